From an optimization exercise on the open Yosys and OpenROAD flow, aimed at small area; shortcuts taken in it are not production practice. Where RTL was checked, it was by simulation tests only, not by an equivalence proof against the original. Runs are listed by start time; runs that overlapped did not see each other's results, and the first one shown may already differ from the original design. The series may have gaps, and a smaller design here may also do less where the tests do not look. Only the layout flow was run in runs 1 to 5; the RTL was not checked for function there. Power figures rest on the tool's default switching activity, not on a simulated workload.

===== flow/run.sh =====
#!/bin/bash
# synth_recipe.tcl (not shown) runs the flow's synth.tcl, then flattens the netlist and writes it again
# the make line also repeats each setting of config.mk as NAME=value (left out here)
make -C /OpenROAD-flow-scripts/flow DESIGN_CONFIG=/design/flow/config.mk WORK_HOME=/design/flow/orfs CLKGATE_MAP_FILE= SYNTH_SCRIPT=/design/flow/synth_recipe.tcl finish

===== flow/config.mk =====
export PLATFORM = sky130hd
export DESIGN_NAME = vga_enh_top
export DESIGN_NICKNAME = vga_enh_top
export VERILOG_FILES = /design/flow/design.v
export SDC_FILE = /design/flow/constraint.sdc
export NUM_CORES = 4
export LEC_CHECK = 0
export CAP_MARGIN = 20
export CORE_MARGIN = 2
export CORE_UTILIZATION = 40
export SLEW_MARGIN = 20

===== flow/constraint.sdc =====
create_clock -name core_clock -period 10.0 [get_ports {wb_clk_i}]
set_input_delay 2.0000 -clock core_clock [delete_from_list [all_inputs] [get_ports {wb_clk_i}]]
set_output_delay 2.0000 -clock core_clock [all_outputs]
set_load 0.01 [all_outputs]

===== flow/design.v =====
`timescale 1ns / 10ps
 `timescale 1ns / 10ps
module vga_clkgen (
	pclk_i, rst_i, pclk_o, dvi_pclk_p_o, dvi_pclk_m_o, pclk_ena_o
);
	input  pclk_i;        
	input  rst_i;         
	output pclk_o;        
	output dvi_pclk_p_o;  
	output dvi_pclk_m_o;  
	output pclk_ena_o;    
	reg dvi_pclk_p_o;
	reg dvi_pclk_m_o;
	always @(posedge pclk_i)
	  if (rst_i) begin
	    dvi_pclk_p_o <= 1'b0;
	    dvi_pclk_m_o <= 1'b0;
	  end else begin
	    dvi_pclk_p_o <= ~dvi_pclk_p_o;
	    dvi_pclk_m_o <= dvi_pclk_p_o;
	  end
	assign pclk_o     = pclk_i;
	assign pclk_ena_o = 1'b1;
endmodule
 `timescale 1ns / 10ps
module vga_vtim(clk, ena, rst, Tsync, Tgdel, Tgate, Tlen, Sync, Gate, Done);
	input clk;  
	input ena;  
	input rst;  
	input [ 7:0] Tsync;  
	input [ 7:0] Tgdel;  
	input [15:0] Tgate;  
	input [15:0] Tlen;   
	output Sync;  
	output Gate;  
	output Done;  
	reg Sync;
	reg Gate;
	reg Done;
	reg  [15:0] cnt, cnt_len;
	wire [16:0] cnt_nxt, cnt_len_nxt;
	wire        cnt_done, cnt_len_done;
	assign cnt_nxt = {1'b0, cnt} -17'h1;
	assign cnt_done = cnt_nxt[16];
	assign cnt_len_nxt = {1'b0, cnt_len} -17'h1;
	assign cnt_len_done = cnt_len_nxt[16];
	reg [4:0] state;
	parameter [4:0] idle_state = 5'b00001;
	parameter [4:0] sync_state = 5'b00010;
	parameter [4:0] gdel_state = 5'b00100;
	parameter [4:0] gate_state = 5'b01000;
	parameter [4:0] len_state  = 5'b10000;
	always @(posedge clk)
	  if (rst)
	    begin
	        state   <= idle_state;
	        cnt     <= 16'h0;
	        cnt_len <= 16'b0;
	        Sync    <= 1'b0;
	        Gate    <= 1'b0;
	        Done    <= 1'b0;
	    end
	  else if (ena)
	    begin
	        cnt     <= cnt_nxt[15:0];
	        cnt_len <= cnt_len_nxt[15:0];
	        Done    <= 1'b0;
	        case (state)
	          idle_state:
	            begin
	                state   <= sync_state;
	                cnt     <= Tsync;
	                cnt_len <= Tlen;
	                Sync    <= 1'b1;
	            end
	          sync_state:
	            if (cnt_done)
	              begin
	                  state <= gdel_state;
	                  cnt   <= Tgdel;
	                  Sync  <= 1'b0;
	              end
	          gdel_state:
	            if (cnt_done)
	              begin
	                  state <= gate_state;
	                  cnt   <= Tgate;
	                  Gate  <= 1'b1;
	              end
	          gate_state:
	            if (cnt_done)
	              begin
	                  state <= len_state;
	                  Gate  <= 1'b0;
	              end
	          len_state:
	            if (cnt_len_done)
	              begin
	                  state   <= sync_state;
	                  cnt     <= Tsync;
	                  cnt_len <= Tlen;
	                  Sync    <= 1'b1;
	                  Done    <= 1'b1;
	              end
	        endcase
	    end
endmodule
 `timescale 1ns / 10ps
module vga_tgen(
	clk, clk_ena, rst,
	Thsync, Thgdel, Thgate, Thlen, Tvsync, Tvgdel, Tvgate, Tvlen,
	eol, eof, gate, hsync, vsync, csync, blank
	);
	input clk;
	input clk_ena;
	input rst;
	input [ 7:0] Thsync;  
	input [ 7:0] Thgdel;  
	input [15:0] Thgate;  
	input [15:0] Thlen;   
	input [ 7:0] Tvsync;  
	input [ 7:0] Tvgdel;  
	input [15:0] Tvgate;  
	input [15:0] Tvlen;   
	output eol;   
	output eof;   
	output gate;  
	output hsync;  
	output vsync;  
	output csync;  
	output blank;  
	wire Hgate, Vgate;
	wire Hdone;
	vga_vtim hor_gen(
		.clk(clk),
		.ena(clk_ena),
		.rst(rst),
		.Tsync(Thsync),
		.Tgdel(Thgdel),
		.Tgate(Thgate),
		.Tlen(Thlen),
		.Sync(hsync),
		.Gate(Hgate),
		.Done(Hdone)
	);
	wire vclk_ena = Hdone & clk_ena;
	vga_vtim ver_gen(
		.clk(clk),
		.ena(vclk_ena),
		.rst(rst),
		.Tsync(Tvsync),
		.Tgdel(Tvgdel),
		.Tgate(Tvgate),
		.Tlen(Tvlen),
		.Sync(vsync),
		.Gate(Vgate),
		.Done(eof)
	);
	assign eol  = Hdone;
	assign gate = Hgate & Vgate;
	assign csync = hsync | vsync;
	assign blank = ~gate;
endmodule
 `timescale 1ns / 10ps
module vga_colproc(clk, srst, vdat_buffer_di, ColorDepth, PseudoColor, 
	vdat_buffer_empty, vdat_buffer_rreq, rgb_fifo_full,
	rgb_fifo_wreq, r, g, b,
	clut_req, clut_ack, clut_offs, clut_q
	);
	input clk;                     
	input srst;                    
	input [31:0] vdat_buffer_di;   
	input [1:0] ColorDepth;        
	input       PseudoColor;       
	input  vdat_buffer_empty;
	output vdat_buffer_rreq;       
	reg    vdat_buffer_rreq;
	input  rgb_fifo_full;
	output rgb_fifo_wreq;
	reg    rgb_fifo_wreq;
	output [7:0] r, g, b;          
	reg    [7:0] r, g, b;
	output        clut_req;        
	reg clut_req;
	input         clut_ack;        
	output [ 7:0] clut_offs;       
	reg [7:0] clut_offs;
	input  [23:0] clut_q;          
	reg [31:0] DataBuffer;
	reg [7:0] Ra, Ga, Ba;
	reg [1:0] colcnt;
	reg RGBbuf_wreq;
	always @(posedge clk)
		if (vdat_buffer_rreq)
			DataBuffer <= vdat_buffer_di;
	parameter idle        = 7'b000_0000, 
	          fill_buf    = 7'b000_0001,
	          bw_8bpp     = 7'b000_0010,
	          col_8bpp    = 7'b000_0100,
	          col_16bpp_a = 7'b000_1000,
	          col_16bpp_b = 7'b001_0000,
	          col_24bpp   = 7'b010_0000,
	          col_32bpp   = 7'b100_0000;
	reg [6:0] c_state;    
	reg [6:0] nxt_state;  
	always @(c_state or vdat_buffer_empty or ColorDepth or PseudoColor or rgb_fifo_full or colcnt or clut_ack)
	begin : nxt_state_decoder
		nxt_state = c_state;
		case (c_state)
			idle:
				if (!vdat_buffer_empty && !rgb_fifo_full)
					nxt_state = fill_buf;
			fill_buf:
				case (ColorDepth)
					2'b00: 
						if (PseudoColor)
							nxt_state = col_8bpp;
						else
							nxt_state = bw_8bpp;
					2'b01:
						nxt_state = col_16bpp_a;
					2'b10:
						nxt_state = col_24bpp;
					2'b11:
						nxt_state = col_32bpp;
				endcase
			bw_8bpp:
				if (!rgb_fifo_full && !(|colcnt) )
					if (!vdat_buffer_empty)
						nxt_state = fill_buf;
					else
						nxt_state = idle;
			col_8bpp:
				if (!(|colcnt))
					if (!vdat_buffer_empty && !rgb_fifo_full)
						nxt_state = fill_buf;
					else
						nxt_state = idle;
			col_16bpp_a:
				if (!rgb_fifo_full)
					nxt_state = col_16bpp_b;
			col_16bpp_b:
				if (!rgb_fifo_full)
					if (!vdat_buffer_empty)
						nxt_state = fill_buf;
					else
						nxt_state = idle;
			col_24bpp:
				if (!rgb_fifo_full)
					if (colcnt == 2'h1)  
						nxt_state = col_24bpp;  
					else if (!vdat_buffer_empty)
						nxt_state = fill_buf;
					else
						nxt_state = idle;
			col_32bpp:
				if (!rgb_fifo_full)
					if (!vdat_buffer_empty)
						nxt_state = fill_buf;
					else
						nxt_state = idle;
		endcase
	end  
	always @(posedge clk)
			if (srst)
				c_state <= idle;
			else
				c_state <= nxt_state;
	reg iclut_req;
	reg ivdat_buf_rreq;
	reg [7:0] iR, iG, iB, iRa, iGa, iBa;
	always @(c_state or vdat_buffer_empty or colcnt or DataBuffer or rgb_fifo_full or clut_ack or clut_q or Ba or Ga or Ra)
	begin : output_decoder
		ivdat_buf_rreq = 1'b0;
		RGBbuf_wreq = 1'b0;
		iclut_req = 1'b0;
		iR  = 'h0;
		iG  = 'h0;
		iB  = 'h0;
		iRa = 'h0;
		iGa = 'h0;
		iBa = 'h0;
		case (c_state)
			idle:
				begin
					if (!rgb_fifo_full)
						if (!vdat_buffer_empty)
							ivdat_buf_rreq = 1'b1;
					RGBbuf_wreq = clut_ack;
					iR = clut_q[23:16];
					iG = clut_q[15: 8];
					iB = clut_q[ 7: 0];
				end
			fill_buf:
				begin
					RGBbuf_wreq = clut_ack;
					iR = clut_q[23:16];
					iG = clut_q[15: 8];
					iB = clut_q[ 7: 0];
				end
			bw_8bpp:
			begin
				if (!rgb_fifo_full)
					begin
						RGBbuf_wreq = 1'b1;
						if ( (!vdat_buffer_empty) && !(|colcnt) )
							ivdat_buf_rreq = 1'b1;
					end
				case (colcnt)
					2'b11:
					begin
						iR = DataBuffer[31:24];
						iG = DataBuffer[31:24];
						iB = DataBuffer[31:24];
					end
					2'b10:
					begin
						iR = DataBuffer[23:16];
						iG = DataBuffer[23:16];
						iB = DataBuffer[23:16];
					end
					2'b01:
					begin
						iR = DataBuffer[15:8];
						iG = DataBuffer[15:8];
						iB = DataBuffer[15:8];
					end
					default:
					begin
						iR = DataBuffer[7:0];
						iG = DataBuffer[7:0];
						iB = DataBuffer[7:0];
					end
				endcase
			end
			col_8bpp:
			begin
				if (!(|colcnt))
					if (!vdat_buffer_empty && !rgb_fifo_full)
						ivdat_buf_rreq = 1'b1;
				RGBbuf_wreq = clut_ack;
				iR = clut_q[23:16];
				iG = clut_q[15: 8];
				iB = clut_q[ 7: 0];
				iclut_req = !rgb_fifo_full || (colcnt[1] ^ colcnt[0]);
			end
			col_16bpp_a:
			begin
				if (!rgb_fifo_full)
					RGBbuf_wreq = 1'b1;
				iR[7:3] = DataBuffer[31:27];
				iG[7:2] = DataBuffer[26:21];
				iB[7:3] = DataBuffer[20:16];
			end
			col_16bpp_b:
			begin
				if (!rgb_fifo_full)
					begin
						RGBbuf_wreq = 1'b1;
						if (!vdat_buffer_empty)
							ivdat_buf_rreq = 1'b1;
					end
				iR[7:3] = DataBuffer[15:11];
				iG[7:2] = DataBuffer[10: 5];
				iB[7:3] = DataBuffer[ 4: 0];
			end
			col_24bpp:
			begin
				if (!rgb_fifo_full)
					begin
						RGBbuf_wreq = 1'b1;
						if ( (colcnt != 2'h1) && !vdat_buffer_empty)
							ivdat_buf_rreq = 1'b1;
					end
				case (colcnt)
					2'b11:
					begin
						iR  = DataBuffer[31:24];
						iG  = DataBuffer[23:16];
						iB  = DataBuffer[15: 8];
						iRa = DataBuffer[ 7: 0];
					end
					2'b10:
					begin
						iR  = Ra;
						iG  = DataBuffer[31:24];
						iB  = DataBuffer[23:16];
						iRa = DataBuffer[15: 8];
						iGa = DataBuffer[ 7: 0];
					end
					2'b01:
					begin
						iR  = Ra;
						iG  = Ga;
						iB  = DataBuffer[31:24];
						iRa = DataBuffer[23:16];
						iGa = DataBuffer[15: 8];
						iBa = DataBuffer[ 7: 0];
					end
					default:
					begin
						iR = Ra;
						iG = Ga;
						iB = Ba;
					end
				endcase
			end
			col_32bpp:
			begin
				if (!rgb_fifo_full)
					begin
						RGBbuf_wreq = 1'b1;
						if (!vdat_buffer_empty)
							ivdat_buf_rreq = 1'b1;
					end
				iR[7:0] = DataBuffer[23:16];
				iG[7:0] = DataBuffer[15:8];
				iB[7:0] = DataBuffer[7:0];
			end
		endcase
	end  
	always @(posedge clk)
		begin
			r  <= iR;
			g  <= iG;
			b  <= iB;
			if (RGBbuf_wreq)
				begin
					Ra <= iRa;
					Ba <= iBa;
					Ga <= iGa;
				end
			if (srst)
				begin
					vdat_buffer_rreq <= 1'b0;
					rgb_fifo_wreq <= 1'b0;
					clut_req <= 1'b0;
				end
			else
				begin
					vdat_buffer_rreq <= ivdat_buf_rreq;
					rgb_fifo_wreq <= RGBbuf_wreq;
					clut_req <= iclut_req;
				end
	end
	always @(colcnt or DataBuffer)
	  case (colcnt)
	      2'b11: clut_offs = DataBuffer[31:24];
	      2'b10: clut_offs = DataBuffer[23:16];
	      2'b01: clut_offs = DataBuffer[15: 8];
	      2'b00: clut_offs = DataBuffer[ 7: 0];
	  endcase
	always @(posedge clk)
	  if (srst)
	    colcnt <= 2'b11;
	  else if (RGBbuf_wreq)
	    colcnt <= colcnt -2'h1;
endmodule
 `timescale 1ns / 10ps
module vga_fifo (
	clk,
	aclr,
	sclr,
	wreq,
	rreq,
	d,
	q,
	nword,
	empty,
	full,
	aempty,
	afull
	);
	parameter aw =  3;                          
	parameter dw =  8;                          
	input             clk;                      
	input             aclr;                     
	input             sclr;                     
	input             wreq;                     
	input             rreq;                     
	input  [dw:1]     d;                        
	output [dw:1]     q;                        
	output [aw:0]     nword;                    
	output            empty;                    
	output            full;                     
	output            aempty;                   
	output            afull;                    
	reg [aw:0] nword;
	reg        empty, full;
	reg  [aw:1] rp, wp;
	wire [dw:1] ramq;
	wire fwreq, frreq;
	function lsb;
	   input [aw:1] q;
	   case (aw)
	       2: lsb = ~q[2];
	       3: lsb = &q[aw-1:1] ^ ~(q[3] ^ q[2]);
	       4: lsb = &q[aw-1:1] ^ ~(q[4] ^ q[3]);
	       5: lsb = &q[aw-1:1] ^ ~(q[5] ^ q[3]);
	       6: lsb = &q[aw-1:1] ^ ~(q[6] ^ q[5]);
	       7: lsb = &q[aw-1:1] ^ ~(q[7] ^ q[6]);
	       8: lsb = &q[aw-1:1] ^ ~(q[8] ^ q[6] ^ q[5] ^ q[4]);
	       9: lsb = &q[aw-1:1] ^ ~(q[9] ^ q[5]);
	      10: lsb = &q[aw-1:1] ^ ~(q[10] ^ q[7]);
	      11: lsb = &q[aw-1:1] ^ ~(q[11] ^ q[9]);
	      12: lsb = &q[aw-1:1] ^ ~(q[12] ^ q[6] ^ q[4] ^ q[1]);
	      13: lsb = &q[aw-1:1] ^ ~(q[13] ^ q[4] ^ q[3] ^ q[1]);
	      14: lsb = &q[aw-1:1] ^ ~(q[14] ^ q[5] ^ q[3] ^ q[1]);
	      15: lsb = &q[aw-1:1] ^ ~(q[15] ^ q[14]);
	      16: lsb = &q[aw-1:1] ^ ~(q[16] ^ q[15] ^ q[13] ^ q[4]);
	   endcase
	endfunction
  assign fwreq = wreq;
  assign frreq = rreq;
	always @(posedge clk or negedge aclr)
	  if (~aclr)      rp <= 0;
	  else if (sclr)  rp <= 0;
	  else if (frreq) rp <= {rp[aw-1:1], lsb(rp)};
	always @(posedge clk or negedge aclr)
	  if (~aclr)      wp <= 0;
	  else if (sclr)  wp <= 0;
	  else if (fwreq) wp <= {wp[aw-1:1], lsb(wp)};
	reg [dw:1] mem [(1<<aw) -1:0];
	always @(posedge clk)
	  if (fwreq)
	    mem[wp] <= d;
	assign q = mem[rp];
	assign aempty = (rp[aw-1:1] == wp[aw:2]) & (lsb(rp) == wp[1]) & frreq & ~fwreq;
	always @(posedge clk or negedge aclr)
	  if (~aclr)
	    empty <= 1'b1;
	  else if (sclr)
	    empty <= 1'b1;
	  else
	    empty <= aempty | (empty & (~fwreq + frreq));
	assign afull = (wp[aw-1:1] == rp[aw:2]) & (lsb(wp) == rp[1]) & fwreq & ~frreq;
	always @(posedge clk or negedge aclr)
	  if (~aclr)
	    full <= 1'b0;
	  else if (sclr)
	    full <= 1'b0;
	  else
	    full <= afull | ( full & (~frreq + fwreq) );
	always @(posedge clk or negedge aclr)
	  if (~aclr)
	    nword <= 0;
	  else if (sclr)
	    nword <= 0;
	  else
	    begin
	        if (wreq & !rreq)
	          nword <= nword +1;
	        else if (rreq & !wreq)
	          nword <= nword -1;
	    end
	always @(posedge clk)
	  if (full & fwreq)
	    $display("Writing while FIFO full (%m)\n");
	always @(posedge clk)
	  if (empty & frreq)
	    $display("Reading while FIFO empty (%m)\n");
endmodule
 `timescale 1ns / 10ps
module vga_fifo_dc (rclk, wclk, rclr, wclr, wreq, d, rreq, q, empty, full,
	mem_waddr_o, mem_we_o, mem_d_o, mem_raddr_o, mem_q_i);
	parameter AWIDTH = 7;   
	parameter DWIDTH = 16;  
	input rclk;              
	input wclk;              
	input rclr;              
	input wclr;              
	input wreq;              
	input [DWIDTH -1:0] d;   
	input rreq;              
	output [DWIDTH -1:0] q;  
	output empty;            
	reg empty;
	output full;             
	reg full;
	output [AWIDTH -1:0] mem_waddr_o;  
	output               mem_we_o;     
	output [DWIDTH -1:0] mem_d_o;      
	output [AWIDTH -1:0] mem_raddr_o;  
	input  [DWIDTH -1:0] mem_q_i;      
	reg rrst, wrst, srclr, ssrclr, swclr, sswclr;
	reg [AWIDTH -1:0] rptr, wptr, rptr_gray, wptr_gray;
	function [AWIDTH:1] bin2gray;
		input [AWIDTH:1] bin;
		integer n;
	begin
		for (n=1; n<AWIDTH; n=n+1)
			bin2gray[n] = bin[n+1] ^ bin[n];
		bin2gray[AWIDTH] = bin[AWIDTH];
	end
	endfunction
	function [AWIDTH:1] gray2bin;
		input [AWIDTH:1] gray;
	begin
		gray2bin = bin2gray(gray);
	end
	endfunction
	always @(posedge rclk)
	begin
	    swclr  <= wclr;
	    sswclr <= swclr;
	    rrst   <= rclr | sswclr;
	end
	always @(posedge wclk)
	begin
	    srclr  <= rclr;
	    ssrclr <= srclr;
	    wrst   <= wclr | ssrclr;
	end
	always @(posedge rclk)
	  if (rrst) begin
	      rptr      <= 0;
	      rptr_gray <= 0;
	  end else if (rreq) begin
	      rptr      <= rptr +1'h1;
	      rptr_gray <= bin2gray(rptr +1'h1);
	  end
	always @(posedge wclk)
	  if (wrst) begin
	      wptr      <= 0;
	      wptr_gray <= 0;
	  end else if (wreq) begin
	      wptr      <= wptr +1'h1;
	      wptr_gray <= bin2gray(wptr +1'h1);
	  end
	reg [AWIDTH-1:0] srptr_gray, ssrptr_gray;
	reg [AWIDTH-1:0] swptr_gray, sswptr_gray;
	always @(posedge rclk)
	begin
	    swptr_gray  <= wptr_gray;
	    sswptr_gray <= swptr_gray;
	end
	always @(posedge wclk)
	begin
	    srptr_gray  <= rptr_gray;
	    ssrptr_gray <= srptr_gray;
	end
	always @(posedge rclk)
	  if (rrst)
	    empty <= 1'b1;
	  else if (rreq)
	    empty <= bin2gray(rptr +1'h1) == sswptr_gray;
	  else
	    empty <= empty & (rptr_gray == sswptr_gray);
	always @(posedge wclk)
	  if (wrst)
	    full <= 1'b0;
	  else if (wreq)
	    full <= bin2gray(wptr +2'h2) == ssrptr_gray;
	  else
	    full <= full & (bin2gray(wptr + 2'h1) == ssrptr_gray);
	assign mem_waddr_o = wptr;
	assign mem_we_o    = wreq;
	assign mem_d_o     = d;
	assign mem_raddr_o = rptr;
	assign q           = mem_q_i;
endmodule
 `timescale 1ns / 10ps
module vga_pgen (
	clk_i, ctrl_ven, ctrl_HSyncL, Thsync, Thgdel, Thgate, Thlen,
	ctrl_VSyncL, Tvsync, Tvgdel, Tvgate, Tvlen, ctrl_CSyncL, ctrl_BlankL,
	eoh, eov,
	ctrl_dvi_odf, ctrl_cd, ctrl_pc,
	fb_data_fifo_rreq, fb_data_fifo_empty, fb_data_fifo_q, ImDoneFifoQ,
	stat_acmp, clut_req, clut_adr, clut_q, clut_ack, ctrl_cbsw, clut_switch,
	cursor_adr,
	cursor0_en, cursor0_res, cursor0_xy, cc0_adr_o, cc0_dat_i,
	cursor1_en, cursor1_res, cursor1_xy, cc1_adr_o, cc1_dat_i,
	line_fifo_wreq, line_fifo_full, line_fifo_d, line_fifo_rreq, line_fifo_q,
	pclk_i,
	pclk_o, hsync_o, vsync_o, csync_o, blank_o, r_o, g_o, b_o
);
	input clk_i;  
	input ctrl_ven;            
	input        ctrl_HSyncL;  
	input [ 7:0] Thsync;       
	input [ 7:0] Thgdel;       
	input [15:0] Thgate;       
	input [15:0] Thlen;        
	input        ctrl_VSyncL;  
	input [ 7:0] Tvsync;       
	input [ 7:0] Tvgdel;       
	input [15:0] Tvgate;       
	input [15:0] Tvlen;        
	input ctrl_CSyncL;         
	input ctrl_BlankL;         
	output eoh;                
	reg eoh;
	output eov;                
	reg eov;
	input  [ 1: 0] ctrl_dvi_odf;
	input  [ 1: 0] ctrl_cd;
	input          ctrl_pc;
	input  [31: 0] fb_data_fifo_q;
	input          fb_data_fifo_empty;
	output         fb_data_fifo_rreq;
	input          ImDoneFifoQ;
	output         stat_acmp;    
	reg stat_acmp;
	output         clut_req;
	output [ 8: 0] clut_adr;
	input  [23: 0] clut_q;
	input          clut_ack;
	input          ctrl_cbsw;    
	output         clut_switch;  
	input  [ 8: 0] cursor_adr;   
	input          cursor0_en;   
	input          cursor0_res;  
	input  [31: 0] cursor0_xy;   
	output [ 3: 0] cc0_adr_o;    
	input  [15: 0] cc0_dat_i;    
	input          cursor1_en;   
	input          cursor1_res;  
	input  [31: 0] cursor1_xy;   
	output [ 3: 0] cc1_adr_o;    
	input  [15: 0] cc1_dat_i;    
	input          line_fifo_full;
	output         line_fifo_wreq;
	output [23: 0] line_fifo_d;
	output         line_fifo_rreq;
	input  [23: 0] line_fifo_q;
	input  pclk_i;             
	output pclk_o;             
	output hsync_o;            
	output vsync_o;            
	output csync_o;            
	output blank_o;            
	output [ 7:0] r_o, g_o, b_o;
	reg       hsync_o, vsync_o, csync_o, blank_o;
	reg [7:0] r_o, g_o, b_o;
	reg nVen;  
	wire eol, eof;
	wire ihsync, ivsync, icsync, iblank;
	wire pclk_ena;
	always @(posedge pclk_i)
	  nVen <= ~ctrl_ven;
	vga_clkgen clk_gen(
	  .pclk_i       ( pclk_i       ),
	  .rst_i        ( nVen         ),
	  .pclk_o       ( pclk_o       ),
	  .dvi_pclk_p_o ( dvi_pclk_p_o ),
	  .dvi_pclk_m_o ( dvi_pclk_m_o ),
	  .pclk_ena_o   ( pclk_ena     )
	);
	vga_tgen vtgen(
		.clk(pclk_i),
		.clk_ena ( pclk_ena    ),
		.rst     ( nVen        ),
		.Thsync  ( Thsync      ),
		.Thgdel  ( Thgdel      ),
		.Thgate  ( Thgate      ),
		.Thlen   ( Thlen       ),
		.Tvsync  ( Tvsync      ),
		.Tvgdel  ( Tvgdel      ),
		.Tvgate  ( Tvgate      ),
		.Tvlen   ( Tvlen       ),
		.eol     ( eol         ),
		.eof     ( eof         ),
		.gate    ( gate        ),
		.hsync   ( ihsync      ),
		.vsync   ( ivsync      ),
		.csync   ( icsync      ),
		.blank   ( iblank      )
	);
	reg seol, seof;    
	reg dseol, dseof;  
	always @(posedge clk_i)
	  if (~ctrl_ven)
	    begin
	        seol  <= 1'b0;
	        dseol <= 1'b0;
	        seof  <= 1'b0;
	        dseof <= 1'b0;
	        eoh   <= 1'b0;
	        eov   <= 1'b0;
	    end
	  else
	    begin
	        seol  <= eol;
	        dseol <= seol;
	        seof  <= eof;
	        dseof <= seof;
	        eoh   <= seol & !dseol;
	        eov   <= seof & !dseof;
	    end
	reg hsync, vsync, csync, blank;
	always @(posedge pclk_i)
	    begin
	        hsync <= ihsync ^ ctrl_HSyncL;
	        vsync <= ivsync ^ ctrl_VSyncL;
	        csync <= icsync ^ ctrl_CSyncL;
	        blank <= iblank ^ ctrl_BlankL;
	        hsync_o <= hsync;
	        vsync_o <= vsync;
	        csync_o <= csync;
	        blank_o <= blank;
	    end
	wire [23:0] color_proc_q;            
	wire        color_proc_wreq;
	wire [ 7:0] clut_offs;                
	wire ImDoneFifoQ;
	reg  dImDoneFifoQ, ddImDoneFifoQ;
	wire [23:0] cur1_q;
	wire        cur1_wreq;
	wire [23:0] rgb_fifo_d;
	wire        rgb_fifo_empty, rgb_fifo_full, rgb_fifo_rreq, rgb_fifo_wreq;
	wire sclr = ~ctrl_ven;
	vga_colproc color_proc (
		.clk               ( clk_i               ),
		.srst              ( sclr                ),
		.vdat_buffer_di    ( fb_data_fifo_q      ),  
		.ColorDepth        ( ctrl_cd             ),
		.PseudoColor       ( ctrl_pc             ),
		.vdat_buffer_empty ( fb_data_fifo_empty  ),  
		.vdat_buffer_rreq  ( fb_data_fifo_rreq   ),  
		.rgb_fifo_full     ( rgb_fifo_full       ),
		.rgb_fifo_wreq     ( color_proc_wreq     ),
		.r                 ( color_proc_q[23:16] ),
		.g                 ( color_proc_q[15: 8] ),
		.b                 ( color_proc_q[ 7: 0] ),
		.clut_req          ( clut_req            ),
		.clut_ack          ( clut_ack            ),
		.clut_offs         ( clut_offs           ),
		.clut_q            ( clut_q              )
	);
	always @(posedge clk_i)
	  if (sclr)
	    dImDoneFifoQ <= 1'b0;
	  else if (fb_data_fifo_rreq)
	    dImDoneFifoQ <= ImDoneFifoQ;
	always @(posedge clk_i)
	  if (sclr)
	    ddImDoneFifoQ <= 1'b0;
	  else
	    ddImDoneFifoQ <= dImDoneFifoQ;
	assign clut_switch = ddImDoneFifoQ & !dImDoneFifoQ;
	always @(posedge clk_i)
	  if (sclr)
	    stat_acmp <= 1'b0;
	  else if (ctrl_cbsw)
	    stat_acmp <= stat_acmp ^ clut_switch;   
	assign clut_adr = {stat_acmp, clut_offs};
	assign cur1_wreq = color_proc_wreq;
	assign cur1_q    = color_proc_q;
	assign cc1_adr_o  = 4'h0;
	assign rgb_fifo_wreq = cur1_wreq;
	assign rgb_fifo_d = cur1_q;
	assign cc0_adr_o  = 4'h0;
	wire [4:0] rgb_fifo_nword;
	vga_fifo #(4, 24) rgb_fifo (
		.clk    ( clk_i          ),
		.aclr   ( 1'b1           ),
		.sclr   ( sclr           ),
		.d      ( rgb_fifo_d     ),
		.wreq   ( rgb_fifo_wreq  ),
		.q      ( line_fifo_d    ),
		.rreq   ( rgb_fifo_rreq  ),
		.empty  ( rgb_fifo_empty ),
		.nword  ( rgb_fifo_nword ),
		.full   ( ),
		.aempty ( ),
		.afull  ( )
	);
	assign rgb_fifo_full = rgb_fifo_nword[3];  
	assign line_fifo_rreq = gate & pclk_ena;
	assign rgb_fifo_rreq = ~line_fifo_full & ~rgb_fifo_empty;
	assign line_fifo_wreq = rgb_fifo_rreq;
	wire [7:0] r = line_fifo_q[23:16];
	wire [7:0] g = line_fifo_q[15: 8];
	wire [7:0] b = line_fifo_q[ 7: 0];
	always @(posedge pclk_i)
	  if (pclk_ena) begin
	    r_o <= r;
	    g_o <= g;
	    b_o <= b;
	  end
endmodule
 `timescale 1ns / 10ps
module vga_csm_pb (clk_i, req0_i, ack0_o, adr0_i, dat0_i, dat0_o, we0_i, req1_i, ack1_o, adr1_i, dat1_i, dat1_o, we1_i,
	mem_adr_o, mem_we_o, mem_d_o, mem_q_i);
	parameter DWIDTH = 32;  
	parameter AWIDTH = 8;   
	input clk_i;                     
	input  [ AWIDTH   -1:0] adr0_i;  
	input  [ DWIDTH   -1:0] dat0_i;  
	output [ DWIDTH   -1:0] dat0_o;  
	input                   we0_i;   
	input                   req0_i;  
	output                  ack0_o;  
	input  [ AWIDTH   -1:0] adr1_i;  
	input  [ DWIDTH   -1:0] dat1_i;  
	output [ DWIDTH   -1:0] dat1_o;  
	input                   we1_i;   
	input                   req1_i;  
	output                  ack1_o;  
	output [ AWIDTH   -1:0] mem_adr_o;  
	output                  mem_we_o;   
	output [ DWIDTH   -1:0] mem_d_o;    
	input  [ DWIDTH   -1:0] mem_q_i;    
	wire acc0, acc1;
	reg  dacc0, dacc1;
	wire sel0, sel1;
	reg  ack0, ack1;
	wire [DWIDTH -1:0] mem_q;
	assign acc0 = req0_i;
	assign acc1 = req1_i && !sel0;
	always@(posedge clk_i)
		begin
			dacc0 <= acc0 & !ack0_o;
			dacc1 <= acc1 & !ack1_o;
		end
	assign sel0 = acc0 && !dacc0;
	assign sel1 = acc1 && !dacc1;
	always@(posedge clk_i)
		begin
			ack0 <= sel0 && !ack0_o;
			ack1 <= sel1 && !ack1_o;
		end
	wire [AWIDTH -1:0] mem_adr = sel0 ? adr0_i : adr1_i;
	wire [DWIDTH -1:0] mem_d   = sel0 ? dat0_i : dat1_i;
	wire               mem_we  = sel0 ? req0_i && we0_i : req1_i && we1_i;
	assign mem_adr_o = mem_adr;
	assign mem_we_o  = mem_we;
	assign mem_d_o   = mem_d;
	assign mem_q     = mem_q_i;
	assign dat0_o = mem_q;
	assign dat1_o = mem_q;
	assign ack0_o = ( (sel0 && we0_i) || ack0 );
	assign ack1_o = ( (sel1 && we1_i) || ack1 );
endmodule
 `timescale 1ns / 10ps
module vga_wb_master (clk_i, rst_i, nrst_i,
	cyc_o, stb_o, cti_o, bte_o, we_o, adr_o, sel_o, ack_i, err_i, dat_i, sint,
	ctrl_ven, ctrl_cd, ctrl_vbl, ctrl_vbsw, busy,
	VBAa, VBAb, Thgate, Tvgate,
	stat_avmp, vmem_switch, ImDoneFifoQ,
	cursor_adr, cursor0_ba, cursor1_ba, cursor0_ld, cursor1_ld,
	fb_data_fifo_rreq, fb_data_fifo_q, fb_data_fifo_empty);
	input         clk_i;     
	input         rst_i;     
	input         nrst_i;    
	output        cyc_o;     
	reg cyc_o;
	output        stb_o;     
	reg stb_o;
	output [ 2:0] cti_o;     
	reg [2:0] cti_o;
	output [ 1:0] bte_o;     
	reg [1:0] bte_o;
	output        we_o;      
	reg we_o;
	output [31:0] adr_o;     
	output [ 3:0] sel_o;     
	reg [3:0] sel_o;
	input         ack_i;     
	input         err_i;     
	input [31:0]  dat_i;     
	output        sint;      
	input       ctrl_ven;    
	input [1:0] ctrl_cd;     
	input [1:0] ctrl_vbl;    
	input       ctrl_vbsw;   
	output      busy;        
	input [31: 2] VBAa;      
	input [31: 2] VBAb;      
	input [15:0] Thgate;     
	input [15:0] Tvgate;     
	output stat_avmp;        
	output vmem_switch;      
	output ImDoneFifoQ;
	output [ 8: 0] cursor_adr;  
	input  [31:11] cursor0_ba;
	input  [31:11] cursor1_ba;
	input          cursor0_ld;  
	input          cursor1_ld;  
	input          fb_data_fifo_rreq;
	output [31: 0] fb_data_fifo_q;
	output         fb_data_fifo_empty;
	reg vmem_acc;                  
	wire vmem_req, vmem_ack;       
	wire ImDone;                   
	reg  dImDone;                  
	wire ImDoneStrb;               
	reg  dImDoneStrb;              
	reg sclr;                      
	reg [31:11] cursor_ba;               
	reg [ 8: 0] cursor_adr;              
	wire        cursor0_we, cursor1_we;  
	reg         ld_cursor0, ld_cursor1;  
	reg         cur_acc;                 
	reg         cur_acc_sel;             
	wire        cur_ack;                 
	wire        cur_done;                
	always @(posedge clk_i)
	  sclr <= ~ctrl_ven;
	reg  [ 2:0] burst_cnt;                        
	wire        burst_done;                       
	reg         sel_VBA;                          
	reg  [31:2] vmemA;                            
	always @(posedge clk_i)
	  if (sclr)
	    vmem_acc <= 1'b0;  
	  else
	    vmem_acc <= (vmem_req | (vmem_acc & !(burst_done & vmem_ack)) ) & !ImDone & !cur_acc;
	always @(posedge clk_i)
	  if (sclr)
	    cur_acc <= 1'b0;  
	  else
	    cur_acc <= (cur_acc | ImDone & (ld_cursor0 | ld_cursor1)) & !cur_done;
	assign busy = vmem_acc | cur_acc;
	assign vmem_ack = ack_i & stb_o & vmem_acc;
	assign cur_ack  = ack_i & stb_o & cur_acc;
	assign sint = err_i;  
	assign vmem_switch = ImDoneStrb;
	always @(posedge clk_i)
	  if (sclr)
	    sel_VBA <= 1'b0;
	  else if (ctrl_vbsw)
	    sel_VBA <= sel_VBA ^ vmem_switch;   
	assign stat_avmp = sel_VBA;  
	vga_fifo #(4, 1) clut_sw_fifo (
		.clk    ( clk_i             ),
		.aclr   ( 1'b1              ),
		.sclr   ( sclr              ),
		.d      ( ImDone            ),
		.wreq   ( vmem_ack          ),
		.q      ( ImDoneFifoQ       ),
		.rreq   ( fb_data_fifo_rreq ),
		.nword  ( ),
		.empty  ( ),
		.full   ( ),
		.aempty ( ),
		.afull  ( )
	);
	wire [3:0] burst_cnt_val;
	assign burst_cnt_val = {1'b0, burst_cnt} -4'h1;
	assign burst_done = burst_cnt_val[3];
	always @(posedge clk_i)
	  if ( (burst_done & vmem_ack) | !vmem_acc)
	    case (ctrl_vbl)
	      2'b00: burst_cnt <= 3'b000;  
	      2'b01: burst_cnt <= 3'b001;  
	      2'b10: burst_cnt <= 3'b011;  
	      2'b11: burst_cnt <= 3'b111;  
	    endcase
	  else if(vmem_ack)
	    burst_cnt <= burst_cnt_val[2:0];
	reg  [15:0] hgate_cnt;
	reg  [16:0] hgate_cnt_val;
	reg  [1:0]  hgate_div_cnt;
	reg  [2:0]  hgate_div_val;
	wire hdone = hgate_cnt_val[16] & vmem_ack;  
	always @(hgate_cnt or hgate_div_cnt or ctrl_cd)
	  begin
	      hgate_div_val = {1'b0, hgate_div_cnt} - 3'h1;
	      if (ctrl_cd != 2'b10)
	        hgate_cnt_val = {1'b0, hgate_cnt} - 17'h1;
	      else if ( hgate_div_val[2] )
	        hgate_cnt_val = {1'b0, hgate_cnt} - 17'h1;
	      else
	        hgate_cnt_val = {1'b0, hgate_cnt};
	  end
	always @(posedge clk_i)
	  if (sclr)
	    begin
	        case(ctrl_cd)
	          2'b00: hgate_cnt <= Thgate >> 2;  
	          2'b01: hgate_cnt <= Thgate >> 1;  
	          2'b10: hgate_cnt <= Thgate >> 2;  
	          2'b11: hgate_cnt <= Thgate;       
	        endcase
	        hgate_div_cnt <= 2'b10;
	    end
	  else if (vmem_ack)
	    if (hdone)
	      begin
	          case(ctrl_cd)
	            2'b00: hgate_cnt <= Thgate >> 2;  
	            2'b01: hgate_cnt <= Thgate >> 1;  
	            2'b10: hgate_cnt <= Thgate >> 2;  
	            2'b11: hgate_cnt <= Thgate;       
	          endcase
	          hgate_div_cnt <= 2'b10;
	      end
	    else  
	      begin
	          hgate_cnt <= hgate_cnt_val[15:0];
	          if ( hgate_div_val[2] )
	            hgate_div_cnt <= 2'b10;
	          else
	            hgate_div_cnt <= hgate_div_val[1:0];
	      end
	reg  [15:0] vgate_cnt;
	wire [16:0] vgate_cnt_val;
	wire        vdone;
	assign vgate_cnt_val = {1'b0, vgate_cnt} - 17'h1;
	assign vdone = vgate_cnt_val[16];
	always @(posedge clk_i)
	  if (sclr | ImDoneStrb)
	    vgate_cnt <= Tvgate;
	  else if (hdone)
	    vgate_cnt <= vgate_cnt_val[15:0];
	assign ImDone = hdone & vdone;
	assign ImDoneStrb = ImDone & !dImDone;
	always @(posedge clk_i)
	  begin
	      dImDone <= ImDone;
	      dImDoneStrb <= ImDoneStrb;
	  end
	always @(posedge clk_i)
	  if (sclr | dImDoneStrb)
	    if (!sel_VBA)
	      vmemA <= VBAa;
	    else
	      vmemA <= VBAb;
	  else if (vmem_ack)
	    vmemA <= vmemA +30'h1;
	always @(posedge clk_i)
	  if (ImDone)
	    cur_acc_sel <= ld_cursor0;  
	always @(posedge clk_i)
	if (sclr)
	  begin
	      ld_cursor0 <= 1'b0;
	      ld_cursor1 <= 1'b0;
	  end
	else
	  begin
	      ld_cursor0 <= cursor0_ld | (ld_cursor0 & !(cur_done &  cur_acc_sel));
	      ld_cursor1 <= cursor1_ld | (ld_cursor1 & !(cur_done & !cur_acc_sel));
	  end
	always @(posedge clk_i)
	  if (!cur_acc)
	    cursor_ba <= ld_cursor0 ? cursor0_ba : cursor1_ba;
	wire [9:0] next_cursor_adr = {1'b0, cursor_adr} + 10'h1;
	assign cur_done = next_cursor_adr[9] & cur_ack;
	always @(posedge clk_i)
	  if (!cur_acc)
	    cursor_adr <= 9'h0;
	  else if (cur_ack)
	    cursor_adr <= next_cursor_adr;
	assign cursor1_we = cur_ack & !cur_acc_sel;
	assign cursor0_we = cur_ack &  cur_acc_sel;
	assign adr_o = cur_acc ? {cursor_ba, cursor_adr, 2'b00} : {vmemA, 2'b00};
	wire wb_cycle = vmem_acc & !(burst_done & vmem_ack & !vmem_req) & !ImDone ||
	                cur_acc & !cur_done;
	always @(posedge clk_i or negedge nrst_i)
	  if (!nrst_i)
	    begin
	        cyc_o <= 1'b0;
	        stb_o <= 1'b0;
	        sel_o <= 4'b1111;
	        cti_o <= 3'b000;
	        bte_o <= 2'b00;
	        we_o  <= 1'b0;
	    end
	  else
	    if (rst_i)
	      begin
	          cyc_o <= 1'b0;
	          stb_o <= 1'b0;
	          sel_o <= 4'b1111;
	          cti_o <= 3'b000;
	          bte_o <= 2'b00;
	          we_o  <= 1'b0;
	      end
	    else
	      begin
	          cyc_o <= wb_cycle;
	          stb_o <= wb_cycle;
	          sel_o <= 4'b1111;    
	          if (wb_cycle) begin
	            if (cur_acc)
	              cti_o <= &next_cursor_adr[8:0] ? 3'b111 : 3'b010;
	            else if (ctrl_vbl == 2'b00)
	              cti_o <= 3'b000;
	            else if (vmem_ack)
	              cti_o <= (burst_cnt == 3'h1) ? 3'b111 : 3'b010;
	          end else
	            cti_o <= (ctrl_vbl == 2'b00) ? 3'b000 : 3'b010;
	          bte_o <= 2'b00;      
	          we_o  <= 1'b0;       
	      end
	wire [4:0] fb_data_fifo_nword;
	vga_fifo #(4, 32) data_fifo (
		.clk    ( clk_i              ),
		.aclr   ( 1'b1               ),
		.sclr   ( sclr               ),
		.d      ( dat_i              ),
		.wreq   ( vmem_ack           ),
		.q      ( fb_data_fifo_q     ),
		.rreq   ( fb_data_fifo_rreq  ),
		.nword  ( fb_data_fifo_nword ),
		.empty  ( fb_data_fifo_empty ),
		.full   ( ), 
		.aempty ( ),
		.afull  ( )
	);
	assign vmem_req = ~fb_data_fifo_nword[4] & ~fb_data_fifo_nword[3];
endmodule
 `timescale 1ns / 10ps
module vga_wb_slave(
	clk_i, rst_i, arst_i, adr_i, dat_i, dat_o, sel_i, we_i, stb_i, cyc_i, ack_o, rty_o, err_o, inta_o,
	wbm_busy, dvi_odf, bl, csl, vsl, hsl, pc, cd, vbl, cbsw, vbsw, ven, avmp, acmp,
	cursor0_res, cursor0_en, cursor0_xy, cursor0_ba, cursor0_ld, cc0_adr_i, cc0_dat_o,
	cursor1_res, cursor1_en, cursor1_xy, cursor1_ba, cursor1_ld, cc1_adr_i, cc1_dat_o,
	vbsint_in, cbsint_in, hint_in, vint_in, luint_in, sint_in,
	Thsync, Thgdel, Thgate, Thlen, Tvsync, Tvgdel, Tvgate, Tvlen, VBARa, VBARb,
	clut_acc, clut_ack, clut_q
	);
	input         clk_i;
	input         rst_i;
	input         arst_i;
	input  [11:2] adr_i;
	input  [31:0] dat_i;
	output [31:0] dat_o;
	reg [31:0] dat_o;
	input  [ 3:0] sel_i;
	input         we_i;
	input         stb_i;
	input         cyc_i;
	output        ack_o;
	reg ack_o;
	output        rty_o;
	reg rty_o;
	output        err_o;
	reg err_o;
	output        inta_o;
	reg inta_o;
	input  wbm_busy;              
	output [1:0] dvi_odf;         
	output bl;                    
	output csl;                   
	output vsl;                   
	output hsl;                   
	output pc;                    
	output [1:0] cd;              
	output [1:0] vbl;             
	output cbsw;                  
	output vbsw;                  
	output ven;                   
	output         cursor0_res;   
	output         cursor0_en;    
	output [31: 0] cursor0_xy;    
	output [31:11] cursor0_ba;    
	output         cursor0_ld;    
	input  [ 3: 0] cc0_adr_i;     
	output [15: 0] cc0_dat_o;     
	output         cursor1_res;   
	output         cursor1_en;    
	output [31: 0] cursor1_xy;    
	output [31:11] cursor1_ba;    
	output         cursor1_ld;    
	input  [ 3: 0] cc1_adr_i;     
	output [15: 0] cc1_dat_o;     
	reg [31: 0] cursor0_xy;
	reg [31:11] cursor0_ba;
	reg         cursor0_ld;
	reg [31: 0] cursor1_xy;
	reg [31:11] cursor1_ba;
	reg         cursor1_ld;
	input avmp;           
	input acmp;           
	input vbsint_in;      
	input cbsint_in;      
	input hint_in;        
	input vint_in;        
	input luint_in;       
	input sint_in;        
	output [ 7:0] Thsync;
	output [ 7:0] Thgdel;
	output [15:0] Thgate;
	output [15:0] Thlen;
	output [ 7:0] Tvsync;
	output [ 7:0] Tvgdel;
	output [15:0] Tvgate;
	output [15:0] Tvlen;
	output [31:2] VBARa;
	reg [31:2] VBARa;
	output [31:2] VBARb;
	reg [31:2] VBARb;
	output        clut_acc;
	input         clut_ack;
	input  [23:0] clut_q;
	parameter REG_ADR_HIBIT = 7;
	wire [REG_ADR_HIBIT:0] REG_ADR  = adr_i[REG_ADR_HIBIT : 2];
	wire                   CLUT_ADR = adr_i[11];
	parameter [REG_ADR_HIBIT : 0] CTRL_ADR  = 6'b00_0000;
	parameter [REG_ADR_HIBIT : 0] STAT_ADR  = 6'b00_0001;
	parameter [REG_ADR_HIBIT : 0] HTIM_ADR  = 6'b00_0010;
	parameter [REG_ADR_HIBIT : 0] VTIM_ADR  = 6'b00_0011;
	parameter [REG_ADR_HIBIT : 0] HVLEN_ADR = 6'b00_0100;
	parameter [REG_ADR_HIBIT : 0] VBARA_ADR = 6'b00_0101;
	parameter [REG_ADR_HIBIT : 0] VBARB_ADR = 6'b00_0110;
	parameter [REG_ADR_HIBIT : 0] C0XY_ADR  = 6'b00_1100;
	parameter [REG_ADR_HIBIT : 0] C0BAR_ADR = 6'b00_1101;
	parameter [REG_ADR_HIBIT : 0] CCR0_ADR  = 6'b01_0???;
	parameter [REG_ADR_HIBIT : 0] C1XY_ADR  = 6'b01_1100;
	parameter [REG_ADR_HIBIT : 0] C1BAR_ADR = 6'b01_1101;
	parameter [REG_ADR_HIBIT : 0] CCR1_ADR  = 6'b10_0???;
	reg [31:0] ctrl, stat, htim, vtim, hvlen;
	wire hint, vint, vbsint, cbsint, luint, sint;
	wire hie, vie, vbsie, cbsie;
	wire acc, acc32, reg_acc, reg_wacc;
	wire cc0_acc, cc1_acc;
	wire [31:0] ccr0_dat_o, ccr1_dat_o;
	reg [31:0] reg_dato;  
	assign acc      =  cyc_i & stb_i;
	assign acc32    = (sel_i == 4'b1111);
	assign clut_acc =  CLUT_ADR & acc & acc32;
	assign reg_acc  = ~CLUT_ADR & acc & acc32;
	assign reg_wacc =  reg_acc & we_i;
	assign cc0_acc  = (REG_ADR[REG_ADR_HIBIT:3] == CCR0_ADR[REG_ADR_HIBIT:3]) & acc & acc32;
	assign cc1_acc  = (REG_ADR[REG_ADR_HIBIT:3] == CCR1_ADR[REG_ADR_HIBIT:3]) & acc & acc32;
	always @(posedge clk_i)
	  ack_o <= ((reg_acc & acc32) | clut_ack) & ~(wbm_busy & REG_ADR == CTRL_ADR) & ~ack_o ;
	always @(posedge clk_i)
	  rty_o <= ((reg_acc & acc32) | clut_ack) & (wbm_busy & REG_ADR == CTRL_ADR) & ~rty_o ;
	always @(posedge clk_i)
	  err_o <= acc & ~acc32 & ~err_o;
	always @(posedge clk_i or negedge arst_i)
	begin : gen_regs
	  if (!arst_i)
	    begin
	        htim       <= 0;
	        vtim       <= 0;
	        hvlen      <= 0;
	        VBARa      <= 0;
	        VBARb      <= 0;
	        cursor0_xy <= 0;
	        cursor0_ba <= 0;
	        cursor1_xy <= 0;
	        cursor1_ba <= 0;
	    end
	  else if (rst_i)
	    begin
	        htim       <= 0;
	        vtim       <= 0;
	        hvlen      <= 0;
	        VBARa      <= 0;
	        VBARb      <= 0;
	        cursor0_xy <= 0;
	        cursor0_ba <= 0;
	        cursor1_xy <= 0;
	        cursor1_ba <= 0;
	    end
	  else if (reg_wacc)
	    case (adr_i)
	        HTIM_ADR  : htim       <= dat_i;
	        VTIM_ADR  : vtim       <= dat_i;
	        HVLEN_ADR : hvlen      <= dat_i;
	        VBARA_ADR : VBARa      <= dat_i[31: 2];
	        VBARB_ADR : VBARb      <= dat_i[31: 2];
	        C0XY_ADR  : cursor0_xy <= dat_i[31: 0];
	        C0BAR_ADR : cursor0_ba <= dat_i[31:11];
	        C1XY_ADR  : cursor1_xy <= dat_i[31: 0];
	        C1BAR_ADR : cursor1_ba <= dat_i[31:11];
	    endcase
	end
	always @(posedge clk_i)
	  begin
	     cursor0_ld <= reg_wacc && (adr_i == C0BAR_ADR);
	     cursor1_ld <= reg_wacc && (adr_i == C1BAR_ADR);
	  end
	always @(posedge clk_i or negedge arst_i)
	  if (!arst_i)
	    ctrl <= 0;
	  else if (rst_i)
	    ctrl <= 0;
	  else if (reg_wacc & (REG_ADR == CTRL_ADR) & ~wbm_busy )
	    ctrl <= dat_i;
	  else begin
	    ctrl[6] <= ctrl[6] & !cbsint_in;
	    ctrl[5] <= ctrl[5] & !vbsint_in;
	  end
	always @(posedge clk_i or negedge arst_i)
	  if (!arst_i)
	    stat <= 0;
	  else if (rst_i)
	    stat <= 0;
	  else begin
	        stat[21] <= 1'b0;
	        stat[20] <= 1'b0;
	    stat[17] <= acmp;
	    stat[16] <= avmp;
	    if (reg_wacc & (REG_ADR == STAT_ADR) )
	      begin
	          stat[7] <= cbsint_in | (stat[7] & !dat_i[7]);
	          stat[6] <= vbsint_in | (stat[6] & !dat_i[6]);
	          stat[5] <= hint_in   | (stat[5] & !dat_i[5]);
	          stat[4] <= vint_in   | (stat[4] & !dat_i[4]);
	          stat[1] <= luint_in  | (stat[3] & !dat_i[1]);
	          stat[0] <= sint_in   | (stat[0] & !dat_i[0]);
	      end
	    else
	      begin
	          stat[7] <= stat[7] | cbsint_in;
	          stat[6] <= stat[6] | vbsint_in;
	          stat[5] <= stat[5] | hint_in;
	          stat[4] <= stat[4] | vint_in;
	          stat[1] <= stat[1] | luint_in;
	          stat[0] <= stat[0] | sint_in;
	      end
	  end
	assign dvi_odf     = ctrl[29:28];
	assign cursor1_res = ctrl[25];
	assign cursor1_en  = ctrl[24];
	assign cursor0_res = ctrl[23];
	assign cursor0_en  = ctrl[20];
	assign bl          = ctrl[15];
	assign csl         = ctrl[14];
	assign vsl         = ctrl[13];
	assign hsl         = ctrl[12];
	assign pc          = ctrl[11];
	assign cd          = ctrl[10:9];
	assign vbl         = ctrl[8:7];
	assign cbsw        = ctrl[6];
	assign vbsw        = ctrl[5];
	assign cbsie       = ctrl[4];
	assign vbsie       = ctrl[3];
	assign hie         = ctrl[2];
	assign vie         = ctrl[1];
	assign ven         = ctrl[0];
	assign cbsint = stat[7];
	assign vbsint = stat[6];
	assign hint   = stat[5];
	assign vint   = stat[4];
	assign luint  = stat[1];
	assign sint   = stat[0];
	assign Thsync = htim[31:24];
	assign Thgdel = htim[23:16];
	assign Thgate = htim[15:0];
	assign Thlen  = hvlen[31:16];
	assign Tvsync = vtim[31:24];
	assign Tvgdel = vtim[23:16];
	assign Tvgate = vtim[15:0];
	assign Tvlen  = hvlen[15:0];
		assign ccr0_dat_o = 32'h0;
		assign cc0_dat_o = 32'h0;
		assign ccr1_dat_o = 32'h0;
		assign cc1_dat_o = 32'h0;
	always @(REG_ADR or ctrl or stat or htim or vtim or hvlen or VBARa or VBARb or acmp or
		cursor0_xy or cursor0_ba or cursor1_xy or cursor1_ba or ccr0_dat_o or ccr1_dat_o)
	  casez (REG_ADR)
	      CTRL_ADR  : reg_dato = ctrl;
	      STAT_ADR  : reg_dato = stat;
	      HTIM_ADR  : reg_dato = htim;
	      VTIM_ADR  : reg_dato = vtim;
	      HVLEN_ADR : reg_dato = hvlen;
	      VBARA_ADR : reg_dato = {VBARa, 2'b0};
	      VBARB_ADR : reg_dato = {VBARb, 2'b0};
	      C0XY_ADR  : reg_dato = cursor0_xy;
	      C0BAR_ADR : reg_dato = {cursor0_ba, 11'h0};
	      CCR0_ADR  : reg_dato = ccr0_dat_o;
	      C1XY_ADR  : reg_dato = cursor1_xy;
	      C1BAR_ADR : reg_dato = {cursor1_ba, 11'h0};
	      CCR1_ADR  : reg_dato = ccr1_dat_o;
	      default   : reg_dato = 32'h0000_0000;
	  endcase
	always @(posedge clk_i)
	  dat_o <= reg_acc ? reg_dato : {8'h0, clut_q};
	always @(posedge clk_i)
	  inta_o <= (hint & hie) | (vint & vie) | (vbsint & vbsie) | (cbsint & cbsie) | luint | sint;
endmodule
 `timescale 1ns / 10ps
module vga_enh_top (
	wb_clk_i, wb_rst_i, wb_inta_o,
	wbs_adr_i, wbs_dat_i, wbs_dat_o, wbs_sel_i, wbs_we_i, wbs_stb_i, wbs_cyc_i, wbs_ack_o, wbs_rty_o, wbs_err_o,
	wbm_adr_o, wbm_dat_i, wbm_cti_o, wbm_bte_o, wbm_sel_o, wbm_we_o, wbm_stb_o, wbm_cyc_o, wbm_ack_i, wbm_err_i,
	clut_mem_adr_o, clut_mem_we_o, clut_mem_d_o, clut_mem_q_i,
	line_mem_wadr_o, line_mem_we_o, line_mem_d_o, line_mem_radr_o, line_mem_q_i,
	hsync_pad_o, vsync_pad_o, csync_pad_o, blank_pad_o, r_pad_o, g_pad_o, b_pad_o
	);
	parameter ARST_LVL = 1'b0;
	parameter LINE_FIFO_AWIDTH = 7;
	input  wb_clk_i;              
	input  wb_rst_i;              
	output wb_inta_o;             
	input  [11:0] wbs_adr_i;      
	input  [31:0] wbs_dat_i;      
	output [31:0] wbs_dat_o;      
	input  [ 3:0] wbs_sel_i;      
	input         wbs_we_i;       
	input         wbs_stb_i;      
	input         wbs_cyc_i;      
	output        wbs_ack_o;      
	output        wbs_rty_o;      
	output        wbs_err_o;      
	output [31:0] wbm_adr_o;      
	input  [31:0] wbm_dat_i;      
	output [ 3:0] wbm_sel_o;      
	output        wbm_we_o;       
	output        wbm_stb_o;      
	output        wbm_cyc_o;      
	output [ 2:0] wbm_cti_o;      
	output [ 1:0] wbm_bte_o;      
	input         wbm_ack_i;      
	input         wbm_err_i;      
	output [ 8:0] clut_mem_adr_o;             
	output        clut_mem_we_o;              
	output [23:0] clut_mem_d_o;               
	input  [23:0] clut_mem_q_i;               
	output [LINE_FIFO_AWIDTH-1:0] line_mem_wadr_o;  
	output        line_mem_we_o;              
	output [23:0] line_mem_d_o;               
	output [LINE_FIFO_AWIDTH-1:0] line_mem_radr_o;  
	input  [23:0] line_mem_q_i;               
	output        hsync_pad_o;                
	output        vsync_pad_o;                
	output        csync_pad_o;                
	output        blank_pad_o;                
	output [ 7:0] r_pad_o, g_pad_o, b_pad_o;  
	wire arst = 1'b1;  
	wire         ctrl_bl, ctrl_csl, ctrl_vsl, ctrl_hsl, ctrl_pc, ctrl_cbsw, ctrl_vbsw, ctrl_ven;
	wire [ 1: 0] ctrl_cd, ctrl_vbl, ctrl_dvi_odf;
	wire [ 7: 0] Thsync, Thgdel, Tvsync, Tvgdel;
	wire [15: 0] Thgate, Thlen, Tvgate, Tvlen;
	wire [31: 2] VBARa, VBARb;
	wire [ 8: 0] cursor_adr;
	wire [31: 0] cursor0_xy, cursor1_xy;
	wire         cursor0_en, cursor1_en;
	wire [31:11] cursor0_ba, cursor1_ba;
	wire         cursor0_ld, cursor1_ld;
	wire         cursor0_res, cursor1_res;
	wire [15: 0] cc0_dat_o, cc1_dat_o;
	wire stat_avmp, stat_acmp, vmem_swint, clut_swint, hint, vint, sint;
	wire wmb_busy;
	reg luint;
	wire [ 3: 0] cc0_adr_i, cc1_adr_i;
	wire        fb_data_fifo_rreq, fb_data_fifo_empty;
	wire [31:0] fb_data_fifo_q;
	wire        ImDoneFifoQ;
	wire        line_fifo_wreq, line_fifo_rreq, line_fifo_empty_rd;
	wire [23:0] line_fifo_d, line_fifo_q;
	wire        ext_clut_req, ext_clut_ack;
	wire [23:0] ext_clut_q;
	wire        cp_clut_req, cp_clut_ack;
	wire [ 8:0] cp_clut_adr;
	wire [23:0] cp_clut_q;
	vga_wb_slave wbs (
		.clk_i       ( wb_clk_i        ),
		.rst_i       ( wb_rst_i        ),
		.arst_i      ( arst            ),
		.adr_i       ( wbs_adr_i[11:2] ),
		.dat_i       ( wbs_dat_i       ),
		.dat_o       ( wbs_dat_o       ),
		.sel_i       ( wbs_sel_i       ),
		.we_i        ( wbs_we_i        ),
		.stb_i       ( wbs_stb_i       ),
		.cyc_i       ( wbs_cyc_i       ),
		.ack_o       ( wbs_ack_o       ),
		.rty_o       ( wbs_rty_o       ),
		.err_o       ( wbs_err_o       ),
		.inta_o      ( wb_inta_o       ),
		.wbm_busy    ( wbm_busy     ),  
		.dvi_odf     ( ctrl_dvi_odf ),  
		.bl          ( ctrl_bl      ),  
		.csl         ( ctrl_csl     ),  
		.vsl         ( ctrl_vsl     ),  
		.hsl         ( ctrl_hsl     ),  
		.pc          ( ctrl_pc      ),  
		.cd          ( ctrl_cd      ),  
		.vbl         ( ctrl_vbl     ),  
		.cbsw        ( ctrl_cbsw    ),  
		.vbsw        ( ctrl_vbsw    ),  
		.ven         ( ctrl_ven     ),  
		.acmp        ( stat_acmp    ),  
		.avmp        ( stat_avmp    ),  
		.cursor0_res ( cursor0_res  ),  
		.cursor0_en  ( cursor0_en   ),  
		.cursor0_xy  ( cursor0_xy   ),  
		.cursor0_ba  ( cursor0_ba   ),  
		.cursor0_ld  ( cursor0_ld   ),  
 		.cc0_adr_i   ( cc0_adr_i    ),  
		.cc0_dat_o   ( cc0_dat_o    ),  
		.cursor1_res ( cursor1_res  ),  
		.cursor1_en  ( cursor1_en   ),  
		.cursor1_xy  ( cursor1_xy   ),  
		.cursor1_ba  ( cursor1_ba   ),  
		.cursor1_ld  ( cursor1_ld   ),  
 		.cc1_adr_i   ( cc1_adr_i    ),  
		.cc1_dat_o   ( cc1_dat_o    ),  
		.vbsint_in   ( vmem_swint   ),  
		.cbsint_in   ( clut_swint   ),  
		.hint_in     ( hint         ),  
		.vint_in     ( vint         ),  
		.luint_in    ( luint        ),  
		.sint_in     ( sint         ),  
		.Thsync      ( Thsync       ),
		.Thgdel      ( Thgdel       ),
		.Thgate      ( Thgate       ),
		.Thlen       ( Thlen        ),
		.Tvsync      ( Tvsync       ),
		.Tvgdel      ( Tvgdel       ),
		.Tvgate      ( Tvgate       ),
		.Tvlen       ( Tvlen        ),
		.VBARa       ( VBARa        ),
		.VBARb       ( VBARb        ),
		.clut_acc    ( ext_clut_req ),
		.clut_ack    ( ext_clut_ack ),
		.clut_q      ( ext_clut_q   )
	);
	vga_wb_master wbm (
		.clk_i  ( wb_clk_i  ),
		.rst_i  ( wb_rst_i  ),
		.nrst_i ( arst      ),
		.cyc_o  ( wbm_cyc_o ),
		.stb_o  ( wbm_stb_o ),
		.cti_o  ( wbm_cti_o ),
		.bte_o  ( wbm_bte_o ),
		.we_o   ( wbm_we_o  ),
		.adr_o  ( wbm_adr_o ),
		.sel_o  ( wbm_sel_o ),
		.ack_i  ( wbm_ack_i ),
		.err_i  ( wbm_err_i ),
		.dat_i  ( wbm_dat_i ),
		.sint        (sint         ),
		.ctrl_ven    (ctrl_ven     ),
		.ctrl_cd     (ctrl_cd      ),
		.ctrl_vbl    (ctrl_vbl     ),
		.ctrl_vbsw   (ctrl_vbsw    ),
		.busy        (wbm_busy     ),
		.VBAa        (VBARa        ),
		.VBAb        (VBARb        ),
		.Thgate      (Thgate       ),
		.Tvgate      (Tvgate       ),
		.stat_avmp   (stat_avmp    ),
		.vmem_switch (vmem_swint   ),
		.ImDoneFifoQ ( ImDoneFifoQ ),
		.cursor_adr  ( cursor_adr  ),
		.cursor0_ba  ( cursor0_ba  ),     
		.cursor0_ld  ( cursor0_ld  ),     
		.cursor1_ba  ( cursor1_ba  ),     
		.cursor1_ld  ( cursor1_ld  ),     
		.fb_data_fifo_rreq  ( fb_data_fifo_rreq  ),
		.fb_data_fifo_q     ( fb_data_fifo_q     ),
		.fb_data_fifo_empty ( fb_data_fifo_empty )
	);
	vga_csm_pb #(24, 9) clut_mem(
		.clk_i(wb_clk_i),
		.req0_i(cp_clut_req),
		.ack0_o(cp_clut_ack),
		.adr0_i(cp_clut_adr),
		.dat0_i(24'h0),
		.dat0_o(cp_clut_q),
		.we0_i(1'b0),  
		.req1_i(ext_clut_req),
		.ack1_o(ext_clut_ack),
		.adr1_i(wbs_adr_i[10:2]),
		.dat1_i(wbs_dat_i[23:0]),
		.dat1_o(ext_clut_q),
		.we1_i(wbs_we_i),
		.mem_adr_o(clut_mem_adr_o),
		.mem_we_o (clut_mem_we_o),
		.mem_d_o  (clut_mem_d_o),
		.mem_q_i  (clut_mem_q_i)
	);
	vga_pgen pixel_generator (
		.clk_i              ( wb_clk_i           ),
		.ctrl_ven           ( ctrl_ven           ),
		.ctrl_HSyncL        ( ctrl_hsl           ),
		.Thsync             ( Thsync             ),
		.Thgdel             ( Thgdel             ),
		.Thgate             ( Thgate             ),
		.Thlen              ( Thlen              ),
		.ctrl_VSyncL        ( ctrl_vsl           ),
		.Tvsync             ( Tvsync             ),
		.Tvgdel             ( Tvgdel             ),
		.Tvgate             ( Tvgate             ),
		.Tvlen              ( Tvlen              ),
		.ctrl_CSyncL        ( ctrl_csl           ),
		.ctrl_BlankL        ( ctrl_bl            ),
		.eoh                ( hint               ),
		.eov                ( vint               ),
		.fb_data_fifo_rreq  ( fb_data_fifo_rreq  ),
		.fb_data_fifo_q     ( fb_data_fifo_q     ),
		.fb_data_fifo_empty ( fb_data_fifo_empty ),
		.ImDoneFifoQ        ( ImDoneFifoQ        ),
		.stat_acmp          ( stat_acmp          ),
		.clut_req           ( cp_clut_req        ),
		.clut_ack           ( cp_clut_ack        ),
		.clut_adr           ( cp_clut_adr        ),
		.clut_q             ( cp_clut_q          ),
		.ctrl_cbsw          ( ctrl_cbsw          ),
		.clut_switch        ( clut_swint         ),
		.cursor_adr         ( cursor_adr         ),   
		.cursor0_en         ( cursor0_en         ),   
		.cursor0_res        ( cursor0_res        ),   
		.cursor0_xy         ( cursor0_xy         ),   
		.cc0_adr_o          ( cc0_adr_i          ),   
		.cc0_dat_i          ( cc0_dat_o          ),   
		.cursor1_en         ( cursor1_en         ),   
		.cursor1_res        ( cursor1_res        ),   
		.cursor1_xy         ( cursor1_xy         ),   
		.cc1_adr_o          ( cc1_adr_i          ),   
		.cc1_dat_i          ( cc1_dat_o          ),   
		.ctrl_dvi_odf       ( ctrl_dvi_odf       ),
		.ctrl_cd            ( ctrl_cd            ),
		.ctrl_pc            ( ctrl_pc            ),
		.line_fifo_wreq     ( line_fifo_wreq     ),
		.line_fifo_d        ( line_fifo_d        ),
		.line_fifo_full     ( line_fifo_full_wr  ),
		.line_fifo_rreq     ( line_fifo_rreq     ),
		.line_fifo_q        ( line_fifo_q        ),
		.pclk_i             ( wb_clk_i           ),
		.pclk_o             (                    ),
		.hsync_o            ( hsync_pad_o        ),
		.vsync_o            ( vsync_pad_o        ),
		.csync_o            ( csync_pad_o        ),
		.blank_o            ( blank_pad_o        ),
		.r_o                ( r_pad_o            ),
		.g_o                ( g_pad_o            ),
		.b_o                ( b_pad_o            )
	);
	wire ctrl_ven_not = ~ctrl_ven;
	vga_fifo_dc #(LINE_FIFO_AWIDTH, 24) line_fifo (
		.rclk  ( wb_clk_i           ),
		.wclk  ( wb_clk_i           ),
		.rclr  ( 1'b0               ),
		.wclr  ( ctrl_ven_not       ),
		.wreq  ( line_fifo_wreq     ),
		.d     ( line_fifo_d        ),
		.rreq  ( line_fifo_rreq     ),
		.q     ( line_fifo_q        ),
		.empty ( line_fifo_empty_rd ),
		.full  ( line_fifo_full_wr  ),
		.mem_waddr_o ( line_mem_wadr_o ),
		.mem_we_o    ( line_mem_we_o   ),
		.mem_d_o     ( line_mem_d_o    ),
		.mem_raddr_o ( line_mem_radr_o ),
		.mem_q_i     ( line_mem_q_i    )
	);
	reg luint_pclk, sluint;
	always @(posedge wb_clk_i)
	  luint_pclk <= line_fifo_rreq & line_fifo_empty_rd;
	always @(posedge wb_clk_i)
	  if (!ctrl_ven)
	    begin
	        sluint <= 1'b0;
	        luint  <= 1'b0;
	    end
	  else
	    begin
	        sluint <= luint_pclk;   
	        luint  <= sluint;       
	    end
endmodule

==> results of run 1 <==
==> power by group through the flow <==
stage          registers (mW)  clock network [mW]  logic (mW)
6_report                 7.38                6.52       0.248
5_1_grt                  7.38                6.92       0.256
4_1_cts                  7.38                6.65       0.246
3_5_place_dp             7.52                   0       0.245
3_3_place_gp             7.52                   0       0.243
2_1_floorplan            7.52                   0      0.0640
==> how the worst max path moves through the flow <==
stage                  from                      end  slack (ns)  depth (start not counted)
3_5_place_dp   wbs_adr_i[2]        clut_mem_adr_o[0]        4.00                          4
6_report       wbs_adr_i[2]        clut_mem_adr_o[0]        3.99                          4
2_1_floorplan     wbm_ack_i  wbm.data_fifo.mem[0][0]        4.89                          4
3_3_place_gp   wbs_adr_i[2]        clut_mem_adr_o[0]        4.04                          4
4_1_cts            register          line_mem_d_o[1]        3.30                          4
5_1_grt            register         line_mem_d_o[14]        3.85                          5
==> routing by layer <==
layer	up-vias	global-route usage, %	part of all wire [%]
li1	20500	-	-
met2	1836	37.4	48
met5	-	0	0.0059
met1	22900	29.9	41
met4	2	10.5	4.6
met3	370	3.63	6.7
==> registers in the layout, summed over array words and instances, names as in the netlist, 32 cells and up, named ones only <==
register / cells
pixel_generator.color_proc.DataBuffer: 32
pixel_generator.rgb_fifo.mem: 384
wbm.data_fifo.mem: 512
wbs.ctrl: 32
wbs.cursor0_xy: 32
wbs.cursor1_xy: 32
wbs.dat_o: 32
wbs.htim: 32
wbs.hvlen: 32
wbs.vtim: 32
==> cell families (layout without fill, tap and decap cells) <==
kind of cell,after synthesis,after routing,share of synthesized area (%)
AND/OR/NAND/NOR,1603,1603,10.4
adder cells (fa/ha/maj),42,42,0.781
AO/OA/AOI/OAI,1011,1011,9.36
flip-flops,1678,1678,63.8
XOR/XNOR,182,182,2.30
other,2,17,0.0109
multiplexers,386,386,10.8
buffers and inverters,453,801,2.55
==> layout make-up <==
| type | instances | area [um2] | share of cell area [%] |
|---|---|---|---|
| diodes | 8 | 20.0 | 0.0248 |
| clock buffers | 243 | 4970 | 6.17 |
| clock inverters | 79 | 802 | 0.995 |
| inverters | 59 | 221 | 0.275 |
| multi-input cells | 3233 | 23500 | 29.2 |
| flip-flops and latches | 1678 | 44200 | 54.8 |
| well taps | 2310 | 2890 | 3.59 |
| repair buffers | 420 | 3970 | 4.92 |
==> layout by cell type (no fill, tap or decap), drive strengths merged, types with 30 or more instances in the layout <==
| master | instances |
|---|---|
| nand3 | 69 |
| inv | 67 |
| dfxtp | 623 |
| clkdlybuf4s50 | 303 |
| mux2i | 48 |
| a222oi | 39 |
| mux2 | 53 |
| o21ai | 127 |
| a22oi | 135 |
| buf | 117 |
| clkinv | 57 |
| a211oi | 57 |
| and2 | 62 |
| a221oi | 45 |
| clkbuf | 243 |
| nor2 | 244 |
| nand2 | 890 |
| xor2 | 76 |
| a21oi | 429 |
| and3 | 30 |
| nor3 | 77 |
| xnor2 | 106 |
| nor2b | 39 |
| ha | 40 |
| nand4 | 38 |
| nor4 | 38 |
| mux4 | 285 |
| edfxtp | 1055 |
==> results_dict.tcl, run 1 <==
set metrics [dict create \
    yosys-top-cells-count "1,055 x edfxtp_1, 890 x nand2_1, 623 x dfxtp_1" \
    timing.rr.end "pixel_generator.color_proc.DataBuffer[7]" \
    cts.htree.levels 4 \
    fill_cells 15100 \
    crit_family "buffers and inverters" \
    p_switching_mw 2.95 \
    p_leak_nw 25.7 \
    cts_resized 0 \
    ir_worst_vdd_mv 0.161 \
    postCtsHoldBufs 0 \
    fp.dieW_um 420 \
    r2r-start "wbm.data_fifo.rp[1]" \
    slowest_stage "clkdlybuf4s50_1" \
    layout_setup_ws_ns 3.99 \
    via_count 45600 \
    async_reset_ff_share_pct 0 \
    drv_cap 0 \
    via_per_inst 5.68 \
    floorplan.initialDensity_pct 40.3 \
    crit_type "in -> out" \
    dp_cells 7697 \
    ys_ff_latch 1678 \
    nets 5746 \
    final_util_pct 46.9 \
    core_area_mm2 0.172 \
    power_mw 14.1 \
    grt_max_degree 137 \
    wire_per_inst_um 25.5 \
    path_common_cell "clkdlybuf4s50_1" \
    rows 152 \
    ctsRootBufferMaster "clkbuf_16" \
    finalCritPeriodShare_pct 60.1 \
    cts_buffer_depth 3 \
    area_growth_pct 16.4 \
    numCtsBuffers 177 \
    slew-limit-headroom_pct 21.5 \
    grt-ovfl-total 0 \
    io_buffer_count 304 \
    seqPwrFrac_pct 52.1 \
    finalMaxSlewViolations 0 \
    synth_ff_type "edfxtp_1" \
    fin_crit_ns 6.01 \
    clk_pin_slew_ns 0.05 \
    comb_power_share_pct 1.8 \
    worst_pin_slew_ns 1.17 \
    syn-cell-area_mm2 0.0692 \
    holdWs_ns 0.323 \
    hold_path_class "reg -> reg" \
    max_freq_ghz 0.166 \
    worstPathArrival_ns 4.01 \
    routed_wl_um 205000 \
    whs_path_depth 0 \
    outcome "no timing/DRC/antenna violations" \
    cts_tree "built" \
    internal_power_mw 11.2 \
    syn_inst 5357 \
    antenna_found_initial 17 \
    fin_area_mm2 0.0806 \
    gr-usage-all-layers_pct 22.9 \
    place_area_mm2 0.0747 \
    fp.dieH_um 420 \
    fin_tns_setup_ns 0 \
    yosysSeqAreaShare_pct 63.8 \
    cp-end-kind "output pin" \
    yosysMostFrequentCell "edfxtp_1" \
    reg2reg_depth 4 \
    yosysTopAreaCellShare_pct 45.8 \
    setup_violations 0 \
    start_kind "input port" \
    grt_pass1_wl_um 297000 \
    worstPathMaxFanout 10 \
    path_cells "clkdlybuf4s50_1, nand2_1, o31ai_1, clkdlybuf4s50_1" \
    synth_edf_count 1055 \
    fin_cells 8030 \
    holdPathEnd "line_fifo.sswptr_gray[3]" \
    place_congestion 0.928 \
    fin_skew_ns 0.0451 \
    dp_hpwl_um 130000 \
    dieArea_mm2 0.176 \
    drive_above_1_share_pct 13.8 \
    avgSynthCellArea_um2 12.9 \
    rrSetupSlack_ns 6.40 \
    grt_setup_unrepaired "false" \
    hold_viol 0 \
    powerDensity_mw_per_mm2 176 \
    min_from "line_fifo.swptr_gray[3]" \
    synth-warning-count 19 \
    critPathRequiredTime_ns 8.00 \
    max_stage_delay_ns 0.98 \
    tritoncts_num_sinks 1678 \
    preCtsSetupSlack_ns 4.00 \
    insertion_delay_ns 0.81 \
    ant_nets 0 \
    synth_top_cell_by_area "edfxtp_1" \
    firstDrtPassIters 12 \
    drc 0 \
    cp_num_buf_inv 2 \
    ys_types 83 \
    post_cts_buffers 0 \
    drt_iter0_drc 5137 \
    grt_pass1_vias 43700 \
    ios 316 \
    synthTopCellsByArea "edfxtp_1 46%, dfxtp_1 18%, mux4_2 9.3%" \
    clkPwrFrac_pct 46.1 \
    switching_share_pct 20.9 \
]
==> inputs of run 2 (changes only) <==
--- a/flow/config.mk
+++ b/flow/config.mk
@@ -5,7 +5,9 @@
 export SDC_FILE = /design/flow/constraint.sdc
 export NUM_CORES = 4
 export LEC_CHECK = 0
+export ABC_AREA = 1
 export CAP_MARGIN = 20
 export CORE_MARGIN = 2
-export CORE_UTILIZATION = 40
+export CORE_UTILIZATION = 60
+export CTS_BUF_LIST = sky130_fd_sc_hd__clkbuf_4
 export SLEW_MARGIN = 20
==> run 2 against run 1 <==
Compared with the run above:
- via count up 25%
- synthesized area up 3.3%
- non-clock buffer count down 45
- clock-buffer cell count up 404
- sequential share of layout area down 0.29 points
- first-iteration DRC count up 41%
- worst hold slack worse by 0.0013 ns
- final cell count up 19%
- largest power group unchanged
- highest routed layer unchanged
==> results_dict.tcl, run 2 <==
set metrics [dict create \
    clk_pin_slew_ns 0.07 \
    routed_wl_um 216000 \
    grt_pass1_vias 51900 \
    wire_per_inst_um 22.6 \
    finalCritPeriodShare_pct 65.1 \
    postCtsHoldBufs 0 \
    grt-ovfl-total 0 \
    multi_input_area_mm2 0.0232 \
    fill_cells 9332 \
    ios 316 \
    firstDrtPassIters 6 \
    insertion_delay_ns 1.32 \
    regMostFlops "wbm.data_fifo.mem" \
    fin_crit_ns 6.51 \
    area_growth_pct 13.3 \
    grt_max_degree 203 \
    final_cell_mix "1,055 x edfxtp_1, 1,023 x o21ai_0, 859 x nand2_1, 781 x nor2_1, 664 x a21oi_1" \
    via_per_inst 5.98 \
    syn_inst 7297 \
    p_leak_nw 29.8 \
    nets 7850 \
    preCtsSetupSlack_ns 3.82 \
    finalMaxSlewViolations 0 \
    yosys-top-cells-count "1,055 x edfxtp_1, 1,023 x o21ai_0, 859 x nand2_1" \
    drc 0 \
    fin_skew_ns 0.0656 \
    fp.dieH_um 349 \
    largest_reg_flops 512 \
    cp-end-kind "output pin" \
    synthTopCellsByArea "edfxtp_1 44%, dfxtp_1 17%, o21ai_0 7.2%" \
    hold_path_class "reg -> reg" \
    setup_violations 0 \
    final_util_pct 68.6 \
    cts_resized 0 \
    avgSynthCellArea_um2 9.80 \
    yosysTopAreaCellShare_pct 44.3 \
    gr-usage-all-layers_pct 34.8 \
    cts_tree "built" \
    drt_iter0_drc 7227 \
    reg.largest.list "wbm.data_fifo.mem x512, pixel_generator.rgb_fifo.mem x384" \
    start_kind "register" \
    slew-limit-headroom_pct 19.9 \
    grt_pass1_wl_um 317000 \
    post_cts_buffers 0 \
    via_count 57100 \
    core_area_mm2 0.118 \
    cts.htree.levels 5 \
    rows 126 \
    min_from "line_fifo.srptr_gray[2]" \
    crit_type "reg -> out" \
    drv_cap 0 \
    drive_above_1_share_pct 10.7 \
    ys_types 53 \
    hold_viol 0 \
    powerDensity_mw_per_mm2 166 \
    dieArea_mm2 0.122 \
    final_common_cell "edfxtp_1" \
    async_reset_ff_share_pct 0 \
    synth_edf_count 1055 \
    critPathRequiredTime_ns 8.00 \
    r2r-start "wbm.cyc_o" \
    synth-warning-count 19 \
    grt_setup_unrepaired "false" \
    yosysSeqAreaShare_pct 61.8 \
    synth_top_cell_by_area "edfxtp_1" \
    worstPathArrival_ns 4.51 \
    outcome "no timing/DRC/antenna violations" \
    ir_worst_vdd_mv 0.154 \
    layout_setup_ws_ns 3.49 \
    io_buffer_count 304 \
    dp_hpwl_um 134000 \
    fin_tns_setup_ns 0 \
    ant_nets 0 \
    ctsRootBufferMaster "clkbuf_4" \
    floorplan.initialDensity_pct 60.5 \
    fp.dieW_um 349 \
    seq_area_mm2 0.0442 \
    numCtsBuffers 429 \
    yosysMostFrequentCell "edfxtp_1" \
    tritoncts_num_sinks 1678 \
    worst_pin_slew_ns 1.19 \
    antenna_found_initial 24 \
    cts_buffer_depth 4 \
    ys_ff_latch 1678 \
    synth_ff_type "edfxtp_1" \
    syn-cell-area_mm2 0.0715 \
    max_freq_ghz 0.154 \
    place_congestion 0.992 \
    worstPathMaxFanout 202 \
]
## run 2: cell types whose count changed in the layout (fill, tap and decap cells not counted), moves of 134 or more
| cell | change |
|---|---|
| a21oi_1 | +235 |
| nand3_1 | +134 |
| mux4_2 | -285 |
| inv_1 | +590 |
| o21ai_0 | +899 |
| o22ai_1 | +218 |
| clkbuf_4 | +646 |
| clkbuf_16 | -183 |
| nor2_1 | +556 |
## run 2: routing by layer
layer  part of all wire (%)  global-route usage, %  up-vias
met5                  0.073                      0        -
met4                    3.2                   13.2       20
met3                     12                   9.57      417
met2                     43                   50.5     2993
met1                     42                   49.9    27200
li1                       -                      -    26500
## run 2: power breakdown
group | switching, mW | internal [mW]
combinational | 0.166 | 0.0977
sequential | 0.0240 | 7.35
clock | 2.74 | 3.07
## run 2: final cells by class
cell class | count | share of cell area, %
Multi-Input combinational cell | 4513 | 28.6
Sequential cell | 1678 | 54.5
Antenna cell | 16 | 0.0494
Inverter | 676 | 3.15
Timing Repair Buffer | 375 | 4.57
Clock inverter | 106 | 0.696
Tap cell | 1536 | 2.37
Clock buffer | 647 | 6.00
## run 2: worst paths after layout
kind                               to  slack, ns  cells past startpoint
min          line_fifo.ssrptr_gray[2]       0.32                      0
max reg2reg         wbm.hgate_cnt[12]       6.18                     13
max                  line_mem_d_o[11]       3.49                      7
min reg2reg  line_fifo.ssrptr_gray[2]       0.32                      0
## run 2: cells by family (layout without fill, tap and decap cells)
kind of cell               after synthesis  count (layout)  synth area share, %
buffers and inverters                 1113            1804                 6.16
AOI/OAI and AO/OA                     2219            2219                 17.0
xor gates and xnor gates               122             122                 1.49
other                                    2              25               0.0105
and+or+nand+nor                       2025            2025                 11.5
adders and majority gates               42              42                0.756
DFF                                   1678            1678                 61.8
muxes                                   96              96                 1.34
## run 2: worst max-delay path, stage by stage, from the launching register on
cell,delay [ns]
dfxtp_4,1.03
buf_12,0.68
a21oi_1,0.16
o21ai_0,0.13
o21ai_0,0.13
o211ai_1,0.22
nand2_1,0.10
clkdlybuf4s50_1,0.50
## run 2: metrics by stage
stage | power, mW | hold slack, ns | instances | cell area, um2
detailed placement | 7.78 | 0.313 | 8773 | 75400
global placement | 7.77 | 0.310 | 8772 | 75400
global route | 13.9 | 0.323 | 9543 | 81000
floorplan | 7.59 | 0.310 | 7304 | 71500
CTS | 13.5 | 0.319 | 9526 | 80900
finish | 13.4 | 0.322 | 9547 | 81000
==> inputs of run 3 (changes only) <==
--- a/flow/design.v
+++ b/flow/design.v
@@ -164,7 +164,7 @@
  `timescale 1ns / 10ps
 module vga_colproc(clk, srst, vdat_buffer_di, ColorDepth, PseudoColor, 
 	vdat_buffer_empty, vdat_buffer_rreq, rgb_fifo_full,
-	rgb_fifo_wreq, r, g, b,
+	rgb_fifo_wreq, rgb_early_wreq, r, g, b,
 	clut_req, clut_ack, clut_offs, clut_q
 	);
 	input clk;                     
@@ -178,8 +178,8 @@
 	input  rgb_fifo_full;
 	output rgb_fifo_wreq;
 	reg    rgb_fifo_wreq;
+	output       rgb_early_wreq;   
 	output [7:0] r, g, b;          
-	reg    [7:0] r, g, b;
 	output        clut_req;        
 	reg clut_req;
 	input         clut_ack;        
@@ -421,9 +421,6 @@
 	end  
 	always @(posedge clk)
 		begin
-			r  <= iR;
-			g  <= iG;
-			b  <= iB;
 			if (RGBbuf_wreq)
 				begin
 					Ra <= iRa;
@@ -443,6 +440,10 @@
 					clut_req <= iclut_req;
 				end
 	end
+	assign rgb_early_wreq = RGBbuf_wreq;
+	assign r = iR;
+	assign g = iG;
+	assign b = iB;
 	always @(colcnt or DataBuffer)
 	  case (colcnt)
 	      2'b11: clut_offs = DataBuffer[31:24];
@@ -457,108 +458,48 @@
 	    colcnt <= colcnt -2'h1;
 endmodule
  `timescale 1ns / 10ps
-module vga_fifo (
-	clk,
-	aclr,
-	sclr,
-	wreq,
-	rreq,
-	d,
-	q,
-	nword,
-	empty,
-	full,
-	aempty,
-	afull
-	);
-	parameter aw =  3;                          
-	parameter dw =  8;                          
-	input             clk;                      
-	input             aclr;                     
-	input             sclr;                     
-	input             wreq;                     
-	input             rreq;                     
-	input  [dw:1]     d;                        
-	output [dw:1]     q;                        
-	output [aw:0]     nword;                    
-	output            empty;                    
-	output            full;                     
-	output            aempty;                   
-	output            afull;                    
-	reg [aw:0] nword;
-	reg        empty, full;
-	reg  [aw:1] rp, wp;
-	wire [dw:1] ramq;
-	wire fwreq, frreq;
-	function lsb;
-	   input [aw:1] q;
-	   case (aw)
-	       2: lsb = ~q[2];
-	       3: lsb = &q[aw-1:1] ^ ~(q[3] ^ q[2]);
-	       4: lsb = &q[aw-1:1] ^ ~(q[4] ^ q[3]);
-	       5: lsb = &q[aw-1:1] ^ ~(q[5] ^ q[3]);
-	       6: lsb = &q[aw-1:1] ^ ~(q[6] ^ q[5]);
-	       7: lsb = &q[aw-1:1] ^ ~(q[7] ^ q[6]);
-	       8: lsb = &q[aw-1:1] ^ ~(q[8] ^ q[6] ^ q[5] ^ q[4]);
-	       9: lsb = &q[aw-1:1] ^ ~(q[9] ^ q[5]);
-	      10: lsb = &q[aw-1:1] ^ ~(q[10] ^ q[7]);
-	      11: lsb = &q[aw-1:1] ^ ~(q[11] ^ q[9]);
-	      12: lsb = &q[aw-1:1] ^ ~(q[12] ^ q[6] ^ q[4] ^ q[1]);
-	      13: lsb = &q[aw-1:1] ^ ~(q[13] ^ q[4] ^ q[3] ^ q[1]);
-	      14: lsb = &q[aw-1:1] ^ ~(q[14] ^ q[5] ^ q[3] ^ q[1]);
-	      15: lsb = &q[aw-1:1] ^ ~(q[15] ^ q[14]);
-	      16: lsb = &q[aw-1:1] ^ ~(q[16] ^ q[15] ^ q[13] ^ q[4]);
-	   endcase
-	endfunction
-  assign fwreq = wreq;
-  assign frreq = rreq;
-	always @(posedge clk or negedge aclr)
-	  if (~aclr)      rp <= 0;
-	  else if (sclr)  rp <= 0;
-	  else if (frreq) rp <= {rp[aw-1:1], lsb(rp)};
-	always @(posedge clk or negedge aclr)
-	  if (~aclr)      wp <= 0;
-	  else if (sclr)  wp <= 0;
-	  else if (fwreq) wp <= {wp[aw-1:1], lsb(wp)};
-	reg [dw:1] mem [(1<<aw) -1:0];
+module vga_fifo (clk, sclr, wreq, rreq, d, q, nword, empty);
+	parameter L  = 15;  
+	parameter aw = 4;   
+	parameter nw = 5;   
+	parameter dw = 8;   
+	input           clk;
+	input           sclr;   
+	input           wreq;
+	input           rreq;
+	input  [dw-1:0] d;
+	output [dw-1:0] q;
+	output [nw-1:0] nword;
+	output          empty;
+	reg [nw-1:0] nword;
+	reg          empty;
+	reg [aw-1:0] rp, wp;
+	wire [aw-1:0] rp_nxt = (rp == L-1) ? {aw{1'b0}} : rp + 1'b1;
+	wire [aw-1:0] wp_nxt = (wp == L-1) ? {aw{1'b0}} : wp + 1'b1;
+	always @(posedge clk)
+	  if (sclr)      rp <= 0;
+	  else if (rreq) rp <= rp_nxt;
 	always @(posedge clk)
-	  if (fwreq)
+	  if (sclr)      wp <= 0;
+	  else if (wreq) wp <= wp_nxt;
+	reg [dw-1:0] mem [0:L-1];
+	always @(posedge clk)
+	  if (wreq)
 	    mem[wp] <= d;
 	assign q = mem[rp];
-	assign aempty = (rp[aw-1:1] == wp[aw:2]) & (lsb(rp) == wp[1]) & frreq & ~fwreq;
-	always @(posedge clk or negedge aclr)
-	  if (~aclr)
-	    empty <= 1'b1;
-	  else if (sclr)
+	wire aempty = (rp_nxt == wp) & rreq & ~wreq;
+	always @(posedge clk)
+	  if (sclr)
 	    empty <= 1'b1;
 	  else
-	    empty <= aempty | (empty & (~fwreq + frreq));
-	assign afull = (wp[aw-1:1] == rp[aw:2]) & (lsb(wp) == rp[1]) & fwreq & ~frreq;
-	always @(posedge clk or negedge aclr)
-	  if (~aclr)
-	    full <= 1'b0;
-	  else if (sclr)
-	    full <= 1'b0;
-	  else
-	    full <= afull | ( full & (~frreq + fwreq) );
-	always @(posedge clk or negedge aclr)
-	  if (~aclr)
-	    nword <= 0;
-	  else if (sclr)
-	    nword <= 0;
-	  else
-	    begin
-	        if (wreq & !rreq)
-	          nword <= nword +1;
-	        else if (rreq & !wreq)
-	          nword <= nword -1;
-	    end
+	    empty <= aempty | (empty & ~(wreq ^ rreq));
 	always @(posedge clk)
-	  if (full & fwreq)
-	    $display("Writing while FIFO full (%m)\n");
-	always @(posedge clk)
-	  if (empty & frreq)
-	    $display("Reading while FIFO empty (%m)\n");
+	  if (sclr)
+	    nword <= 0;
+	  else if (wreq & !rreq)
+	    nword <= nword + 1'b1;
+	  else if (rreq & !wreq)
+	    nword <= nword - 1'b1;
 endmodule
  `timescale 1ns / 10ps
 module vga_fifo_dc (rclk, wclk, rclr, wclr, wreq, d, rreq, q, empty, full,
@@ -573,86 +514,59 @@
 	input [DWIDTH -1:0] d;   
 	input rreq;              
 	output [DWIDTH -1:0] q;  
-	output empty;            
+	output empty;
 	reg empty;
-	output full;             
+	output full;
 	reg full;
 	output [AWIDTH -1:0] mem_waddr_o;  
 	output               mem_we_o;     
 	output [DWIDTH -1:0] mem_d_o;      
 	output [AWIDTH -1:0] mem_raddr_o;  
 	input  [DWIDTH -1:0] mem_q_i;      
-	reg rrst, wrst, srclr, ssrclr, swclr, sswclr;
-	reg [AWIDTH -1:0] rptr, wptr, rptr_gray, wptr_gray;
-	function [AWIDTH:1] bin2gray;
-		input [AWIDTH:1] bin;
-		integer n;
-	begin
-		for (n=1; n<AWIDTH; n=n+1)
-			bin2gray[n] = bin[n+1] ^ bin[n];
-		bin2gray[AWIDTH] = bin[AWIDTH];
-	end
-	endfunction
-	function [AWIDTH:1] gray2bin;
-		input [AWIDTH:1] gray;
-	begin
-		gray2bin = bin2gray(gray);
-	end
-	endfunction
+	reg rrst, wrst, swclr, sswclr;
+	reg [AWIDTH -1:0] rptr, wptr;
 	always @(posedge rclk)
 	begin
 	    swclr  <= wclr;
 	    sswclr <= swclr;
-	    rrst   <= rclr | sswclr;
-	end
-	always @(posedge wclk)
-	begin
-	    srclr  <= rclr;
-	    ssrclr <= srclr;
-	    wrst   <= wclr | ssrclr;
+	    rrst   <= sswclr;
+	    wrst   <= wclr;
 	end
+	wire [AWIDTH-1:0] rptr_inc = rptr + 1'h1;
+	wire [AWIDTH-1:0] wptr_inc = wptr + 1'h1;
 	always @(posedge rclk)
-	  if (rrst) begin
-	      rptr      <= 0;
-	      rptr_gray <= 0;
-	  end else if (rreq) begin
-	      rptr      <= rptr +1'h1;
-	      rptr_gray <= bin2gray(rptr +1'h1);
-	  end
+	  if (rrst)
+	      rptr <= 0;
+	  else if (rreq)
+	      rptr <= rptr_inc;
 	always @(posedge wclk)
-	  if (wrst) begin
-	      wptr      <= 0;
-	      wptr_gray <= 0;
-	  end else if (wreq) begin
-	      wptr      <= wptr +1'h1;
-	      wptr_gray <= bin2gray(wptr +1'h1);
-	  end
-	reg [AWIDTH-1:0] srptr_gray, ssrptr_gray;
-	reg [AWIDTH-1:0] swptr_gray, sswptr_gray;
+	  if (wrst)
+	      wptr <= 0;
+	  else if (wreq)
+	      wptr <= wptr_inc;
+	reg [AWIDTH-1:0] srptr, ssrptr;
+	reg [AWIDTH-1:0] swptr, sswptr;
 	always @(posedge rclk)
 	begin
-	    swptr_gray  <= wptr_gray;
-	    sswptr_gray <= swptr_gray;
-	end
-	always @(posedge wclk)
-	begin
-	    srptr_gray  <= rptr_gray;
-	    ssrptr_gray <= srptr_gray;
+	    swptr  <= wptr;
+	    sswptr <= swptr;
+	    srptr  <= rptr;
+	    ssrptr <= srptr;
 	end
 	always @(posedge rclk)
 	  if (rrst)
 	    empty <= 1'b1;
 	  else if (rreq)
-	    empty <= bin2gray(rptr +1'h1) == sswptr_gray;
+	    empty <= rptr_inc == sswptr;
 	  else
-	    empty <= empty & (rptr_gray == sswptr_gray);
+	    empty <= empty & (rptr == sswptr);
 	always @(posedge wclk)
 	  if (wrst)
 	    full <= 1'b0;
 	  else if (wreq)
-	    full <= bin2gray(wptr +2'h2) == ssrptr_gray;
+	    full <= (wptr + 2'h2) == ssrptr;
 	  else
-	    full <= full & (bin2gray(wptr + 2'h1) == ssrptr_gray);
+	    full <= full & (wptr_inc == ssrptr);
 	assign mem_waddr_o = wptr;
 	assign mem_we_o    = wreq;
 	assign mem_d_o     = d;
@@ -801,6 +715,7 @@
 	    end
 	wire [23:0] color_proc_q;            
 	wire        color_proc_wreq;
+	wire        color_proc_ewreq;
 	wire [ 7:0] clut_offs;                
 	wire ImDoneFifoQ;
 	reg  dImDoneFifoQ, ddImDoneFifoQ;
@@ -819,6 +734,7 @@
 		.vdat_buffer_rreq  ( fb_data_fifo_rreq   ),  
 		.rgb_fifo_full     ( rgb_fifo_full       ),
 		.rgb_fifo_wreq     ( color_proc_wreq     ),
+		.rgb_early_wreq    ( color_proc_ewreq    ),
 		.r                 ( color_proc_q[23:16] ),
 		.g                 ( color_proc_q[15: 8] ),
 		.b                 ( color_proc_q[ 7: 0] ),
@@ -850,21 +766,36 @@
 	assign rgb_fifo_wreq = cur1_wreq;
 	assign rgb_fifo_d = cur1_q;
 	assign cc0_adr_o  = 4'h0;
-	wire [4:0] rgb_fifo_nword;
-	vga_fifo #(4, 24) rgb_fifo (
-		.clk    ( clk_i          ),
-		.aclr   ( 1'b1           ),
-		.sclr   ( sclr           ),
-		.d      ( rgb_fifo_d     ),
-		.wreq   ( rgb_fifo_wreq  ),
-		.q      ( line_fifo_d    ),
-		.rreq   ( rgb_fifo_rreq  ),
-		.empty  ( rgb_fifo_empty ),
-		.nword  ( rgb_fifo_nword ),
-		.full   ( ),
-		.aempty ( ),
-		.afull  ( )
-	);
+	reg  [3:0] rgb_fifo_nword;
+	reg  [3:0] rgb_rp, rgb_ewp;
+	reg        rgb_fifo_empty_r;
+	reg [23:0] rgb_mem [0:11];
+	wire [3:0] rgb_rp_nxt  = (rgb_rp  == 4'd11) ? 4'd0 : rgb_rp  + 4'd1;
+	wire [3:0] rgb_ewp_nxt = (rgb_ewp == 4'd11) ? 4'd0 : rgb_ewp + 4'd1;
+	always @(posedge clk_i)
+	  if (color_proc_ewreq)
+	    rgb_mem[rgb_ewp] <= color_proc_q;
+	always @(posedge clk_i)
+	  if (sclr)                  rgb_ewp <= 4'd0;
+	  else if (color_proc_ewreq) rgb_ewp <= rgb_ewp_nxt;
+	always @(posedge clk_i)
+	  if (sclr)               rgb_rp <= 4'd0;
+	  else if (rgb_fifo_rreq) rgb_rp <= rgb_rp_nxt;
+	assign line_fifo_d = rgb_mem[rgb_rp];
+	always @(posedge clk_i)
+	  if (sclr)
+	    rgb_fifo_empty_r <= 1'b1;
+	  else
+	    rgb_fifo_empty_r <= ((rgb_rp_nxt == rgb_ewp) & rgb_fifo_rreq & ~rgb_fifo_wreq) |
+	                        (rgb_fifo_empty_r & ~(rgb_fifo_wreq ^ rgb_fifo_rreq));
+	assign rgb_fifo_empty = rgb_fifo_empty_r;
+	always @(posedge clk_i)
+	  if (sclr)
+	    rgb_fifo_nword <= 4'd0;
+	  else if (rgb_fifo_wreq & !rgb_fifo_rreq)
+	    rgb_fifo_nword <= rgb_fifo_nword + 4'd1;
+	  else if (rgb_fifo_rreq & !rgb_fifo_wreq)
+	    rgb_fifo_nword <= rgb_fifo_nword - 4'd1;
 	assign rgb_fifo_full = rgb_fifo_nword[3];  
 	assign line_fifo_rreq = gate & pclk_ena;
 	assign rgb_fifo_rreq = ~line_fifo_full & ~rgb_fifo_empty;
@@ -946,16 +877,12 @@
 	output        cyc_o;     
 	reg cyc_o;
 	output        stb_o;     
-	reg stb_o;
 	output [ 2:0] cti_o;     
 	reg [2:0] cti_o;
 	output [ 1:0] bte_o;     
-	reg [1:0] bte_o;
 	output        we_o;      
-	reg we_o;
 	output [31:0] adr_o;     
 	output [ 3:0] sel_o;     
-	reg [3:0] sel_o;
 	input         ack_i;     
 	input         err_i;     
 	input [31:0]  dat_i;     
@@ -1022,20 +949,6 @@
 	  else if (ctrl_vbsw)
 	    sel_VBA <= sel_VBA ^ vmem_switch;   
 	assign stat_avmp = sel_VBA;  
-	vga_fifo #(4, 1) clut_sw_fifo (
-		.clk    ( clk_i             ),
-		.aclr   ( 1'b1              ),
-		.sclr   ( sclr              ),
-		.d      ( ImDone            ),
-		.wreq   ( vmem_ack          ),
-		.q      ( ImDoneFifoQ       ),
-		.rreq   ( fb_data_fifo_rreq ),
-		.nword  ( ),
-		.empty  ( ),
-		.full   ( ),
-		.aempty ( ),
-		.afull  ( )
-	);
 	wire [3:0] burst_cnt_val;
 	assign burst_cnt_val = {1'b0, burst_cnt} -4'h1;
 	assign burst_done = burst_cnt_val[3];
@@ -1148,31 +1061,15 @@
 	assign adr_o = cur_acc ? {cursor_ba, cursor_adr, 2'b00} : {vmemA, 2'b00};
 	wire wb_cycle = vmem_acc & !(burst_done & vmem_ack & !vmem_req) & !ImDone ||
 	                cur_acc & !cur_done;
-	always @(posedge clk_i or negedge nrst_i)
-	  if (!nrst_i)
-	    begin
-	        cyc_o <= 1'b0;
-	        stb_o <= 1'b0;
-	        sel_o <= 4'b1111;
-	        cti_o <= 3'b000;
-	        bte_o <= 2'b00;
-	        we_o  <= 1'b0;
-	    end
-	  else
+	always @(posedge clk_i)
 	    if (rst_i)
 	      begin
 	          cyc_o <= 1'b0;
-	          stb_o <= 1'b0;
-	          sel_o <= 4'b1111;
 	          cti_o <= 3'b000;
-	          bte_o <= 2'b00;
-	          we_o  <= 1'b0;
 	      end
 	    else
 	      begin
 	          cyc_o <= wb_cycle;
-	          stb_o <= wb_cycle;
-	          sel_o <= 4'b1111;    
 	          if (wb_cycle) begin
 	            if (cur_acc)
 	              cti_o <= &next_cursor_adr[8:0] ? 3'b111 : 3'b010;
@@ -1182,23 +1079,21 @@
 	              cti_o <= (burst_cnt == 3'h1) ? 3'b111 : 3'b010;
 	          end else
 	            cti_o <= (ctrl_vbl == 2'b00) ? 3'b000 : 3'b010;
-	          bte_o <= 2'b00;      
-	          we_o  <= 1'b0;       
 	      end
+	assign stb_o = cyc_o;
+	assign sel_o = 4'b1111;
+	assign bte_o = 2'b00;
+	assign we_o  = 1'b0;
 	wire [4:0] fb_data_fifo_nword;
-	vga_fifo #(4, 32) data_fifo (
+	vga_fifo #(.L(16), .aw(4), .nw(5), .dw(33)) data_fifo (
 		.clk    ( clk_i              ),
-		.aclr   ( 1'b1               ),
 		.sclr   ( sclr               ),
-		.d      ( dat_i              ),
+		.d      ( {ImDone, dat_i}    ),
 		.wreq   ( vmem_ack           ),
-		.q      ( fb_data_fifo_q     ),
+		.q      ( {ImDoneFifoQ, fb_data_fifo_q} ),
 		.rreq   ( fb_data_fifo_rreq  ),
 		.nword  ( fb_data_fifo_nword ),
-		.empty  ( fb_data_fifo_empty ),
-		.full   ( ), 
-		.aempty ( ),
-		.afull  ( )
+		.empty  ( fb_data_fifo_empty )
 	);
 	assign vmem_req = ~fb_data_fifo_nword[4] & ~fb_data_fifo_nword[3];
 endmodule
@@ -1322,21 +1217,9 @@
 	  rty_o <= ((reg_acc & acc32) | clut_ack) & (wbm_busy & REG_ADR == CTRL_ADR) & ~rty_o ;
 	always @(posedge clk_i)
 	  err_o <= acc & ~acc32 & ~err_o;
-	always @(posedge clk_i or negedge arst_i)
+	always @(posedge clk_i)
 	begin : gen_regs
-	  if (!arst_i)
-	    begin
-	        htim       <= 0;
-	        vtim       <= 0;
-	        hvlen      <= 0;
-	        VBARa      <= 0;
-	        VBARb      <= 0;
-	        cursor0_xy <= 0;
-	        cursor0_ba <= 0;
-	        cursor1_xy <= 0;
-	        cursor1_ba <= 0;
-	    end
-	  else if (rst_i)
+	  if (rst_i)
 	    begin
 	        htim       <= 0;
 	        vtim       <= 0;
@@ -1366,10 +1249,8 @@
 	     cursor0_ld <= reg_wacc && (adr_i == C0BAR_ADR);
 	     cursor1_ld <= reg_wacc && (adr_i == C1BAR_ADR);
 	  end
-	always @(posedge clk_i or negedge arst_i)
-	  if (!arst_i)
-	    ctrl <= 0;
-	  else if (rst_i)
+	always @(posedge clk_i)
+	  if (rst_i)
 	    ctrl <= 0;
 	  else if (reg_wacc & (REG_ADR == CTRL_ADR) & ~wbm_busy )
 	    ctrl <= dat_i;
@@ -1377,35 +1258,40 @@
 	    ctrl[6] <= ctrl[6] & !cbsint_in;
 	    ctrl[5] <= ctrl[5] & !vbsint_in;
 	  end
-	always @(posedge clk_i or negedge arst_i)
-	  if (!arst_i)
-	    stat <= 0;
-	  else if (rst_i)
-	    stat <= 0;
+	reg [17:16] stat_pg;
+	reg [ 7: 4] stat_int;
+	reg [ 1: 0] stat_err;
+	always @(posedge clk_i)
+	  if (rst_i)
+	    begin
+	        stat_pg  <= 0;
+	        stat_int <= 0;
+	        stat_err <= 0;
+	    end
 	  else begin
-	        stat[21] <= 1'b0;
-	        stat[20] <= 1'b0;
-	    stat[17] <= acmp;
-	    stat[16] <= avmp;
+	    stat_pg[17] <= acmp;
+	    stat_pg[16] <= avmp;
 	    if (reg_wacc & (REG_ADR == STAT_ADR) )
 	      begin
-	          stat[7] <= cbsint_in | (stat[7] & !dat_i[7]);
-	          stat[6] <= vbsint_in | (stat[6] & !dat_i[6]);
-	          stat[5] <= hint_in   | (stat[5] & !dat_i[5]);
-	          stat[4] <= vint_in   | (stat[4] & !dat_i[4]);
-	          stat[1] <= luint_in  | (stat[3] & !dat_i[1]);
-	          stat[0] <= sint_in   | (stat[0] & !dat_i[0]);
+	          stat_int[7] <= cbsint_in | (stat_int[7] & !dat_i[7]);
+	          stat_int[6] <= vbsint_in | (stat_int[6] & !dat_i[6]);
+	          stat_int[5] <= hint_in   | (stat_int[5] & !dat_i[5]);
+	          stat_int[4] <= vint_in   | (stat_int[4] & !dat_i[4]);
+	          stat_err[1] <= luint_in;
+	          stat_err[0] <= sint_in   | (stat_err[0] & !dat_i[0]);
 	      end
 	    else
 	      begin
-	          stat[7] <= stat[7] | cbsint_in;
-	          stat[6] <= stat[6] | vbsint_in;
-	          stat[5] <= stat[5] | hint_in;
-	          stat[4] <= stat[4] | vint_in;
-	          stat[1] <= stat[1] | luint_in;
-	          stat[0] <= stat[0] | sint_in;
+	          stat_int[7] <= stat_int[7] | cbsint_in;
+	          stat_int[6] <= stat_int[6] | vbsint_in;
+	          stat_int[5] <= stat_int[5] | hint_in;
+	          stat_int[4] <= stat_int[4] | vint_in;
+	          stat_err[1] <= stat_err[1] | luint_in;
+	          stat_err[0] <= stat_err[0] | sint_in;
 	      end
 	  end
+	always @(stat_pg or stat_int or stat_err)
+	  stat = {14'h0, stat_pg, 8'h0, stat_int, 2'b00, stat_err};
 	assign dvi_odf     = ctrl[29:28];
 	assign cursor1_res = ctrl[25];
 	assign cursor1_en  = ctrl[24];
==> flow/config.mk (replaced) <==
export PLATFORM = sky130hd
export DESIGN_NAME = vga_enh_top
export DESIGN_NICKNAME = vga_enh_top
export VERILOG_FILES = /design/flow/design.v
export SDC_FILE = /design/flow/constraint.sdc
export NUM_CORES = 4
export LEC_CHECK = 0
export CAP_MARGIN = 20
export CORE_MARGIN = 2
export CORE_UTILIZATION = 40
export SLEW_MARGIN = 20
==> run 3 against run 2 <==
Compared with the run above:
- largest cell class unchanged
- worst setup slack better by 0.43 ns
- critical path depth fell by 2
- first-iteration DRC count down 24%
- global-route usage down 12 points
- worst hold slack better by 0.0015 ns
- sequential share of layout area shrank 0.064 points
- still clean on timing, DRC and antenna
- non-clock buffer count up 21
- via count decreased by 24%
- maximum frequency grew 7.0%
==> results_dict.tcl, run 3 <==
set metrics [dict create \
    outcome "no timing/DRC/antenna violations" \
    postCtsHoldBufs 0 \
    async_reset_ff_share_pct 0 \
    crit_type "reg -> out" \
    dieArea_mm2 0.163 \
    drive_above_1_share_pct 13.1 \
    fp.dieH_um 403 \
    dr_wl_met3_um 18800 \
    largest_reg_flops 528 \
    grt_max_degree 122 \
    r2r-start "pixel_generator.color_proc.c_state[1]" \
    yosysTopAreaCellShare_pct 45.1 \
    drv_cap 0 \
    timing.rr.end "pixel_generator.rgb_mem[2][4]" \
    drc 0 \
    insertion_delay_ns 0.82 \
    nets 5419 \
    wl_met2_um 82600 \
    wire_per_inst_um 25.6 \
    final_common_cell "edfxtp_1" \
    clk_pin_slew_ns 0.06 \
    critPathRequiredTime_ns 8.00 \
    cts.htree.levels 4 \
    syn-cell-area_mm2 0.0638 \
    rows 146 \
    ys_types 88 \
    ys_ff_latch 1542 \
    finalMaxSlewViolations 0 \
    ctsRootBufferMaster "clkbuf_16" \
    regMostFlops "wbm.data_fifo.mem" \
    max_stage_delay_ns 0.81 \
    worstPathMaxFanout 44 \
    synth_ff_type "edfxtp_1" \
    start_kind "register" \
    holdPathEnd "pixel_generator.hsync_o" \
    worstPathArrival_ns 4.08 \
    finalCritPeriodShare_pct 60.8 \
    ir_worst_vdd_mv 0.191 \
    min_from "pixel_generator.hsync" \
    setup_violations 0 \
    worst_pin_slew_ns 1.13 \
    area_growth_pct 16.5 \
    whs_path_depth 0 \
    ios 316 \
    yosysSeqAreaShare_pct 63.4 \
    hold_viol 0 \
    floorplan.initialDensity_pct 40.3 \
    grt_pass1_wl_um 277000 \
    grt-ovfl-total 0 \
    fill_cells 13900 \
    fin_tns_setup_ns 0 \
    power_mw 13.1 \
    slowest_stage "buf_4" \
    cp-end-kind "output pin" \
    gr-usage-all-layers_pct 23.0 \
    fin_crit_ns 6.08 \
    place_congestion 0.900 \
    syn_inst 5039 \
    tritoncts_num_sinks 1542 \
    reg.largest.list "wbm.data_fifo.mem x528, pixel_generator.rgb_mem x288" \
    rrSetupSlack_ns 6.10 \
    cts_tree "built" \
    antenna_found_initial 34 \
    slew-limit-headroom_pct 24.8 \
    reg2reg_depth 7 \
    cts_buffer_depth 3 \
    synth_edf_count 959 \
    hold_path_class "reg -> reg" \
    final_cell_mix "959 x edfxtp_1, 876 x nand2_1, 571 x dfxtp_1, 406 x a21oi_1, 303 x clkdlybuf4s50_1" \
    yosysMostFrequentCell "edfxtp_1" \
    io_buffer_count 304 \
    cts_resized 0 \
    synthTopCellsByArea "edfxtp_1 45%, dfxtp_1 18%, mux4_2 8.4%" \
    dp_hpwl_um 121000 \
    drt_iter0_drc 5468 \
    highest_layer "met5" \
    firstDrtPassIters 9 \
    synth_top_cell_by_area "edfxtp_1" \
    fin_skew_ns 0.0341 \
    max_freq_ghz 0.164 \
    routed_wl_um 191000 \
    yosys-top-cells-count "959 x edfxtp_1, 877 x nand2_1, 583 x dfxtp_1" \
    ant_nets 0 \
    via_per_inst 5.81 \
    grt_setup_unrepaired "false" \
    path_cells "buf_4, mux4_2, mux2i_1, o21ai_0, clkdlybuf4s50_1" \
    p_leak_nw 23.8 \
    synth-warning-count 17 \
    numCtsBuffers 163 \
    via_count 43300 \
    powerDensity_mw_per_mm2 176 \
    fp.dieW_um 403 \
    core_area_mm2 0.158 \
    post_cts_buffers 0 \
    grt_pass1_vias 40300 \
    wl_met1_um 83100 \
    avgSynthCellArea_um2 12.7 \
]
==> run 3: changes by cell type after synthesis, sizes merged, moves of 82 or more <==
cell    before  now
inv        670   67
nand3      206   72
edfxtp    1055  959
mux4         0  237
o22ai      239   22
nor2       823  204
a21oi      665  406
o211ai     122    7
o21ai     1045  158
a22oi       46  128
==> run 3: cell type report <==
| class | count | area, um2 | area share (%) |
|---|---|---|---|
| multi-input cells | 3072 | 21900 | 29.4 |
| clock buffers | 215 | 4500 | 6.05 |
| inverters | 69 | 259 | 0.348 |
| repair buffers | 396 | 3750 | 5.04 |
| diodes | 8 | 20.0 | 0.0269 |
| well taps | 2072 | 2590 | 3.49 |
| clock inverters | 81 | 853 | 1.15 |
| flip-flops and latches | 1542 | 40500 | 54.5 |
==> run 3: cell families after synthesis <==
family / after synthesis / synth area share, %
other: 2 / 0.0118
buffers and inverters: 432 / 2.67
adder cells (fa/ha/maj): 40 / 0.808
flip-flops: 1542 / 63.4
AO/OA/AOI/OAI: 1000 / 10.0
XOR/XNOR: 156 / 2.14
multiplexers: 365 / 10.5
AND/OR/NAND/NOR: 1502 / 10.5
==> run 3: through the flow <==
| stage | instances | area, um2 | worst slack (ns) | utilization [%] | hold slack [ns] |
|---|---|---|---|---|---|
| after floorplan | 5046 | 63800 | 4.84 | - | 0.310 |
| after global placement | 7149 | 69000 | 4.19 | 43.5 | 0.313 |
| after detailed placement | 7149 | 69000 | 4.19 | 43.5 | 0.312 |
| after CTS | 7445 | 74300 | 3.61 | 46.9 | 0.324 |
| after global routing | 7449 | 74300 | 3.53 | 46.9 | 0.325 |
| final | 7455 | 74400 | 3.92 | 46.9 | 0.323 |
==> run 3: power breakdown <==
part	switching, mW	internal, mW
clock	2.58	3.48
sequential	0.00569	6.74
combinational	0.170	0.0907
==> run 3: per-layer routing <==
layer | up-vias | global-route usage (%)
li1 | 19300 | -
met3 | 342 | 5.08
met2 | 2043 | 33.5
met5 | - | 0
met1 | 21600 | 33.7
met4 | 24 | 8.22
==> run 3: worst max-delay path: cells and delay by family (launching register included) <==
kind | cells | cell delay, ns
flops | 1 | 0.72
buf+inv | 2 | 1.49
compound gates | 1 | 0.59
mux | 2 | 0.44
==> run 3: worst max-delay path by stage <==
stage                         endpoint  cells past startpoint
2_1_floorplan  wbm.data_fifo.mem[3][0]                      4
3_3_place_gp        wbs.cursor0_ba[12]                     10
3_5_place_dp        wbs.cursor0_ba[12]                     10
4_1_cts                line_mem_d_o[3]                      5
5_1_grt                line_mem_d_o[3]                      5
6_report               line_mem_d_o[3]                      5
==> inputs of run 4 (changes only) <==
==> flow/flow/run.sh (new file) <==
#!/bin/bash
# The standard layout (standard.sh), with three changes:
#  - after the standard synthesis, its combinational logic is re-mapped for
#    area (registers untouched: same names, same cells)
#  - port buffers use the smallest buffer cell
#  - clock tree: sink clusters of up to 20 flip-flops, no dummy loads
set -euo pipefail
HERE=$(cd "$(dirname "$0")" && pwd)
R=orfs/results/$FLOW_PLATFORM/vga_enh_top/base
LIB=$FLOW_HOME/platforms/$FLOW_PLATFORM/lib/sky130_fd_sc_hd__tt_025C_1v80.lib

bash standard.sh synth > flow_synth.log 2>&1
cp $R/1_2_yosys.v $R/1_2_yosys.standard.v
bash "$HERE/remap.sh" $R/1_2_yosys.standard.v $R/1_2_yosys.v "$LIB" "$FLOW_TOP" remap.log
rm -f $R/1_synth.odb $R/1_synth.sdc

export BUFFER_PORTS_ARGS="-buffer_cell sky130_fd_sc_hd__buf_1"
export CTS_ARGS="-sink_clustering_enable -repair_clock_nets -dont_use_dummy_load -sink_clustering_size 20 -sink_clustering_max_diameter 60 -buf_list sky130_fd_sc_hd__clkbuf_16"
bash standard.sh > flow_layout.log 2>&1
==> flow/flow/area.abc (new file) <==
strash
&get -n
&fraig -x
&put
scorr
dc2
dch -f
&get -n
&st
&dch -f
&nf -a -R 1000
&put
==> flow/flow/dont_use.txt (new file) <==
-dont_use sky130_fd_sc_hd__probe_p_8 -dont_use sky130_fd_sc_hd__probec_p_8 -dont_use sky130_fd_sc_hd__lpflow_bleeder_1 -dont_use sky130_fd_sc_hd__lpflow_clkbufkapwr_1 -dont_use sky130_fd_sc_hd__lpflow_clkbufkapwr_16 -dont_use sky130_fd_sc_hd__lpflow_clkbufkapwr_2 -dont_use sky130_fd_sc_hd__lpflow_clkbufkapwr_4 -dont_use sky130_fd_sc_hd__lpflow_clkbufkapwr_8 -dont_use sky130_fd_sc_hd__lpflow_clkinvkapwr_1 -dont_use sky130_fd_sc_hd__lpflow_clkinvkapwr_16 -dont_use sky130_fd_sc_hd__lpflow_clkinvkapwr_2 -dont_use sky130_fd_sc_hd__lpflow_clkinvkapwr_4 -dont_use sky130_fd_sc_hd__lpflow_clkinvkapwr_8 -dont_use sky130_fd_sc_hd__lpflow_decapkapwr_12 -dont_use sky130_fd_sc_hd__lpflow_decapkapwr_3 -dont_use sky130_fd_sc_hd__lpflow_decapkapwr_4 -dont_use sky130_fd_sc_hd__lpflow_decapkapwr_6 -dont_use sky130_fd_sc_hd__lpflow_decapkapwr_8 -dont_use sky130_fd_sc_hd__lpflow_inputiso0n_1 -dont_use sky130_fd_sc_hd__lpflow_inputiso0p_1 -dont_use sky130_fd_sc_hd__lpflow_inputiso1n_1 -dont_use sky130_fd_sc_hd__lpflow_inputiso1p_1 -dont_use sky130_fd_sc_hd__lpflow_inputisolatch_1 -dont_use sky130_fd_sc_hd__lpflow_isobufsrc_1 -dont_use sky130_fd_sc_hd__lpflow_isobufsrc_16 -dont_use sky130_fd_sc_hd__lpflow_isobufsrc_2 -dont_use sky130_fd_sc_hd__lpflow_isobufsrc_4 -dont_use sky130_fd_sc_hd__lpflow_isobufsrc_8 -dont_use sky130_fd_sc_hd__lpflow_isobufsrckapwr_16 -dont_use sky130_fd_sc_hd__lpflow_lsbuf_lh_hl_isowell_tap_1 -dont_use sky130_fd_sc_hd__lpflow_lsbuf_lh_hl_isowell_tap_2 -dont_use sky130_fd_sc_hd__lpflow_lsbuf_lh_hl_isowell_tap_4 -dont_use sky130_fd_sc_hd__lpflow_lsbuf_lh_isowell_4 -dont_use sky130_fd_sc_hd__lpflow_lsbuf_lh_isowell_tap_1 -dont_use sky130_fd_sc_hd__lpflow_lsbuf_lh_isowell_tap_2 -dont_use sky130_fd_sc_hd__lpflow_lsbuf_lh_isowell_tap_4 -dont_use sky130_fd_sc_hd__fill_1 -dont_use sky130_fd_sc_hd__fill_2 -dont_use sky130_fd_sc_hd__fill_4 -dont_use sky130_fd_sc_hd__fill_8 
==> flow/flow/remap.sh (new file) <==
#!/bin/bash
# usage: remap.sh IN.v OUT.v LIB TOP LOG
# Re-maps the combinational logic of the standard synthesis netlist for area.
# Sequential cells (and tie cells) are kept as black boxes, so every register
# keeps its instance name and cell type.
set -euo pipefail
IN=$1; OUT=$2; LIB=$3; TOP=$4; LOG=$5
HERE=$(cd "$(dirname "$0")" && pwd)
YOSYS=$(command -v yosys || echo "$FLOW_HOME/../tools/install/yosys/bin/yosys")
SEQ=$(grep -o 'sky130_fd_sc_hd__[a-z0-9_]*' "$IN" | sort -u | grep -E '__(e?df|sdf|dl|conb)' | tr '\n' ' ')
cat > remap.ys <<EOT
read_liberty -ignore_miss_func $LIB
blackbox $SEQ
read_verilog $IN
hierarchy -top $TOP
flatten
rename -hide w:*.*
opt_clean -purge
opt -fast
abc -liberty $LIB $(cat "$HERE/dont_use.txt") -script $HERE/area.abc
opt_clean -purge
splitnets
opt_clean -purge
setundef -zero
hilomap -singleton -hicell sky130_fd_sc_hd__conb_1 HI -locell sky130_fd_sc_hd__conb_1 LO
insbuf -buf sky130_fd_sc_hd__buf_4 A X
opt_clean -purge
write_verilog -noattr -noexpr -nohex -nodec $OUT
stat -liberty $LIB
EOT
"$YOSYS" -l "$LOG" -q remap.ys
==> flow/standard.sh (new file) <==
#!/bin/bash
# synth_recipe.tcl (not shown) runs the flow's synth.tcl, then flattens the netlist and writes it again
# the make line also repeats each setting of config.mk as NAME=value (left out here)
make -C /OpenROAD-flow-scripts/flow DESIGN_CONFIG=/design/flow/config.mk WORK_HOME=/design/flow/orfs CLKGATE_MAP_FILE= SYNTH_SCRIPT=/design/flow/synth_recipe.tcl "${@:-finish}"
removed: flow/run.sh
==> run 4 against run 3 <==
Compared with the run above:
- still clean
- total power is 15% lower
- combinational power is 25% lower
- non-clock buffer count is 15 higher
- sequential power hardly changed
- wire length is 2.2% lower
- via count is 3.6% lower
- global-route usage is 0.56 points higher
- worst hold slack worse by 0.00080 ns
- sequential share of layout area is 4.6 points higher
- synthesized cell count is 8.9% lower
- critical path type unchanged
==> results_dict.tcl, run 4 <==
set metrics [dict create \
    outcome "no timing/DRC/antenna violations" \
    cts_buffer_depth 3 \
    dieArea_mm2 0.155 \
    crit_type "reg -> out" \
    slew-limit-headroom_pct 19.3 \
    numCtsBuffers 120 \
    hold_viol 0 \
    io_buffer_count 304 \
    cp-end-kind "output pin" \
    worst_pin_slew_ns 1.21 \
    critPathRequiredTime_ns 8.00 \
    grt_pass1_vias 39800 \
    cts.htree.levels 3 \
    drc 0 \
    finalCritPeriodShare_pct 58.7 \
    syn_inst 4589 \
    cts_resized 0 \
    rows 143 \
    reg.largest.list "wbm.data_fifo.mem x528, pixel_generator.rgb_mem x288" \
    fin_cells 7150 \
    postCtsHoldBufs 0 \
    ios 316 \
    avgSynthCellArea_um2 13.2 \
    preCtsSetupSlack_ns 3.96 \
    floorplan.initialDensity_pct 40.2 \
    slowest_stage "o21ai_0" \
    tritoncts_num_sinks 1542 \
    syn-cell-area_mm2 0.0608 \
    setup_violations 0 \
    nets 5253 \
    grt_pass1_wl_um 272000 \
    fin_crit_ns 5.87 \
    ir_worst_vdd_mv 0.161 \
    worstPathArrival_ns 3.87 \
    dp_cells 7024 \
    place_congestion 0.888 \
    final_util_pct 45.3 \
    wire_per_inst_um 26.1 \
    final_common_cell "edfxtp_1" \
    routed_wl_um 187000 \
    clk_pin_slew_ns 0.05 \
    ctsRootBufferMaster "clkbuf_16" \
    antenna_found_initial 27 \
    regMostFlops "wbm.data_fifo.mem" \
    drive_above_1_share_pct 9.87 \
    via_per_inst 5.84 \
    via_count 41700 \
    grt_setup_unrepaired "false" \
    hold_path_class "reg -> reg" \
    powerDensity_mw_per_mm2 163 \
    path_common_cell "buf_4" \
    cts_tree "built" \
    fin_tns_setup_ns 0 \
    dp_hpwl_um 118000 \
    firstDrtPassIters 10 \
    worstPathMaxFanout 31 \
    reg2reg_depth 19 \
    cp_num_buf_inv 4 \
    area_growth_pct 12.8 \
    whs_path_depth 0 \
    drv_cap 0 \
    fp.dieW_um 394 \
    max_stage_delay_ns 0.75 \
    path_cells "buf_4, clkinv_1, nor2_1, buf_4, nand2_1, and3_1, o21ai_0, buf_1" \
    final_cell_mix "959 x edfxtp_1, 775 x nand2_1, 571 x dfxtp_1, 450 x a21oi_1, 303 x buf_1" \
    start_kind "register" \
    grt-ovfl-total 0 \
    insertion_delay_ns 0.80 \
    largest_reg_flops 528 \
    max_freq_ghz 0.170 \
    ant_nets 0 \
    p_leak_nw 21.5 \
    post_cts_buffers 0 \
    crit_family "buffers and inverters" \
    cp_num_cells 8 \
    synth-warning-count 17 \
    finalMaxSlewViolations 0 \
    fin_skew_ns 0.115 \
    core_area_mm2 0.151 \
    grt_max_degree 177 \
    gr-usage-all-layers_pct 23.6 \
    layout_setup_ws_ns 4.13 \
    drt_iter0_drc 5437 \
    power_mw 11.1 \
    fp.dieH_um 394 \
]
-- run 4: stage by stage --
stage | hold WS (ns) | area [um2]
2_1_floorplan | 0.310 | 60800
3_3_place_gp | 0.310 | 65500
3_5_place_dp | 0.312 | 65500
4_1_cts | 0.325 | 68500
5_1_grt | 0.328 | 68600
6_report | 0.322 | 68600
-- run 4: path summary, 6_finish.rpt --
path | start | slack, ns | to
max reg2reg | wbm.vmemA[2] | 4.87 | wbm.vmemA[31]
min | pixel_generator.csync | 0.32 | pixel_generator.csync_o
max | pixel_generator.color_proc.colcnt[1] | 4.13 | clut_mem_adr_o[3]
min reg2reg | pixel_generator.csync | 0.32 | pixel_generator.csync_o
-- run 4: area by class of cell --
| cell class | count | area (um2) |
|---|---|---|
| Inverter | 35 | 131 |
| Fill cell | 13700 | 82800 |
| Tap cell | 2030 | 2540 |
| Multi-Input combinational cell | 3008 | 20400 |
| Sequential cell | 1542 | 40500 |
| Timing Repair Buffer | 411 | 1960 |
| Clock buffer | 120 | 3000 |
| Antenna cell | 4 | 10.0 |
-- run 4: power by group --
group | total, mW | internal [mW] | switching (mW)
logic | 0.195 | 0.0348 | 0.160
registers | 6.74 | 6.74 | 0.00612
clock network | 4.21 | 2.09 | 2.12
-- run 4: worst register-to-register path: cells and delay by family (launching register included) --
kind               cells  cell delay (ns)
AOI/OAI and AO/OA      3             0.33
DFF                    1             0.48
and+or+nand+nor       16             4.15
-- run 4: routing by layer --
metal,vias to the layer above,wire [um],GRT usage [%]
met5,-,241,0
li1,18700,-,-
met4,36,7400,9.30
met3,353,17900,5.61
met2,1912,85200,36.6
met1,20800,76200,31.9
==> inputs of run 5 (changes only) <==
==> flow/run.sh (new file) <==
#!/bin/bash
# synth_recipe.tcl (not shown) runs the flow's synth.tcl, then flattens the netlist and writes it again
# the make line also repeats each setting of config.mk as NAME=value (left out here)
make -C /OpenROAD-flow-scripts/flow DESIGN_CONFIG=/design/flow/config.mk WORK_HOME=/design/flow/orfs CLKGATE_MAP_FILE= SYNTH_SCRIPT=/design/flow/synth_recipe.tcl finish
--- a/flow/config.mk
+++ b/flow/config.mk
@@ -8,4 +8,7 @@
 export CAP_MARGIN = 20
 export CORE_MARGIN = 2
 export CORE_UTILIZATION = 40
+export CTS_BUF_LIST = sky130_fd_sc_hd__clkbuf_16
+export CTS_CLUSTER_DIAMETER = 60
+export CTS_CLUSTER_SIZE = 20
 export SLEW_MARGIN = 20
removed: flow/flow/run.sh
removed: flow/flow/area.abc
removed: flow/flow/dont_use.txt
removed: flow/flow/remap.sh
removed: flow/standard.sh
==> run 5 against run 4 <==
Compared with the run above:
- synthesized area is 5.0% higher
- sequential share of layout area is 3.7 points lower
- via count up 2.8%
- critical path depth fell by 3
- sequential cell count unchanged
- clock skew shrank 0.047 ns
- maximum frequency decreased by 3.0%
- design area up 6.7%
- clock-buffer cell count is 2 higher
- final cell count increased by 3.3%
- wire length increased by 1.6%
- combinational power rose by 33%
==> results_dict.tcl, run 5 <==
set metrics [dict create \
    drt_iter0_drc 5613 \
    syn_inst 5039 \
    async_reset_ff_share_pct 0 \
    floorplan.initialDensity_pct 40.3 \
    post_cts_buffers 0 \
    regMostFlops "wbm.data_fifo.mem" \
    finalMaxSlewViolations 0 \
    holdPathEnd "line_fifo.ssrptr[0]" \
    grt-ovfl-total 0 \
    fp.dieH_um 403 \
    firstDrtPassIters 10 \
    r2r-start "pixel_generator.color_proc.c_state[1]" \
    synth-warning-count 17 \
    ys_types 88 \
    dp_cells 7149 \
    reg.largest.list "wbm.data_fifo.mem x528, pixel_generator.rgb_mem x288" \
    drc 0 \
    ir_worst_vdd_mv 0.182 \
    nets 5375 \
    critPathRequiredTime_ns 8.00 \
    slew-limit-headroom_pct 24.2 \
    grt_pass1_vias 39600 \
    dp_hpwl_um 121000 \
    via_per_inst 5.81 \
    via_count 42900 \
    ys_ff_latch 1542 \
    place_congestion 0.900 \
    finalCritPeriodShare_pct 60.5 \
    yosysTopAreaCellShare_pct 45.1 \
    start_kind "register" \
    rrSetupSlack_ns 6.13 \
    postCtsHoldBufs 0 \
    max_freq_ghz 0.165 \
    multi_input_area_mm2 0.0219 \
    synth_edf_count 959 \
    worstPathArrival_ns 4.05 \
    dieArea_mm2 0.163 \
    grt_setup_unrepaired "false" \
    cts_tree "built" \
    drv_cap 0 \
    fin_tns_setup_ns 0 \
    synth_top_cell_by_area "edfxtp_1" \
    fin_crit_ns 6.05 \
    cts_resized 0 \
    hold_path_class "reg -> reg" \
    largest_reg_flops 528 \
    drive_above_1_share_pct 12.4 \
    grt_max_degree 122 \
    wire_per_inst_um 25.7 \
    core_area_mm2 0.158 \
    yosys-top-cells-count "959 x edfxtp_1, 877 x nand2_1, 583 x dfxtp_1" \
    synthTopCellsByArea "edfxtp_1 45%, dfxtp_1 18%, mux4_2 8.4%" \
    worstPathMaxFanout 44 \
    routed_wl_um 190000 \
    p_leak_nw 23.3 \
    reg2reg_depth 7 \
    area_growth_pct 14.6 \
    cp-end-kind "output pin" \
    min_from "line_fifo.srptr[0]" \
    cts.htree.levels 3 \
    clk_pin_slew_ns 0.08 \
    whs_path_depth 0 \
    ios 316 \
    fp.dieW_um 403 \
    final_util_pct 46.2 \
    io_buffer_count 304 \
    ctsRootBufferMaster "clkbuf_16" \
    yosysSeqAreaShare_pct 63.4 \
    rows 146 \
    setup_violations 0 \
    seq_area_mm2 0.0405 \
    fin_cells 7384 \
    grt_pass1_wl_um 275000 \
    worst_pin_slew_ns 1.12 \
    crit_type "reg -> out" \
    avgSynthCellArea_um2 12.7 \
    holdWs_ns 0.322 \
    timing.rr.end "pixel_generator.rgb_mem[2][9]" \
    hold_viol 0 \
    final_common_cell "edfxtp_1" \
    antenna_found_initial 34 \
    final_cell_mix "959 x edfxtp_1, 876 x nand2_1, 571 x dfxtp_1, 406 x a21oi_1, 303 x clkdlybuf4s50_1" \
    outcome "no timing/DRC/antenna violations" \
    fin_skew_ns 0.0684 \
    yosysMostFrequentCell "edfxtp_1" \
    ant_nets 0 \
    insertion_delay_ns 0.80 \
    numCtsBuffers 119 \
    cts_buffer_depth 3 \
    fill_cells 14000 \
    syn-cell-area_mm2 0.0638 \
    synth_ff_type "edfxtp_1" \
    gr-usage-all-layers_pct 22.7 \
    tritoncts_num_sinks 1542 \
    powerDensity_mw_per_mm2 165 \
]
run 5: cell type report:
class,instances,share of cell area (%)
flip-flops and latches,1542,55.4
well taps,2072,3.54
clock inverters,103,1.49
repair buffers,396,5.12
inverters,69,0.354
clock buffers,122,4.17
diodes,8,0.0274
multi-input cells,3072,29.9
run 5: worst max path at each step:
stage | end | slack, ns | startpoint | cells after the start
4_1_cts | line_mem_d_o[3] | 3.67 | register | 5
3_5_place_dp | wbs.cursor0_ba[12] | 4.19 | wbs_sel_i[3] | 10
5_1_grt | line_mem_d_o[3] | 3.58 | register | 5
3_3_place_gp | wbs.cursor0_ba[12] | 4.19 | wbs_sel_i[3] | 10
2_1_floorplan | wbm.data_fifo.mem[3][0] | 4.84 | wbm_ack_i | 4
6_report | line_mem_d_o[3] | 3.95 | register | 5
run 5: per-stage QoR:
stage	setup slack [ns]	instance area [um2]	total power, mW
6_report	3.95	73200	12.0
5_1_grt	3.58	73100	12.4
4_1_cts	3.67	73100	12.1
3_5_place_dp	4.19	69000	7.14
3_3_place_gp	4.19	69000	7.13
2_1_floorplan	4.84	63800	6.96
run 5: worst max-delay path: stages, from the launching register on:
cell and delay, ns:
dfxtp_4 0.73, buf_4 0.81, mux4_2 0.37, mux2i_1 0.07, o21ai_0 0.59, clkdlybuf4s50_1 0.68
run 5: layer usage:
metal | global-route usage, % | wire length [um] | part of all wire (%) | vias up
met5 | 0 | 181 | 0.095 | -
met4 | 7.18 | 6180 | 3.3 | 26
met3 | 4.83 | 18400 | 9.7 | 311
met2 | 33.3 | 82400 | 43 | 1953
met1 | 33.7 | 82700 | 44 | 21500
li1 | - | - | - | 19100
run 5: kinds of logic (layout without fill, tap and decap cells):
kind of cell | Yosys count | in the layout | share of synthesized area (%)
flops | 1542 | 1542 | 63.4
simple gates | 1502 | 1502 | 10.5
compound gates | 1000 | 1000 | 10.0
buf+inv | 432 | 690 | 2.67
mux | 365 | 365 | 10.5
xor+xnor | 156 | 156 | 2.14
fa+ha+maj | 40 | 40 | 0.808
other cells | 2 | 17 | 0.0118
run 5: report_power, final:
group / total (mW) / internal, mW / switching, mW
Combinational: 0.260 / 0.0907 / 0.170
Clock: 5.05 / 2.50 / 2.55
Sequential: 6.74 / 6.73 / 0.00573
==> inputs of run 6 (changes only) <==
--- a/flow/design.v
+++ b/flow/design.v
@@ -44,16 +44,13 @@
 	assign cnt_done = cnt_nxt[16];
 	assign cnt_len_nxt = {1'b0, cnt_len} -17'h1;
 	assign cnt_len_done = cnt_len_nxt[16];
-	reg [4:0] state;
-	parameter [4:0] idle_state = 5'b00001;
-	parameter [4:0] sync_state = 5'b00010;
-	parameter [4:0] gdel_state = 5'b00100;
-	parameter [4:0] gate_state = 5'b01000;
-	parameter [4:0] len_state  = 5'b10000;
+	reg gdel_st, len_st;
+	wire idle_st = ~(Sync | gdel_st | Gate | len_st);
 	always @(posedge clk)
 	  if (rst)
 	    begin
-	        state   <= idle_state;
+	        gdel_st <= 1'b0;
+	        len_st  <= 1'b0;
 	        cnt     <= 16'h0;
 	        cnt_len <= 16'b0;
 	        Sync    <= 1'b0;
@@ -65,44 +62,49 @@
 	        cnt     <= cnt_nxt[15:0];
 	        cnt_len <= cnt_len_nxt[15:0];
 	        Done    <= 1'b0;
-	        case (state)
-	          idle_state:
-	            begin
-	                state   <= sync_state;
-	                cnt     <= Tsync;
-	                cnt_len <= Tlen;
-	                Sync    <= 1'b1;
-	            end
-	          sync_state:
-	            if (cnt_done)
-	              begin
-	                  state <= gdel_state;
-	                  cnt   <= Tgdel;
-	                  Sync  <= 1'b0;
-	              end
-	          gdel_state:
-	            if (cnt_done)
-	              begin
-	                  state <= gate_state;
-	                  cnt   <= Tgate;
-	                  Gate  <= 1'b1;
-	              end
-	          gate_state:
-	            if (cnt_done)
-	              begin
-	                  state <= len_state;
-	                  Gate  <= 1'b0;
-	              end
-	          len_state:
-	            if (cnt_len_done)
-	              begin
-	                  state   <= sync_state;
-	                  cnt     <= Tsync;
-	                  cnt_len <= Tlen;
-	                  Sync    <= 1'b1;
-	                  Done    <= 1'b1;
-	              end
-	        endcase
+	        if (idle_st)
+	          begin
+	              cnt     <= Tsync;
+	              cnt_len <= Tlen;
+	              Sync    <= 1'b1;
+	          end
+	        else if (Sync)
+	          begin
+	              if (cnt_done)
+	                begin
+	                    gdel_st <= 1'b1;
+	                    cnt     <= Tgdel;
+	                    Sync    <= 1'b0;
+	                end
+	          end
+	        else if (gdel_st)
+	          begin
+	              if (cnt_done)
+	                begin
+	                    gdel_st <= 1'b0;
+	                    cnt     <= Tgate;
+	                    Gate    <= 1'b1;
+	                end
+	          end
+	        else if (Gate)
+	          begin
+	              if (cnt_done)
+	                begin
+	                    len_st <= 1'b1;
+	                    Gate   <= 1'b0;
+	                end
+	          end
+	        else  
+	          begin
+	              if (cnt_len_done)
+	                begin
+	                    len_st  <= 1'b0;
+	                    cnt     <= Tsync;
+	                    cnt_len <= Tlen;
+	                    Sync    <= 1'b1;
+	                    Done    <= 1'b1;
+	                end
+	          end
 	    end
 endmodule
  `timescale 1ns / 10ps
@@ -193,16 +195,16 @@
 	always @(posedge clk)
 		if (vdat_buffer_rreq)
 			DataBuffer <= vdat_buffer_di;
-	parameter idle        = 7'b000_0000, 
-	          fill_buf    = 7'b000_0001,
-	          bw_8bpp     = 7'b000_0010,
-	          col_8bpp    = 7'b000_0100,
-	          col_16bpp_a = 7'b000_1000,
-	          col_16bpp_b = 7'b001_0000,
-	          col_24bpp   = 7'b010_0000,
-	          col_32bpp   = 7'b100_0000;
-	reg [6:0] c_state;    
-	reg [6:0] nxt_state;  
+	parameter idle        = 3'd0,
+	          fill_buf    = 3'd1,
+	          bw_8bpp     = 3'd2,
+	          col_8bpp    = 3'd3,
+	          col_16bpp_a = 3'd4,
+	          col_16bpp_b = 3'd5,
+	          col_24bpp   = 3'd6,
+	          col_32bpp   = 3'd7;
+	reg [2:0] c_state;
+	reg [2:0] nxt_state;
 	always @(c_state or vdat_buffer_empty or ColorDepth or PseudoColor or rgb_fifo_full or colcnt or clut_ack)
 	begin : nxt_state_decoder
 		nxt_state = c_state;
@@ -544,15 +546,17 @@
 	      wptr <= 0;
 	  else if (wreq)
 	      wptr <= wptr_inc;
-	reg [AWIDTH-1:0] srptr, ssrptr;
-	reg [AWIDTH-1:0] swptr, sswptr;
+	reg d1, d2;  
+	reg e1, e2;  
 	always @(posedge rclk)
 	begin
-	    swptr  <= wptr;
-	    sswptr <= swptr;
-	    srptr  <= rptr;
-	    ssrptr <= srptr;
+	    d1 <= wreq & ~wrst;
+	    d2 <= d1;
+	    e1 <= rreq & ~rrst;
+	    e2 <= e1;
 	end
+	wire [AWIDTH-1:0] sswptr = wptr - d1 - d2;
+	wire [AWIDTH-1:0] ssrptr = rptr - e1 - e2;
 	always @(posedge rclk)
 	  if (rrst)
 	    empty <= 1'b1;
@@ -681,12 +685,11 @@
 		.blank   ( iblank      )
 	);
 	reg seol, seof;    
-	reg dseol, dseof;  
+	reg dseof;         
 	always @(posedge clk_i)
 	  if (~ctrl_ven)
 	    begin
 	        seol  <= 1'b0;
-	        dseol <= 1'b0;
 	        seof  <= 1'b0;
 	        dseof <= 1'b0;
 	        eoh   <= 1'b0;
@@ -695,10 +698,9 @@
 	  else
 	    begin
 	        seol  <= eol;
-	        dseol <= seol;
 	        seof  <= eof;
 	        dseof <= seof;
-	        eoh   <= seol & !dseol;
+	        eoh   <= seol;
 	        eov   <= seof & !dseof;
 	    end
 	reg hsync, vsync, csync, blank;
==> flow/flow/run.sh (new file) <==
#!/bin/bash
# The standard layout (standard.sh), with three changes:
#  - after the standard synthesis, its combinational logic is re-mapped for
#    area by remap.sh (registers untouched: same instance names, same cells)
#  - port buffers use the smallest buffer cell
#  - clock tree: sink clusters of at most 16 flip-flops within 50 um, driven by clkbuf_8, no dummy loads
# Each tool's output goes to a log file in this folder (flow_*.log, remap_*.log)
# and ORFS's own logs are under orfs/logs.
set -euo pipefail
HERE=$(cd "$(dirname "$0")" && pwd)
R=orfs/results/$FLOW_PLATFORM/vga_enh_top/base
LIB=$FLOW_HOME/platforms/$FLOW_PLATFORM/lib/sky130_fd_sc_hd__tt_025C_1v80.lib

bash standard.sh synth > flow_synth.log 2>&1
cp $R/1_2_yosys.v $R/1_2_yosys.standard.v
bash "$HERE/remap.sh" $R/1_2_yosys.standard.v $R/1_2_yosys.v "$LIB" "$FLOW_TOP" > flow_remap.log 2>&1
rm -f $R/1_synth.odb $R/1_synth.sdc

export BUFFER_PORTS_ARGS="-buffer_cell sky130_fd_sc_hd__buf_1"
export CTS_ARGS="-sink_clustering_enable -repair_clock_nets -dont_use_dummy_load -sink_clustering_size 16 -sink_clustering_max_diameter 50 -buf_list sky130_fd_sc_hd__clkbuf_8"
bash standard.sh > flow_layout.log 2>&1
==> flow/flow/abc1.abc (new file) <==
strash
&get -n
&fraig -x
&put
scorr
dc2
dch -f
&get -n
&st
&dch -f
&nf -a -R 1000
&put
==> flow/flow/abc2.abc (new file) <==
strash
&get -n
&fraig -x
&put
dc2
dch -f
amap -F 2 -A 5
==> flow/flow/abc3.abc (new file) <==
strash
&get -n
&fraig -x
&put
dc2
dch -f
amap
strash
dch -f
amap
==> flow/flow/abc4.abc (new file) <==
strash
&get -n
&fraig -x
&put
dc2
dch -f
amap -F 2 -A 5
strash
dch -f
amap -F 2 -A 5
==> flow/flow/abc5.abc (new file) <==
strash
&get -n
&fraig -x
&put
dc2
dch -f
amap
strash
dc2
dch -f
amap
strash
dc2
dch -f
amap
strash
dc2
dch -f
amap
==> flow/flow/dont_use.txt (new file) <==
-dont_use sky130_fd_sc_hd__probe_p_8 -dont_use sky130_fd_sc_hd__probec_p_8 -dont_use sky130_fd_sc_hd__lpflow_bleeder_1 -dont_use sky130_fd_sc_hd__lpflow_clkbufkapwr_1 -dont_use sky130_fd_sc_hd__lpflow_clkbufkapwr_16 -dont_use sky130_fd_sc_hd__lpflow_clkbufkapwr_2 -dont_use sky130_fd_sc_hd__lpflow_clkbufkapwr_4 -dont_use sky130_fd_sc_hd__lpflow_clkbufkapwr_8 -dont_use sky130_fd_sc_hd__lpflow_clkinvkapwr_1 -dont_use sky130_fd_sc_hd__lpflow_clkinvkapwr_16 -dont_use sky130_fd_sc_hd__lpflow_clkinvkapwr_2 -dont_use sky130_fd_sc_hd__lpflow_clkinvkapwr_4 -dont_use sky130_fd_sc_hd__lpflow_clkinvkapwr_8 -dont_use sky130_fd_sc_hd__lpflow_decapkapwr_12 -dont_use sky130_fd_sc_hd__lpflow_decapkapwr_3 -dont_use sky130_fd_sc_hd__lpflow_decapkapwr_4 -dont_use sky130_fd_sc_hd__lpflow_decapkapwr_6 -dont_use sky130_fd_sc_hd__lpflow_decapkapwr_8 -dont_use sky130_fd_sc_hd__lpflow_inputiso0n_1 -dont_use sky130_fd_sc_hd__lpflow_inputiso0p_1 -dont_use sky130_fd_sc_hd__lpflow_inputiso1n_1 -dont_use sky130_fd_sc_hd__lpflow_inputiso1p_1 -dont_use sky130_fd_sc_hd__lpflow_inputisolatch_1 -dont_use sky130_fd_sc_hd__lpflow_isobufsrc_1 -dont_use sky130_fd_sc_hd__lpflow_isobufsrc_16 -dont_use sky130_fd_sc_hd__lpflow_isobufsrc_2 -dont_use sky130_fd_sc_hd__lpflow_isobufsrc_4 -dont_use sky130_fd_sc_hd__lpflow_isobufsrc_8 -dont_use sky130_fd_sc_hd__lpflow_isobufsrckapwr_16 -dont_use sky130_fd_sc_hd__lpflow_lsbuf_lh_hl_isowell_tap_1 -dont_use sky130_fd_sc_hd__lpflow_lsbuf_lh_hl_isowell_tap_2 -dont_use sky130_fd_sc_hd__lpflow_lsbuf_lh_hl_isowell_tap_4 -dont_use sky130_fd_sc_hd__lpflow_lsbuf_lh_isowell_4 -dont_use sky130_fd_sc_hd__lpflow_lsbuf_lh_isowell_tap_1 -dont_use sky130_fd_sc_hd__lpflow_lsbuf_lh_isowell_tap_2 -dont_use sky130_fd_sc_hd__lpflow_lsbuf_lh_isowell_tap_4 -dont_use sky130_fd_sc_hd__fill_1 -dont_use sky130_fd_sc_hd__fill_2 -dont_use sky130_fd_sc_hd__fill_4 -dont_use sky130_fd_sc_hd__fill_8 
==> flow/flow/remap.sh (new file) <==
#!/bin/bash
# usage: remap.sh IN.v OUT.v LIB TOP
# Re-maps the combinational logic of the standard synthesis netlist for area,
# with each ABC script abc*.abc beside this file, and keeps the smallest result.
# Sequential cells (and tie cells) are kept as black boxes, so every register
# keeps its instance name and cell type. Each run's Yosys log is remap_<script>.log.
set -euo pipefail
IN=$1; OUT=$2; LIB=$3; TOP=$4
HERE=$(cd "$(dirname "$0")" && pwd)
YOSYS=$(command -v yosys || echo "$FLOW_HOME/../tools/install/yosys/bin/yosys")
SEQ=$(grep -o 'sky130_fd_sc_hd__[a-z0-9_]*' "$IN" | sort -u | grep -E '__(e?df|sdf|dl|conb)' | tr '\n' ' ')
best=""; best_area=""
for S in "$HERE"/abc*.abc; do
  n=$(basename "$S" .abc)
  cat > remap_$n.ys <<EOT
read_liberty -ignore_miss_func $LIB
blackbox $SEQ
read_verilog $IN
hierarchy -top $TOP
flatten
rename -hide w:*.*
opt_clean -purge
opt -fast
abc -liberty $LIB $(cat "$HERE/dont_use.txt") -script $S
opt_clean -purge
splitnets
opt_clean -purge
setundef -zero
hilomap -singleton -hicell sky130_fd_sc_hd__conb_1 HI -locell sky130_fd_sc_hd__conb_1 LO
insbuf -buf sky130_fd_sc_hd__buf_4 A X
opt_clean -purge
write_verilog -noattr -noexpr -nohex -nodec remap_$n.v
tee -o remap_$n.stat stat -liberty $LIB
EOT
  if timeout 900 "$YOSYS" -l remap_$n.log -q remap_$n.ys > /dev/null 2>&1; then
    a=$(awk '/Chip area/{print $NF}' remap_$n.stat | tail -1)
    echo "$n $a" >> remap_areas.txt
    if [[ -n "$a" ]] && { [[ -z "$best_area" ]] || awk -v a="$a" -v b="$best_area" 'BEGIN{exit !(a<b)}'; }; then
      best=$n; best_area=$a
    fi
  else
    echo "$n failed" >> remap_areas.txt
  fi
done
[[ -n "$best" ]] || { echo "no remap succeeded"; exit 1; }
echo "best $best $best_area" >> remap_areas.txt
cp remap_$best.v "$OUT"
==> flow/standard.sh (new file) <==
#!/bin/bash
# synth_recipe.tcl (not shown) runs the flow's synth.tcl, then flattens the netlist and writes it again
# the make line also repeats each setting of config.mk as NAME=value (left out here)
make -C /OpenROAD-flow-scripts/flow DESIGN_CONFIG=/design/flow/config.mk WORK_HOME=/design/flow/orfs CLKGATE_MAP_FILE= SYNTH_SCRIPT=/design/flow/synth_recipe.tcl "${@:-finish}"
--- a/flow/config.mk
+++ b/flow/config.mk
@@ -7,8 +7,5 @@
 export LEC_CHECK = 0
 export CAP_MARGIN = 20
 export CORE_MARGIN = 2
-export CORE_UTILIZATION = 40
-export CTS_BUF_LIST = sky130_fd_sc_hd__clkbuf_16
-export CTS_CLUSTER_DIAMETER = 60
-export CTS_CLUSTER_SIZE = 20
+export CORE_UTILIZATION = 55
 export SLEW_MARGIN = 20
removed: flow/run.sh
==> run 6 against run 5 <==
Compared with the run above:
- sequential share of layout area rose by 5.9 points
- maximum frequency fell by 6.0%
- clock-buffer cell count rose by 22
- core utilization rose by 15 points
- first-iteration DRC count rose by 15%
- largest cell class unchanged
- total power fell by 17%
- synthesized cell count fell by 3.8%
- worst setup slack got worse by 0.39 ns
- critical path type is now reg -> reg
- sequential power fell by 2%
==> results_dict.tcl, run 6 <==
set metrics [dict create \
    drive_above_1_share_pct 6.25 \
    ant_nets 0 \
    drt_iter0_drc 6440 \
    syn_inst 4845 \
    grt_setup_unrepaired "false" \
    preCtsSetupSlack_ns 3.78 \
    dp_cells 6656 \
    slowest_stage "clkinv_1" \
    regMostFlops "wbm.data_fifo.mem" \
    clkPwrFrac_pct 32.1 \
    final_util_pct 61.4 \
    switching_share_pct 21.1 \
    ios 316 \
    reg.largest.list "wbm.data_fifo.mem x528, pixel_generator.rgb_mem x288" \
    dp_hpwl_um 125000 \
    drv_cap 0 \
    comb_power_share_pct 2.1 \
    clk_pin_slew_ns 0.09 \
    core_area_mm2 0.106 \
    cts_resized 0 \
    hold_viol 0 \
    multi_input_area_mm2 0.0177 \
    final_common_cell "edfxtp_1" \
    grt_pass1_vias 42200 \
    largest_reg_flops 528 \
    critPathRequiredTime_ns 10.56 \
    start_kind "register" \
    grt_pass1_wl_um 283000 \
    grt_max_degree 156 \
    max_stage_delay_ns 0.77 \
    fin_cells 6817 \
    drc 0 \
    fin_skew_ns 0.0838 \
    cts_tree "built" \
    via_per_inst 6.79 \
    outcome "no timing/DRC/antenna violations" \
    avgSynthCellArea_um2 12.1 \
    via_count 46300 \
    synth-warning-count 17 \
    worst_pin_slew_ns 1.16 \
    insertion_delay_ns 0.88 \
    finalMaxSlewViolations 0 \
    layout_setup_ws_ns 3.57 \
    post_cts_buffers 0 \
    floorplan.initialDensity_pct 55.7 \
    cts_buffer_depth 3 \
    seq_area_mm2 0.0398 \
    postCtsHoldBufs 0 \
    crit_type "reg -> reg" \
    slew-limit-headroom_pct 22.7 \
    worstPathArrival_ns 7.00 \
    firstDrtPassIters 10 \
    io_buffer_count 304 \
    final_cell_mix "959 x edfxtp_1, 573 x nor2_1, 539 x dfxtp_1, 502 x o22ai_1, 408 x clkinv_1" \
    gr-usage-all-layers_pct 35.4 \
    p_switching_mw 2.12 \
    ir_worst_vdd_mv 0.134 \
    place_congestion 0.965 \
    hold_path_class "reg -> reg" \
    antenna_found_initial 30 \
    worstPathMaxFanout 18 \
    internal_power_mw 7.92 \
    fin_tns_setup_ns 0 \
    routed_wl_um 198000 \
    finalCritPeriodShare_pct 64.3 \
    ctsRootBufferMaster "clkbuf_8" \
    grt-ovfl-total 0 \
    nets 5548 \
    holdWs_ns 0.332 \
    fp.dieW_um 331 \
    max_freq_ghz 0.155 \
    dieArea_mm2 0.110 \
    fill_cells 8667 \
    setup_violations 0 \
    fp.dieH_um 331 \
    seqPwrFrac_pct 65.7 \
    rows 119 \
    p_leak_nw 20.3 \
    powerDensity_mw_per_mm2 155 \
    fin_crit_ns 6.43 \
    cp-end-kind "register" \
    tritoncts_num_sinks 1507 \
    area_growth_pct 10.3 \
    syn-cell-area_mm2 0.0589 \
    cts.htree.levels 4 \
    numCtsBuffers 144 \
    wire_per_inst_um 29.1 \
]
run 6: cell count changes in the layout (fill, tap and decap cells not counted), sizes merged, moves of 140 or more:
cell | previous run | this run
clkdlybuf4s50 | 303 | 0
nand2 | 877 | 133
mux4 | 237 | 0
a221oi | 49 | 189
o22ai | 22 | 502
buf | 93 | 430
clkinv | 39 | 408
nor2 | 204 | 614
run 6: per-stage QoR:
stage	instance area [um2]	power (mW)
after detailed placement	62900	6.95
after global routing	64900	10.3
after CTS	64900	10.1
final	64900	10.0
after floorplan	58900	6.80
after global placement	62900	6.94
run 6: final timing paths:
path / start / endpoint / slack [ns] / cells after the start
worst max-delay path: wbm.hgate_cnt[0] / wbm.hgate_cnt[2] / 3.57 / 33
worst min-delay path: pixel_generator.hsync / pixel_generator.hsync_o / 0.33 / 0
worst max register to register: wbm.hgate_cnt[0] / wbm.hgate_cnt[2] / 3.57 / 33
worst min register to register: pixel_generator.hsync / pixel_generator.hsync_o / 0.33 / 0
run 6: layout make-up:
class                      instances  area share (%)
multi-input combinational       2914            27.2
clock buffer                     144            3.05
sequential                      1507            61.3
timing repair buffer             432            3.33
inverter                         414            2.41
antenna                           15          0.0578
tap                             1391            2.68
run 6: worst max-delay path: cells and delay by family, from the launching register on:
kind | cells | cell delay (ns)
AND/OR/NAND/NOR | 16 | 3.03
AO/OA/AOI/OAI | 2 | 0.37
buffers and inverters | 15 | 2.31
flip-flops | 1 | 0.43
run 6: layer usage:
layer  global-route usage, %  up-vias  wire, um
met2                    52.3     2551     87500
met1                    49.2    22700     79200
met5                       0        -       172
li1                        -    20500         -
met4                    15.7       26      9010
met3                    9.59      505     22100
run 6: power groups by stage:
stage | sequential (mW) | clock (mW) | combinational, mW
5_1_grt | 6.60 | 3.48 | 0.223
3_5_place_dp | 6.74 | 0 | 0.205
2_1_floorplan | 6.75 | 0 | 0.0526
3_3_place_gp | 6.74 | 0 | 0.202
4_1_cts | 6.60 | 3.26 | 0.206
6_report | 6.60 | 3.23 | 0.213
==> inputs of run 7 (changes only) <==
==> flow/run.sh (new file) <==
#!/bin/bash
# synth_recipe.tcl (not shown) runs the flow's synth.tcl, then flattens the netlist and writes it again
# the make line also repeats each setting of config.mk as NAME=value (left out here)
make -C /OpenROAD-flow-scripts/flow DESIGN_CONFIG=/design/flow/config.mk WORK_HOME=/design/flow/orfs CLKGATE_MAP_FILE= SYNTH_SCRIPT=/design/flow/synth_recipe.tcl finish
--- a/flow/config.mk
+++ b/flow/config.mk
@@ -7,5 +7,8 @@
 export LEC_CHECK = 0
 export CAP_MARGIN = 20
 export CORE_MARGIN = 2
-export CORE_UTILIZATION = 55
+export CORE_UTILIZATION = 40
+export CTS_BUF_LIST = sky130_fd_sc_hd__clkbuf_16
+export CTS_CLUSTER_DIAMETER = 60
+export CTS_CLUSTER_SIZE = 20
 export SLEW_MARGIN = 20
removed: flow/flow/run.sh
removed: flow/flow/abc1.abc
removed: flow/flow/abc2.abc
removed: flow/flow/abc3.abc
removed: flow/flow/abc4.abc
removed: flow/flow/abc5.abc
removed: flow/flow/dont_use.txt
removed: flow/flow/remap.sh
removed: flow/standard.sh
==> run 7 against run 6 <==
Compared with the run above:
- total power increased by 18%
- sequential power about the same
- worst setup slack improved by 0.50 ns
- wire length decreased by 3.7%
- clock power increased by 55%
- first-iteration DRC count decreased by 21%
- non-clock buffer count decreased by 34
- synthesized cell count increased by 7.1%
- combinational power increased by 23%
- maximum frequency increased by 8.4%
- synthesized area increased by 8.7%
- via count decreased by 5.9%
- critical endpoint is now clut_mem_adr_o[0]
==> results_dict.tcl, run 7 <==
set metrics [dict create \
    internal_power_mw 9.24 \
    fp.dieW_um 404 \
    synth_edf_count 959 \
    yosysTopAreaCellShare_pct 45.0 \
    p_leak_nw 23.2 \
    ys_ff_latch 1507 \
    rrSetupSlack_ns 6.28 \
    cts_tree "built" \
    place_congestion 0.907 \
    grt_pass1_vias 40900 \
    cp-end-kind "output pin" \
    fin_skew_ns 0.0824 \
    start_kind "input port" \
    synthTopCellsByArea "edfxtp_1 45%, dfxtp_1 17%, mux4_2 8.3%" \
    final_common_cell "edfxtp_1" \
    antenna_found_initial 21 \
    seqPwrFrac_pct 55.6 \
    clkPwrFrac_pct 42.2 \
    yosysMostFrequentCell "edfxtp_1" \
    firstDrtPassIters 6 \
    yosysSeqAreaShare_pct 62.2 \
    critPathRequiredTime_ns 8.00 \
    floorplan.initialDensity_pct 40.3 \
    insertion_delay_ns 0.79 \
    fin_area_mm2 0.0730 \
    drive_above_1_share_pct 12.3 \
    dieArea_mm2 0.163 \
    grt_setup_unrepaired "false" \
    outcome "no timing/DRC/antenna violations" \
    nets 5519 \
    drv_cap 0 \
    reg.largest.list "wbm.data_fifo.mem x528, pixel_generator.rgb_mem x288" \
    io_buffer_count 304 \
    cts.htree.levels 3 \
    clk_pin_slew_ns 0.06 \
    worstPathArrival_ns 3.94 \
    multi_input_area_mm2 0.0225 \
    highest_layer "met5" \
    slew-limit-headroom_pct 14.8 \
    fin_crit_ns 5.94 \
    final_util_pct 46.0 \
    max_freq_ghz 0.168 \
    p_switching_mw 2.63 \
    numCtsBuffers 117 \
    final_cell_mix "959 x edfxtp_1, 924 x nand2_1, 535 x dfxtp_1, 467 x a21oi_1, 303 x clkdlybuf4s50_1" \
    holdWs_ns 0.326 \
    worst_pin_slew_ns 1.28 \
    syn_inst 5191 \
    hold_path_class "reg -> reg" \
    switching_share_pct 22.2 \
    seq_area_mm2 0.0398 \
    ir_worst_vdd_mv 0.170 \
    grt_pass1_wl_um 278000 \
    wire_per_inst_um 25.4 \
    yosys-top-cells-count "959 x edfxtp_1, 928 x nand2_1, 548 x dfxtp_1" \
    fin_tns_setup_ns 0 \
    via_count 43600 \
    synth_top_cell_by_area "edfxtp_1" \
    largest_reg_flops 528 \
    drt_iter0_drc 5056 \
    grt_max_degree 135 \
    powerDensity_mw_per_mm2 163 \
    ctsRootBufferMaster "clkbuf_16" \
    dp_hpwl_um 120000 \
    place_area_mm2 0.0689 \
    hold_viol 0 \
    avgSynthCellArea_um2 12.3 \
    tritoncts_num_sinks 1507 \
    grt-ovfl-total 0 \
    synth_ff_type "edfxtp_1" \
    core_area_mm2 0.159 \
    cts_buffer_depth 3 \
    ys_types 89 \
    crit_type "in -> out" \
    rows 146 \
    finalCritPeriodShare_pct 59.4 \
    synth-warning-count 17 \
    setup_violations 0 \
    via_per_inst 5.80 \
    finalMaxSlewViolations 0 \
    wl_met1_um 84400 \
    routed_wl_um 191000 \
    comb_power_share_pct 2.2 \
    area_growth_pct 14.2 \
    postCtsHoldBufs 0 \
    cts_resized 0 \
    ios 316 \
    ant_nets 0 \
    regMostFlops "wbm.data_fifo.mem" \
    drc 0 \
    gr-usage-all-layers_pct 22.9 \
    dr_wl_met3_um 18000 \
    post_cts_buffers 0 \
    worstPathMaxFanout 9 \
    syn-cell-area_mm2 0.0640 \
    async_reset_ff_share_pct 0 \
    wl_met2_um 82500 \
    fill_cells 14100 \
    fp.dieH_um 404 \
]
run 7: metal layers:
metal	vias up	global-route usage, %
li1	19500	-
met3	289	5.33
met5	-	0
met4	26	6.48
met2	1967	33.5
met1	21800	33.9
run 7: through the flow:
| step | total power [mW] | worst slack (ns) | instances |
|---|---|---|---|
| after CTS | 12.0 | 3.94 | 7502 |
| final | 11.9 | 4.06 | 7511 |
| after detailed placement | 7.00 | 3.97 | 7288 |
| after global routing | 12.2 | 3.77 | 7504 |
| after floorplan | 6.82 | 4.89 | 5198 |
| after global placement | 7.00 | 4.04 | 7288 |
run 7: critical path, stage by stage:
cell	delay, ns
clkdlybuf4s50_1	0.77
nand2_1	0.22
o31ai_1	0.26
clkdlybuf4s50_1	0.68
run 7: logic make-up after synthesis:
family / after synthesis / synth area share [%]
AO/OA/AOI/OAI: 1046 / 10.0
flip-flops: 1507 / 62.2
XOR/XNOR: 159 / 2.18
other: 2 / 0.0117
adder cells (fa/ha/maj): 48 / 0.986
AND/OR/NAND/NOR: 1615 / 11.2
multiplexers: 359 / 10.4
buffers and inverters: 455 / 3.02
run 7: final timing paths:
check | cells after the start | endpoint | from
worst min register to register | 0 | line_fifo.rrst | line_fifo.sswclr
worst max-delay path | 4 | clut_mem_adr_o[0] | wbs_adr_i[2]
worst min-delay path | 0 | line_fifo.rrst | line_fifo.sswclr
worst max register to register | 7 | pixel_generator.rgb_mem[2][13] | pixel_generator.color_proc.c_state[0]
run 7: layout make-up:
| class | instances | area share [%] |
|---|---|---|
| diodes | 8 | 0.0274 |
| clock buffers | 118 | 4.04 |
| clock inverters | 96 | 1.56 |
| inverters | 76 | 0.391 |
| multi-input cells | 3236 | 30.8 |
| flip-flops and latches | 1507 | 54.5 |
| well taps | 2072 | 3.55 |
| repair buffers | 398 | 5.14 |
run 7: power by group through the flow:
stage | registers, mW | logic, mW | clock network [mW]
floorplan | 6.75 | 0.0742 | 0
global placement | 6.74 | 0.252 | 0
detailed placement | 6.74 | 0.257 | 0
CTS | 6.60 | 0.258 | 5.09
global route | 6.60 | 0.276 | 5.33
finish | 6.60 | 0.263 | 5.01
==> inputs of run 8 (changes only) <==
--- a/flow/design.v
+++ b/flow/design.v
@@ -461,8 +461,7 @@
 endmodule
  `timescale 1ns / 10ps
 module vga_fifo (clk, sclr, wreq, rreq, d, q, nword, empty);
-	parameter L  = 15;  
-	parameter aw = 4;   
+	parameter L  = 16;  
 	parameter nw = 5;   
 	parameter dw = 8;   
 	input           clk;
@@ -475,21 +474,30 @@
 	output          empty;
 	reg [nw-1:0] nword;
 	reg          empty;
-	reg [aw-1:0] rp, wp;
-	wire [aw-1:0] rp_nxt = (rp == L-1) ? {aw{1'b0}} : rp + 1'b1;
-	wire [aw-1:0] wp_nxt = (wp == L-1) ? {aw{1'b0}} : wp + 1'b1;
+	reg [L-1:0] rp, wp;
+	wire [L-1:0] rp_nxt = {rp[L-2:0], rp[L-1]};
+	wire [L-1:0] wp_nxt = {wp[L-2:0], wp[L-1]};
 	always @(posedge clk)
-	  if (sclr)      rp <= 0;
+	  if (sclr)      rp <= {{L-1{1'b0}}, 1'b1};
 	  else if (rreq) rp <= rp_nxt;
 	always @(posedge clk)
-	  if (sclr)      wp <= 0;
+	  if (sclr)      wp <= {{L-1{1'b0}}, 1'b1};
 	  else if (wreq) wp <= wp_nxt;
 	reg [dw-1:0] mem [0:L-1];
+	integer i;
 	always @(posedge clk)
-	  if (wreq)
-	    mem[wp] <= d;
-	assign q = mem[rp];
-	wire aempty = (rp_nxt == wp) & rreq & ~wreq;
+	  for (i = 0; i < L; i = i + 1)
+	    if (wreq & wp[i])
+	      mem[i] <= d;
+	reg [dw-1:0] qr;
+	always @*
+	  begin
+	      qr = {dw{1'b0}};
+	      for (i = 0; i < L; i = i + 1)
+	        qr = qr | ({dw{rp[i]}} & mem[i]);
+	  end
+	assign q = qr;
+	wire aempty = |(rp_nxt & wp) & rreq & ~wreq;
 	always @(posedge clk)
 	  if (sclr)
 	    empty <= 1'b1;
@@ -769,26 +777,35 @@
 	assign rgb_fifo_d = cur1_q;
 	assign cc0_adr_o  = 4'h0;
 	reg  [3:0] rgb_fifo_nword;
-	reg  [3:0] rgb_rp, rgb_ewp;
+	reg [11:0] rgb_rp, rgb_ewp;    
 	reg        rgb_fifo_empty_r;
 	reg [23:0] rgb_mem [0:11];
-	wire [3:0] rgb_rp_nxt  = (rgb_rp  == 4'd11) ? 4'd0 : rgb_rp  + 4'd1;
-	wire [3:0] rgb_ewp_nxt = (rgb_ewp == 4'd11) ? 4'd0 : rgb_ewp + 4'd1;
-	always @(posedge clk_i)
-	  if (color_proc_ewreq)
-	    rgb_mem[rgb_ewp] <= color_proc_q;
+	wire [11:0] rgb_rp_nxt  = {rgb_rp[10:0],  rgb_rp[11]};
+	wire [11:0] rgb_ewp_nxt = {rgb_ewp[10:0], rgb_ewp[11]};
+	integer k;
+	always @(posedge clk_i)
+	  for (k = 0; k < 12; k = k + 1)
+	    if (color_proc_ewreq & rgb_ewp[k])
+	      rgb_mem[k] <= color_proc_q;
 	always @(posedge clk_i)
-	  if (sclr)                  rgb_ewp <= 4'd0;
+	  if (sclr)                  rgb_ewp <= 12'h001;
 	  else if (color_proc_ewreq) rgb_ewp <= rgb_ewp_nxt;
 	always @(posedge clk_i)
-	  if (sclr)               rgb_rp <= 4'd0;
+	  if (sclr)               rgb_rp <= 12'h001;
 	  else if (rgb_fifo_rreq) rgb_rp <= rgb_rp_nxt;
-	assign line_fifo_d = rgb_mem[rgb_rp];
+	reg [23:0] rgb_q;
+	always @*
+	  begin
+	      rgb_q = 24'h0;
+	      for (k = 0; k < 12; k = k + 1)
+	        rgb_q = rgb_q | ({24{rgb_rp[k]}} & rgb_mem[k]);
+	  end
+	assign line_fifo_d = rgb_q;
 	always @(posedge clk_i)
 	  if (sclr)
 	    rgb_fifo_empty_r <= 1'b1;
 	  else
-	    rgb_fifo_empty_r <= ((rgb_rp_nxt == rgb_ewp) & rgb_fifo_rreq & ~rgb_fifo_wreq) |
+	    rgb_fifo_empty_r <= ((|(rgb_rp_nxt & rgb_ewp)) & rgb_fifo_rreq & ~rgb_fifo_wreq) |
 	                        (rgb_fifo_empty_r & ~(rgb_fifo_wreq ^ rgb_fifo_rreq));
 	assign rgb_fifo_empty = rgb_fifo_empty_r;
 	always @(posedge clk_i)
@@ -1087,7 +1104,7 @@
 	assign bte_o = 2'b00;
 	assign we_o  = 1'b0;
 	wire [4:0] fb_data_fifo_nword;
-	vga_fifo #(.L(16), .aw(4), .nw(5), .dw(33)) data_fifo (
+	vga_fifo #(.L(16), .nw(5), .dw(33)) data_fifo (
 		.clk    ( clk_i              ),
 		.sclr   ( sclr               ),
 		.d      ( {ImDone, dat_i}    ),
==> flow/flow/run.sh (new file) <==
#!/bin/bash
# The standard layout (standard.sh), with three changes:
#  - after the standard synthesis, its combinational logic is re-mapped for
#    area by remap.sh (registers untouched: same instance names, same cells)
#  - port buffers use the smallest buffer cell
#  - clock tree: sink clusters of at most 16 flip-flops within 50 um, driven by clkbuf_8, no dummy loads
# Each tool's output goes to a log file in this folder (flow_*.log, remap_*.log)
# and ORFS's own logs are under orfs/logs.
set -euo pipefail
HERE=$(cd "$(dirname "$0")" && pwd)
R=orfs/results/$FLOW_PLATFORM/vga_enh_top/base
LIB=$FLOW_HOME/platforms/$FLOW_PLATFORM/lib/sky130_fd_sc_hd__tt_025C_1v80.lib

bash standard.sh synth > flow_synth.log 2>&1
cp $R/1_2_yosys.v $R/1_2_yosys.standard.v
bash "$HERE/remap.sh" $R/1_2_yosys.standard.v $R/1_2_yosys.v "$LIB" "$FLOW_TOP" > flow_remap.log 2>&1
rm -f $R/1_synth.odb $R/1_synth.sdc

export BUFFER_PORTS_ARGS="-buffer_cell sky130_fd_sc_hd__buf_1"
export CTS_ARGS="-sink_clustering_enable -repair_clock_nets -dont_use_dummy_load -sink_clustering_size 16 -sink_clustering_max_diameter 50 -buf_list sky130_fd_sc_hd__clkbuf_8"
bash standard.sh > flow_layout.log 2>&1
==> flow/flow/abc1.abc (new file) <==
strash
&get -n
&fraig -x
&put
scorr
dc2
dch -f
&get -n
&st
&dch -f
&nf -a -R 1000
&put
==> flow/flow/abc2.abc (new file) <==
strash
&get -n
&fraig -x
&put
dc2
dch -f
amap -F 2 -A 5
==> flow/flow/abc3.abc (new file) <==
strash
&get -n
&fraig -x
&put
dc2
dch -f
amap
strash
dch -f
amap
==> flow/flow/abc4.abc (new file) <==
strash
&get -n
&fraig -x
&put
dc2
dch -f
amap -F 2 -A 5
strash
dch -f
amap -F 2 -A 5
==> flow/flow/abc5.abc (new file) <==
strash
&get -n
&fraig -x
&put
dc2
dch -f
amap
strash
dc2
dch -f
amap
strash
dc2
dch -f
amap
strash
dc2
dch -f
amap
==> flow/flow/dont_use.txt (new file) <==
-dont_use sky130_fd_sc_hd__probe_p_8 -dont_use sky130_fd_sc_hd__probec_p_8 -dont_use sky130_fd_sc_hd__lpflow_bleeder_1 -dont_use sky130_fd_sc_hd__lpflow_clkbufkapwr_1 -dont_use sky130_fd_sc_hd__lpflow_clkbufkapwr_16 -dont_use sky130_fd_sc_hd__lpflow_clkbufkapwr_2 -dont_use sky130_fd_sc_hd__lpflow_clkbufkapwr_4 -dont_use sky130_fd_sc_hd__lpflow_clkbufkapwr_8 -dont_use sky130_fd_sc_hd__lpflow_clkinvkapwr_1 -dont_use sky130_fd_sc_hd__lpflow_clkinvkapwr_16 -dont_use sky130_fd_sc_hd__lpflow_clkinvkapwr_2 -dont_use sky130_fd_sc_hd__lpflow_clkinvkapwr_4 -dont_use sky130_fd_sc_hd__lpflow_clkinvkapwr_8 -dont_use sky130_fd_sc_hd__lpflow_decapkapwr_12 -dont_use sky130_fd_sc_hd__lpflow_decapkapwr_3 -dont_use sky130_fd_sc_hd__lpflow_decapkapwr_4 -dont_use sky130_fd_sc_hd__lpflow_decapkapwr_6 -dont_use sky130_fd_sc_hd__lpflow_decapkapwr_8 -dont_use sky130_fd_sc_hd__lpflow_inputiso0n_1 -dont_use sky130_fd_sc_hd__lpflow_inputiso0p_1 -dont_use sky130_fd_sc_hd__lpflow_inputiso1n_1 -dont_use sky130_fd_sc_hd__lpflow_inputiso1p_1 -dont_use sky130_fd_sc_hd__lpflow_inputisolatch_1 -dont_use sky130_fd_sc_hd__lpflow_isobufsrc_1 -dont_use sky130_fd_sc_hd__lpflow_isobufsrc_16 -dont_use sky130_fd_sc_hd__lpflow_isobufsrc_2 -dont_use sky130_fd_sc_hd__lpflow_isobufsrc_4 -dont_use sky130_fd_sc_hd__lpflow_isobufsrc_8 -dont_use sky130_fd_sc_hd__lpflow_isobufsrckapwr_16 -dont_use sky130_fd_sc_hd__lpflow_lsbuf_lh_hl_isowell_tap_1 -dont_use sky130_fd_sc_hd__lpflow_lsbuf_lh_hl_isowell_tap_2 -dont_use sky130_fd_sc_hd__lpflow_lsbuf_lh_hl_isowell_tap_4 -dont_use sky130_fd_sc_hd__lpflow_lsbuf_lh_isowell_4 -dont_use sky130_fd_sc_hd__lpflow_lsbuf_lh_isowell_tap_1 -dont_use sky130_fd_sc_hd__lpflow_lsbuf_lh_isowell_tap_2 -dont_use sky130_fd_sc_hd__lpflow_lsbuf_lh_isowell_tap_4 -dont_use sky130_fd_sc_hd__fill_1 -dont_use sky130_fd_sc_hd__fill_2 -dont_use sky130_fd_sc_hd__fill_4 -dont_use sky130_fd_sc_hd__fill_8 
==> flow/flow/remap.sh (new file) <==
#!/bin/bash
# usage: remap.sh IN.v OUT.v LIB TOP
# Re-maps the combinational logic of the standard synthesis netlist for area,
# with each ABC script abc*.abc beside this file, and keeps the smallest result.
# Sequential cells (and tie cells) are kept as black boxes, so every register
# keeps its instance name and cell type. Each run's Yosys log is remap_<script>.log.
set -euo pipefail
IN=$1; OUT=$2; LIB=$3; TOP=$4
HERE=$(cd "$(dirname "$0")" && pwd)
YOSYS=$(command -v yosys || echo "$FLOW_HOME/../tools/install/yosys/bin/yosys")
SEQ=$(grep -o 'sky130_fd_sc_hd__[a-z0-9_]*' "$IN" | sort -u | grep -E '__(e?df|sdf|dl|conb)' | tr '\n' ' ')
best=""; best_area=""
for S in "$HERE"/abc*.abc; do
  n=$(basename "$S" .abc)
  cat > remap_$n.ys <<EOT
read_liberty -ignore_miss_func $LIB
blackbox $SEQ
read_verilog $IN
hierarchy -top $TOP
flatten
rename -hide w:*.*
opt_clean -purge
opt -fast
abc -liberty $LIB $(cat "$HERE/dont_use.txt") -script $S
opt_clean -purge
splitnets
opt_clean -purge
setundef -zero
hilomap -singleton -hicell sky130_fd_sc_hd__conb_1 HI -locell sky130_fd_sc_hd__conb_1 LO
insbuf -buf sky130_fd_sc_hd__buf_4 A X
opt_clean -purge
write_verilog -noattr -noexpr -nohex -nodec remap_$n.v
tee -o remap_$n.stat stat -liberty $LIB
EOT
  if timeout 900 "$YOSYS" -l remap_$n.log -q remap_$n.ys > /dev/null 2>&1; then
    a=$(awk '/Chip area/{print $NF}' remap_$n.stat | tail -1)
    echo "$n $a" >> remap_areas.txt
    if [[ -n "$a" ]] && { [[ -z "$best_area" ]] || awk -v a="$a" -v b="$best_area" 'BEGIN{exit !(a<b)}'; }; then
      best=$n; best_area=$a
    fi
  else
    echo "$n failed" >> remap_areas.txt
  fi
done
[[ -n "$best" ]] || { echo "no remap succeeded"; exit 1; }
echo "best $best $best_area" >> remap_areas.txt
cp remap_$best.v "$OUT"
==> flow/standard.sh (new file) <==
#!/bin/bash
# synth_recipe.tcl (not shown) runs the flow's synth.tcl, then flattens the netlist and writes it again
# the make line also repeats each setting of config.mk as NAME=value (left out here)
make -C /OpenROAD-flow-scripts/flow DESIGN_CONFIG=/design/flow/config.mk WORK_HOME=/design/flow/orfs CLKGATE_MAP_FILE= SYNTH_SCRIPT=/design/flow/synth_recipe.tcl "${@:-finish}"
--- a/flow/config.mk
+++ b/flow/config.mk
@@ -7,8 +7,5 @@
 export LEC_CHECK = 0
 export CAP_MARGIN = 20
 export CORE_MARGIN = 2
-export CORE_UTILIZATION = 40
-export CTS_BUF_LIST = sky130_fd_sc_hd__clkbuf_16
-export CTS_CLUSTER_DIAMETER = 60
-export CTS_CLUSTER_SIZE = 20
+export CORE_UTILIZATION = 55
 export SLEW_MARGIN = 20
removed: flow/run.sh
==> run 8 against run 7 <==
Compared with the run above:
- sequential cell count increased by 32
- synthesized area decreased by 8.7%
- critical path depth increased by 29
- worst hold slack improved by 0.0024 ns
- sequential power increased by 2%
- design area decreased by 12%
- sequential share of layout area increased by 8.2 points
- still clean
- non-clock buffer count increased by 37
- core utilization increased by 15 points
- highest routed layer unchanged
- clock power decreased by 35%
==> results_dict.tcl, run 8 <==
set metrics [dict create \
    dieArea_mm2 0.109 \
    fp.dieH_um 330 \
    worstPathMaxFanout 18 \
    p_switching_mw 2.15 \
    cts_tree "built" \
    syn-cell-area_mm2 0.0584 \
    p_leak_nw 20.4 \
    outcome "no timing/DRC/antenna violations" \
    finalMaxSlewViolations 0 \
    regMostFlops "wbm.data_fifo.mem" \
    fin_crit_ns 6.74 \
    postCtsHoldBufs 0 \
    crit_type "reg -> reg" \
    hold_viol 0 \
    ctsRootBufferMaster "clkbuf_8" \
    gr-usage-all-layers_pct 36.8 \
    switching_share_pct 21.1 \
    seqPwrFrac_pct 66.1 \
    setup_violations 0 \
    grt_max_degree 189 \
    max_freq_ghz 0.148 \
    cts_resized 0 \
    critPathRequiredTime_ns 10.58 \
    r2r-start "wbm.hgate_cnt[0]" \
    final_common_cell "edfxtp_1" \
    io_buffer_count 304 \
    rrSetupSlack_ns 3.26 \
    reg2reg_depth 33 \
    drt_iter0_drc 6893 \
    comb_power_share_pct 1.9 \
    holdPathEnd "pixel_generator.vsync_o" \
    slowest_stage "nand2_1" \
    routed_wl_um 203000 \
    fp.dieW_um 330 \
    final_cell_mix "959 x edfxtp_1, 614 x nor2_1, 561 x dfxtp_1, 438 x clkinv_1, 303 x buf_1" \
    worst_pin_slew_ns 1.22 \
    whs_path_depth 0 \
    cts_buffer_depth 3 \
    grt_pass1_wl_um 289000 \
    insertion_delay_ns 0.86 \
    tritoncts_num_sinks 1539 \
    internal_power_mw 8.04 \
    drc 0 \
    ir_worst_vdd_mv 0.145 \
    dp_hpwl_um 128000 \
    via_count 44900 \
    syn_inst 4654 \
    cts.htree.levels 4 \
    via_per_inst 6.77 \
    timing.rr.end "wbm.hgate_cnt[1]" \
    cp-end-kind "register" \
    rows 119 \
    finalCritPeriodShare_pct 67.4 \
    numCtsBuffers 143 \
    final_util_pct 61.2 \
    ios 316 \
    clkPwrFrac_pct 32.0 \
    fill_cells 8553 \
    hold_path_class "reg -> reg" \
    floorplan.initialDensity_pct 55.4 \
    worstPathArrival_ns 7.32 \
    core_area_mm2 0.105 \
    area_growth_pct 10.4 \
    min_from "pixel_generator.vsync" \
    nets 5361 \
    fin_skew_ns 0.0760 \
    avgSynthCellArea_um2 12.5 \
    multi_input_area_mm2 0.0165 \
    drv_cap 0 \
    ant_nets 0 \
    clk_pin_slew_ns 0.07 \
    holdWs_ns 0.328 \
    wire_per_inst_um 30.6 \
    crit_family "simple AND/OR/NAND/NOR gates" \
    fin_tns_setup_ns 0 \
    largest_reg_flops 528 \
    powerDensity_mw_per_mm2 158 \
    power_mw 10.2 \
    firstDrtPassIters 11 \
    slew-limit-headroom_pct 17.9 \
    place_congestion 0.933 \
    synth-warning-count 19 \
    max_stage_delay_ns 0.94 \
    reg.largest.list "wbm.data_fifo.mem x528, pixel_generator.rgb_mem x288" \
    post_cts_buffers 0 \
    grt_pass1_vias 41600 \
    grt_setup_unrepaired "false" \
    seq_area_mm2 0.0404 \
    start_kind "register" \
    grt-ovfl-total 0 \
    drive_above_1_share_pct 6.74 \
    cp_num_buf_inv 15 \
    antenna_found_initial 20 \
]
[run 8: cell type report]
class / count / area share [%]
diodes: 11 / 0.0427
clock buffers: 143 / 3.05
inverters: 442 / 2.57
multi-input cells: 2665 / 25.6
flip-flops and latches: 1539 / 62.7
well taps: 1391 / 2.70
repair buffers: 435 / 3.32
[run 8: stage by stage]
stage,worst slack [ns],std cells,area (um2)
3_3_place_gp,3.42,6470,62400
2_1_floorplan,1.43,4661,58400
6_report,3.26,6626,64500
4_1_cts,3.40,6615,64400
5_1_grt,2.40,6622,64400
3_5_place_dp,3.45,6472,62500
[run 8: power groups by stage]
stage | clock network, mW | registers, mW | logic (mW)
finish | 3.26 | 6.73 | 0.198
global route | 3.51 | 6.73 | 0.208
CTS | 3.30 | 6.73 | 0.191
detailed placement | 0 | 6.87 | 0.191
global placement | 0 | 6.87 | 0.188
floorplan | 0 | 6.88 | 0.0492
[run 8: how the worst max path moves through the flow]
| stage | startpoint | to | slack (ns) | depth (start not counted) |
|---|---|---|---|---|
| floorplan | wbs_adr_i[6] | wbs.ctrl[6] | 1.43 | 8 |
| global placement | wbm.hgate_cnt[0] | wbm.hgate_cnt[10] | 3.42 | 33 |
| detailed placement | wbm.hgate_cnt[0] | wbm.hgate_cnt[7] | 3.45 | 33 |
| CTS | wbm.hgate_cnt[0] | wbm.hgate_cnt[10] | 3.40 | 33 |
| global route | wbm.hgate_cnt[0] | wbm.hgate_cnt[11] | 2.40 | 33 |
| finish | wbm.hgate_cnt[0] | wbm.hgate_cnt[1] | 3.26 | 33 |
[run 8: layer usage]
metal	wire [um]	track usage, %	share of wire (%)	vias up
met5	84	0	0.041	-
met4	10400	17.5	5.2	12
met3	23100	7.84	11	505
met2	92100	57.3	45	2838
met1	77000	49.4	38	22000
li1	-	-	-	19600
==> inputs of run 9 (changes only) <==
--- a/flow/design.v
+++ b/flow/design.v
@@ -51,29 +51,20 @@
 	    begin
 	        gdel_st <= 1'b0;
 	        len_st  <= 1'b0;
-	        cnt     <= 16'h0;
-	        cnt_len <= 16'b0;
 	        Sync    <= 1'b0;
 	        Gate    <= 1'b0;
 	        Done    <= 1'b0;
 	    end
 	  else if (ena)
 	    begin
-	        cnt     <= cnt_nxt[15:0];
-	        cnt_len <= cnt_len_nxt[15:0];
 	        Done    <= 1'b0;
 	        if (idle_st)
-	          begin
-	              cnt     <= Tsync;
-	              cnt_len <= Tlen;
-	              Sync    <= 1'b1;
-	          end
+	          Sync    <= 1'b1;
 	        else if (Sync)
 	          begin
 	              if (cnt_done)
 	                begin
 	                    gdel_st <= 1'b1;
-	                    cnt     <= Tgdel;
 	                    Sync    <= 1'b0;
 	                end
 	          end
@@ -82,7 +73,6 @@
 	              if (cnt_done)
 	                begin
 	                    gdel_st <= 1'b0;
-	                    cnt     <= Tgate;
 	                    Gate    <= 1'b1;
 	                end
 	          end
@@ -99,13 +89,26 @@
 	              if (cnt_len_done)
 	                begin
 	                    len_st  <= 1'b0;
-	                    cnt     <= Tsync;
-	                    cnt_len <= Tlen;
 	                    Sync    <= 1'b1;
 	                    Done    <= 1'b1;
 	                end
 	          end
 	    end
+	always @(posedge clk)
+	  if (ena)
+	    begin
+	        cnt     <= cnt_nxt[15:0];
+	        cnt_len <= cnt_len_nxt[15:0];
+	        if (idle_st | (len_st & cnt_len_done))
+	          begin
+	              cnt     <= Tsync;
+	              cnt_len <= Tlen;
+	          end
+	        else if (Sync & cnt_done)
+	          cnt <= Tgdel;
+	        else if (gdel_st & cnt_done)
+	          cnt <= Tgate;
+	    end
 endmodule
  `timescale 1ns / 10ps
 module vga_tgen(
--- a/flow/config.mk
+++ b/flow/config.mk
@@ -7,5 +7,5 @@
 export LEC_CHECK = 0
 export CAP_MARGIN = 20
 export CORE_MARGIN = 2
-export CORE_UTILIZATION = 55
+export CORE_UTILIZATION = 60
 export SLEW_MARGIN = 20
==> run 9 against run 8 <==
Compared with the run above:
- first-iteration DRC count is 13% higher
- worst hold slack worse by 0.0024 ns
- final cell count is 4.1% lower
==> results_dict.tcl, run 9 <==
set metrics [dict create \
    outcome "no timing/DRC/antenna violations" \
    wl_met2_um 83300 \
    fin_crit_ns 6.43 \
    fp.dieW_um 315 \
    dp_cells 6201 \
    grt_max_degree 207 \
    drv_cap 0 \
    hold_viol 0 \
    grt_pass1_wl_um 277000 \
    start_kind "register" \
    critPathRequiredTime_ns 10.52 \
    fin_skew_ns 0.0720 \
    max_freq_ghz 0.155 \
    cts_tree "built" \
    holdPathEnd "line_fifo.rrst" \
    power_mw 10.2 \
    wl_met1_um 75300 \
    tritoncts_num_sinks 1539 \
    via_per_inst 7.03 \
    floorplan.initialDensity_pct 60.4 \
    core_area_mm2 0.0963 \
    grt_pass1_vias 40500 \
    whs_path_depth 0 \
    wire_per_inst_um 30.6 \
    insertion_delay_ns 0.87 \
    antenna_found_initial 21 \
    rows 114 \
    via_count 44600 \
    reg.largest.list "wbm.data_fifo.mem x528, pixel_generator.rgb_mem x288" \
    fin_area_mm2 0.0641 \
    crit_type "reg -> reg" \
    fin_tns_setup_ns 0 \
    nets 5204 \
    regMostFlops "wbm.data_fifo.mem" \
    syn_inst 4495 \
    dr_wl_met3_um 27500 \
    slew-limit-headroom_pct 22.9 \
    timing.rr.end "wbm.hgate_cnt[9]" \
    max_stage_delay_ns 0.79 \
    finalCritPeriodShare_pct 64.3 \
    p_leak_nw 20.3 \
    numCtsBuffers 140 \
    hold_path_class "reg -> reg" \
    crit_start "wbm.hgate_cnt[0]" \
    worst_pin_slew_ns 1.16 \
    ctsRootBufferMaster "clkbuf_8" \
    cts_buffer_depth 3 \
    area_growth_pct 10.3 \
    powerDensity_mw_per_mm2 159 \
    fp.dieH_um 315 \
    slowest_stage "nand2_1" \
    ant_nets 0 \
    synth-warning-count 19 \
    dp_hpwl_um 121000 \
    holdWs_ns 0.326 \
    drc 0 \
    worstPathArrival_ns 6.95 \
    largest_reg_flops 528 \
    min_from "line_fifo.sswclr" \
    postCtsHoldBufs 0 \
    cts_resized 0 \
    drive_above_1_share_pct 6.89 \
    routed_wl_um 194000 \
    cp-end-kind "register" \
    setup_violations 0 \
    firstDrtPassIters 9 \
    syn-cell-area_mm2 0.0581 \
    avgSynthCellArea_um2 12.9 \
    r2r-start "wbm.hgate_cnt[0]" \
    finalMaxSlewViolations 0 \
    cts.htree.levels 4 \
    clk_pin_slew_ns 0.06 \
    fin_cells 6354 \
    rrSetupSlack_ns 3.57 \
    ios 316 \
    post_cts_buffers 0 \
    io_buffer_count 304 \
    final_common_cell "edfxtp_1" \
    reg2reg_depth 33 \
    final_cell_mix "991 x edfxtp_1, 533 x nor2_1, 531 x dfxtp_1, 407 x clkinv_1, 303 x buf_1" \
    worstPathMaxFanout 18 \
    gr-usage-all-layers_pct 38.4 \
    dieArea_mm2 0.0994 \
    ir_worst_vdd_mv 0.153 \
    grt_setup_unrepaired "false" \
    grt-ovfl-total 0 \
    place_area_mm2 0.0621 \
    place_congestion 0.970 \
    drt_iter0_drc 7803 \
    highest_layer "met5" \
]
[run 9: metal layers]
metal / track usage, % / up-vias
li1: - / 19100
met1: 55.5 / 21700
met2: 55.3 / 3321
met3: 10.4 / 471
met4: 15.6 / 18
met5: 0.435 / -
[run 9: how the worst max path moves through the flow]
stage,endpoint,depth (start not counted)
after floorplan,wbs.ctrl[6],8
after CTS,wbm.hgate_cnt[7],33
after global placement,wbm.hgate_cnt[5],33
after detailed placement,wbm.hgate_cnt[7],33
after global routing,wbm.hgate_cnt[9],33
final,wbm.hgate_cnt[9],33
[run 9: critical path, delay by kind of cell (launching register included)]
kind | cells | cell delay [ns]
AOI/OAI and AO/OA | 2 | 0.35
DFF | 1 | 0.40
and+or+nand+nor | 16 | 3.09
buffers and inverters | 15 | 2.28
[run 9: power by group]
group | switching [mW] | internal [mW] | total (mW)
sequential | 0.00385 | 6.74 | 6.74
clock | 1.96 | 1.25 | 3.21
combinational | 0.165 | 0.0383 | 0.203
total | 2.13 | 8.03 | 10.2
[run 9: final cells by class]
type | count | area [um2]
antenna | 11 | 27.5
clock buffer | 140 | 1930
fill | 7310 | 32200
inverter | 409 | 1540
multi-input combinational | 2540 | 16000
sequential | 1539 | 40800
tap | 1276 | 1600
timing repair buffer | 439 | 2230
[run 9: stage by stage]
step	utilization [%]	setup WS (ns)
2_1_floorplan	-	3.01
3_3_place_gp	64.4	3.66
3_5_place_dp	64.5	3.64
4_1_cts	66.5	3.62
5_1_grt	66.5	2.77
6_report	66.6	3.57
==> inputs of run 10 (changes only) <==
--- a/flow/flow/run.sh
+++ b/flow/flow/run.sh
@@ -3,7 +3,7 @@
 #  - after the standard synthesis, its combinational logic is re-mapped for
 #    area by remap.sh (registers untouched: same instance names, same cells)
 #  - port buffers use the smallest buffer cell
-#  - clock tree: sink clusters of at most 16 flip-flops within 50 um, driven by clkbuf_8, no dummy loads
+#  - clock tree: sink clusters of at most 16 flip-flops within 70 um, driven by clkbuf_8, no dummy loads
 # Each tool's output goes to a log file in this folder (flow_*.log, remap_*.log)
 # and ORFS's own logs are under orfs/logs.
 set -euo pipefail
@@ -17,5 +17,5 @@
 rm -f $R/1_synth.odb $R/1_synth.sdc
 
 export BUFFER_PORTS_ARGS="-buffer_cell sky130_fd_sc_hd__buf_1"
-export CTS_ARGS="-sink_clustering_enable -repair_clock_nets -dont_use_dummy_load -sink_clustering_size 16 -sink_clustering_max_diameter 50 -buf_list sky130_fd_sc_hd__clkbuf_8"
+export CTS_ARGS="-sink_clustering_enable -repair_clock_nets -dont_use_dummy_load -sink_clustering_size 16 -sink_clustering_max_diameter 70 -buf_list sky130_fd_sc_hd__clkbuf_8"
 bash standard.sh > flow_layout.log 2>&1
==> flow/flow/abc6.abc (new file) <==
strash
&get -n
&fraig -x
&put
dc2
dch -f
amap -F 2 -A 5
strash
dch -f
amap -F 2 -A 5
strash
dch -f
amap -F 2 -A 5
==> flow/flow/abc7.abc (new file) <==
strash
&get -n
&fraig -x
&put
dc2
dch -f
amap -F 3 -A 10
strash
dch -f
amap -F 3 -A 10
==> run 10 against run 9 <==
Compared with the run above:
- still clean on timing, DRC and antenna
- sequential cell count unchanged
- worst hold slack worse by 0.00070 ns
- critical path depth down 26
- synthesized cell count down 0.87%
- die area down 0.23%
- critical path type is now reg -> out
- critical endpoint is now clut_mem_adr_o[2]
==> results_dict.tcl, run 10 <==
set metrics [dict create \
    max_freq_ghz 0.154 \
    syn_inst 4456 \
    final_common_cell "edfxtp_1" \
    grt_max_degree 77 \
    grt_setup_unrepaired "false" \
    cts_resized 0 \
    outcome "no timing/DRC/antenna violations" \
    ios 316 \
    grt-ovfl-total 0 \
    crit_start "pixel_generator.color_proc.colcnt[0]" \
    synth-warning-count 19 \
    numCtsBuffers 108 \
    dp_hpwl_um 124000 \
    worstPathMaxFanout 13 \
    tritoncts_num_sinks 1539 \
    hold_viol 0 \
    dieArea_mm2 0.0991 \
    postCtsHoldBufs 0 \
    drv_cap 0 \
    critPathRequiredTime_ns 8.00 \
    regMostFlops "wbm.data_fifo.mem" \
    fill_cells 7417 \
    final_util_pct 65.8 \
    multi_input_area_mm2 0.0160 \
    grt_pass1_vias 40300 \
    start_kind "register" \
    crit_type "reg -> out" \
    routed_wl_um 196000 \
    firstDrtPassIters 9 \
    cp-end-kind "output pin" \
    via_per_inst 7.05 \
    hold_path_class "reg -> reg" \
    finalCritPeriodShare_pct 65.0 \
    cts_buffer_depth 3 \
    ir_worst_vdd_mv 0.146 \
    fin_tns_setup_ns 0 \
    wire_per_inst_um 31.2 \
    largest_reg_flops 528 \
    finalMaxSlewViolations 0 \
    final_cell_mix "991 x edfxtp_1, 524 x dfxtp_1, 523 x nor2_1, 388 x clkinv_1, 303 x buf_1" \
    reg2reg_depth 33 \
    floorplan.initialDensity_pct 60.2 \
    place_congestion 0.973 \
    clk_pin_slew_ns 0.10 \
    p_leak_nw 19.9 \
    grt_pass1_wl_um 278000 \
    drc 0 \
    timing.rr.end "wbm.hgate_cnt[5]" \
    via_count 44200 \
    cts_tree "built" \
    rrSetupSlack_ns 3.76 \
    ctsRootBufferMaster "clkbuf_8" \
    area_growth_pct 9.32 \
    worstPathArrival_ns 4.50 \
    core_area_mm2 0.0963 \
    crit_end "clut_mem_adr_o[2]" \
    post_cts_buffers 0 \
    fp.dieH_um 315 \
    drt_iter0_drc 7856 \
    worst_pin_slew_ns 1.34 \
    rows 114 \
    powerDensity_mw_per_mm2 155 \
    nets 5118 \
    avgSynthCellArea_um2 13.0 \
    setup_violations 0 \
    fin_skew_ns 0.0860 \
    syn-cell-area_mm2 0.0580 \
    fp.dieW_um 315 \
    antenna_found_initial 18 \
    ant_nets 0 \
    r2r-start "wbm.hgate_cnt[0]" \
    seq_area_mm2 0.0408 \
    slew-limit-headroom_pct 10.2 \
    fin_crit_ns 6.50 \
    io_buffer_count 304 \
    reg.largest.list "wbm.data_fifo.mem x528, pixel_generator.rgb_mem x288" \
    insertion_delay_ns 0.83 \
    cts.htree.levels 3 \
    drive_above_1_share_pct 6.24 \
    gr-usage-all-layers_pct 38.7 \
]
==> run 10: worst min path at each step <==
stage               cells after the start             startpoint  slack [ns]                       to
floorplan                               0       line_fifo.sswclr        0.31           line_fifo.rrst
global placement                        0  pixel_generator.vsync        0.31  pixel_generator.vsync_o
finish                                  0  pixel_generator.blank        0.33  pixel_generator.blank_o
global route                            0  pixel_generator.vsync        0.34  pixel_generator.vsync_o
CTS                                     0  pixel_generator.blank        0.34  pixel_generator.blank_o
detailed placement                      0  pixel_generator.csync        0.31  pixel_generator.csync_o
==> run 10: per-stage QoR <==
stage          total power, mW  setup slack (ns)  hold slack [ns]  std cells  instance area [um2]
6_report                  9.81              3.50            0.325       6268                63400
5_1_grt                   10.1              2.87            0.345       6263                63400
4_1_cts                   9.82              3.67            0.337       6255                63300
3_5_place_dp              7.09              3.75            0.314       6147                61800
3_3_place_gp              7.09              3.59            0.311       6146                61800
2_1_floorplan             6.94             0.830            0.310       4463                58000
==> run 10: cell type report <==
type / instances / share of cell area (%)
well taps: 1276 / 2.52
flip-flops and latches: 1539 / 64.3
diodes: 11 / 0.0434
multi-input cells: 2519 / 25.2
repair buffers: 424 / 3.26
clock buffers: 108 / 2.34
inverters: 391 / 2.32
==> run 10: critical path, stage by stage (launching register included) <==
cell      delay (ns)
dfxtp_1         0.59
clkinv_1        0.34
nor2_1          0.80
clkinv_1        0.64
nor2_1          0.38
a211oi_1        0.16
o22ai_1         0.55
buf_1           0.21
==> run 10: power by group <==
part / internal, mW / switching, mW
logic: 0.0372 / 0.173
clock network: 0.964 / 1.89
registers: 6.74 / 0.00470
total: 7.74 / 2.07
==> run 10: routing by layer <==
metal	up-vias	part of all wire, %	GRT usage, %
li1	18900	-	-
met1	21500	37	54.3
met2	3270	44	57.5
met3	514	14	9.68
met4	20	4.9	17.4
met5	-	0.063	0
==> inputs of run 11 (changes only) <==
--- a/flow/config.mk
+++ b/flow/config.mk
@@ -7,5 +7,5 @@
 export LEC_CHECK = 0
 export CAP_MARGIN = 20
 export CORE_MARGIN = 2
-export CORE_UTILIZATION = 60
+export CORE_UTILIZATION = 66
 export SLEW_MARGIN = 20
==> run 11 against run 10 <==
Compared with the run above:
- still clean
- final cell count down 1.8%
- combinational power decreased by 3%
- wire length down 2.7%
- highest routed layer unchanged
- sequential cell count unchanged
- critical path type is now reg -> reg
- synthesized cell count unchanged
- sequential share of layout area increased by 0.10 points
==> results_dict.tcl, run 11 <==
set metrics [dict create \
    syn_inst 4456 \
    tritoncts_num_sinks 1539 \
    worstPathArrival_ns 6.96 \
    regMostFlops "wbm.data_fifo.mem" \
    fp.dieW_um 300 \
    reg2reg_depth 33 \
    worst_pin_slew_ns 1.22 \
    grt-ovfl-total 0 \
    syn-cell-area_mm2 0.0580 \
    cp_num_cells 33 \
    powerDensity_mw_per_mm2 154 \
    crit_family "simple AND/OR/NAND/NOR gates" \
    postCtsHoldBufs 0 \
    rows 108 \
    final_common_cell "edfxtp_1" \
    dieArea_mm2 0.0902 \
    max_stage_delay_ns 0.82 \
    final_cell_mix "991 x edfxtp_1, 534 x dfxtp_1, 524 x nor2_1, 389 x clkinv_1, 303 x buf_1" \
    crit_type "reg -> reg" \
    dp_hpwl_um 122000 \
    reg.largest.list "wbm.data_fifo.mem x528, pixel_generator.rgb_mem x288" \
    max_freq_ghz 0.156 \
    avgSynthCellArea_um2 13.0 \
    largest_reg_flops 528 \
    via_count 44500 \
    core_area_mm2 0.0869 \
    finalCritPeriodShare_pct 64.2 \
    fp.dieH_um 300 \
    ir_worst_vdd_mv 0.170 \
    cts_tree "built" \
    hold_path_class "reg -> reg" \
    hold_viol 0 \
    clk_pin_slew_ns 0.10 \
    drive_above_1_share_pct 6.21 \
    synth-warning-count 19 \
    p_leak_nw 19.9 \
    worstPathMaxFanout 19 \
    fin_skew_ns 0.0688 \
    antenna_found_initial 18 \
    grt_pass1_vias 41200 \
    gr-usage-all-layers_pct 41.7 \
    critPathRequiredTime_ns 10.54 \
    fin_area_mm2 0.0633 \
    fin_crit_ns 6.42 \
    drv_cap 0 \
    place_area_mm2 0.0617 \
    drc 0 \
    wire_per_inst_um 31.0 \
    grt_pass1_wl_um 274000 \
    routed_wl_um 191000 \
    grt_setup_unrepaired "false" \
    post_cts_buffers 0 \
    outcome "no timing/DRC/antenna violations" \
    nets 5128 \
    setup_violations 0 \
    ios 316 \
    slew-limit-headroom_pct 18.4 \
    grt_max_degree 112 \
    floorplan.initialDensity_pct 66.7 \
    cts.htree.levels 3 \
    whs_path_depth 0 \
    drt_iter0_drc 7826 \
    cp_num_buf_inv 15 \
    cts_resized 0 \
    insertion_delay_ns 0.84 \
    ctsRootBufferMaster "clkbuf_8" \
    ant_nets 0 \
    place_congestion 1.00 \
    cp-end-kind "register" \
    slowest_stage "nand2_1" \
    firstDrtPassIters 14 \
    finalMaxSlewViolations 0 \
    io_buffer_count 304 \
    start_kind "register" \
    numCtsBuffers 106 \
    fin_tns_setup_ns 0 \
    layout_setup_ws_ns 3.58 \
    area_growth_pct 9.11 \
    via_per_inst 7.23 \
    preCtsSetupSlack_ns 3.81 \
    cts_buffer_depth 3 \
]
==> run 11: power by group <==
group	internal, mW	leakage, nW	switching, mW
clock	0.947	0.762	1.87
sequential	6.74	13.7	0.00461
combinational	0.0363	5.41	0.166
total	7.72	19.9	2.04
==> run 11: per-layer routing <==
| layer | routed length, um | up-vias | track usage [%] |
|---|---|---|---|
| met5 | 107 | - | 0 |
| met3 | 27900 | 691 | 10.4 |
| met2 | 83400 | 3557 | 62.4 |
| met4 | 12500 | 16 | 22.3 |
| met1 | 66700 | 21300 | 56.8 |
| li1 | - | 18900 | - |
==> run 11: worst paths after layout <==
path / start / end / slack (ns)
setup reg to reg: wbm.hgate_cnt[0] / wbm.hgate_cnt[12] / 3.58
hold / removal: pixel_generator.vsync / pixel_generator.vsync_o / 0.33
hold reg to reg: pixel_generator.vsync / pixel_generator.vsync_o / 0.33
setup / recovery: wbm.hgate_cnt[0] / wbm.hgate_cnt[12] / 3.58
==> run 11: stage by stage <==
stage	total power, mW	instances	hold WS [ns]	util [%]
finish	9.76	6153	0.334	72.8
global route	9.98	6150	0.339	72.8
CTS	9.74	6144	0.332	72.7
detailed placement	7.08	6038	0.312	71.1
global placement	7.08	6037	0.311	71.0
floorplan	6.94	4463	0.310	-
==> run 11: final cells by class <==
cell class	instances	area (um2)
Antenna cell	7	17.5
Clock buffer	106	1460
Fill cell	5951	23600
Inverter	391	1470
Multi-Input combinational cell	2519	16000
Sequential cell	1539	40700
Tap cell	1155	1450
Timing Repair Buffer	436	2160
==> run 11: worst reg2reg max path: cells and delay by family (launching register included) <==
| family | cells | cell delay [ns] |
|---|---|---|
| and+or+nand+nor | 16 | 3.09 |
| buffers and inverters | 15 | 2.32 |
| AOI/OAI and AO/OA | 2 | 0.36 |
| DFF | 1 | 0.43 |

[afterwards: timing with drivers on the ports]
No port has a modelled driver above. Below, the same layouts with a new extraction and two added sets of constraints. Step 1 (the two cells are an assumption about what drives the block):
set clk [get_ports {wb_clk_i}]
set_driving_cell -lib_cell sky130_fd_sc_hd__clkbuf_16 $clk
set_driving_cell -lib_cell sky130_fd_sc_hd__buf_2 [delete_from_list [all_inputs] $clk]
Step 2 moves the port delays by t, midway between the first and last clock arrival at a register: inputs arrive t later, outputs are due t later. That takes back most of the time a late clock gives input paths. Three values: ideal, step 1, step 2; two values: the first two.
run	t, ns	slack for setup (ns)	worst setup path after step 2
run 1	0.875	3.990 / 3.829 / 3.829	input to output
run 2	1.363	3.492 / 3.417 / 3.686	input to register
run 3	0.886	3.919 / 3.828 / 4.058	input to output
run 4	0.821	4.134 / 4.054 / 3.785	input to register
run 5	0.851	3.953 / 3.863 / 4.073	input to output
run 6	0.903	3.568 / 3.568 / 3.568	register to register
run 7	0.831	4.064 / 3.978 / 3.954	input to register
run 8	0.908	3.256 / 3.256 / 3.256	register to register
run 9	0.902	3.569 / 3.569 / 3.569	register to register
run 10	0.867	3.500 / 3.425 / 3.310	input to register
run 11	0.879	3.578 / 3.578 / 3.578	register to register
After both steps setup and hold are still met in every run listed. The setup slack of run 4, which loses most, moves by -0.080 ns with the drivers and by -0.349 ns with both steps.
